What follows belongs to an exercise in optimizing a design on an open flow for small area, a short achievable clock period and few clock cycles; a production flow would make more cautious choices.
RTL that was checked went through simulation tests only; none was proved equivalent to the original.
Runs are listed by start time; runs that overlapped did not see each other's results, and the first one shown may already differ from the original design.
The series may have gaps, and a smaller design here may also do less where the tests do not look.
Only the layout flow was run in runs 2 and 4; the RTL was not checked for function there.

`flow/config.mk`:
```
export PLATFORM = sky130hd
export DESIGN_NAME = CPU_top
export DESIGN_NICKNAME = CPU_top
export VERILOG_FILES = /design/flow/design.v
export SDC_FILE = /design/flow/constraint.sdc
export NUM_CORES = 8
export LEC_CHECK = 0
export CAP_MARGIN = 30
export CORE_MARGIN = 2
export CORE_UTILIZATION = 30
export SLEW_MARGIN = 30
```
`flow/constraint.sdc`:
```
create_clock -name core_clock -period 27.0 [get_ports {clk}]
set_input_delay 5.4000 -clock core_clock [delete_from_list [all_inputs] [get_ports {clk}]]
set_output_delay 5.4000 -clock core_clock [all_outputs]
set_load 0.01 [all_outputs]
```
`flow/design.v`:
```
`timescale 1ns / 1ps
module ALU(
input [63:0] aluin1_ex, aluin2_ex,
input [3:0] alu_control,
output sub_carryout,
output reg [63:0] result
    );
    wire [63:0] sub_in1, sub_in2;
    wire [63:0] sub_out;
    always@(alu_control, aluin1_ex, aluin2_ex ,sub_out)begin
        case(alu_control)
            4'b0000: begin  
                result = aluin1_ex & aluin2_ex; 
            end
            4'b0001: begin  
                result = aluin1_ex | aluin2_ex; 
            end
            4'b0010:begin  
                result = aluin1_ex + aluin2_ex;
            end
            4'b0110:begin  
                result = aluin1_ex - aluin2_ex;
            end
            4'b1011: begin 
                if (aluin1_ex[63] == 1'b1 && aluin2_ex[63] == 1'b0) result = 1; 
                else if (aluin1_ex[63] == 1'b0 && aluin2_ex[63] == 1'b1) result = 0;  
                else if (aluin1_ex[63] == 1'b0 && aluin2_ex[63] == 1'b0 && aluin1_ex < aluin2_ex) result = 1;  
                else if (aluin1_ex[63] == 1'b1 && aluin2_ex[63] == 1'b1 && aluin1_ex > aluin2_ex) result = 1;  
                else result = 0;  
            end
            4'b1111: result = aluin1_ex ^ aluin2_ex;  
            4'b1100: result = ~(aluin1_ex|aluin2_ex);  
            4'b0101 : begin 
                result = aluin1_ex << aluin2_ex[5:0]; 
            end
            4'b1010 : begin 
                result = (aluin1_ex < aluin2_ex) ? 1 : 0;
            end
            4'b0111 : begin  
                result = aluin1_ex >> aluin2_ex[5:0]; 
            end
            4'b1000: begin  
                result = $signed(aluin1_ex) >>> aluin2_ex[5:0];
            end
            default: begin
                result = 64'b0;
            end
        endcase
    end
    assign sub_in1 = aluin1_ex;
    assign sub_in2 = aluin2_ex;
    FA_alu sub_alu(
    .in1(sub_in1),
    .in2(sub_in2),
    .result(sub_out),
    .mod(1),
    .carry_out(sub_carryout)
    );
endmodule
module FA_alu(
    input mod,
    input [63:0] in1, in2,
    output carry_out,
    output [63:0] result  
    );
    wire [63:0] B_comp;
    wire [63:0] carry;
    wire [63:0] sum;
    assign carry_out = carry[63];
    assign B_comp = in2^{64{mod}};
    assign result = sum;
    adder adder0(
    .a(in1[0]),
    .b(B_comp[0]),
    .cin(mod),
    .cout(carry[0]),
    .sum(sum[0])
    );
    genvar i;
    generate
        for(i=1; i<64; i = i+1)begin: FA_loop
            adder adder(
            .a(in1[i]),
            .b(B_comp[i]),
            .cin(carry[i-1]),
            .sum(sum[i]),
            .cout(carry[i])
            );
        end
    endgenerate
endmodule
module adder(
    input a, b, cin,
    output cout, sum
    );
    assign cout = (a&b) | (a&cin) | (b&cin);
    assign sum = cin^a^b;
endmodule
`timescale 1ns / 1ps
module alu_ctrl(
input [1:0] aluop_ex,
input [6:0] funct7,
input [2:0] funct3,
output reg [3:0] alu_control
    );
    always@(*)begin
        case(aluop_ex)
            2'b00: alu_control = 4'b0010;  
            2'b01: alu_control = 4'b0110;  
            2'b10: begin  
                case(funct3)
                    3'b000:
                        case(funct7)
                            7'b0000000: alu_control = 4'b0010;  
                            7'b0100000: alu_control = 4'b0110;  
                            7'b0000001: alu_control = 4'b1001; 
                            default: alu_control = 4'b0000;  
                        endcase 
                    3'b001: alu_control = 4'b0101;  
                    3'b010: alu_control = 4'b1011;  
                    3'b011: alu_control = 4'b1010;  
                    3'b100:
                       case(funct7)
                            7'b0000001: alu_control = 4'b1101;  
                            7'b0000000: alu_control = 4'b1111;  
                            default: alu_control = 4'b0000;  
                       endcase
                    3'b110:
                       case(funct7) 
                            7'b0000000: alu_control = 4'b0001;  
                            7'b0000001: alu_control = 4'b1110 ; 
                            default: alu_control = 4'b0000;  
                       endcase
                    3'b111:
                       case(funct7)
                            7'b0000000: alu_control = 4'b0000;  
                            default: alu_control = 4'b0000;  
                       endcase 
                    3'b101:
                        case(funct7)
                            7'b0000000: alu_control = 4'b0111;  
                            7'b0100000: alu_control = 4'b1000;  
                            default: alu_control = 4'b0000;
                        endcase
                    default: alu_control = 4'b0000;
                endcase
            end
            2'b11: begin  
                case(funct3)
                    3'b000: alu_control = 4'b0010;  
                    3'b100: alu_control = 4'b1111;  
                    3'b111: alu_control = 4'b0000;  
                    3'b110: alu_control = 4'b0001;  
                    3'b010: alu_control = 4'b1011;  
                    3'b011: alu_control = 4'b1010;  
                    3'b001: alu_control = 4'b0101;  
                    3'b101: 
                        case(funct7)
                            7'b0000000: alu_control = 4'b0111;  
                            7'b0100000: alu_control = 4'b1000; 
                            default: alu_control = 4'b0000;  
                        endcase
                    default: alu_control = 4'b0000;  
                endcase
            end
        endcase
    end
endmodule
`timescale 1ns / 1ps
module branch_detection(
input branch, equal, hazard, jmp, jalr_id, jalr_ex, branch_ex, msb, msb2, 
input [2:0] funct3, funct3_ex,
output reg isbranch, if_flush, branch_select, pcwrite
    );
    always@(*)begin
        if(hazard)begin
            isbranch = 1'b0;
            if_flush = 1'b0;
            branch_select = 1'b0;
            pcwrite = 1'b1;
        end
        else if(jmp | jalr_id | jalr_ex)begin  
            isbranch = 1'b0;
            if_flush = 1'b1;
            branch_select = 1'b0;
            pcwrite = 1'b1;
        end 
        else if(branch) begin  
            if(equal == 1'b1 && funct3 == 3'b000)begin  
                isbranch = 1'b1;
                if_flush = 1'b1;
                branch_select = 1'b0;
                pcwrite = 1'b1;
            end
            else if(equal == 1'b0 && funct3 == 3'b001) begin  
                isbranch = 1'b1;
                if_flush = 1'b1;
                branch_select = 1'b0;
                pcwrite = 1'b1;
            end
            else if(funct3 == 3'b100 || funct3 == 3'b101 ||
                    funct3 == 3'b110 || funct3 == 3'b111) begin  
                isbranch = 1'b0;
                if_flush = 1'b1;
                branch_select = 1'b0;
                pcwrite = 1'b0;
            end
            else begin 
                isbranch = 1'b0;
                if_flush = 1'b0;
                branch_select = 1'b0;
                pcwrite = 1'b1;
            end
        end
        else if(branch_ex) begin  
            if(msb == 1'b1 && funct3_ex == 3'b100)begin  
                isbranch = 1'b1;
                if_flush = 1'b1;
                branch_select = 1'b1;
                pcwrite = 1'b1;
            end 
            else if(msb == 1'b0 && funct3_ex == 3'b101)begin  
                isbranch = 1'b1;
                if_flush = 1'b1;
                branch_select = 1'b1;
                pcwrite = 1'b1;
            end 
            else if(msb2 == 1'b0 && funct3_ex == 3'b110)begin  
                isbranch = 1'b1;
                if_flush = 1'b1;
                branch_select = 1'b1;
                pcwrite = 1'b1;
            end 
            else if(msb2 == 1'b1 && funct3_ex == 3'b111)begin  
                isbranch = 1'b1;
                if_flush = 1'b1;
                branch_select = 1'b1;
                pcwrite = 1'b1;
            end 
            else begin
                isbranch = 1'b0;
                if_flush = 1'b0;
                branch_select = 1'b0;
                pcwrite = 1'b1;
            end
        end
        else begin  
            isbranch = 1'b0;
            if_flush = 1'b0;
            branch_select = 1'b0;
            pcwrite = 1'b1;
        end
    end
endmodule
module branch_mux (
input regwrite_ex, regwrite_mem, branch,
input [4:0] rs_id, rt_id, dst_ex, dst_mem,
output reg [1:0] forwardA_id, forwardB_id);
    always@*begin
        if(branch)begin
            if(regwrite_ex && dst_ex && dst_ex == rt_id)begin  
                forwardB_id = 2'b01;
            end
            else if(regwrite_mem && dst_mem && dst_mem == rt_id)begin 
                forwardB_id = 2'b10;
            end
            else begin 
                forwardB_id = 2'b00;
            end
            if(regwrite_ex && dst_ex && dst_ex == rs_id)begin  
                forwardA_id = 2'b01;
            end
            else if(regwrite_mem && dst_mem && dst_mem == rs_id)begin 
                forwardA_id = 2'b10;
            end
            else begin 
                forwardA_id = 2'b00;
            end
        end
        else begin 
            forwardA_id = 2'b00;
            forwardB_id = 2'b00;
        end
    end  
endmodule
`timescale 1ns / 1ps
module control_unit(
input [6:0] opcode,
output reg jmp, branch, memread, memtoreg, memwrite, alusrc, regwrite, regdst_id, jalr_id,
           illegal_opcode, exception_ret,
output reg [1:0] aluop,
output reg [2:0] sign_select
    );
    always@(opcode)begin
        case(opcode)
            7'b0110011:begin  
                sign_select <= 3'b000;
                regdst_id <= 1'b0;
                jmp <= 1'b0;
                regdst_id <= 1'b0;
                branch <= 1'b0;
                memread <= 1'b0;
                memtoreg <= 1'b0;
                memwrite <= 1'b0;
                alusrc <= 1'b0;
                regwrite <= 1'b1;
                aluop <= 2'b10;
                jalr_id <= 1'b0;
                illegal_opcode <= 1'b0;
                exception_ret <= 1'b0;
            end
            7'b0010011:begin  
                sign_select <= 3'b000;
                jmp <= 1'b0;
                regdst_id <= 1'b0;
                branch <= 1'b0;
                memread <= 1'b0;
                memtoreg <= 1'b0;
                memwrite <= 1'b0;
                alusrc <= 1'b1;
                regwrite <= 1'b1;
                aluop <= 2'b11;
                jalr_id <= 1'b0;
                illegal_opcode <= 1'b0;
                exception_ret <= 1'b0;
            end
            7'b0000011:begin  
                sign_select <= 3'b000;
                jmp <= 1'b0;
                branch <= 1'b0;
                regdst_id <= 1'b0;
                memread <= 1'b1;
                memtoreg <= 1'b1;
                memwrite <= 1'b0;
                alusrc <= 1'b1;
                regwrite <= 1'b1;
                aluop <= 2'b00;
                jalr_id <= 1'b0;
                illegal_opcode <= 1'b0;
                exception_ret <= 1'b0;
            end
            7'b1100111:begin  
                sign_select <= 3'b000;
                jmp <= 1'b0;
                branch <= 1'b0;
                memread <= 1'b0;
                regdst_id <= 1'b0;
                memtoreg <= 1'b0;
                memwrite <= 1'b0;
                alusrc <= 1'b1;
                regwrite <= 1'b1;
                aluop <= 2'b00;
                jalr_id <= 1'b1;
                illegal_opcode <= 1'b0;
                exception_ret <= 1'b0;
            end
            7'b1110011:begin  
                sign_select <= 3'b000;
                jmp <= 1'b0;
                branch <= 1'b0;
                memread <= 1'b0;
                regdst_id <= 1'b0;
                memtoreg <= 1'b0;
                memwrite <= 1'b0;
                alusrc <= 1'b0;
                regwrite <= 1'b0;
                aluop <= 2'b00;
                jalr_id <= 1'b0;
                illegal_opcode <= 1'b0;
                exception_ret <= 1'b1;
            end
            7'b1100011:begin  
                sign_select <= 3'b011;
                jmp <= 1'b0;
                branch <= 1'b1;
                regdst_id <= 1'b0;
                memread <= 1'b0;
                memtoreg <= 1'b0;
                memwrite <= 1'b0;
                alusrc <= 1'b0;
                regwrite <= 1'b0;
                aluop <= 2'b01;
                jalr_id <= 1'b0;
                illegal_opcode <= 1'b0;
                exception_ret <= 1'b0;
            end
            7'b0100011:begin  
                sign_select <= 3'b001;
                jmp <= 1'b0;
                branch <= 1'b0;
                regdst_id <= 1'b1;
                memread <= 1'b0;
                memtoreg <= 1'b0;
                memwrite <= 1'b1;
                alusrc <= 1'b1;
                regwrite <= 1'b0;
                aluop <= 2'b00;
                jalr_id <= 1'b0;
                illegal_opcode <= 1'b0;
                exception_ret <= 1'b0;
            end
            7'b1101111:begin  
                sign_select <= 3'b000;
                jmp <= 1'b1;
                branch <= 1'b0;
                memread <= 1'b0;
                regdst_id <= 1'b0;
                memtoreg <= 1'b0;
                memwrite <= 1'b0;
                alusrc <= 1'b0;
                regwrite <= 1'b1;
                aluop <= 2'b00;
                jalr_id <= 1'b0;
                illegal_opcode <= 1'b0;
                exception_ret <= 1'b0;
            end
            7'b0000000: begin 
                sign_select <= 3'b000;
                jmp <= 1'b0;
                branch <= 1'b0;
                regdst_id <= 1'b0;
                memread <= 1'b0;
                memtoreg <= 1'b0;
                memwrite <= 1'b0;
                alusrc <= 1'b0;
                regwrite <= 1'b0;
                aluop <= 2'b00;
                jalr_id <= 1'b0;
                illegal_opcode <= 1'b0;
                exception_ret <= 1'b0;
            end
            default: begin
                sign_select <= 3'b000;
                jmp <= 1'b0;
                branch <= 1'b0;
                regdst_id <= 1'b0;
                memread <= 1'b0;
                memtoreg <= 1'b0;
                memwrite <= 1'b0;
                alusrc <= 1'b0;
                regwrite <= 1'b0;
                aluop <= 2'b00;
                jalr_id <= 1'b0;
                illegal_opcode <= 1'b1;
                exception_ret <= 1'b0;
            end
        endcase
    end
endmodule
module flush_control (
    input branch_flush, hazard, exception_ret,
    input [2:0] trap_type,
    output reg ifid_flush, idex_flush, exmem_flush, memwb_flush, exception_handled
    );
    always @(*) begin
        ifid_flush = 1'b0;
        idex_flush = 1'b0;
        exmem_flush = 1'b0;
        memwb_flush = 1'b0;
        exception_handled = 1'b0;
        if(exception_ret) begin
            ifid_flush = 1'b1;
            exception_handled = 1'b1;
        end
        else if(branch_flush) begin
            ifid_flush = 1'b1;
        end
        else if(hazard) begin
            idex_flush = 1'b1;
        end
        case (trap_type)
            3'b011: begin
                ifid_flush = 1'b1;
            end
            3'b010: begin
                ifid_flush = 1'b1;
                idex_flush = 1'b1;
            end
            3'b001: begin
                ifid_flush = 1'b1;
                idex_flush = 1'b1;
                exmem_flush = 1'b1;
                memwb_flush = 1'b1;
            end
        default: ;
    endcase
end
endmodule
module exception_pc_ctrl(
    input [2:0] trap_type,
    output reg exception_mod
    );
    always@(*)begin
        case(trap_type)
            3'b001: exception_mod = 1;
            3'b011: exception_mod = 1;
            3'b010: exception_mod = 1;
            default: exception_mod = 0;
        endcase
    end
endmodule
`timescale 1ns / 1ps
module ex_mem(
input clk, rstn, memread_ex, memwrite_ex, memtoreg_ex, regwrite_ex, exmem_flush,
input [4:0] dst_ex,
input [63:0] aluresult_ex, forwardBout_ex, pcadd4_ex, dmem_rdata,
output mem_access_fault,
output [63:0] dmemrd_mem,
output reg memread_mem, memtoreg_mem, regwrite_mem,
output reg [4:0] dst_mem,
output reg [63:0] aluresult_mem, pcadd4_mem
    );
    always@(posedge clk or negedge rstn)begin
        if(!rstn)begin
            memread_mem <= 1'b0;
            memtoreg_mem <= 1'b0;
            regwrite_mem <= 1'b0;
            aluresult_mem = 64'b0;
            pcadd4_mem <= 64'b0;
            dst_mem <= 5'b0;
        end
        else if(exmem_flush)begin
            memread_mem <= 1'b0;
            memtoreg_mem <= 1'b0;
            regwrite_mem <= 1'b0;
            aluresult_mem <= aluresult_ex;
            dst_mem <= dst_ex;
            pcadd4_mem <= pcadd4_ex;
        end
        else begin
            memread_mem <= memread_ex;
            memtoreg_mem <= memtoreg_ex;
            regwrite_mem <= regwrite_ex;
            aluresult_mem <= aluresult_ex;
            dst_mem <= dst_ex;
            pcadd4_mem <= pcadd4_ex;
        end
    end
    assign mem_access_fault = 1'b0;
    assign dmemrd_mem = dmem_rdata;
endmodule
`timescale 1ns / 1ps
module forwarding_unit(
input regwrite_mem, regwrite_wb,
input [4:0] rs_id, rt_id, rs_ex, rt_ex, dst_mem, dst_wb,
output reg [1:0] forwardA, forwardB
    );
    always@(*)begin
        if(regwrite_mem && dst_mem && dst_mem == rs_ex)
            forwardA = 2'b10;
        else if(regwrite_wb && dst_wb && dst_wb == rs_ex)
            forwardA = 2'b01;
        else 
            forwardA = 2'b00;
        if(regwrite_mem && dst_mem && dst_mem == rt_ex)
            forwardB = 2'b10;
        else if(regwrite_wb && dst_wb && dst_wb == rt_ex)
            forwardB = 2'b01;
        else 
            forwardB = 2'b00;
    end
endmodule
`timescale 1ns / 1ps
module hazard_detection_unit(
input branch, memread_ex, regwrite_ex, regwrite_mem, memread_mem, 
input [4:0] rs_id, rt_id, rt_ex, dst_ex, dst_mem, rd_ex,
output reg ifid_write, hazard, pcwrite
    );
    always@(*)begin
        if(memread_ex && rd_ex && (dst_ex == rs_id || dst_ex == rt_id))begin
            ifid_write = 1'b0;
            hazard = 1'b1;
            pcwrite = 1'b0;
        end
        else begin 
            ifid_write = 1'b1;
            hazard = 1'b0;
            pcwrite = 1'b1;
        end
    end  
endmodule
`timescale 1ns / 1ps
module id_ex(
input clk, idex_flush, rstn, alusrc_id, memread_id, memwrite_id,
      memtoreg_id, regwrite_id, regdst_id,jalr_id, jmp, branch,
input [1:0] aluop_id,
input [2:0] funct3_id,
input [4:0] rs_id, rt_id, rd_id,
input [6:0] funct7_id,
input [63:0] bmuxA, bmuxB, signextend_id, pcadd4_id, branch_addr,
output reg alusrc_ex, memread_ex, memwrite_ex, memtoreg_ex,
           regwrite_ex, regdst_ex, jalr_ex, jmp_ex, branch_ex,
output reg [1:0] aluop_ex,
output reg [2:0] funct3_ex,
output reg [4:0] rs_ex, rt_ex, rd_ex,
output reg [6:0] funct7_ex,
output reg [63:0] regrd1_ex, regrd2_ex, signextend_ex, pcadd4_ex, branch_addr_ex
    );
    always@(posedge clk or negedge rstn)begin
        if(!rstn) begin
            funct3_ex <= 3'b0;
            funct7_ex <= 7'b0;
            regdst_ex   <= 1'b0;
            alusrc_ex   <= 1'b0;
            memread_ex  <= 1'b0;
            memwrite_ex <= 1'b0;
            memtoreg_ex <= 1'b0;
            regwrite_ex <= 1'b0;
            jalr_ex     <= 1'b0;
            jmp_ex      <= 1'b0;
            branch_ex      <= 1'b0;
            aluop_ex <= 2'b00;
            rs_ex <= 5'b0;
            rt_ex <= 5'b0;
            rd_ex <= 5'b0;
            regrd1_ex <= 64'b0;
            regrd2_ex <= 64'b0;
            signextend_ex <= 64'b0;
            pcadd4_ex <= 64'b0;
            branch_addr_ex <= 64'b0;
        end
        else begin
            if(idex_flush)begin
                funct3_ex   <= 3'b0;
                funct7_ex   <= 7'b0;
                regdst_ex   <= 1'b0;
                alusrc_ex   <= 1'b0;
                memread_ex  <= 1'b0;
                memwrite_ex <= 1'b0;
                memtoreg_ex <= 1'b0;
                regwrite_ex <= 1'b0;
                jalr_ex     <= 1'b0;
                jmp_ex      <= 1'b0;
                branch_ex      <= 1'b0;
                aluop_ex <= 2'b00;
                rs_ex <= rs_id;
                rt_ex <= rt_id;
                rd_ex <= rd_id;
                regrd1_ex <= bmuxA;
                regrd2_ex <= bmuxB;
                signextend_ex <= signextend_id;
                pcadd4_ex <= pcadd4_id;
                branch_addr_ex <= branch_addr;
            end
            else begin
                funct3_ex <= funct3_id;
                funct7_ex <= funct7_id;
                regdst_ex   <= regdst_id;
                alusrc_ex   <= alusrc_id;
                memread_ex  <= memread_id;
                memwrite_ex <= memwrite_id;
                memtoreg_ex <= memtoreg_id;
                regwrite_ex <= regwrite_id;
                jalr_ex     <= jalr_id;
                jmp_ex      <= jmp;
                branch_ex      <= branch;
                aluop_ex <= aluop_id;
                rs_ex <= rs_id;
                rt_ex <= rt_id;
                rd_ex <= rd_id;
                regrd1_ex <= bmuxA;
                regrd2_ex <= bmuxB;
                signextend_ex <= signextend_id;
                pcadd4_ex <= pcadd4_id;
                branch_addr_ex <= branch_addr;
            end
        end
    end
endmodule
`timescale 1ns / 1ps
module if_id(
input clk, rstn, ifid_flush, ifid_write,
input [31:0] inst_if,
input [63:0] pcadd4_if,
output reg [31:0] inst_id,
output reg [63:0] pcadd4_id
    );
    always@(posedge clk or negedge rstn)begin
        if(!rstn) begin
            pcadd4_id <= 64'b0;
            inst_id <= 32'b0;
        end 
        else begin
            if(ifid_flush) begin
                pcadd4_id <= 64'd0;
                inst_id <= 32'b0;
            end
            else if(ifid_write)begin
                pcadd4_id <= pcadd4_if;
                inst_id <= inst_if;
            end
        end
    end
endmodule
`timescale 1ns / 1ps
module mem_wb(
input clk, rstn, memtoreg_mem, regwrite_mem, memwb_flush,
input [4:0] dst_mem,
input [63:0] dmemrd_mem, aluresult_mem,
output reg memtoreg_wb, regwrite_wb,
output reg [4:0] dst_wb,
output reg [63:0] dmemrd_wb, ALUresult_wb
    );
    always@(posedge clk)begin
        if(!rstn)begin 
            memtoreg_wb = 1'b0;
            regwrite_wb = 1'b0;
            dmemrd_wb = 64'b0;
            ALUresult_wb = 64'b0;
            dst_wb = 5'b0;
        end
        else if(memwb_flush)begin
            memtoreg_wb = 1'b0;
            regwrite_wb = 1'b0;
            dmemrd_wb    <= dmemrd_mem;
            dst_wb       <= dst_mem;
            ALUresult_wb <= aluresult_mem;
        end
        else begin
            memtoreg_wb  <= memtoreg_mem;
            regwrite_wb  <= regwrite_mem;
            dmemrd_wb    <= dmemrd_mem;
            dst_wb       <= dst_mem;
            ALUresult_wb <= aluresult_mem;
        end
    end
endmodule
`timescale 1ns / 1ps
module mux(
input [1:0] select,
input [63:0] a,b,c,d,
output reg [63:0] o
    );
    always@(*)begin
        case(select)
            2'b00: o = a;
            2'b01: o = b;
            2'b10: o = c;
            2'b11: o = d;
            default: o = 64'b0;
        endcase
    end
endmodule
`timescale 1ns / 1ps
module pc(
input clk, rstn, pcwrite,
input [63:0] pcin_if,
output reg [63:0] pcout_if
    );
    wire enable;
    assign enable = pcwrite & rstn;
    always@(posedge clk or negedge rstn)begin
        if(!rstn) pcout_if <= 64'hFFFFFFFFFFFFFFFC;
        else begin 
            if(enable) pcout_if <= pcin_if;
        end
    end
endmodule
`timescale 1ns / 1ps
module reg_file(
input clk, rstn, regwrite_wb,
input [4:0] rs_id, rt_id, dst_wb,
input [63:0] regwd_wb,
output [63:0] regrd1_id, regrd2_id
    );
    reg [63:0] register [0:31];
    always@(negedge clk or negedge rstn)begin
        if(!rstn)begin   
            register[0] <= 64'b0;     
            register[1] <= 64'b0;     
            register[2] <= 64'd2048;  
            register[3] <= 64'b0;     
            register[4] <= 64'b0;     
            register[5] <= 64'b0;     
            register[6] <= 64'b0;     
            register[7] <= 64'b0;     
            register[8] <= 64'b0;     
            register[9] <= 64'b0;     
            register[10] <= 64'b0;    
            register[11] <= 64'b0;    
            register[12] <= 64'b0;    
            register[13] <= 64'b0;    
            register[14] <= 64'b0;    
            register[15] <= 64'b0;    
            register[16] <= 64'b0;    
            register[17] <= 64'b0;    
            register[18] <= 64'b0;    
            register[19] <= 64'b0;    
            register[20] <= 64'b0;    
            register[21] <= 64'b0;    
            register[22] <= 64'b0;    
            register[23] <= 64'b0;    
            register[24] <= 64'b0;    
            register[25] <= 64'b0;    
            register[26] <= 64'b0;    
            register[27] <= 64'b0;    
            register[28] <= 64'b0;    
            register[29] <= 64'b0;    
            register[30] <= 64'b0;    
            register[31] <= 64'b0;    
        end
        else begin
            if(regwrite_wb)begin
                if(dst_wb != 5'b0)begin  
                    register[dst_wb] <= regwd_wb;
                end
            end
        end
    end
    assign regrd1_id = register[rs_id];
    assign regrd2_id = register[rt_id];
endmodule
`timescale 1ns / 1ps
module sign_mux(
input [63:0] a,b,c,d,e,
input [2:0] select,
output reg [63:0] o
    );
    always@*
        case(select)
            3'b000: o = a;
            3'b001: o = b;
            3'b010: o = c; 
            3'b011: o = d;
            3'b100: o = e;
            default: o = 3'b000;
        endcase
endmodule
`timescale 1ns / 1ps
module trap_detection(
    input rstn, illegal_opcode, inst_access_fault, mem_access_fault,clk,
    input [63:0] pc_ex_if, pcadd4_id, pcadd4_ex, pcadd4_mem,
    output [2:0] trap_type,
    output reg [63:0] mepc, mtvec_addr
    );
    reg mem_access_fault_d, illegal_opcode_d, inst_access_fault_d;
    reg [2:0] mcause;
        reg [63:0] mtvec [0:4];
    assign trap_type = mcause;
    always @(posedge clk) begin
        mem_access_fault_d     <= mem_access_fault;
        illegal_opcode_d       <= illegal_opcode;
        inst_access_fault_d    <= inst_access_fault;
    end
    wire mem_access_fault_edge  = mem_access_fault & ~mem_access_fault_d;
    wire illegal_opcode_edge    = illegal_opcode & ~illegal_opcode_d;
    wire inst_access_fault_edge = inst_access_fault & ~inst_access_fault_d;
    always @(posedge clk or negedge rstn) begin
        if(!rstn) begin
            mtvec[0] <= 64'd472;    
            mtvec[1] <= 64'd480;    
            mtvec[2] <= 64'd488;    
            mtvec[3] <= 64'd496;
            mtvec[4] <= 64'd504;
            mepc <= 0;
        end
        else begin
            if (mem_access_fault_edge) mepc <= pcadd4_mem;
            else if (illegal_opcode_edge) mepc <= pcadd4_id;
            else if (inst_access_fault_edge) mepc <= pc_ex_if;
        end
    end
    always@(*) begin 
        if(mem_access_fault) begin        
            mcause = 3'b001; 
            mtvec_addr = mtvec[0];
        end
        else if(illegal_opcode) begin     
            mcause = 3'b010;
            mtvec_addr = mtvec[1];
        end
        else if(inst_access_fault) begin    
            mcause = 3'b011;
            mtvec_addr = mtvec[2];
        end
        else begin
            mcause = 3'b000;        
            mtvec_addr = 64'd0;
        end
    end
endmodule
`timescale 1ns / 1ps
module CPU_top(
input clk, rstn,
output imem_en,
output [63:0] imem_addr,
input [31:0] imem_rdata,
output dmem_re, dmem_we,
output [63:0] dmem_addr, dmem_wdata,
input [63:0] dmem_rdata
    );
    wire [31:0] inst_if;
    wire [63:0] pcadd4_if, pcin_if, pcout_if, branch_if, pc_exception, pc_ex_if;
    wire pcwrite_en, ifid_write, branch, equal, hazard, jmp, isbranch, branch_flush,
         alusrc_id, memread_id, memwrite_id, memtoreg_id, regwrite_id, regdst_id, jalr_id, branch_select
         ,pcwrite_bu, illegal_opcode, inst_access_fault, exception_mod, exception_handled,
         ifid_flush, idex_flush, exmem_flush, memwb_flush, exception_ret;
    wire pcwrite;
    wire [1:0] aluop_id, forwardA_id, forwardB_id;
    wire [2:0] funct3_id,sign_select_id;
    wire [4:0] rs1_id, rs2_id, rd_id;
    wire [6:0] opcode, funct7_id;
    wire [31:0] inst_id;
    wire [63:0] pcadd4_id, signextend_id, branch_addr, jmp_addr,
                regrd1_id, regrd2_id, bmuxA, bmuxB, signextend_itype, signextend_stype, 
                signextend_utype, signextend_btype, signextend_jtype;
    wire memread_ex, regwrite_ex, alusrc_ex, regdst_ex,
         memwrite_ex, memtoreg_ex, jalr_ex, jmp_ex, branch_ex, msb2;
    wire [1:0] aluop_ex, forwardA, forwardB;
    wire [2:0] funct3_ex, trap_type;
    wire [3:0] alucontrol_ex;
    wire [4:0] rs_ex, rt_ex, rd_ex, dst_ex;
    wire [6:0] funct7_ex;
    wire [63:0] signextend_ex, aluresult_ex, regrd1_ex, regrd2_ex, forwardBout_ex,
                aluin1_ex, aluin2_ex, aluresult_exx, pcadd4_ex, branch_addr_ex, mepc_addr, mtvec_addr;
    wire regwrite_mem, memread_mem, memwrite_mem, memtoreg_mem, mem_access_fault;
    wire [4:0] dst_mem;
    wire [63:0] aluresult_mem, forwardBout_mem, dmemrd_mem, pcadd4_mem;
    wire memtoreg_wb, regwrite_wb;
    wire [4:0] dst_wb;
    wire [63:0] dmemrd_wb, regwd_wb, ALUresult_wb;
    (* DONT_TOUCH = "true" *) mux pc_mux(
    .a(pcadd4_if), 
    .b(jmp_addr),
    .c(branch_if),
    .d(64'b0),
    .select({isbranch,jmp}),
    .o(pcin_if) 
    );
    (* DONT_TOUCH = "true" *) pc pc(
    .clk(clk), 
    .rstn(rstn),
    .pcin_if(pcin_if),
    .pcwrite(pcwrite_en),
    .pcout_if(pcout_if) 
    );
    assign pc_exception = exception_handled? mepc_addr : mtvec_addr;
    assign pcwrite_en = pcwrite & pcwrite_bu;
    assign pcadd4_if =  (exception_mod|exception_handled)? pc_exception: jalr_ex? aluresult_ex : (pcout_if + 4);
    assign branch_if = branch_select? branch_addr_ex : branch_addr;
    assign pc_ex_if = pcout_if + 4;
    assign imem_en = pcwrite_en;
    assign imem_addr = pcin_if;
    assign inst_if = imem_rdata;
    assign inst_access_fault = 1'b0;
    (* DONT_TOUCH = "true" *) if_id if_id(
    .clk(clk), 
    .rstn(rstn),
    .ifid_flush(ifid_flush),
    .ifid_write(ifid_write),
    .inst_if(inst_if),
    .pcadd4_if(pcadd4_if),
    .pcadd4_id(pcadd4_id), 
    .inst_id(inst_id)
    );
    assign opcode = inst_id[6:0];
    assign rd_id = inst_id[11:7];
    assign funct3_id = inst_id[14:12];
    assign rs1_id = inst_id[19:15];
    assign rs2_id = inst_id[24:20];
    assign funct7_id = inst_id[31:25];
    (* DONT_TOUCH = "true" *) reg_file register_file(
    .clk(clk), 
    .rstn(rstn),
    .rs_id(rs1_id),
    .rt_id(rs2_id),
    .dst_wb(dst_wb),
    .regwd_wb(regwd_wb),
    .regwrite_wb(regwrite_wb),
    .regrd1_id(regrd1_id), 
    .regrd2_id(regrd2_id)
    );
    assign signextend_itype = {{52{inst_id[31]}},inst_id[31:20]};
    assign signextend_stype = {{52{inst_id[31]}},{inst_id[31:25],inst_id[11:7]}};
    assign signextend_utype = {{44{inst_id[31]}},inst_id[31:12]};
    assign signextend_btype = {{51{inst_id[31]}},{inst_id[31],inst_id[7],inst_id[30:25],inst_id[11:8]}, 1'b0};
    assign signextend_jtype = {{43{inst_id[31]}}, inst_id[31], inst_id[19:12], inst_id[20], inst_id[30:21], 1'b0};
    (* DONT_TOUCH = "true" *) sign_mux sign_mux(
    .a(signextend_itype), 
    .b(signextend_stype),
    .c(signextend_utype),
    .d(signextend_btype),
    .e(64'b0),
    .select(sign_select_id),
    .o(signextend_id) 
    );
    assign branch_addr = pcadd4_id - 64'd4 + (signextend_id << 1);
    assign jmp_addr = pcadd4_id - 64'd4 + (signextend_jtype << 1);
    assign equal = (bmuxA == bmuxB);
   (* DONT_TOUCH = "true" *) hazard_detection_unit hazard_detection_unit(
    .branch(branch), 
    .memread_ex(memread_ex),
    .regwrite_mem(regwrite_mem),
    .regwrite_ex(regwrite_ex),
    .memread_mem(memread_mem),
    .rs_id(rs1_id),
    .rt_id(rs2_id),
    .rt_ex(rt_ex),
    .rd_ex(rd_ex),
    .dst_ex(dst_ex),
    .dst_mem(dst_mem),
    .ifid_write(ifid_write), 
    .hazard(hazard),
    .pcwrite(pcwrite)
    );
    (* DONT_TOUCH = "true" *) control_unit control_unit(
    .opcode(opcode), 
    .sign_select(sign_select_id), 
    .jmp(jmp),
    .branch(branch),
    .memread(memread_id),
    .memtoreg(memtoreg_id),
    .memwrite(memwrite_id),
    .alusrc(alusrc_id),
    .regwrite(regwrite_id),
    .aluop(aluop_id),
    .regdst_id(regdst_id),
    .jalr_id(jalr_id),
    .illegal_opcode(illegal_opcode),
    .exception_ret(exception_ret)
    );
    (* DONT_TOUCH = "true" *) branch_detection branch_detection(
    .branch(branch), 
    .branch_ex(branch_ex),
    .equal(equal),
    .hazard(hazard),
    .msb2(msb2),
    .jmp(jmp),
    .msb(aluresult_ex[63]),
    .jalr_id(jalr_id),
    .jalr_ex(jalr_ex),
    .funct3(funct3_id),
    .funct3_ex(funct3_ex),
    .isbranch(isbranch), 
    .if_flush(branch_flush),
    .branch_select(branch_select),
    .pcwrite(pcwrite_bu)
    );
    branch_mux branch_mux(
    .regwrite_ex(regwrite_ex),
    .regwrite_mem(regwrite_mem),
    .rs_id(rs1_id),
    .rt_id(rs2_id),
    .dst_ex(dst_ex),
    .dst_mem(dst_mem),
    .forwardA_id(forwardA_id),
    .forwardB_id(forwardB_id),
    .branch(branch)
    );
    (* DONT_TOUCH = "true" *) mux branch_muxA(
    .a(regrd1_id), 
    .b(aluresult_exx),
    .c(aluresult_mem),
    .d(64'b0),
    .select(forwardA_id),
    .o(bmuxA) 
    );
    (* DONT_TOUCH = "true" *) mux branch_muxB(
    .a(regrd2_id), 
    .b(aluresult_exx),
    .c(aluresult_mem),
    .d(64'b0),
    .select(forwardB_id),
    .o(bmuxB) 
    );
    (* DONT_TOUCH = "true" *) flush_control flush_control(
    .trap_type(trap_type),  
    .branch_flush(branch_flush),
    .hazard(hazard),
    .exception_ret(exception_ret),
    .ifid_flush(ifid_flush),  
    .idex_flush(idex_flush),
    .exmem_flush(exmem_flush),
    .memwb_flush(memwb_flush),
    .exception_handled(exception_handled)
    );
    (* DONT_TOUCH = "true" *) exception_pc_ctrl exception_pc_ctrl(
    .trap_type(trap_type),
    .exception_mod(exception_mod)
    );
    (* DONT_TOUCH = "true" *) id_ex id_ex(
    .clk(clk), 
    .idex_flush(idex_flush),
    .funct3_id(funct3_id),
    .funct7_id(funct7_id),
    .rstn(rstn),
    .alusrc_id(alusrc_id),
    .memread_id(memread_id),
    .memwrite_id(memwrite_id),
    .memtoreg_id(memtoreg_id),
    .regwrite_id(regwrite_id),
    .aluop_id(aluop_id),
    .rs_id(rs1_id),
    .rt_id(rs2_id),
    .branch(branch),
    .regdst_id(regdst_id),
    .rd_id(rd_id),
    .bmuxA(bmuxA),
    .bmuxB(bmuxB),
    .signextend_id(signextend_id), 
    .jalr_id(jalr_id),
    .pcadd4_id(pcadd4_id),
    .jmp(jmp),
    .branch_addr(branch_addr),
    .alusrc_ex(alusrc_ex), 
    .memread_ex(memread_ex),
    .memwrite_ex(memwrite_ex),
    .memtoreg_ex(memtoreg_ex),
    .regwrite_ex(regwrite_ex),
    .aluop_ex(aluop_ex),
    .funct3_ex(funct3_ex),
    .funct7_ex(funct7_ex),
    .rs_ex(rs_ex),
    .rt_ex(rt_ex),
    .rd_ex(rd_ex),
    .branch_ex(branch_ex),
    .regrd1_ex(regrd1_ex),
    .regrd2_ex(regrd2_ex),
    .signextend_ex(signextend_ex),
    .regdst_ex(regdst_ex),
    .jalr_ex(jalr_ex),
    .pcadd4_ex(pcadd4_ex),
    .jmp_ex(jmp_ex),
    .branch_addr_ex(branch_addr_ex)
    );
    (* DONT_TOUCH = "true" *) alu_ctrl clu_ctrl(
    .aluop_ex(aluop_ex), 
    .funct7(funct7_ex),
    .funct3(funct3_ex),
    .alu_control(alucontrol_ex) 
    );
    (* DONT_TOUCH = "true" *) ALU ALU(
    .aluin1_ex(aluin1_ex), 
    .aluin2_ex(aluin2_ex),
    .alu_control(alucontrol_ex),
    .result(aluresult_ex), 
    .sub_carryout(msb2)
    );
    assign aluresult_exx = (jalr_ex | jmp_ex)? pcadd4_ex : aluresult_ex;
    (* DONT_TOUCH = "true" *) mux forwardAmux(
    .a(regrd1_ex), 
    .b(regwd_wb),
    .c(aluresult_mem),
    .d(64'b0),
    .select(forwardA),
    .o(aluin1_ex) 
    );
    (* DONT_TOUCH = "true" *) mux forwardBmux(
    .a(regrd2_ex), 
    .b(regwd_wb),
    .c(aluresult_mem),
    .d(64'b0),
    .select(forwardB),
    .o(forwardBout_ex) 
    );
    assign aluin2_ex = alusrc_ex? signextend_ex : forwardBout_ex;
    (* DONT_TOUCH = "true" *) forwarding_unit forwarding_unit(
    .regwrite_mem(regwrite_mem), 
    .regwrite_wb(regwrite_wb),
    .rs_id(rs1_id),
    .rt_id(rs2_id),
    .rs_ex(rs_ex),
    .rt_ex(rt_ex),
    .dst_mem(dst_mem),
    .dst_wb(dst_wb),
    .forwardA(forwardA), 
    .forwardB(forwardB)
    );
    assign dst_ex = regdst_ex? rt_ex : rd_ex;
    (* DONT_TOUCH = "true" *) trap_detection trap_detection(
    .rstn(rstn),  
    .clk(clk),
    .illegal_opcode(illegal_opcode),
    .inst_access_fault(inst_access_fault),
    .mem_access_fault(mem_access_fault),
    .pc_ex_if(pc_ex_if),
    .pcadd4_id(pcadd4_id),
    .pcadd4_ex(pcadd4_ex),
    .pcadd4_mem(pcadd4_mem),
    .trap_type(trap_type),  
    .mepc(mepc_addr),
    .mtvec_addr(mtvec_addr)
    );
    (* DONT_TOUCH = "true" *) ex_mem ex_mem(
    .clk(clk), 
    .rstn(rstn),
    .memread_ex(memread_ex),
    .memwrite_ex(memwrite_ex),
    .memtoreg_ex(memtoreg_ex),
    .regwrite_ex(regwrite_ex),
    .dst_ex(dst_ex),
    .aluresult_ex(aluresult_exx),
    .forwardBout_ex(forwardBout_ex),
    .exmem_flush(exmem_flush),
    .pcadd4_ex(pcadd4_ex),
    .dmem_rdata(dmem_rdata),
    .memread_mem(memread_mem),  
    .memtoreg_mem(memtoreg_mem),
    .regwrite_mem(regwrite_mem),
    .dmemrd_mem(dmemrd_mem),
    .mem_access_fault(mem_access_fault),
    .dst_mem(dst_mem),
    .aluresult_mem(aluresult_mem),
    .pcadd4_mem(pcadd4_mem)
    );
    assign dmem_re = memread_ex;
    assign dmem_we = memwrite_ex;
    assign dmem_addr = aluresult_exx;
    assign dmem_wdata = forwardBout_ex;
    (* DONT_TOUCH = "true" *) mem_wb mem_wb(
    .clk(clk), 
    .rstn(rstn),
    .memtoreg_mem(memtoreg_mem),
    .regwrite_mem(regwrite_mem),
    .dst_mem(dst_mem),
    .dmemrd_mem(dmemrd_mem),
    .aluresult_mem(aluresult_mem),
    .memwb_flush(memwb_flush),
    .memtoreg_wb(memtoreg_wb), 
    .regwrite_wb(regwrite_wb),
    .dst_wb(dst_wb),
    .dmemrd_wb(dmemrd_wb),
    .ALUresult_wb(ALUresult_wb)
    );
    assign regwd_wb = memtoreg_wb? dmemrd_wb : ALUresult_wb;
endmodule
```
`flow/run.sh`:
```
#!/bin/bash
# synth_recipe.tcl (not shown) runs the flow's synth.tcl, then flattens the netlist and writes it again
# the make line also repeats each setting of config.mk as NAME=value (left out here)
make -C /OpenROAD-flow-scripts/flow DESIGN_CONFIG=/design/flow/config.mk WORK_HOME=/design/flow/orfs CLKGATE_MAP_FILE= SYNTH_SCRIPT=/design/flow/synth_recipe.tcl finish
```
==> results of run 1 <==
[cells in the final DEF, fill, tap and decap left out, types with 68 or more instances in the layout]
| master | instances |
|---|---|
| nand2_1 | 2159 |
| dfrtn_1 | 1983 |
| o21ai_0 | 1820 |
| a22oi_1 | 1733 |
| nor2_1 | 1689 |
| a21oi_1 | 1532 |
| buf_4 | 670 |
| dfrtp_1 | 538 |
| nand3_1 | 440 |
| nor3_1 | 392 |
| inv_1 | 381 |
| ha_1 | 319 |
| clkbuf_16 | 315 |
| clkdlybuf4s50_1 | 291 |
| and2_1 | 227 |
| xnor2_1 | 223 |
| a222oi_1 | 210 |
| nand4_1 | 158 |
| a211oi_1 | 155 |
| o211ai_1 | 147 |
| dfxtp_1 | 135 |
| mux2_2 | 132 |
| a22o_1 | 126 |
| a31oi_1 | 123 |
| o22ai_1 | 120 |
| mux2i_1 | 119 |
| xor2_1 | 115 |
| nor4_1 | 113 |
| a221oi_1 | 104 |
| diode_2 | 103 |
| a21o_1 | 96 |
| nand2b_1 | 90 |
| o21ai_1 | 86 |
| o21a_1 | 85 |
| nor2_4 | 77 |
| or3_1 | 75 |
| clkbuf_1 | 68 |
[kinds of logic after synthesis]
family	share of synthesized area
xor gates and xnor gates	0.0189
and+or+nand+nor	0.163
muxes	0.0238
DFF	0.429
adders and majority gates	0.0260
buffers and inverters	0.0506
AOI/OAI and AO/OA	0.288
[flip-flops by register name, indices dropped and copies added, names as in the netlist, 32 cells and up]
signal	count
register_file.register	1984
pc.pcout_if	64
id_ex.regrd1_ex	64
id_ex.branch_addr_ex	64
ex_mem.aluresult_mem	64
mem_wb.dmemrd_wb	64
if_id.inst_id	32
mem_wb.ALUresult_wb	64
trap_detection.mepc	64
id_ex.pcadd4_ex	63
if_id.pcadd4_id	64
id_ex.regrd2_ex	64
[layer usage]
metal,share of wire,wire length (microns),GRT usage
met1,0.39,415000,0.509
met2,0.38,407000,0.510
met3,0.14,150000,0.145
met4,0.089,94700,0.277
met5,0.00065,696,0.00136
[through the flow]
stage	worst slack, ns	instances
floorplan	3.46	18600
global placement	0.844	24900
detailed placement	0.907	24900
CTS	0.0196	25500
global route	0.0530	25500
finish	0.112	25600
[final cells by class]
cell class / instances / area (sq um)
Clock inverter: 114 / 1540
Fill cell: 54000 / 339000
Clock buffer: 448 / 9030
Inverter: 392 / 1480
Sequential cell: 2724 / 67600
Multi-Input combinational cell: 13800 / 84400
Timing Repair Buffer: 1050 / 9650
Tap cell: 6942 / 8690
Antenna cell: 103 / 258
[critical path, stage by stage, from the launching register on]
cell and delay, ns:
dfrtn_1 0.38, a222oi_1 0.35, nand3_1 0.13, nor3_1 0.32, nand2_1 0.30, a222oi_1 0.63
xnor2_1 0.21, o21ai_1 0.10, a221o_1 0.36, nor4_4 0.38, nand4_1 0.55, nor4_2 0.37
nand4_1 0.15, a211oi_1 0.27, and4_4 0.29, buf_12 0.18, mux2i_2 0.13, nor3_4 0.56
buf_4 0.36, a221o_1 0.41, clkdlybuf4s50_1 0.62
[how the worst max path moves through the flow]
| stage | start | slack (ns) | cells past startpoint | endpoint |
|---|---|---|---|---|
| floorplan | register_file.register[12][8]$_DFFE_NN0P_ | 3.46 | 21 | imem_addr[5] |
| global placement | register_file.register[24][15]$_DFFE_NN0P_ | 0.84 | 20 | imem_addr[0] |
| detailed placement | register_file.register[24][15]$_DFFE_NN0P_ | 0.91 | 20 | imem_addr[0] |
| CTS | register_file.register[24][15]$_DFFE_NN0P_ | 0.02 | 19 | imem_addr[1] |
| global route | register_file.register[24][15]$_DFFE_NN0P_ | 0.05 | 21 | imem_addr[8] |
| finish | register_file.register[24][15]$_DFFE_NN0P_ | 0.11 | 20 | imem_addr[1] |
[timing repair]
action | CTS | global route
setup endpoints to repair | 5 | 47
gates cloned | 0 | 0
pin swaps | 2 | 3
gates resized for setup | 1 | 3
buffers inserted | 0 | 3
endpoints found under the hold margin | 0 | 0
==> results.ini, run 1 <==
[route]
first_iter_violations=33900
antenna_left=0
remaining_drc_errors=0
num_vias=172000
drtPass1Iterations=17
wire_per_inst_microns=41.7
via_per_inst=6.71
wl_mm=1070

[placement]
gp_congestion=1.08
placed_cell_area_sq_um=171000
dp_hpwl_mm=732
io_buffers=292

[clocking]
cts.sinks=2724
cts_tree=yes
numCtsBuffers=312
cts_buffer_depth=4
ctsHoldBuffers=0
worstSkewPairLatency_ns=1.09
path_clk_slew_ns=0.06
cts.htree.levels=5
cts-root-buf=clkbuf_16

[worst_setup_path]
start_kind=flop
reg2reg_slack_ns=6.88
rr_endpoint=pc.pcout_if[8]$_DFFE_PN1P_
cp-end-kind=output pin
timing.rr.start=register_file.register[24][15]$_DFFE_NN0P_
crit_type=flop to output pin
cp.arrival_ns=21.49
worstPathRequired_ns=21.60
r2r_cells=20
crit_fanout=11

[floorplan]
start_util=0.302
io_pins=293
rows=265
core_sq_um=522000
die_height_microns=728
die_area_sq_um=530000
die_w_microns=728

[yosys]
ys.flop_type=dfrtn_1
synthTopCellsByCount=nand2_1, dfrtn_1, o21ai_0
yosys_warnings=21
synth_most_common_cell=nand2_1
synth_cells=18600
synth.avg_cell_area_sq_um=8.47
synth_area_sq_um=157000
synth_cell_types=116
ys_seq_elements=2724
ys_top_cells_by_area=dfrtn_1, dfrtp_1, a22oi_1
ys_seq_area_frac=0.429
synth_top_area_cell=dfrtn_1
synth_top_cell_area_share=0.315
synth_async_sr_flop_share=0.950
synth_enable_flop_cells=0

[global_routing]
grt-ovfl-total=0
antenna_found_initial=145
track_usage=0.386
grt_first_pass_wirelength_mm=1410
grt_pass1_vias=157000
grt_max_degree=169

[status]
outcome=complete, no violations

[worst_hold_path]
worstHoldStart=id_ex.regwrite_ex$_DFF_PN0_
hold_path.class=flop to flop
min_to=ex_mem.regwrite_mem$_DFF_PN0_
holdPathStages=0

[run]
max_cap_violations=0

[sta]
tightest_slew_ns=1.32
rsz0062_at_grt=false
worst_hold_slack_ns=0.383
max-slew-margin-rel=0.119
hold_viol=0
fin_setup_tns_ns=0
report.final.slew_viol_count=0
setup_viol_count_final=0
fin_skew_ns=0.183

[layout]
finalNetCount=18700
finish.utilization=0.350
drive_above_1_share=0.106
layout.cell_area.non_filler_sq_um=183000
area_delta_synth_final_pct=16.1

Testbench counts, summed over its fixed seeds: cycles 37,456.
Power of run 1 is not shown: the default activity estimate is doubtful for this run.
==> run 2, diff against run 1 <==
==> flow/design.v (replaced) <==
`timescale 1ns / 1ps
module ALU(
input [63:0] a, b,
input sub,         
input arith,       
input left,        
input s_add, s_sll, s_slt, s_sltu, s_xor, s_sr, s_or, s_and,
output [63:0] sum,
output carry,      
output eq,         
output [63:0] res
    );
    wire [63:0] bx = b ^ {64{sub}};
    wire [63:0] g0 = a & bx;
    wire [63:0] p0 = a ^ bx;
    wire [63:0] G [0:6];
    wire [63:0] P [0:6];
    assign G[0] = {g0[63:1], g0[0] | (p0[0] & sub)};
    assign P[0] = p0;
    genvar l, j;
    generate
        for (l = 0; l < 6; l = l + 1) begin: g_lv
            for (j = 0; j < 64; j = j + 1) begin: g_bit
                if (((j >> l) & 1) == 1) begin: g_op
                    localparam integer k = ((j >> l) << l) - 1;
                    assign G[l+1][j] = G[l][j] | (P[l][j] & G[l][k]);
                    assign P[l+1][j] = P[l][j] & P[l][k];
                end else begin: g_pass
                    assign G[l+1][j] = G[l][j];
                    assign P[l+1][j] = P[l][j];
                end
            end
        end
    endgenerate
    assign sum = p0 ^ {G[6][62:0], sub};
    assign carry = G[6][63];
    wire [63:0] x = a ^ b;
    assign eq = ~|x;
    wire ltu = ~carry;
    wire gtu = carry & ~eq;
    wire slt = (a[63] ^ b[63]) ? a[63] : (a[63] ? gtu : ltu);
    wire [63:0] ain, sr, sl;
    genvar i;
    generate
        for (i = 0; i < 64; i = i + 1) begin: g_rev
            assign ain[i] = left ? a[63-i] : a[i];
            assign sl[i] = sr[63-i];
        end
    endgenerate
    wire f = arith & a[63];
    wire [111:0] x0 = {{48{f}}, ain};
    reg [63:0] r0, r1;
    always @* begin
        case (b[5:4])
            2'd0: r0 = x0[63:0];
            2'd1: r0 = x0[79:16];
            2'd2: r0 = x0[95:32];
            default: r0 = x0[111:48];
        endcase
    end
    wire [75:0] x1 = {{12{f}}, r0};
    always @* begin
        case (b[3:2])
            2'd0: r1 = x1[63:0];
            2'd1: r1 = x1[67:4];
            2'd2: r1 = x1[71:8];
            default: r1 = x1[75:12];
        endcase
    end
    wire [66:0] x2 = {{3{f}}, r1};
    reg [63:0] r2;
    always @* begin
        case (b[1:0])
            2'd0: r2 = x2[63:0];
            2'd1: r2 = x2[64:1];
            2'd2: r2 = x2[65:2];
            default: r2 = x2[66:3];
        endcase
    end
    assign sr = r2;
    assign res = ({64{s_add}} & sum)
               | ({64{s_sll}} & sl)
               | {63'd0, s_slt & slt}
               | {63'd0, s_sltu & ltu}
               | ({64{s_xor}} & x)
               | ({64{s_sr}} & sr)
               | ({64{s_or}} & (a | b))
               | ({64{s_and}} & (a & b));
endmodule
`timescale 1ns / 1ps
module branch_detection(
input [31:0] w,
input [11:0] pc,
output pt,
output [63:0] tgt
    );
    wire w_jal = (w[6:0] == 7'b1101111) & ({w[31], w[19:12], w[20], w[30:21]} != 20'd1);
    wire w_bb = (w[6:0] == 7'b1100011) & w[31];
    assign pt = w_jal | w_bb;
    wire [22:0] off = w[2] ? {w[31], w[31], w[19:12], w[20], w[30:21], 2'b00}
                           : {{9{w[31]}}, w[31], w[7], w[30:25], w[11:8], 2'b00};
    wire [23:0] t = {12'd0, pc} + {off[22], off};
    assign tgt = {{40{t[23]}}, t};
endmodule
`timescale 1ns / 1ps
module control_unit(
input [31:0] w,
output [31:0] rs1_oh, rs2_oh,    
output c_op, c_opi, c_ld, c_st, c_br, c_jal, c_jalr,
output c_use1, c_use2, c_wr, c_ldw,
output c_sub, c_arith, c_left,
output s_add, s_sll, s_slt, s_sltu, s_xor, s_sr, s_or, s_and, s_link,
output b_rs2, b_immi, b_imms,
output t_eq, t_ne, t_lt, t_ge, t_ltu, t_geu, c_pt
    );
    wire [6:0] op = w[6:0];
    wire [2:0] f3 = w[14:12];
    wire [4:0] rs1 = w[19:15];
    wire [4:0] rs2 = w[24:20];
    wire rdnz = (w[11:7] != 5'd0);
    wire alt = w[30];
    genvar i;
    generate
        for (i = 0; i < 32; i = i + 1) begin: g_oh
            assign rs1_oh[i] = (rs1 == i);
            assign rs2_oh[i] = (rs2 == i);
        end
    endgenerate
    assign c_op   = (op == 7'b0110011);
    assign c_opi  = (op == 7'b0010011);
    assign c_ld   = (op == 7'b0000011);
    assign c_st   = (op == 7'b0100011);
    assign c_br   = (op == 7'b1100011);
    assign c_jal  = (op == 7'b1101111);
    assign c_jalr = (op == 7'b1100111);
    wire alu = c_op | c_opi;
    wire ft_b = ({w[31], w[7], w[30:25], w[11:8]} == 12'd1);
    wire ft_j = ({w[31], w[19:12], w[20], w[30:21]} == 20'd1);
    wire brt = c_br & ~ft_b;
    assign c_use1 = c_op | c_opi | c_ld | c_st | c_br | c_jalr;
    assign c_use2 = c_op | c_st | c_br;
    assign c_wr = (alu | c_jal | c_jalr) & rdnz;
    assign c_ldw = c_ld & rdnz;
    assign c_sub = c_br | (alu & (f3 == 3'b010 || f3 == 3'b011)) | (c_op & f3 == 3'b000 & alt);
    assign c_arith = alt & (f3 == 3'b101);
    assign c_left = (f3 == 3'b001);
    assign s_add = alu & (f3 == 3'b000);
    assign s_sll = alu & (f3 == 3'b001);
    assign s_slt = alu & (f3 == 3'b010);
    assign s_sltu = alu & (f3 == 3'b011);
    assign s_xor = alu & (f3 == 3'b100);
    assign s_sr = alu & (f3 == 3'b101);
    assign s_or = alu & (f3 == 3'b110);
    assign s_and = alu & (f3 == 3'b111);
    assign s_link = c_jal | c_jalr;
    assign b_rs2 = c_op | c_br;
    assign b_immi = c_opi | c_ld | c_jalr;
    assign b_imms = c_st;
    assign t_eq = brt & (f3 == 3'b000);
    assign t_ne = brt & (f3 == 3'b001);
    assign t_lt = brt & (f3 == 3'b100);
    assign t_ge = brt & (f3 == 3'b101);
    assign t_ltu = brt & (f3 == 3'b110);
    assign t_geu = brt & (f3 == 3'b111);
    assign c_pt = (c_jal & ~ft_j) | (c_br & w[31]);
endmodule
`timescale 1ns / 1ps
module rdmux(
input [31:1] sel,
input [64*31-1:0] d,
output [63:0] o
    );
    reg [63:0] m;
    integer k;
    always @* begin
        m = 64'd0;
        for (k = 1; k < 32; k = k + 1)
            m = m | ({64{sel[k]}} & d[64*(k-1) +: 64]);
    end
    assign o = m;
endmodule
`timescale 1ns / 1ps
module CPU_top(
input clk, rstn,
output imem_en,
output [63:0] imem_addr,
input [31:0] imem_rdata,
output dmem_re, dmem_we,
output [63:0] dmem_addr, dmem_wdata,
input [63:0] dmem_rdata
    );
    wire rst = ~rstn;
    reg [63:0] pcf;           
    reg        en;            
    reg        rv;            
    reg [11:0] rpc;           
    reg [31:0] ir;            
    reg [11:0] irpc;
    reg        irv;
    reg [31:0] ib;            
    reg [11:0] ibpc;
    reg        ibv;
    reg        mv, wv;        
    reg [4:0]  mrd, wrd;
    reg        ldrv;          
    reg [4:0]  ldrrd;
    reg [63:0] ldr;
    reg        resv;          
    reg [4:0]  resrd;
    reg [63:0] res;
    reg        dwe, dre;
    reg [11:3] daddr;         
    reg [63:0] dwdata;
    reg [64*31-1:0] rf;       
    reg [31:1] rfv;           
    reg c_op, c_opi, c_ld, c_st, c_br, c_jal, c_jalr;
    reg c_use1, c_use2, c_wr, c_ldw;
    reg c_sub, c_arith, c_left;
    reg s_add, s_sll, s_slt, s_sltu, s_xor, s_sr, s_or, s_and, s_link;
    reg b_rs2, b_immi, b_imms;
    reg t_eq, t_ne, t_lt, t_ge, t_ltu, t_geu, c_pt;
    reg [31:1] sel1, sel2;    
    reg sr1, sr2;             
    reg sl1, sl2;             
    reg x2a, x2b;             
    assign imem_en = en;
    assign imem_addr = pcf;
    assign dmem_we = dwe;
    assign dmem_re = dre;
    assign dmem_addr = {52'd0, daddr, 3'b000};
    assign dmem_wdata = dwdata;
    wire [4:0] rs1 = ir[19:15];
    wire [4:0] rs2 = ir[24:20];
    wire [4:0] rd  = ir[11:7];
    wire haz1 = c_use1 & ((mv & (mrd == rs1)) | (wv & (wrd == rs1)));
    wire haz2 = c_use2 & ((mv & (mrd == rs2)) | (wv & (wrd == rs2)));
    wire hazw = c_wr & mv & (wv | (ldrv & resv));
    wire fire = irv & ~(haz1 | haz2 | hazw);
    wire wdx = fire & c_wr;
    wire [63:0] p1, p2;
    rdmux rd1(.sel(sel1), .d(rf), .o(p1));
    rdmux rd2(.sel(sel2), .d(rf), .o(p2));
    wire [63:0] va = p1 | ({64{sl1}} & ldr) | ({64{sr1}} & res) | {52'd0, x2a, 11'd0};
    wire [63:0] vb = p2 | ({64{sl2}} & ldr) | ({64{sr2}} & res) | {52'd0, x2b, 11'd0};
    wire [63:0] imm_i = {{52{ir[31]}}, ir[31:20]};
    wire [63:0] imm_s = {{52{ir[31]}}, ir[31:25], ir[11:7]};
    wire [63:0] bop = ({64{b_rs2}} & vb) | ({64{b_immi}} & imm_i) | ({64{b_imms}} & imm_s);
    wire [63:0] sum, alu_res;
    wire carry, eq;
    ALU ALU(
    .a(va), .b(bop),
    .sub(c_sub), .arith(c_arith), .left(c_left),
    .s_add(s_add), .s_sll(s_sll), .s_slt(s_slt), .s_sltu(s_sltu),
    .s_xor(s_xor), .s_sr(s_sr), .s_or(s_or), .s_and(s_and),
    .sum(sum), .carry(carry), .eq(eq), .res(alu_res)
    );
    wire [12:0] link = {1'b0, irpc} + 13'd4;
    wire taken = (t_eq & eq) | (t_ne & ~eq) | (t_lt & sum[63]) | (t_ge & ~sum[63])
               | (t_ltu & ~carry) | (t_geu & carry);
    wire [22:0] off_b = {{9{ir[31]}}, ir[31], ir[7], ir[30:25], ir[11:8], 2'b00};
    wire [23:0] tgt = {12'd0, irpc} + (c_pt ? 24'd4 : {off_b[22], off_b});
    wire redir = fire & ((c_br & (taken ^ c_pt)) | c_jalr);
    wire [63:0] target = c_jalr ? sum : {{40{tgt[23]}}, tgt};
    wire pt;
    wire [63:0] ptgt;
    branch_detection predict(.w(imem_rdata), .pc(rpc), .pt(pt), .tgt(ptgt));
    wire irfree = ~irv | fire;
    wire take = rv & ~ibv;                
    wire pred = take & pt;
    wire ibv_n = ~redir & (irfree ? 1'b0 : (ibv | rv));
    wire [63:0] pcf_seq = pred ? ptgt : (en ? pcf + 64'd4 : pcf);
    always @(posedge clk) begin
        if (rst) begin
            pcf <= 64'd0;
            en <= 1'b1;
            rv <= 1'b0;
            irv <= 1'b0;
            ibv <= 1'b0;
        end else begin
            en <= ~ibv_n;
            ibv <= ibv_n;
            pcf <= redir ? target : pcf_seq;
            rv <= ~redir & ~pred & (en | (rv & ~take));
            if (redir) irv <= 1'b0;
            else if (irfree) irv <= ibv | rv;
        end
    end
    always @(posedge clk) begin
        if (en) rpc <= pcf[11:0];
        if (irfree) begin
            ir <= ibv ? ib : imem_rdata;
            irpc <= ibv ? ibpc : rpc;
        end
        if (~irfree & ~ibv) begin
            ib <= imem_rdata;
            ibpc <= rpc;
        end
    end
    wire wl = ldrv & ~resv;
    wire [4:0] wa = resv ? resrd : ldrrd;
    wire [63:0] wd = resv ? res : ldr;
    wire kill_m = wdx & (mrd == rd);
    wire kill_w = wdx & (wrd == rd);
    wire kill_l = wdx & (ldrrd == rd);
    wire ldnew = wv & ~kill_w;
    wire ldrv_n = ldnew | (ldrv & ~(wl | kill_l));
    wire [4:0] ldrrd_n = ldnew ? wrd : ldrrd;
    wire [31:1] wdec;
    wire [31:1] rfv_n;
    genvar gi;
    generate
        for (gi = 1; gi < 32; gi = gi + 1) begin: g_rf
            assign wdec[gi] = (resv | wl) & (wa == gi);
            assign rfv_n[gi] = rfv[gi] | wdec[gi];
            always @(posedge clk)
                if (wdec[gi]) rf[64*(gi-1) +: 64] <= wd;
        end
    endgenerate
    always @(posedge clk) begin
        if (rst) begin
            rfv <= 31'd0;
            dwe <= 1'b0;
            dre <= 1'b0;
            mv <= 1'b0;
            wv <= 1'b0;
            ldrv <= 1'b0;
            resv <= 1'b0;
        end else begin
            rfv <= rfv_n;
            dwe <= fire & c_st;
            dre <= fire & c_ld;
            mv <= fire & c_ldw;
            wv <= mv & ~kill_m;
            ldrv <= ldrv_n;
            resv <= wdx;
        end
    end
    always @(posedge clk) begin
        daddr <= sum[11:3];
        dwdata <= vb;
        mrd <= rd;
        wrd <= mrd;
        if (ldnew) ldr <= dmem_rdata;
        ldrrd <= ldrrd_n;
        res <= alu_res | {51'd0, {13{s_link}} & link};
        resrd <= rd;
    end
    wire take_rd = irfree & ~ibv;
    wire [31:0] hold = irfree ? ib : ir;
    wire [31:0] r1_r, r2_r, r1_h, r2_h;
    wire [32:0] k_r, k_h;
    control_unit dec_r(
    .w(imem_rdata), .rs1_oh(r1_r), .rs2_oh(r2_r),
    .c_op(k_r[0]), .c_opi(k_r[1]), .c_ld(k_r[2]), .c_st(k_r[3]), .c_br(k_r[4]),
    .c_jal(k_r[5]), .c_jalr(k_r[6]), .c_use1(k_r[7]), .c_use2(k_r[8]), .c_wr(k_r[9]),
    .c_ldw(k_r[10]), .c_sub(k_r[11]), .c_arith(k_r[12]), .c_left(k_r[13]),
    .s_add(k_r[14]), .s_sll(k_r[15]), .s_slt(k_r[16]), .s_sltu(k_r[17]), .s_xor(k_r[18]),
    .s_sr(k_r[19]), .s_or(k_r[20]), .s_and(k_r[21]), .s_link(k_r[22]),
    .b_rs2(k_r[23]), .b_immi(k_r[24]), .b_imms(k_r[25]),
    .t_eq(k_r[26]), .t_ne(k_r[27]), .t_lt(k_r[28]), .t_ge(k_r[29]),
    .t_ltu(k_r[30]), .t_geu(k_r[31]), .c_pt(k_r[32])
    );
    control_unit dec_h(
    .w(hold), .rs1_oh(r1_h), .rs2_oh(r2_h),
    .c_op(k_h[0]), .c_opi(k_h[1]), .c_ld(k_h[2]), .c_st(k_h[3]), .c_br(k_h[4]),
    .c_jal(k_h[5]), .c_jalr(k_h[6]), .c_use1(k_h[7]), .c_use2(k_h[8]), .c_wr(k_h[9]),
    .c_ldw(k_h[10]), .c_sub(k_h[11]), .c_arith(k_h[12]), .c_left(k_h[13]),
    .s_add(k_h[14]), .s_sll(k_h[15]), .s_slt(k_h[16]), .s_sltu(k_h[17]), .s_xor(k_h[18]),
    .s_sr(k_h[19]), .s_or(k_h[20]), .s_and(k_h[21]), .s_link(k_h[22]),
    .b_rs2(k_h[23]), .b_immi(k_h[24]), .b_imms(k_h[25]),
    .t_eq(k_h[26]), .t_ne(k_h[27]), .t_lt(k_h[28]), .t_ge(k_h[29]),
    .t_ltu(k_h[30]), .t_geu(k_h[31]), .c_pt(k_h[32])
    );
    wire [32:0] k_n = take_rd ? k_r : k_h;
    wire [31:0] r1_n = take_rd ? r1_r : r1_h;
    wire [31:0] r2_n = take_rd ? r2_r : r2_h;
    wire [4:0] resrd_n = rd;
    wire [31:0] onres, onldr;
    generate
        for (gi = 0; gi < 32; gi = gi + 1) begin: g_src
            assign onres[gi] = wdx & (resrd_n == gi);
            assign onldr[gi] = ldrv_n & (ldrrd_n == gi);
        end
    endgenerate
    wire [31:1] rfok_n = rfv_n & ~onres[31:1] & ~onldr[31:1];
    always @(posedge clk) begin
        {c_pt, t_geu, t_ltu, t_ge, t_lt, t_ne, t_eq, b_imms, b_immi, b_rs2, s_link, s_and, s_or, s_sr,
         s_xor, s_sltu, s_slt, s_sll, s_add, c_left, c_arith, c_sub, c_ldw, c_wr,
         c_use2, c_use1, c_jalr, c_jal, c_br, c_st, c_ld, c_opi, c_op} <= k_n;
        sel1 <= r1_n[31:1] & rfok_n;
        sel2 <= r2_n[31:1] & rfok_n;
        sr1 <= |(r1_n & onres);
        sr2 <= |(r2_n & onres);
        sl1 <= |(r1_n & onldr);
        sl2 <= |(r2_n & onldr);
        x2a <= r1_n[2] & ~rfv_n[2] & ~onres[2] & ~onldr[2];
        x2b <= r2_n[2] & ~rfv_n[2] & ~onres[2] & ~onldr[2];
    end
endmodule
==> flow/flow/run.sh (new file) <==
#!/bin/bash
# The standard ORFS layout (standard.sh) with these changes:
#  - the timing repair steps aim at more setup slack than zero, so that they
#    work on the paths that set the achieved period (SDC, clock period and I/O
#    constraints stay the standard flow's);
#  - ports are buffered with buf_4 rather than the delay cell buffer_ports
#    picks on its own;
#  - CTS clusters somewhat more sinks per leaf buffer and adds no dummy loads.
set -euo pipefail
bash standard.sh \
  SETUP_SLACK_MARGIN=20.3 \
  "BUFFER_PORTS_ARGS=-buffer_cell sky130_fd_sc_hd__buf_4" \
  "CTS_ARGS=-sink_clustering_enable -repair_clock_nets -dont_use_dummy_load -sink_clustering_size 25 -sink_clustering_max_diameter 80" \
  finish > standard.log 2>&1
==> flow/standard.sh (new file) <==
#!/bin/bash
# synth_recipe.tcl (not shown) runs the flow's synth.tcl, then flattens the netlist and writes it again
# the make line also repeats each setting of config.mk as NAME=value (left out here)
make -C /OpenROAD-flow-scripts/flow DESIGN_CONFIG=/design/flow/config.mk WORK_HOME=/design/flow/orfs CLKGATE_MAP_FILE= SYNTH_SCRIPT=/design/flow/synth_recipe.tcl "${@:-finish}"
--- a/flow/config.mk
+++ b/flow/config.mk
@@ -8,4 +8,5 @@
 export CAP_MARGIN = 30
 export CORE_MARGIN = 2
-export CORE_UTILIZATION = 30
+export CORE_UTILIZATION = 55
 export SLEW_MARGIN = 30
+export SYNTH_HIERARCHICAL = 1
removed: flow/run.sh
==> results.ini, run 2 <==
[sta]
fin_skew_ns=0.126  ; -0.0572 ns
layout_min_cycle_time_ns=7.70
worst_hold_slack_ns=0.464  ; +0.0813 ns
max-slew-margin-rel=0.113  ; -0.00648
setup_viol_count_final=0  ; unchanged
tightest_slew_ns=1.33  ; +0.00482 ns
rsz0062_at_grt=true
fin_crit_sh=0.285
report.final.slew_viol_count=0  ; unchanged
max_freq_mhz=130
hold_viol=0  ; unchanged
fin_setup_tns_ns=0  ; unchanged

[clocking]
cts.sinks=2503  ; -8.1%
numCtsBuffers=139  ; -55%
cts.htree.levels=4  ; -1
worstSkewPairLatency_ns=0.89  ; -0.20 ns
cts_buffer_depth=3  ; -1
ctsHoldBuffers=0  ; unchanged
cts-root-buf=clkbuf_16
path_clk_slew_ns=0.10  ; +0.04 ns
cts_tree=yes

[worst_setup_path]
r2r_cells=28  ; +40%
slowest_delay_ns=0.69  ; +0.06 ns
timing.rr.start=sel1[30]$_DFF_P_
worstPathRequired_ns=27.65  ; +6.05 ns
reg2reg_slack_ns=19.30  ; +12.42 ns
critPathSlowestCell=or4_1
cp-startpoint=sel1[30]$_DFF_P_
cp-end-kind=flop
start_kind=flop
rr_endpoint=pcf[46]$_SDFFE_PN0P_
cpMostUsedCell=buf_6
cp.arrival_ns=8.35  ; -13.14 ns
crit_type=flop to flop
crit_fanout=26  ; +15

[placement]
io_buffers=237  ; -19%
dp_hpwl_mm=356  ; -51%
gp_congestion=1.05  ; -2.6%
placed_cell_area_sq_um=127000  ; -26%

[global_routing]
grt_pass1_vias=94800  ; -40%
grt-ovfl-total=0  ; unchanged
antenna_found_initial=66  ; -54%
grt_max_degree=65  ; -62%
track_usage=0.479  ; +0.0931
grt_first_pass_wirelength_mm=764  ; -46%

[yosys]
synth_area_sq_um=123000  ; -22%
synth_cells=9793  ; -47%
yosys_warnings=9  ; -57%
synth.avg_cell_area_sq_um=12.6  ; +48%

[route]
via_per_inst=7.96  ; +19%
remaining_drc_errors=0  ; unchanged
first_iter_violations=20100  ; -41%
wire_per_inst_microns=43.8  ; +4.9%
drtPass1Iterations=13  ; -4
wl_mm=567  ; -47%
antenna_left=0  ; unchanged
num_vias=103000  ; -40%

[layout]
area_delta_synth_final_pct=11.8
drive_above_1_share=0.206  ; +0.0995
fillCellCount=16900  ; -69%
layout.cell_area.non_filler_sq_um=138000  ; -25%
top_register=rf
register_area_sq_um=72200  ; +6.9%
finalNetCount=10200  ; -45%
final_common_cell=edfxtp_1
final_cell_mix=edfxtp_1, a22oi_1, buf_4, nand2_1, nor2_1
multi_input_area_sq_um=49000  ; -42%
largest_reg_flops=1984  ; unchanged
finish.utilization=0.619  ; +0.269

[floorplan]
io_pins=293  ; unchanged
rows=173  ; -35%
start_util=0.554  ; +0.252
die_area_sq_um=228000  ; -57%
die_height_microns=477  ; -34%
die_w_microns=477  ; -34%
core_sq_um=222000  ; -57%

[worst_hold_path]
worstHoldStart=rfv[3]$_SDFF_PN0_
min_to=rfv[3]$_SDFF_PN0_
holdPathStages=2  ; +2
hold_path.class=flop to flop

[run]
max_cap_violations=0  ; unchanged

[status]
outcome=complete, no violations

## run 2: cell types whose count changed in the layout (fill, tap and decap cells not counted), sizes merged, moves of 542 or more
cell / before / now
a21oi: 1552 / 246
dfrtn: 1983 / 0
dfrtp: 542 / 0
edfxtp: 0 / 2148
nand2: 2181 / 500
nor2: 1782 / 533
o21ai: 1941 / 217
## run 2: metrics by stage
| step | worst slack (ns) | instances |
|---|---|---|
| 4_1_cts | 19.65 | 12800 |
| 6_report | 19.30 | 13000 |
| 3_5_place_dp | 17.05 | 12400 |
| 5_1_grt | 19.34 | 12900 |
| 3_3_place_gp | 17.06 | 12400 |
| 2_1_floorplan | 18.82 | 9847 |
## run 2: worst max path at each step
| stage | endpoint | slack (ns) | cells after the start |
|---|---|---|---|
| 2_1_floorplan | pcf[56]$_SDFFE_PN0P_ | 18.82 | 15 |
| 3_3_place_gp | pcf[36]$_SDFFE_PN0P_ | 17.06 | 30 |
| 3_5_place_dp | pcf[49]$_SDFFE_PN0P_ | 17.05 | 30 |
| 4_1_cts | pcf[23]$_SDFFE_PN0P_ | 19.65 | 16 |
| 5_1_grt | pcf[21]$_SDFFE_PN0P_ | 19.34 | 29 |
| 6_report | pcf[46]$_SDFFE_PN0P_ | 19.30 | 28 |
## run 2: what timing repair did
action	CTS	global route
gates cloned	32	5
pin swaps	69	64
endpoints found under the setup margin	204	157
gates resized for setup	623	164
buffers inserted	203	63
## run 2: cell type report
cell class,count,area share
flip-flops and latches,2503,0.525
multi-input cells,6287,0.356
repair buffers,773,0.0600
well taps,2975,0.0271
clock buffers,139,0.0253
inverters,206,0.00571
diodes,68,0.00124
## run 2: worst max-delay path, delay by kind of cell (launching register included)
kind | cells | cell delay [ns]
multiplexers | 1 | 0.22
flip-flops | 1 | 0.50
AO/OA/AOI/OAI | 11 | 2.94
buffers and inverters | 6 | 1.16
AND/OR/NAND/NOR | 7 | 1.76
XOR/XNOR | 2 | 0.33
adder cells (fa/ha/maj) | 1 | 0.49
## run 2: layer usage
metal	vias up	track usage	routed length (microns)
met2	10100	0.691	237000
li1	39800	-	-
met1	50700	0.591	191000
met5	-	0.00546	437
met3	2446	0.186	88700
met4	42	0.331	50100
Power of run 2 is not shown: the default activity estimate is doubtful for this run.
==> run 3, diff against run 2 <==
==> flow/design.v (replaced) <==
`timescale 1ns / 1ps
module ALU(
input [63:0] a, b,
input sub,         
input arith,       
input left,        
input s_add, s_sll, s_slt, s_sltu, s_xor, s_sr, s_or, s_and,
output [63:0] sum,
output carry,      
output eq,         
output [63:0] res
    );
    wire [63:0] bx = b ^ {64{sub}};
    wire [63:0] g0 = a & bx;
    wire [63:0] p0 = a ^ bx;
    wire [63:0] G [0:6];
    wire [63:0] P [0:6];
    assign G[0] = {g0[63:1], g0[0] | (p0[0] & sub)};
    assign P[0] = p0;
    genvar l, j;
    generate
        for (l = 0; l < 6; l = l + 1) begin: g_lv
            for (j = 0; j < 64; j = j + 1) begin: g_bit
                if (((j >> l) & 1) == 1) begin: g_op
                    localparam integer k = ((j >> l) << l) - 1;
                    assign G[l+1][j] = G[l][j] | (P[l][j] & G[l][k]);
                    assign P[l+1][j] = P[l][j] & P[l][k];
                end else begin: g_pass
                    assign G[l+1][j] = G[l][j];
                    assign P[l+1][j] = P[l][j];
                end
            end
        end
    endgenerate
    assign sum = p0 ^ {G[6][62:0], sub};
    assign carry = G[6][63];
    wire [63:0] x = a ^ b;
    assign eq = ~|x;
    wire ltu = ~carry;
    wire gtu = carry & ~eq;
    wire slt = (a[63] ^ b[63]) ? a[63] : (a[63] ? gtu : ltu);
    wire [63:0] ain, sr, sl;
    genvar i;
    generate
        for (i = 0; i < 64; i = i + 1) begin: g_rev
            assign ain[i] = left ? a[63-i] : a[i];
            assign sl[i] = sr[63-i];
        end
    endgenerate
    wire f = arith & a[63];
    wire [111:0] x0 = {{48{f}}, ain};
    reg [63:0] r0, r1;
    always @* begin
        case (b[5:4])
            2'd0: r0 = x0[63:0];
            2'd1: r0 = x0[79:16];
            2'd2: r0 = x0[95:32];
            default: r0 = x0[111:48];
        endcase
    end
    wire [75:0] x1 = {{12{f}}, r0};
    always @* begin
        case (b[3:2])
            2'd0: r1 = x1[63:0];
            2'd1: r1 = x1[67:4];
            2'd2: r1 = x1[71:8];
            default: r1 = x1[75:12];
        endcase
    end
    wire [66:0] x2 = {{3{f}}, r1};
    reg [63:0] r2;
    always @* begin
        case (b[1:0])
            2'd0: r2 = x2[63:0];
            2'd1: r2 = x2[64:1];
            2'd2: r2 = x2[65:2];
            default: r2 = x2[66:3];
        endcase
    end
    assign sr = r2;
    assign res = ({64{s_add}} & sum)
               | ({64{s_sll}} & sl)
               | {63'd0, s_slt & slt}
               | {63'd0, s_sltu & ltu}
               | ({64{s_xor}} & x)
               | ({64{s_sr}} & sr)
               | ({64{s_or}} & (a | b))
               | ({64{s_and}} & (a & b));
endmodule
`timescale 1ns / 1ps
module rdmux(
input [31:1] sel,
input [64*31-1:0] d,
output [63:0] o
    );
    reg [63:0] m;
    integer k;
    always @* begin
        m = 64'd0;
        for (k = 1; k < 32; k = k + 1)
            m = m | ({64{sel[k]}} & d[64*(k-1) +: 64]);
    end
    assign o = m;
endmodule
`timescale 1ns / 1ps
module CPU_top(
input clk, rstn,
output imem_en,
output [63:0] imem_addr,
input [31:0] imem_rdata,
output dmem_re, dmem_we,
output [63:0] dmem_addr, dmem_wdata,
input [63:0] dmem_rdata
    );
    wire rst = ~rstn;
    reg [63:0] pcf;           
    reg        en;            
    reg        rv;            
    reg [11:0] rpc;           
    reg [31:0] ir;            
    reg [11:0] irpc;
    reg        irv;
    reg [31:0] ib;            
    reg [11:0] ibpc;
    reg        ibv;
    reg        mv, wv;        
    reg [4:0]  mrd, wrd;
    reg        ldrv;          
    reg [4:0]  ldrrd;
    reg [63:0] ldr;
    reg        dwe, dre;
    reg [11:3] daddr;         
    reg [63:0] dwdata;
    reg [64*31-1:0] rf;       
    reg [31:1] rfv;           
    reg c_op, c_opi, c_ld, c_st, c_br, c_jal, c_jalr;
    reg c_use1, c_use2, c_wr, c_ldw;
    reg c_sub, c_arith, c_left;
    reg s_add, s_sll, s_slt, s_sltu, s_xor, s_sr, s_or, s_and, s_link;
    reg b_rs2, b_immi, b_imms;
    reg t_eq, t_ne, t_lt, t_ge, t_ltu, t_geu, c_pt;
    reg [31:1] sel1, sel2;    
    reg sl1, sl2;             
    reg x2a, x2b;             
    assign imem_en = en;
    assign imem_addr = pcf;
    assign dmem_we = dwe;
    assign dmem_re = dre;
    assign dmem_addr = {52'd0, daddr, 3'b000};
    assign dmem_wdata = dwdata;
    wire [4:0] rs1 = ir[19:15];
    wire [4:0] rs2 = ir[24:20];
    wire [4:0] rd  = ir[11:7];
    wire haz1 = c_use1 & ((mv & (mrd == rs1)) | (wv & (wrd == rs1)));
    wire haz2 = c_use2 & ((mv & (mrd == rs2)) | (wv & (wrd == rs2)));
    wire conflict = wv & ldrv & c_wr;    
    wire fire = irv & ~(haz1 | haz2 | conflict);
    wire wsel_dx = fire & c_wr;
    wire wsel_ld = ldrv & ~wsel_dx;
    wire [63:0] p1, p2;
    rdmux rd1(.sel(sel1), .d(rf), .o(p1));
    rdmux rd2(.sel(sel2), .d(rf), .o(p2));
    wire [63:0] va = p1 | ({64{sl1}} & ldr) | {52'd0, x2a, 11'd0};
    wire [63:0] vb = p2 | ({64{sl2}} & ldr) | {52'd0, x2b, 11'd0};
    wire [63:0] imm_i = {{52{ir[31]}}, ir[31:20]};
    wire [63:0] imm_s = {{52{ir[31]}}, ir[31:25], ir[11:7]};
    wire [63:0] bop = ({64{b_rs2}} & vb) | ({64{b_immi}} & imm_i) | ({64{b_imms}} & imm_s);
    wire [63:0] sum, alu_res;
    wire carry, eq;
    ALU ALU(
    .a(va), .b(bop),
    .sub(c_sub), .arith(c_arith), .left(c_left),
    .s_add(s_add), .s_sll(s_sll), .s_slt(s_slt), .s_sltu(s_sltu),
    .s_xor(s_xor), .s_sr(s_sr), .s_or(s_or), .s_and(s_and),
    .sum(sum), .carry(carry), .eq(eq), .res(alu_res)
    );
    wire [12:0] link = {1'b0, irpc} + 13'd4;
    wire [63:0] wres = alu_res | {51'd0, {13{s_link}} & link};
    wire [63:0] wd = wsel_dx ? wres : ldr;
    wire taken = (t_eq & eq) | (t_ne & ~eq) | (t_lt & sum[63]) | (t_ge & ~sum[63])
               | (t_ltu & ~carry) | (t_geu & carry);
    wire [22:0] off_b = {{9{ir[31]}}, ir[31], ir[7], ir[30:25], ir[11:8], 2'b00};
    wire [23:0] tgt = {12'd0, irpc} + (c_pt ? 24'd4 : {off_b[22], off_b});
    wire redir = fire & ((c_br & (taken ^ c_pt)) | c_jalr);
    wire [63:0] target = c_jalr ? sum : {{40{tgt[23]}}, tgt};
    wire [31:0] w = imem_rdata;
    wire w_jal = (w[6:0] == 7'b1101111) & ({w[31], w[19:12], w[20], w[30:21]} != 20'd1);
    wire w_bb = (w[6:0] == 7'b1100011) & w[31];
    wire [22:0] w_off = (w[2] ? {w[31], w[31], w[19:12], w[20], w[30:21], 2'b00}
                              : {{9{w[31]}}, w[31], w[7], w[30:25], w[11:8], 2'b00});
    wire [23:0] ptgt = {12'd0, rpc} + {w_off[22], w_off};
    wire irfree = ~irv | fire;
    reg take;
    reg ibv_n;
    always @* begin
        take = 1'b0;
        ibv_n = ibv;
        if (redir) ibv_n = 1'b0;
        else if (irfree) begin
            if (ibv) ibv_n = 1'b0;
            else take = rv;
        end else if (~ibv & rv) begin
            take = 1'b1;
            ibv_n = 1'b1;
        end
    end
    wire pred = take & (w_jal | w_bb);
    always @(posedge clk) begin
        if (rst) begin
            pcf <= 64'd0;
            en <= 1'b1;
            rv <= 1'b0;
            irv <= 1'b0;
            ibv <= 1'b0;
        end else begin
            en <= ~ibv_n;
            ibv <= ibv_n;
            if (redir) begin
                pcf <= target;
                rv <= 1'b0;
                irv <= 1'b0;
            end else begin
                if (pred) begin
                    pcf <= {{40{ptgt[23]}}, ptgt};
                    rv <= 1'b0;
                end else begin
                    if (en) pcf <= pcf + 64'd4;
                    rv <= en | (rv & ~take);
                end
                if (irfree) irv <= ibv | rv;
            end
        end
    end
    wire [31:0] ir_n = irfree ? (ibv ? ib : imem_rdata) : ir;
    always @(posedge clk) begin
        if (en) rpc <= pcf[11:0];
        ir <= ir_n;
        if (irfree) irpc <= ibv ? ibpc : rpc;
        if (~irfree & ~ibv) begin
            ib <= imem_rdata;
            ibpc <= rpc;
        end
    end
    wire kill_m = wsel_dx & (mrd == rd);
    wire kill_w = wsel_dx & (wrd == rd);
    wire kill_l = wsel_dx & (ldrrd == rd);
    wire ldnew = wv & ~kill_w;
    wire ldrv_n = ldnew | (ldrv & ~(wsel_ld | kill_l));
    wire [4:0] ldrrd_n = ldnew ? wrd : ldrrd;
    wire [31:1] wdec;
    wire [31:1] rfv_n;
    wire [31:1] rfok_n;       
    genvar gi;
    generate
        for (gi = 1; gi < 32; gi = gi + 1) begin: g_rf
            assign wdec[gi] = (wsel_dx & (rd == gi)) | (wsel_ld & (ldrrd == gi));
            assign rfv_n[gi] = rfv[gi] | wdec[gi];
            assign rfok_n[gi] = rfv_n[gi] & ~(ldrv_n & (ldrrd_n == gi));
            always @(posedge clk)
                if (wdec[gi]) rf[64*(gi-1) +: 64] <= wd;
        end
    endgenerate
    always @(posedge clk) begin
        if (rst) begin
            rfv <= 31'd0;
            dwe <= 1'b0;
            dre <= 1'b0;
            mv <= 1'b0;
            wv <= 1'b0;
            ldrv <= 1'b0;
        end else begin
            rfv <= rfv_n;
            dwe <= fire & c_st;
            dre <= fire & c_ld;
            mv <= fire & c_ldw;
            wv <= mv & ~kill_m;
            ldrv <= ldrv_n;
        end
    end
    always @(posedge clk) begin
        daddr <= sum[11:3];
        dwdata <= vb;
        mrd <= rd;
        wrd <= mrd;
        if (ldnew) ldr <= dmem_rdata;
        ldrrd <= ldrrd_n;
    end
    wire [6:0] op_n = ir_n[6:0];
    wire [2:0] f3_n = ir_n[14:12];
    wire [4:0] rs1_n = ir_n[19:15];
    wire [4:0] rs2_n = ir_n[24:20];
    wire [4:0] rd_n = ir_n[11:7];
    wire alt_n = ir_n[30];
    wire op_op   = (op_n == 7'b0110011);
    wire op_opi  = (op_n == 7'b0010011);
    wire op_ld   = (op_n == 7'b0000011);
    wire op_st   = (op_n == 7'b0100011);
    wire op_br   = (op_n == 7'b1100011);
    wire op_jal  = (op_n == 7'b1101111);
    wire op_jalr = (op_n == 7'b1100111);
    wire alu_n = op_op | op_opi;
    wire rdnz_n = (rd_n != 5'd0);
    wire ft_b = ({ir_n[31], ir_n[7], ir_n[30:25], ir_n[11:8]} == 12'd1);
    wire ft_j = ({ir_n[31], ir_n[19:12], ir_n[20], ir_n[30:21]} == 20'd1);
    wire brt = op_br & ~ft_b;
    integer k;
    always @(posedge clk) begin
        c_op <= op_op;
        c_opi <= op_opi;
        c_ld <= op_ld;
        c_st <= op_st;
        c_br <= op_br;
        c_jal <= op_jal;
        c_jalr <= op_jalr;
        c_use1 <= op_op | op_opi | op_ld | op_st | op_br | op_jalr;
        c_use2 <= op_op | op_st | op_br;
        c_wr <= (alu_n | op_jal | op_jalr) & rdnz_n;
        c_ldw <= op_ld & rdnz_n;
        c_sub <= op_br | (alu_n & (f3_n == 3'b010 || f3_n == 3'b011)) | (op_op & f3_n == 3'b000 & alt_n);
        c_arith <= alt_n & (f3_n == 3'b101);
        c_left <= (f3_n == 3'b001);
        s_add <= alu_n & (f3_n == 3'b000);
        s_sll <= alu_n & (f3_n == 3'b001);
        s_slt <= alu_n & (f3_n == 3'b010);
        s_sltu <= alu_n & (f3_n == 3'b011);
        s_xor <= alu_n & (f3_n == 3'b100);
        s_sr <= alu_n & (f3_n == 3'b101);
        s_or <= alu_n & (f3_n == 3'b110);
        s_and <= alu_n & (f3_n == 3'b111);
        s_link <= op_jal | op_jalr;
        b_rs2 <= op_op | op_br;
        b_immi <= op_opi | op_ld | op_jalr;
        b_imms <= op_st;
        t_eq <= brt & (f3_n == 3'b000);
        t_ne <= brt & (f3_n == 3'b001);
        t_lt <= brt & (f3_n == 3'b100);
        t_ge <= brt & (f3_n == 3'b101);
        t_ltu <= brt & (f3_n == 3'b110);
        t_geu <= brt & (f3_n == 3'b111);
        c_pt <= (op_jal & ~ft_j) | (op_br & ir_n[31]);
        for (k = 1; k < 32; k = k + 1) begin
            sel1[k] <= (rs1_n == k) & rfok_n[k];
            sel2[k] <= (rs2_n == k) & rfok_n[k];
        end
        sl1 <= ldrv_n & (ldrrd_n == rs1_n);
        sl2 <= ldrv_n & (ldrrd_n == rs2_n);
        x2a <= (rs1_n == 5'd2) & ~rfv_n[2] & ~(ldrv_n & (ldrrd_n == 5'd2));
        x2b <= (rs2_n == 5'd2) & ~rfv_n[2] & ~(ldrv_n & (ldrrd_n == 5'd2));
    end
endmodule
==> results.ini, run 3 <==
[status]
outcome=complete, no violations

[floorplan]
die_w_microns=465  ; -2.6%
die_area_sq_um=216000  ; -5.1%
die_height_microns=465  ; -2.6%
rows=169  ; -2.3%
start_util=0.552  ; -0.00184
io_pins=293  ; unchanged
core_sq_um=212000  ; -4.8%

[yosys]
synth_most_common_cell=edfxtp_1
yosys_warnings=9  ; unchanged
ys.flop_type=edfxtp_1
synth_cells=9173  ; -6.3%
ys_top_cells_by_area=edfxtp_1, a22oi_1, dfxtp_1
synth-compound-area-share=0.200
ys_seq_area_frac=0.599
synth_area_sq_um=117000  ; -5.1%
synth.avg_cell_area_sq_um=12.7  ; +1.3%
synthTopCellsByCount=edfxtp_1, a22oi_1, nand2_1
synth_top_cell_area_share=0.544
synth_async_sr_flop_share=0
synth_top_family_by_area=compound AO/OA/AOI/OAI gates
synthMuxAreaShare=0.0376
ys_seq_elements=2435
synth_top_area_cell=edfxtp_1
synth_cell_types=106
synthXorXnorAreaFrac=0.0182
yosys.area_share.simple=0.0841
synth_fa_ha_area_frac=0.0241
synth_enable_flop_cells=2116

[layout]
final_common_cell=edfxtp_1
fillCellCount=16300  ; -3.5%
area_delta_synth_final_pct=12.0
finalNetCount=9644  ; -5.7%
drive_above_1_share=0.199  ; -0.00685
final_cell_mix=edfxtp_1, a22oi_1, nand2_1, buf_4, nand3_1
top_register=rf
fin_cells=12200  ; -5.8%
largest_reg_flops=1984  ; unchanged

[route]
wire_per_inst_microns=43.4  ; -0.91%
via_per_inst=7.89  ; -0.85%
first_iter_violations=19800  ; -1.8%
remaining_drc_errors=0  ; unchanged
antenna_left=0  ; unchanged
drtPass1Iterations=13  ; unchanged
wl_mm=529  ; -6.7%
num_vias=96200  ; -6.6%

[clocking]
cts.sinks=2435  ; -2.7%
ctsHoldBuffers=0  ; unchanged
cts_tree=yes
numCtsBuffers=132  ; -5.0%
worstSkewPairLatency_ns=0.87  ; -0.02 ns
cts_buffer_depth=3  ; unchanged
cts-root-buf=clkbuf_16
cts.htree.levels=4  ; unchanged
path_clk_slew_ns=0.08  ; -0.02 ns

[sta]
worst_hold_slack_ns=0.413  ; -0.0513 ns
tightest_slew_ns=1.18  ; -0.148 ns
max-slew-margin-rel=0.215  ; +0.102
fin_setup_tns_ns=0  ; unchanged
layout_min_cycle_time_ns=7.24  ; -0.461 ns
rsz0062_at_grt=true
report.final.slew_viol_count=0  ; unchanged
hold_viol=0  ; unchanged
fin_skew_ns=0.156  ; +0.0303 ns
setup_viol_count_final=0  ; unchanged
max_freq_mhz=138  ; +6.4%
fin_crit_sh=0.268  ; -0.0171

[worst_setup_path]
crit_fanout=5  ; -81%
crit_buf_inv=4  ; -2
slowest_delay_ns=0.38  ; -0.31 ns
critical_path.top_delay_family=compound AO/OA/AOI/OAI gates
critPathSlowestCell=fa_2
worstPathRequired_ns=27.64  ; about the same
cp.arrival_ns=7.88  ; -0.47 ns
reg2reg_slack_ns=19.78  ; +0.48 ns
worstPathCellList=buf_16, mux2_4, ha_4, inv_2, fa_2, nor2b_4, o31ai_4, a211oi_2, nor2_2, o211ai_1, buf_4, a21o_4, buf_12, o21ai_2, a31oi_1, nor2_1
start_kind=input pin
cp-end-kind=flop
crit_type=input pin to flop

[worst_hold_path]
hold_path.class=flop to flop

[global_routing]
grt_first_pass_wirelength_mm=706  ; -7.6%
grt_pass1_vias=87600  ; -7.6%
grt_max_degree=71  ; +9.2%
track_usage=0.469  ; -0.00950
grt-ovfl-total=0  ; unchanged
antenna_found_initial=65  ; -1.5%

[run]
max_cap_violations=0  ; unchanged

[placement]
dp_hpwl_mm=328  ; -7.9%
io_buffers=237  ; unchanged
dp.cells=11700  ; -5.6%
gp_congestion=1.04  ; -1.2%

## run 3: final timing paths
path / endpoint / depth (start not counted) / startpoint
min: wrd[1]$_DFF_P_ / 0 / mrd[1]$_DFF_P_
max: pcf[40]$_SDFFE_PN0P_ / 16 / imem_rdata[2]
max reg2reg: pcf[21]$_SDFFE_PN0P_ / 28 / sel1[10]$_DFF_P_
min reg2reg: wrd[1]$_DFF_P_ / 0 / mrd[1]$_DFF_P_
## run 3: cell type report
class / count / area, sq um / share of cell area
Sequential cell: 2435 / 70500 / 0.539
Antenna cell: 52 / 130 / 0.000995
Multi-Input combinational cell: 5840 / 45100 / 0.345
Timing Repair Buffer: 715 / 7480 / 0.0572
Tap cell: 2821 / 3530 / 0.0270
Clock buffer: 132 / 3300 / 0.0253
Inverter: 202 / 764 / 0.00584
## run 3: what timing repair did
| item | 4_1_cts | 5_1_grt |
|---|---|---|
| gates cloned | 20 | 17 |
| endpoints found under the setup margin | 2071 | 1508 |
| pin swaps | 91 | 82 |
| setup buffers | 175 | 55 |
| gates resized for setup | 550 | 208 |
## run 3: modules after synthesis (local to each module, per instance)
module | flip-flops and latches | cells inside | copies in the design | area, sq um
rdmux | 0 | 1497 | 2 | 10900
CPU_top | 2435 | 4303 | 1 | 81400
ALU | 0 | 1876 | 1 | 13600
## run 3: worst register-to-register path, delay by kind of cell (launching register included)
| family | cells | cell delay (ns) |
|---|---|---|
| adder cells (fa/ha/maj) | 1 | 0.49 |
| flip-flops | 1 | 0.59 |
| AND/OR/NAND/NOR | 8 | 1.94 |
| buffers and inverters | 5 | 1.14 |
| multiplexers | 2 | 0.44 |
| AO/OA/AOI/OAI | 12 | 2.54 |
## run 3: kinds of logic after synthesis
group,count (synthesis)
compound gates,3019
flops,2435
simple gates,1938
buf+inv,962
mux,355
xor+xnor,243
fa+ha+maj,220
other cells,1
## run 3: stage by stage
stage,cell area [sq um],setup WS [ns],utilization
3_5_place_dp,121000,17.59,0.574
6_report,131000,19.76,0.618
4_1_cts,129000,19.90,0.609
3_3_place_gp,121000,17.60,0.573
2_1_floorplan,117000,17.74,-
5_1_grt,131000,19.72,0.617
## run 3: layer usage
layer / vias to the layer above / GRT usage / wire length [microns]
met5: - / 0.00334 / 545
met4: 54 / 0.273 / 39900
met3: 2069 / 0.208 / 89300
met2: 9203 / 0.663 / 219000
met1: 47600 / 0.596 / 181000
li1: 37300 / - / -
Testbench counts for the RTL of run 3, summed over its fixed seeds: cycles 37,687.
Power of run 3 is not shown: the default activity estimate is doubtful for this run.
==> run 4, diff against run 3 <==
==> flow/design.v (replaced) <==
`timescale 1ns / 1ps
module ALU(
input [63:0] a, b,
input sub,         
input arith,       
input left,        
input s_add, s_sll, s_slt, s_sltu, s_xor, s_sr, s_or, s_and,
output [63:0] sum,
output carry,      
output eq,         
output [63:0] res
    );
    wire [63:0] p, g;
    adder add(.a(a), .b(b), .sub(sub), .sum(sum), .carry(carry), .p(p), .g(g));
    assign eq = &p;
    wire ltu = ~carry;
    wire gtu = carry & ~eq;
    wire slt = (a[63] ^ b[63]) ? a[63] : (a[63] ? gtu : ltu);
    wire f = arith & a[63];
    wire fn = ~f;
    wire [63:0] t [0:6];
    genvar i, l;
    generate
        for (i = 0; i < 64; i = i + 1) begin: g_rev
            g_mux2i u(.a0(a[i]), .a1(a[63-i]), .s(left), .y(t[0][i]));
        end
        for (l = 1; l < 7; l = l + 1) begin: g_lvl
            localparam integer SH = 1 << (6 - l);
            wire fill = ((l - 1) % 2 == 0) ? fn : f;
            for (i = 0; i < 64; i = i + 1) begin: g_bit
                if (i + SH < 64) begin: g_in
                    g_mux2i u(.a0(t[l-1][i]), .a1(t[l-1][i+SH]), .s(b[6-l]), .y(t[l][i]));
                end else begin: g_fill
                    g_mux2i u(.a0(t[l-1][i]), .a1(fill), .s(b[6-l]), .y(t[l][i]));
                end
            end
        end
    endgenerate
    wire [63:0] sr_n = t[6];
    wire [63:0] sl_n;
    generate
        for (i = 0; i < 64; i = i + 1) begin: g_sl
            assign sl_n[i] = sr_n[63-i];
        end
    endgenerate
    wire sp = s_xor | s_or;
    wire sg = s_and | s_or;
    wire ns_sll = ~s_sll;
    wire ns_sr = ~s_sr;
    wire [63:0] y1;
    generate
        for (i = 0; i < 64; i = i + 1) begin: g_res
            g_aoi222 u1(.a1(s_add), .b1(sum[i]), .a2(sp), .b2(p[i]), .a3(sg), .b3(g[i]), .y(y1[i]));
            if (i > 0) begin: g_hi
                g_o221ai u2(.a1(ns_sll), .a2(sl_n[i]), .b1(ns_sr), .b2(sr_n[i]), .c(y1[i]), .y(res[i]));
            end
        end
    endgenerate
    assign res[0] = ~y1[0] | (s_sll & ~sl_n[0]) | (s_sr & ~sr_n[0])
                  | (s_slt & slt) | (s_sltu & ltu);
endmodule
module adder(
input [63:0] a, b,
input sub,
output [63:0] sum,
output carry,
output [63:0] p, g
    );
    wire [63:0] bx = b ^ {64{sub}};
    assign g = a & bx;
    assign p = a ^ bx;
    wire [63:0] G [0:6];
    wire [63:0] P [0:6];
    assign G[0] = {g[63:1], g[0] | (p[0] & sub)};
    assign P[0] = p;
    genvar l, j;
    generate
        for (l = 0; l < 6; l = l + 1) begin: g_lv
            for (j = 0; j < 64; j = j + 1) begin: g_bit
                if (((j >> l) & 1) == 1) begin: g_op
                    localparam integer k = ((j >> l) << l) - 1;
                    assign G[l+1][j] = G[l][j] | (P[l][j] & G[l][k]);
                    assign P[l+1][j] = P[l][j] & P[l][k];
                end else begin: g_pass
                    assign G[l+1][j] = G[l][j];
                    assign P[l+1][j] = P[l][j];
                end
            end
        end
    endgenerate
    assign sum = p ^ {G[6][62:0], sub};
    assign carry = G[6][63];
endmodule
`timescale 1ns / 1ps
module branch_detection(
input [31:0] w,
input [11:0] pc,
output pt,
output [11:0] tgt,
output bad
    );
    wire w_jal = (w[6:0] == 7'b1101111) & ({w[31], w[19:12], w[20], w[30:21]} != 20'd1);
    wire w_bb = (w[6:0] == 7'b1100011) & w[31];
    assign pt = w_jal | w_bb;
    wire [11:2] off = {w[30:25], w[2] ? w[24:21] : w[11:8]};
    wire [10:0] hi = w[2] ? {w[31], w[31], w[19:12], w[20]} : {{9{w[31]}}, w[31], w[7]};
    wire [11:2] g, p;
    wire [11:2] G1, P1, G2, P2, G3, P3, G4;
    genvar i;
    generate
        for (i = 2; i < 12; i = i + 1) begin: g_pre
            g_and2 ug(.a(pc[i]), .b(off[i]), .y(g[i]));
            g_xor2 up(.a(pc[i]), .b(off[i]), .y(p[i]));
            if (((i - 2) & 1) == 1) begin: l1
                g_ao21 uG(.a(g[i]), .b(p[i]), .c(g[i-1]), .y(G1[i]));
                g_and2 uP(.a(p[i]), .b(p[i-1]), .y(P1[i]));
            end else begin: l1p
                assign G1[i] = g[i];
                assign P1[i] = p[i];
            end
            if (((i - 2) & 2) == 2) begin: l2
                localparam integer k = ((i - 2) & ~3) + 1 + 2;
                g_ao21 uG(.a(G1[i]), .b(P1[i]), .c(G1[k]), .y(G2[i]));
                g_and2 uP(.a(P1[i]), .b(P1[k]), .y(P2[i]));
            end else begin: l2p
                assign G2[i] = G1[i];
                assign P2[i] = P1[i];
            end
            if (((i - 2) & 4) == 4) begin: l3
                localparam integer k = ((i - 2) & ~7) + 3 + 2;
                g_ao21 uG(.a(G2[i]), .b(P2[i]), .c(G2[k]), .y(G3[i]));
                g_and2 uP(.a(P2[i]), .b(P2[k]), .y(P3[i]));
            end else begin: l3p
                assign G3[i] = G2[i];
                assign P3[i] = P2[i];
            end
            if (((i - 2) & 8) == 8) begin: l4
                g_ao21 uG(.a(G3[i]), .b(P3[i]), .c(G3[9]), .y(G4[i]));
            end else begin: l4p
                assign G4[i] = G3[i];
            end
        end
    endgenerate
    wire [11:3] s;
    generate
        for (i = 3; i < 12; i = i + 1) begin: g_sum
            g_xor2 us(.a(p[i]), .b(G4[i-1]), .y(s[i]));
        end
    endgenerate
    assign tgt = {s, p[2], pc[1:0]};
    wire c12 = G4[11];
    assign bad = c12 ? (hi != 11'h7ff) : (hi != 11'd0);
endmodule
`timescale 1ns / 1ps
module control_unit(
input [31:0] w,
output [31:0] rs1_oh, rs2_oh,    
output c_op, c_opi, c_ld, c_st, c_br, c_jal, c_jalr,
output c_use1, c_use2, c_wr, c_ldw,
output c_sub, c_arith, c_left,
output s_add, s_sll, s_slt, s_sltu, s_xor, s_sr, s_or, s_and, s_link,
output b_rs2, b_immi, b_imms,
output t_eq, t_ne, t_lt, t_ge, t_ltu, t_geu, c_pt
    );
    wire [6:0] op = w[6:0];
    wire [2:0] f3 = w[14:12];
    wire [4:0] rs1 = w[19:15];
    wire [4:0] rs2 = w[24:20];
    wire rdnz = (w[11:7] != 5'd0);
    wire alt = w[30];
    genvar i;
    generate
        for (i = 0; i < 32; i = i + 1) begin: g_oh
            assign rs1_oh[i] = (rs1 == i);
            assign rs2_oh[i] = (rs2 == i);
        end
    endgenerate
    assign c_op   = (op == 7'b0110011);
    assign c_opi  = (op == 7'b0010011);
    assign c_ld   = (op == 7'b0000011);
    assign c_st   = (op == 7'b0100011);
    assign c_br   = (op == 7'b1100011);
    assign c_jal  = (op == 7'b1101111);
    assign c_jalr = (op == 7'b1100111);
    wire alu = c_op | c_opi;
    wire ft_b = ({w[31], w[7], w[30:25], w[11:8]} == 12'd1);
    wire ft_j = ({w[31], w[19:12], w[20], w[30:21]} == 20'd1);
    wire brt = c_br & ~ft_b;
    assign c_use1 = c_op | c_opi | c_ld | c_st | c_br | c_jalr;
    assign c_use2 = c_op | c_st | c_br;
    assign c_wr = (alu | c_jal | c_jalr) & rdnz;
    assign c_ldw = c_ld & rdnz;
    assign c_sub = c_br | (alu & (f3 == 3'b010 || f3 == 3'b011)) | (c_op & f3 == 3'b000 & alt);
    assign c_arith = alt & (f3 == 3'b101);
    assign c_left = (f3 == 3'b001);
    assign s_add = alu & (f3 == 3'b000);
    assign s_sll = alu & (f3 == 3'b001);
    assign s_slt = alu & (f3 == 3'b010);
    assign s_sltu = alu & (f3 == 3'b011);
    assign s_xor = alu & (f3 == 3'b100);
    assign s_sr = alu & (f3 == 3'b101);
    assign s_or = alu & (f3 == 3'b110);
    assign s_and = alu & (f3 == 3'b111);
    assign s_link = c_jal | c_jalr;
    assign b_rs2 = c_op | c_br;
    assign b_immi = c_opi | c_ld | c_jalr;
    assign b_imms = c_st;
    assign t_eq = brt & (f3 == 3'b000);
    assign t_ne = brt & (f3 == 3'b001);
    assign t_lt = brt & (f3 == 3'b100);
    assign t_ge = brt & (f3 == 3'b101);
    assign t_ltu = brt & (f3 == 3'b110);
    assign t_geu = brt & (f3 == 3'b111);
    assign c_pt = (c_jal & ~ft_j) | (c_br & w[31]);
endmodule
`timescale 1ns / 1ps
module rdbit(
input [31:1] sel,
input [31:1] d,
input sl, l, sr, r,
input e,
output o
    );
    wire [10:0] x;
    genvar k;
    generate
        for (k = 0; k < 10; k = k + 1) begin: g_x
            g_aoi222 u(.a1(sel[3*k+1]), .b1(d[3*k+1]), .a2(sel[3*k+2]), .b2(d[3*k+2]),
                       .a3(sel[3*k+3]), .b3(d[3*k+3]), .y(x[k]));
        end
    endgenerate
    g_aoi222 u10(.a1(sel[31]), .b1(d[31]), .a2(sl), .b2(l), .a3(sr), .b3(r), .y(x[10]));
    wire y0, y1, y2;
    g_nand4 n0(.a(x[0]), .b(x[1]), .c(x[2]), .d(x[3]), .y(y0));
    g_nand4 n1(.a(x[4]), .b(x[5]), .c(x[6]), .d(x[7]), .y(y1));
    g_nand3 n2(.a(x[8]), .b(x[9]), .c(x[10]), .y(y2));
    g_or4 n3(.a(y0), .b(y1), .c(y2), .d(e), .y(o));
endmodule
module rdmux(
input [31:1] sel,
input [64*31-1:0] d,
input sl, sr,
input [63:0] l, r,
input [63:0] e,
output [63:0] o
    );
    genvar b, k;
    generate
        for (b = 0; b < 64; b = b + 1) begin: g_bit
            wire [31:1] db;
            for (k = 1; k < 32; k = k + 1) begin: g_reg
                assign db[k] = d[64*(k-1) + b];
            end
            rdbit u(.sel(sel), .d(db), .sl(sl), .l(l[b]), .sr(sr), .r(r[b]), .e(e[b]), .o(o[b]));
        end
    endgenerate
endmodule
`timescale 1ns / 1ps
module g_aoi222(input a1, b1, a2, b2, a3, b3, output y);
    assign y = ~((a1 & b1) | (a2 & b2) | (a3 & b3));
endmodule
module g_aoi22(input a1, b1, a2, b2, output y);
    assign y = ~((a1 & b1) | (a2 & b2));
endmodule
module g_nand4(input a, b, c, d, output y);
    assign y = ~(a & b & c & d);
endmodule
module g_nand3(input a, b, c, output y);
    assign y = ~(a & b & c);
endmodule
module g_or3(input a, b, c, output y);
    assign y = a | b | c;
endmodule
module g_mux2i(input a0, a1, s, output y);
    assign y = ~(s ? a1 : a0);
endmodule
module g_o221ai(input a1, a2, b1, b2, c, output y);
    assign y = ~((a1 | a2) & (b1 | b2) & c);
endmodule
module g_or4(input a, b, c, d, output y);
    assign y = a | b | c | d;
endmodule
module g_xor2(input a, b, output y);
    assign y = a ^ b;
endmodule
module g_and2(input a, b, output y);
    assign y = a & b;
endmodule
module g_ao21(input a, b, c, output y);
    assign y = a | (b & c);
endmodule
module g_ao22(input a1, b1, a2, b2, output y);
    assign y = (a1 & b1) | (a2 & b2);
endmodule
module g_mux2(input a0, a1, s, output y);
    assign y = s ? a1 : a0;
endmodule
module g_pcnext(input a1, b1, c1, a0, fj, b0, c0, tb1, tb0, s, pt, sq, tk, output d);
    wire t1n, x0n, y0n, t0n;
    g_aoi222 u1(.a1(a1), .b1(tb1), .a2(b1), .b2(pt), .a3(c1), .b3(sq), .y(t1n));
    g_aoi22 ux(.a1(a0), .b1(tb0), .a2(fj), .b2(s), .y(x0n));
    g_aoi22 uy(.a1(b0), .b1(pt), .a2(c0), .b2(sq), .y(y0n));
    g_and2 u0(.a(x0n), .b(y0n), .y(t0n));
    g_mux2i um(.a0(t0n), .a1(t1n), .s(tk), .y(d));
endmodule
module g_pcnext_hi(input a1, n1, a0, fj, n0, tb1, tb0, s, sq, tk, output d);
    wire t1n, t0n;
    g_aoi22 u1(.a1(a1), .b1(tb1), .a2(n1), .b2(sq), .y(t1n));
    g_aoi222 u0(.a1(a0), .b1(tb0), .a2(fj), .b2(s), .a3(n0), .b3(sq), .y(t0n));
    g_mux2i um(.a0(t0n), .a1(t1n), .s(tk), .y(d));
endmodule
`timescale 1ns / 1ps
module CPU_top(
input clk, rstn,
output imem_en,
output [63:0] imem_addr,
input [31:0] imem_rdata,
output dmem_re, dmem_we,
output [63:0] dmem_addr, dmem_wdata,
input [63:0] dmem_rdata
    );
    wire rst = ~rstn;
    reg [63:0] pcf;           
    reg        en;            
    reg        rv;            
    reg [11:0] rpc;           
    reg [31:0] ir;            
    reg [11:0] irpc;
    reg        irv;
    reg [31:0] ib;            
    reg [11:0] ibpc;
    reg        ibv;
    reg        mv, wv;        
    reg [4:0]  mrd, wrd;
    reg        ldrv;          
    reg [4:0]  ldrrd;
    reg [63:0] ldr;
    reg        resv;          
    reg [4:0]  resrd;
    reg [63:0] res;
    reg        dwe, dre;
    reg [11:3] daddr;         
    reg [63:0] dwdata;
    reg [64*31-1:0] rf;       
    reg [31:1] rfv;           
    reg c_op, c_opi, c_ld, c_st, c_br, c_jal, c_jalr;
    reg c_use1, c_use2, c_wr, c_ldw;
    reg c_sub, c_arith, c_left;
    reg s_add, s_sll, s_slt, s_sltu, s_xor, s_sr, s_or, s_and, s_link;
    reg b_rs2, b_immi, b_imms;
    reg t_eq, t_ne, t_lt, t_ge, t_ltu, t_geu, c_pt;
    reg [31:1] sel1, sel2;    
    reg sr1, sr2;             
    reg sl1, sl2;             
    reg x2a, x2b;             
    assign imem_en = en;
    assign imem_addr = pcf;
    assign dmem_we = dwe;
    assign dmem_re = dre;
    assign dmem_addr = {52'd0, daddr, 3'b000};
    assign dmem_wdata = dwdata;
    wire [4:0] rs1 = ir[19:15];
    wire [4:0] rs2 = ir[24:20];
    wire [4:0] rd  = ir[11:7];
    wire haz1 = c_use1 & ((mv & (mrd == rs1)) | (wv & (wrd == rs1)));
    wire haz2 = c_use2 & ((mv & (mrd == rs2)) | (wv & (wrd == rs2)));
    wire ldw_if = (wv & (wrd != rd)) | (ldrv & resv & (ldrrd != rd));
    wire [4:0] ldrd_if = (wv & (wrd != rd)) ? wrd : ldrrd;
    wire hazw = c_wr & mv & (mrd != rd) & ldw_if & (ldrd_if != mrd);
    wire fire = irv & ~(haz1 | haz2 | hazw);
    wire wdx = fire & c_wr;
    wire [63:0] p1, p2;
    wire [63:0] imm_i = {{52{ir[31]}}, ir[31:20]};
    wire [63:0] imm_s = {{52{ir[31]}}, ir[31:25], ir[11:7]};
    wire [63:0] e1 = {52'd0, x2a, 11'd0};
    wire [63:0] e2 = ({64{b_immi}} & imm_i) | {52'd0, x2b, 11'd0};
    rdmux rd1(.sel(sel1), .d(rf), .sl(sl1), .l(ldr), .sr(sr1), .r(res), .e(e1), .o(p1));
    rdmux rd2(.sel(sel2), .d(rf), .sl(sl2), .l(ldr), .sr(sr2), .r(res), .e(e2), .o(p2));
    wire [63:0] va = p1;
    wire [63:0] vb = p2;
    wire [11:0] aoff = c_st ? imm_s[11:0] : imm_i[11:0];
    wire [11:0] asum = va[11:0] + aoff;
    wire [63:0] sum, alu_res;
    wire carry, eq;
    ALU ALU(
    .a(va), .b(vb),
    .sub(c_sub), .arith(c_arith), .left(c_left),
    .s_add(s_add), .s_sll(s_sll), .s_slt(s_slt), .s_sltu(s_sltu),
    .s_xor(s_xor), .s_sr(s_sr), .s_or(s_or), .s_and(s_and),
    .sum(sum), .carry(carry), .eq(eq), .res(alu_res)
    );
    wire [12:0] link = {1'b0, irpc} + 13'd4;
    wire taken = (t_eq & eq) | (t_ne & ~eq) | (t_lt & sum[63]) | (t_ge & ~sum[63])
               | (t_ltu & ~carry) | (t_geu & carry);
    wire [22:0] off_b = {{9{ir[31]}}, ir[31], ir[7], ir[30:25], ir[11:8], 2'b00};
    wire [22:0] off_j = {ir[31], ir[31], ir[19:12], ir[20], ir[30:21], 2'b00};
    wire [23:0] tbr = {12'd0, irpc} + (c_jal ? {off_j[22], off_j} : {off_b[22], off_b});
    wire [63:0] tgt_br = {{40{tbr[23]}}, tbr};
    wire c_bad;
    branch_detection dxbad(.w(ir), .pc(irpc), .pt(), .tgt(), .bad(c_bad));
    wire fbr = fire & c_br;
    wire fjr = fire & c_jalr;
    wire jbad = fire & c_jal & c_pt & c_bad;
    wire redir = fjr | (fbr & (taken ? (~c_pt | c_bad) : c_pt)) | jbad;
    wire pt;
    wire [11:0] ptgt;
    branch_detection predict(.w(imem_rdata), .pc(rpc), .pt(pt), .tgt(ptgt), .bad());
    wire irfree = ~irv | fire;
    wire take = rv & ~ibv;                
    wire pred = take & pt;
    wire ibv_n = ~redir & (irfree ? 1'b0 : (ibv | rv));
    wire [63:0] pcf_seq = en ? pcf + 64'd4 : pcf;
    wire a1 = fbr & (~c_pt | c_bad);       
    wire a0 = (fbr & c_pt) | jbad;         
    wire [63:0] tb0 = c_jal ? tgt_br : {51'd0, link};
    wire b1 = ~a1 & pred;
    wire c1 = ~a1 & ~pred;
    wire b0 = ~a0 & ~fjr & pred;
    wire c0 = ~a0 & ~fjr & ~pred;
    wire [63:0] pcf_d;
    genvar pb;
    generate
        for (pb = 0; pb < 13; pb = pb + 1) begin: g_pc
            g_pcnext u(.a1(a1), .b1(b1), .c1(c1), .a0(a0), .fj(fjr), .b0(b0), .c0(c0),
                       .tb1(tgt_br[pb]), .tb0(tb0[pb]), .s(sum[pb]),
                       .pt(pb < 12 ? ptgt[pb % 12] : 1'b0), .sq(pcf_seq[pb]),
                       .tk(taken), .d(pcf_d[pb]));
        end
        for (pb = 13; pb < 64; pb = pb + 1) begin: g_pch
            g_pcnext_hi u(.a1(a1), .n1(~a1), .a0(a0), .fj(fjr), .n0(~a0 & ~fjr),
                          .tb1(tgt_br[pb]), .tb0(tb0[pb]), .s(sum[pb]), .sq(pcf_seq[pb]),
                          .tk(taken), .d(pcf_d[pb]));
        end
    endgenerate
    always @(posedge clk or negedge rstn) begin
        if (!rstn) pcf <= 64'd0;
        else pcf <= pcf_d;
    end
    always @(posedge clk) begin
        if (rst) begin
            en <= 1'b1;
            rv <= 1'b0;
            irv <= 1'b0;
            ibv <= 1'b0;
        end else begin
            en <= ~ibv_n;
            ibv <= ibv_n;
            rv <= ~redir & ~pred & (en | (rv & ~take));
            if (redir) irv <= 1'b0;
            else if (irfree) irv <= ibv | rv;
        end
    end
    always @(posedge clk) begin
        if (en) rpc <= pcf[11:0];
        if (irfree) begin
            ir <= ibv ? ib : imem_rdata;
            irpc <= ibv ? ibpc : rpc;
        end
        if (~irfree & ~ibv) begin
            ib <= imem_rdata;
            ibpc <= rpc;
        end
    end
    wire wl = ldrv & ~resv;
    wire [4:0] wa = resv ? resrd : ldrrd;
    wire [63:0] wd = resv ? res : ldr;
    wire kill_m = wdx & (mrd == rd);
    wire kill_w = wdx & (wrd == rd);
    wire kill_l = wdx & (ldrrd == rd);
    wire ldnew = wv & ~kill_w;
    wire ldrv_n = ldnew | (ldrv & ~(wl | kill_l));
    wire [4:0] ldrrd_n = ldnew ? wrd : ldrrd;
    wire [31:1] wdec;
    wire [31:1] rfv_n;
    genvar gi, gb;
    generate
        for (gi = 1; gi < 32; gi = gi + 1) begin: g_rf
            assign wdec[gi] = (resv | wl) & (wa == gi);
            assign rfv_n[gi] = rfv[gi] | wdec[gi];
            wire [63:0] rf_n;
            for (gb = 0; gb < 64; gb = gb + 1) begin: g_b
                g_ao22 u(.a1(wdec[gi]), .b1(wd[gb]), .a2(~wdec[gi]), .b2(rf[64*(gi-1) + gb]), .y(rf_n[gb]));
            end
            always @(posedge clk)
                rf[64*(gi-1) +: 64] <= rf_n;
        end
    endgenerate
    always @(posedge clk) begin
        if (rst) begin
            rfv <= 31'd0;
            dwe <= 1'b0;
            dre <= 1'b0;
            mv <= 1'b0;
            wv <= 1'b0;
            ldrv <= 1'b0;
            resv <= 1'b0;
        end else begin
            rfv <= rfv_n;
            dwe <= fire & c_st;
            dre <= fire & c_ld;
            mv <= fire & c_ldw;
            wv <= mv & ~kill_m;
            ldrv <= ldrv_n;
            resv <= wdx;
        end
    end
    always @(posedge clk) begin
        daddr <= asum[11:3];
        dwdata <= vb;
        mrd <= rd;
        wrd <= mrd;
        if (ldnew) ldr <= dmem_rdata;
        ldrrd <= ldrrd_n;
        res <= alu_res | {51'd0, {13{s_link}} & link};
        resrd <= rd;
    end
    wire take_rd = irfree & ~ibv;
    wire [31:0] hold = irfree ? ib : ir;
    wire [31:0] r1_r, r2_r, r1_h, r2_h;
    wire [32:0] k_r, k_h;
    control_unit dec_r(
    .w(imem_rdata), .rs1_oh(r1_r), .rs2_oh(r2_r),
    .c_op(k_r[0]), .c_opi(k_r[1]), .c_ld(k_r[2]), .c_st(k_r[3]), .c_br(k_r[4]),
    .c_jal(k_r[5]), .c_jalr(k_r[6]), .c_use1(k_r[7]), .c_use2(k_r[8]), .c_wr(k_r[9]),
    .c_ldw(k_r[10]), .c_sub(k_r[11]), .c_arith(k_r[12]), .c_left(k_r[13]),
    .s_add(k_r[14]), .s_sll(k_r[15]), .s_slt(k_r[16]), .s_sltu(k_r[17]), .s_xor(k_r[18]),
    .s_sr(k_r[19]), .s_or(k_r[20]), .s_and(k_r[21]), .s_link(k_r[22]),
    .b_rs2(k_r[23]), .b_immi(k_r[24]), .b_imms(k_r[25]),
    .t_eq(k_r[26]), .t_ne(k_r[27]), .t_lt(k_r[28]), .t_ge(k_r[29]),
    .t_ltu(k_r[30]), .t_geu(k_r[31]), .c_pt(k_r[32])
    );
    control_unit dec_h(
    .w(hold), .rs1_oh(r1_h), .rs2_oh(r2_h),
    .c_op(k_h[0]), .c_opi(k_h[1]), .c_ld(k_h[2]), .c_st(k_h[3]), .c_br(k_h[4]),
    .c_jal(k_h[5]), .c_jalr(k_h[6]), .c_use1(k_h[7]), .c_use2(k_h[8]), .c_wr(k_h[9]),
    .c_ldw(k_h[10]), .c_sub(k_h[11]), .c_arith(k_h[12]), .c_left(k_h[13]),
    .s_add(k_h[14]), .s_sll(k_h[15]), .s_slt(k_h[16]), .s_sltu(k_h[17]), .s_xor(k_h[18]),
    .s_sr(k_h[19]), .s_or(k_h[20]), .s_and(k_h[21]), .s_link(k_h[22]),
    .b_rs2(k_h[23]), .b_immi(k_h[24]), .b_imms(k_h[25]),
    .t_eq(k_h[26]), .t_ne(k_h[27]), .t_lt(k_h[28]), .t_ge(k_h[29]),
    .t_ltu(k_h[30]), .t_geu(k_h[31]), .c_pt(k_h[32])
    );
    wire [32:0] k_n = take_rd ? k_r : k_h;
    wire [31:0] r1_n = take_rd ? r1_r : r1_h;
    wire [31:0] r2_n = take_rd ? r2_r : r2_h;
    wire [4:0] resrd_n = rd;
    wire [31:0] onres, onldr;
    generate
        for (gi = 0; gi < 32; gi = gi + 1) begin: g_src
            assign onres[gi] = wdx & (resrd_n == gi);
            assign onldr[gi] = ldrv_n & (ldrrd_n == gi);
        end
    endgenerate
    wire [31:1] rfok_n = rfv_n & ~onres[31:1] & ~onldr[31:1];
    wire g2_n = k_n[0] | k_n[4] | k_n[3];     
    always @(posedge clk) begin
        {c_pt, t_geu, t_ltu, t_ge, t_lt, t_ne, t_eq, b_imms, b_immi, b_rs2, s_link, s_and, s_or, s_sr,
         s_xor, s_sltu, s_slt, s_sll, s_add, c_left, c_arith, c_sub, c_ldw, c_wr,
         c_use2, c_use1, c_jalr, c_jal, c_br, c_st, c_ld, c_opi, c_op} <= k_n;
        sel1 <= r1_n[31:1] & rfok_n;
        sel2 <= r2_n[31:1] & rfok_n & {31{g2_n}};
        sr1 <= |(r1_n & onres);
        sr2 <= |(r2_n & onres) & g2_n;
        sl1 <= |(r1_n & onldr);
        sl2 <= |(r2_n & onldr) & g2_n;
        x2a <= r1_n[2] & ~rfv_n[2] & ~onres[2] & ~onldr[2];
        x2b <= r2_n[2] & ~rfv_n[2] & ~onres[2] & ~onldr[2] & g2_n;
    end
endmodule
==> flow/flow/run.sh (replaced) <==
#!/bin/bash
# The standard ORFS layout (standard.sh) with these changes:
#  - the timing repair steps aim at more setup slack than zero, so that they
#    work on the paths that set the achieved period (SDC, clock period and I/O
#    constraints stay the standard flow's);
#  - every port still gets one buffer: buf_2 on inputs, buf_4 on outputs
#    (flow/bp.tcl), rather than the delay cell buffer_ports picks on its own;
#  - CTS clusters somewhat more sinks per leaf buffer and adds no dummy loads.
set -euo pipefail
here=$(pwd)
bash standard.sh \
  SETUP_SLACK_MARGIN=20.3 \
  DONT_BUFFER_PORTS=1 \
  "PRE_GLOBAL_PLACE_TCL=$here/flow/bp.tcl" \
  "CTS_ARGS=-sink_clustering_enable -repair_clock_nets -dont_use_dummy_load -sink_clustering_size 25 -sink_clustering_max_diameter 80" \
  finish > standard.log 2>&1
==> flow/flow/bp.tcl (new file) <==
# Port buffers: inputs get buf_2, outputs buf_4 (every port gets one buffer,
# as in the standard flow).
buffer_ports -inputs -buffer_cell sky130_fd_sc_hd__buf_2
buffer_ports -outputs -buffer_cell sky130_fd_sc_hd__buf_4
==> results.ini, run 4 <==
[layout]
final_cell_mix=dfxtp_1, a22o_1, a222oi_1, mux2i_1, nor2_1
finish.utilization=0.602  ; -0.0164
final_common_cell=dfxtp_1
area_delta_synth_final_pct=9.06
fillCellCount=16300  ; +0.26%
largest_reg_flops=1984  ; unchanged
drive_above_1_share=0.111  ; -0.0883
finalNetCount=10100  ; +4.6%
top_register=rf
fin_cells=12600  ; +3.4%

[status]
outcome=complete, no violations

[sta]
max-slew-margin-rel=0.215  ; +0.000514
max_freq_mhz=146  ; +5.6%
report.final.slew_viol_count=0  ; unchanged
fin_setup_tns_ns=0  ; unchanged
layout_min_cycle_time_ns=6.85  ; -0.383 ns
rsz0062_at_grt=true
fin_skew_ns=0.110  ; -0.0457 ns
fin_crit_sh=0.254  ; -0.0142
hold_viol=0  ; unchanged
tightest_slew_ns=1.16  ; -0.0131 ns
setup_viol_count_final=0  ; unchanged

[worst_setup_path]
worstPathRequired_ns=27.76  ; +0.12 ns
crit_type=flop to flop
crit_fanout=43  ; +38
crit_buf_inv=3  ; -1
critPathSlowestCell=buf_4
r2r_cells=21  ; -25%
worstPathCellList=buf_4, a222oi_1, nand4_1, or4_1, inv_1, fa_1, nor2b_1, o2111ai_1, a311o_2, a211oi_4, o31ai_4, buf_12, nand3_1, a31oi_4, xnor2_4, mux2i_2, nand3_4, mux2_2, a221oi_1, o21ai_0, a21oi_1
rr_endpoint=irv$_SDFFE_PP0N_
critical_path.top_delay_family=compound AO/OA/AOI/OAI gates
start_kind=flop
cp.arrival_ns=7.62  ; -0.26 ns
slowest_delay_ns=0.87  ; +0.49 ns
cp-end-kind=flop
timing.rr.start=sel1[18]$_DFF_P_
reg2reg_slack_ns=20.15  ; +0.37 ns

[worst_hold_path]
min_to=x2a$_DFF_P_
hold_path.class=flop to flop
holdPathStages=1  ; +1
worstHoldStart=rfv[2]$_SDFF_PN0_

[global_routing]
antenna_found_initial=48  ; -26%
grt_pass1_vias=104000  ; +19%
grt-ovfl-total=0  ; unchanged
grt_max_degree=104  ; +46%
track_usage=0.542  ; +0.0725
grt_first_pass_wirelength_mm=806  ; +14%

[floorplan]
rows=165  ; -2.4%
die_height_microns=454  ; -2.4%
start_util=0.552  ; about the same
die_area_sq_um=206000  ; -4.7%
io_pins=293  ; unchanged
core_sq_um=202000  ; -4.7%
die_w_microns=454  ; -2.4%

[yosys]
synth_cells=9555  ; +4.2%
yosys_warnings=9  ; unchanged
synth.avg_cell_area_sq_um=11.6  ; -8.6%
synth_area_sq_um=111000  ; -4.8%

[clocking]
cts.sinks=2502  ; +2.8%
worstSkewPairLatency_ns=0.88  ; about the same
numCtsBuffers=134  ; +1.5%
ctsHoldBuffers=0  ; unchanged
path_clk_slew_ns=0.10  ; +0.02 ns
cts-root-buf=clkbuf_16
cts.htree.levels=4  ; unchanged
cts_tree=yes
cts_buffer_depth=3  ; unchanged

[placement]
dp_hpwl_mm=371  ; +13%
dp.cells=12400  ; +5.5%
gp_congestion=1.05  ; +1.7%
io_buffers=237  ; unchanged

[route]
first_iter_violations=31100  ; +57%
wl_mm=590  ; +11%
remaining_drc_errors=0  ; unchanged
num_vias=113000  ; +17%
drtPass1Iterations=23  ; +10
wire_per_inst_microns=46.7  ; +7.7%
antenna_left=0  ; unchanged
via_per_inst=8.92  ; +13%

[run]
max_cap_violations=0  ; unchanged

-- run 4: cell type report --
cell class | count | area, sq um | area share
multi-input combinational | 6881 | 59100 | 0.487
sequential | 2502 | 52400 | 0.432
tap | 2672 | 3340 | 0.0276
timing repair buffer | 263 | 2540 | 0.0210
inverter | 119 | 504 | 0.00416
clock buffer | 134 | 3350 | 0.0276
antenna | 46 | 115 | 0.000949
-- run 4: through the flow --
step | cell area [sq um] | setup WS [ns] | hold WS [ns]
floorplan | 112000 | 19.60 | 0.329
global route | 121000 | 20.17 | 0.442
finish | 121000 | 20.15 | 0.416
global placement | 116000 | 19.14 | 0.408
CTS | 121000 | 20.18 | 0.414
detailed placement | 117000 | 19.19 | 0.421
-- run 4: worst max path at each step --
| stage | slack (ns) | cells past startpoint | end | start |
|---|---|---|---|---|
| after floorplan | 19.60 | 11 | pcf[11]$_DFF_PN0_ | imem_rdata[2] |
| after global placement | 19.14 | 8 | sel2[4]$_DFF_P_ | imem_rdata[3] |
| after detailed placement | 19.19 | 18 | pcf[30]$_DFF_PN0_ | sel2[10]$_DFF_P_ |
| after CTS | 20.18 | 0 | imem_addr[2] | pcf[2]$_DFF_PN0_ |
| after global routing | 20.17 | 0 | imem_addr[2] | pcf[2]$_DFF_PN0_ |
| final | 20.15 | 21 | irv$_SDFFE_PP0N_ | sel1[18]$_DFF_P_ |
-- run 4: metal layers --
metal	vias to the layer above	part of all wire	global-route usage	wire, microns
li1	42800	-	-	-
met1	54400	0.33	0.662	196000
met2	12100	0.38	0.726	225000
met3	3169	0.17	0.223	100000
met4	18	0.12	0.476	68000
met5	-	0.00027	0.00840	161
-- run 4: repair_timing --
item,CTS,global route
cloned,2,1
endpoints found under the setup margin,124,110
pin swaps,26,20
gates resized for setup,122,49
buffers inserted,8,27
Power of run 4 is not shown: the default activity estimate is doubtful for this run.
==> run 5, diff against run 4 <==
--- a/flow/design.v
+++ b/flow/design.v
@@ -97,4 +97,5 @@
 input [11:0] pc,
 output pt,
+output bb,           
 output [11:0] tgt,
 output bad
@@ -103,4 +104,5 @@
     wire w_bb = (w[6:0] == 7'b1100011) & w[31];
     assign pt = w_jal | w_bb;
+    assign bb = w_bb;
     wire [11:2] off = {w[30:25], w[2] ? w[24:21] : w[11:8]};
     wire [10:0] hi = w[2] ? {w[31], w[31], w[19:12], w[20]} : {{9{w[31]}}, w[31], w[7]};
@@ -237,5 +239,26 @@
     g_or4 n3(.a(y0), .b(y1), .c(y2), .d(e), .y(o));
 endmodule
-module rdmux(
+module rdbit_ne(
+input [31:1] sel,
+input [31:1] d,
+input sl, l, sr, r,
+output o
+    );
+    wire [10:0] x;
+    genvar k;
+    generate
+        for (k = 0; k < 10; k = k + 1) begin: g_x
+            g_aoi222 u(.a1(sel[3*k+1]), .b1(d[3*k+1]), .a2(sel[3*k+2]), .b2(d[3*k+2]),
+                       .a3(sel[3*k+3]), .b3(d[3*k+3]), .y(x[k]));
+        end
+    endgenerate
+    g_aoi222 u10(.a1(sel[31]), .b1(d[31]), .a2(sl), .b2(l), .a3(sr), .b3(r), .y(x[10]));
+    wire y0, y1, y2;
+    g_nand4 n0(.a(x[0]), .b(x[1]), .c(x[2]), .d(x[3]), .y(y0));
+    g_nand4 n1(.a(x[4]), .b(x[5]), .c(x[6]), .d(x[7]), .y(y1));
+    g_nand3 n2(.a(x[8]), .b(x[9]), .c(x[10]), .y(y2));
+    g_or3 n3(.a(y0), .b(y1), .c(y2), .y(o));
+endmodule
+module rdmux #(parameter [63:0] EMASK = {64{1'b1}}) (
 input [31:1] sel,
 input [64*31-1:0] d,
@@ -252,5 +275,9 @@
                 assign db[k] = d[64*(k-1) + b];
             end
-            rdbit u(.sel(sel), .d(db), .sl(sl), .l(l[b]), .sr(sr), .r(r[b]), .e(e[b]), .o(o[b]));
+            if (EMASK[b]) begin: g_e
+                rdbit u(.sel(sel), .d(db), .sl(sl), .l(l[b]), .sr(sr), .r(r[b]), .e(e[b]), .o(o[b]));
+            end else begin: g_ne
+                rdbit_ne u(.sel(sel), .d(db), .sl(sl), .l(l[b]), .sr(sr), .r(r[b]), .o(o[b]));
+            end
         end
     endgenerate
@@ -266,4 +293,10 @@
     assign y = ~(a & b & c & d);
 endmodule
+module g_nand2(input a, b, output y);
+    assign y = ~(a & b);
+endmodule
+module g_and3(input a, b, c, output y);
+    assign y = a & b & c;
+endmodule
 module g_nand3(input a, b, c, output y);
     assign y = ~(a & b & c);
@@ -296,10 +329,14 @@
     assign y = s ? a1 : a0;
 endmodule
-module g_pcnext(input a1, b1, c1, a0, fj, b0, c0, tb1, tb0, s, pt, sq, tk, output d);
-    wire t1n, x0n, y0n, t0n;
-    g_aoi222 u1(.a1(a1), .b1(tb1), .a2(b1), .b2(pt), .a3(c1), .b3(sq), .y(t1n));
-    g_aoi22 ux(.a1(a0), .b1(tb0), .a2(fj), .b2(s), .y(x0n));
-    g_aoi22 uy(.a1(b0), .b1(pt), .a2(c0), .b2(sq), .y(y0n));
-    g_and2 u0(.a(x0n), .b(y0n), .y(t0n));
+module g_pcnext(input a1, b1, h1, c1, a0, fj, b0, h0, c0, tb1, tb0, s, pt, bt, sq, tk,
+                output d);
+    wire x1n, y1n, t1n, x0n, y0n, z0n, t0n;
+    g_aoi22 ux1(.a1(b1), .b1(pt), .a2(h1), .b2(bt), .y(x1n));
+    g_aoi22 uy1(.a1(a1), .b1(tb1), .a2(c1), .b2(sq), .y(y1n));
+    g_and2 u1(.a(x1n), .b(y1n), .y(t1n));
+    g_aoi22 ux0(.a1(b0), .b1(pt), .a2(h0), .b2(bt), .y(x0n));
+    g_aoi22 uy0(.a1(a0), .b1(tb0), .a2(fj), .b2(s), .y(y0n));
+    g_nand2 uz0(.a(c0), .b(sq), .y(z0n));
+    g_and3 u0(.a(x0n), .b(y0n), .c(z0n), .y(t0n));
     g_mux2i um(.a0(t0n), .a1(t1n), .s(tk), .y(d));
 endmodule
@@ -328,7 +365,5 @@
     reg [11:0] irpc;
     reg        irv;
-    reg [31:0] ib;            
-    reg [11:0] ibpc;
-    reg        ibv;
+    reg        stl;           
     reg        mv, wv;        
     reg [4:0]  mrd, wrd;
@@ -363,10 +398,5 @@
     wire [4:0] rs2 = ir[24:20];
     wire [4:0] rd  = ir[11:7];
-    wire haz1 = c_use1 & ((mv & (mrd == rs1)) | (wv & (wrd == rs1)));
-    wire haz2 = c_use2 & ((mv & (mrd == rs2)) | (wv & (wrd == rs2)));
-    wire ldw_if = (wv & (wrd != rd)) | (ldrv & resv & (ldrrd != rd));
-    wire [4:0] ldrd_if = (wv & (wrd != rd)) ? wrd : ldrrd;
-    wire hazw = c_wr & mv & (mrd != rd) & ldw_if & (ldrd_if != mrd);
-    wire fire = irv & ~(haz1 | haz2 | hazw);
+    wire fire = irv & ~stl;
     wire wdx = fire & c_wr;
     wire [63:0] p1, p2;
@@ -375,5 +405,5 @@
     wire [63:0] e1 = {52'd0, x2a, 11'd0};
     wire [63:0] e2 = ({64{b_immi}} & imm_i) | {52'd0, x2b, 11'd0};
-    rdmux rd1(.sel(sel1), .d(rf), .sl(sl1), .l(ldr), .sr(sr1), .r(res), .e(e1), .o(p1));
+    rdmux #(.EMASK(64'h800)) rd1(.sel(sel1), .d(rf), .sl(sl1), .l(ldr), .sr(sr1), .r(res), .e(e1), .o(p1));
     rdmux rd2(.sel(sel2), .d(rf), .sl(sl2), .l(ldr), .sr(sr2), .r(res), .e(e2), .o(p2));
     wire [63:0] va = p1;
@@ -398,5 +428,5 @@
     wire [63:0] tgt_br = {{40{tbr[23]}}, tbr};
     wire c_bad;
-    branch_detection dxbad(.w(ir), .pc(irpc), .pt(), .tgt(), .bad(c_bad));
+    branch_detection dxbad(.w(ir), .pc(irpc), .pt(), .bb(), .tgt(), .bad(c_bad));
     wire fbr = fire & c_br;
     wire fjr = fire & c_jalr;
@@ -405,9 +435,12 @@
     wire pt;
     wire [11:0] ptgt;
-    branch_detection predict(.w(imem_rdata), .pc(rpc), .pt(pt), .tgt(ptgt), .bad());
+    wire pbb;
+    branch_detection predict(.w(imem_rdata), .pc(rpc), .pt(pt), .bb(pbb), .tgt(ptgt), .bad());
+    reg        btbv, rvb;
+    reg [11:0] btbtag, btbtgt;
+    wire hit = btbv & en & (pcf[11:0] == btbtag) & (pcf[63:12] == 52'd0);
     wire irfree = ~irv | fire;
-    wire take = rv & ~ibv;                
-    wire pred = take & pt;
-    wire ibv_n = ~redir & (irfree ? 1'b0 : (ibv | rv));
+    wire take = rv & irfree;              
+    wire pred = take & pt & ~rvb;
     wire [63:0] pcf_seq = en ? pcf + 64'd4 : pcf;
     wire a1 = fbr & (~c_pt | c_bad);       
@@ -415,15 +448,18 @@
     wire [63:0] tb0 = c_jal ? tgt_br : {51'd0, link};
     wire b1 = ~a1 & pred;
-    wire c1 = ~a1 & ~pred;
+    wire h1 = ~a1 & ~pred & hit;
+    wire c1 = ~a1 & ~pred & ~hit;
     wire b0 = ~a0 & ~fjr & pred;
-    wire c0 = ~a0 & ~fjr & ~pred;
+    wire h0 = ~a0 & ~fjr & ~pred & hit;
+    wire c0 = ~a0 & ~fjr & ~pred & ~hit;
     wire [63:0] pcf_d;
     genvar pb;
     generate
         for (pb = 0; pb < 13; pb = pb + 1) begin: g_pc
-            g_pcnext u(.a1(a1), .b1(b1), .c1(c1), .a0(a0), .fj(fjr), .b0(b0), .c0(c0),
+            g_pcnext u(.a1(a1), .b1(b1), .h1(h1), .c1(c1),
+                       .a0(a0), .fj(fjr), .b0(b0), .h0(h0), .c0(c0),
                        .tb1(tgt_br[pb]), .tb0(tb0[pb]), .s(sum[pb]),
-                       .pt(pb < 12 ? ptgt[pb % 12] : 1'b0), .sq(pcf_seq[pb]),
-                       .tk(taken), .d(pcf_d[pb]));
+                       .pt(pb < 12 ? ptgt[pb % 12] : 1'b0), .bt(pb < 12 ? btbtgt[pb % 12] : 1'b0),
+                       .sq(pcf_seq[pb]), .tk(taken), .d(pcf_d[pb]));
         end
         for (pb = 13; pb < 64; pb = pb + 1) begin: g_pch
@@ -439,14 +475,22 @@
     always @(posedge clk) begin
         if (rst) begin
+            btbv <= 1'b0;
+            rvb <= 1'b0;
             en <= 1'b1;
             rv <= 1'b0;
             irv <= 1'b0;
-            ibv <= 1'b0;
+            stl <= 1'b0;
         end else begin
-            en <= ~ibv_n;
-            ibv <= ibv_n;
+            en <= ~stl_n;
+            stl <= stl_n;
             rv <= ~redir & ~pred & (en | (rv & ~take));
+            if (en) rvb <= hit;
+            if (fbr & c_pt) begin
+                btbv <= 1'b1;
+                btbtag <= irpc;
+                btbtgt <= tbr[11:0];
+            end
             if (redir) irv <= 1'b0;
-            else if (irfree) irv <= ibv | rv;
+            else if (irfree) irv <= rv;
         end
     end
@@ -454,10 +498,6 @@
         if (en) rpc <= pcf[11:0];
         if (irfree) begin
-            ir <= ibv ? ib : imem_rdata;
-            irpc <= ibv ? ibpc : rpc;
-        end
-        if (~irfree & ~ibv) begin
-            ib <= imem_rdata;
-            ibpc <= rpc;
+            ir <= imem_rdata;
+            irpc <= rpc;
         end
     end
@@ -515,6 +555,6 @@
         resrd <= rd;
     end
-    wire take_rd = irfree & ~ibv;
-    wire [31:0] hold = irfree ? ib : ir;
+    wire take_rd = irfree;
+    wire [31:0] hold = ir;
     wire [31:0] r1_r, r2_r, r1_h, r2_h;
     wire [32:0] k_r, k_h;
@@ -567,3 +607,18 @@
         x2b <= r2_n[2] & ~rfv_n[2] & ~onres[2] & ~onldr[2] & g2_n;
     end
+    wire [31:0] ir_n = take_rd ? imem_rdata : ir;
+    wire [4:0] rs1_n = ir_n[19:15];
+    wire [4:0] rs2_n = ir_n[24:20];
+    wire [4:0] rd_n = ir_n[11:7];
+    wire irv_n = ~redir & (irfree ? rv : irv);
+    wire mv_n = fire & c_ldw;
+    wire [4:0] mrd_n = rd;
+    wire wv_n = mv & ~kill_m;
+    wire [4:0] wrd_n = mrd;
+    wire haz1_n = k_n[7] & ((mv_n & (mrd_n == rs1_n)) | (wv_n & (wrd_n == rs1_n)));
+    wire haz2_n = k_n[8] & ((mv_n & (mrd_n == rs2_n)) | (wv_n & (wrd_n == rs2_n)));
+    wire ldw_if = (wv_n & (wrd_n != rd_n)) | (ldrv_n & wdx & (ldrrd_n != rd_n));
+    wire [4:0] ldrd_if = (wv_n & (wrd_n != rd_n)) ? wrd_n : ldrrd_n;
+    wire hazw_n = k_n[9] & mv_n & (mrd_n != rd_n) & ldw_if & (ldrd_if != mrd_n);
+    wire stl_n = irv_n & (haz1_n | haz2_n | hazw_n);
 endmodule
==> flow/flow/run.sh (replaced) <==
#!/bin/bash
# The standard ORFS layout (standard.sh) with these changes:
#  - before floorplanning, combinational cells synthesis sized up go back to
#    their smallest size (flow/downsize.tcl); the timing repair sizes up those
#    on critical paths again;
#  - the timing repair steps aim at more setup slack than zero, so that they
#    work on the paths that set the achieved period (SDC, clock period and I/O
#    constraints stay the standard flow's);
#  - ports are buffered with buf_4 rather than the delay cell buffer_ports
#    picks on its own;
#  - CTS clusters somewhat more sinks per leaf buffer and adds no dummy loads.
set -euo pipefail
here=$(pwd)
bash standard.sh \
  "PRE_FLOORPLAN_TCL=$here/flow/downsize.tcl" \
  SETUP_SLACK_MARGIN=20.2 \
  "BUFFER_PORTS_ARGS=-buffer_cell sky130_fd_sc_hd__buf_4" \
  "CTS_ARGS=-sink_clustering_enable -repair_clock_nets -dont_use_dummy_load -sink_clustering_size 25 -sink_clustering_max_diameter 80" \
  finish > standard.log 2>&1
==> flow/flow/downsize.tcl (new file) <==
# Before floorplanning: put combinational cells that synthesis sized up back
# at their smallest drive strength; the timing repair that follows sizes up
# the ones on critical paths again.
set db [ord::get_db]
set block [ord::get_db_block]
set n 0
foreach inst [$block getInsts] {
  set name [[$inst getMaster] getName]
  if {![regexp {^(sky130_fd_sc_hd__[a-z0-9]+)_([0-9]+)$} $name -> base size]} { continue }
  if {$size eq "0" || $size eq "1"} { continue }
  if {[regexp {__(df|edf|sdf|dl|clk|conb|tap|fill|decap|diode)} $base]} { continue }
  set small [$db findMaster ${base}_1]
  if {$small eq "NULL"} { set small [$db findMaster ${base}_0] }
  if {$small eq "NULL"} { continue }
  $inst swapMaster $small
  incr n
}
puts "downsize.tcl: $n cells set to their smallest drive strength"
removed: flow/flow/bp.tcl
==> results.ini, run 5 <==
[floorplan]
die_area_sq_um=201000  ; -2.4%
io_pins=293  ; unchanged
die_w_microns=448  ; -1.2%
start_util=0.552  ; about the same
die_height_microns=448  ; -1.2%
rows=163  ; -1.2%
core_sq_um=197000  ; -2.4%

[run]
max_cap_violations=0  ; unchanged

[sta]
hold_viol=0  ; unchanged
report.final.slew_viol_count=0  ; unchanged
max_freq_mhz=137  ; -5.8%
layout_min_cycle_time_ns=7.28  ; +0.424 ns
rsz0062_at_grt=true
max-slew-margin-rel=0.196  ; -0.0198
fin_crit_sh=0.270  ; +0.0157
fin_setup_tns_ns=0  ; unchanged
fin_skew_ns=0.0983  ; -0.0118 ns
tightest_slew_ns=1.21  ; +0.0419 ns
setup_viol_count_final=0  ; unchanged

[yosys]
synth.avg_cell_area_sq_um=11.4  ; -1.8%
synth_area_sq_um=109000  ; -2.4%
synth_cells=9494  ; -0.64%
yosys_warnings=9  ; unchanged

[placement]
gp_congestion=1.11  ; +5.8%
dp.cells=12500  ; +1.2%
io_buffers=237  ; unchanged
dp_hpwl_mm=389  ; +5.0%

[clocking]
cts.sinks=2480  ; -0.88%
worstSkewPairLatency_ns=0.89  ; about the same
ctsHoldBuffers=0  ; unchanged
numCtsBuffers=134  ; unchanged
cts-root-buf=clkbuf_16
cts_buffer_depth=3  ; unchanged
path_clk_slew_ns=0.09  ; about the same
cts_tree=yes
cts.htree.levels=4  ; unchanged

[layout]
largest_reg_flops=1984  ; unchanged
final_common_cell=dfxtp_1
top_register=rf
fin_cells=12900  ; +2.6%
drive_above_1_share=0.133  ; +0.0220
finalNetCount=10400  ; +3.4%
area_delta_synth_final_pct=14.2
finish.utilization=0.630  ; +0.0285
final_cell_mix=dfxtp_1, a22o_1, a222oi_1, mux2i_1, buf_4

[worst_setup_path]
slowest_delay_ns=0.99  ; +0.12 ns
crit_type=flop to flop
crit_buf_inv=3  ; unchanged
start_kind=flop
critical_path.top_delay_family=compound AO/OA/AOI/OAI gates
crit_fanout=38  ; -12%
worstPathRequired_ns=27.62  ; -0.14 ns
critPathSlowestCell=a222oi_1
cp-end-kind=flop
cp.arrival_ns=7.90  ; +0.28 ns
worstPathCellList=buf_12, a222oi_1, nand4_1, or4_4, xor2_1, ha_4, nand4_1, a211oi_2, nor2_1, o31ai_2, buf_4, a21oi_4, buf_4, a21oi_4, or2_1, a21oi_1, xnor2_1, a222oi_1, o221ai_2

[route]
routed-wl-met2_mm=229  ; +1.8%
antenna_left=0  ; unchanged
num_vias=117000  ; +4.3%
remaining_drc_errors=0  ; unchanged
drtPass1Iterations=37  ; +61%
met1Wirelength_mm=200  ; +2.1%
wl_mm=624  ; +5.8%
top_layer_used=met5
met3_length_mm=117  ; +16%
first_iter_violations=37100  ; +19%
wire_per_inst_microns=48.2  ; +3.1%
via_per_inst=9.07  ; +1.7%

[global_routing]
grt_max_degree=65  ; -38%
grt-ovfl-total=0  ; unchanged
grt_pass1_vias=104000  ; -0.34%
antenna_found_initial=73  ; +52%
grt_first_pass_wirelength_mm=837  ; +3.8%
track_usage=0.583  ; +0.0410

[status]
outcome=complete, no violations

[worst_hold_path]
hold_path.class=flop to flop

-- run 5: metal layers --
metal  vias to the layer above  track usage
li1                      43500            -
met1                     55900        0.687
met2                     13700        0.763
met3                      4200        0.308
met4                        78        0.494
met5                         -       0.0447
-- run 5: layout make-up --
class                      instances  area (sq um)
inverter                         117           536
sequential                      2480         51700
fill                           15800         72800
multi-input combinational       6809         58300
tap                             2640          3300
antenna                           55           138
clock buffer                     134          3350
timing repair buffer             707          6750
-- run 5: repair_timing --
action | in CTS | in global routing
setup buffers | 117 | 82
endpoints found under the setup margin | 190 | 169
resized for setup | 339 | 208
hold endpoints to repair | 0 | 0
gates cloned | 4 | 5
pin swaps | 49 | 104
-- run 5: path summary, 6_finish.rpt --
path	start	endpoint	slack, ns	cells after the start
worst min register to register	c_ld$_DFF_P_	dre$_SDFF_PN0_	0.46	1
min in group asynchronous	rstn	pcf[2]$_DFF_PN0_	4.66	1
worst max-delay path	sel2[1]$_DFF_P_	res[49]$_DFF_P_	19.72	19
worst min-delay path	c_ld$_DFF_P_	dre$_SDFF_PN0_	0.46	1
worst max register to register	sel2[1]$_DFF_P_	res[49]$_DFF_P_	19.72	19
max in group asynchronous	rstn	pcf[23]$_DFF_PN0_	21.02	2
-- run 5: stage by stage --
stage	cell area [sq um]	hold WS, ns	worst slack (ns)
final	124000	0.459	19.72
after global routing	124000	0.476	19.93
after CTS	122000	0.459	20.07
after detailed placement	116000	0.441	18.67
after global placement	116000	0.438	18.72
after floorplan	109000	0.329	19.56
Testbench counts for the RTL of run 5, summed over its fixed seeds: cycles 36,678.
Power of run 5 is not shown: the default activity estimate is doubtful for this run.
==> run 6, diff against run 5 <==
--- a/flow/design.v
+++ b/flow/design.v
@@ -513,15 +513,11 @@
     wire [31:1] wdec;
     wire [31:1] rfv_n;
-    genvar gi, gb;
+    genvar gi;
     generate
         for (gi = 1; gi < 32; gi = gi + 1) begin: g_rf
             assign wdec[gi] = (resv | wl) & (wa == gi);
             assign rfv_n[gi] = rfv[gi] | wdec[gi];
-            wire [63:0] rf_n;
-            for (gb = 0; gb < 64; gb = gb + 1) begin: g_b
-                g_ao22 u(.a1(wdec[gi]), .b1(wd[gb]), .a2(~wdec[gi]), .b2(rf[64*(gi-1) + gb]), .y(rf_n[gb]));
-            end
             always @(posedge clk)
-                rf[64*(gi-1) +: 64] <= rf_n;
+                if (wdec[gi]) rf[64*(gi-1) +: 64] <= wd;
         end
     endgenerate
==> results.ini, run 6 <==
[status]
outcome=complete, no violations

[sta]
fin_setup_tns_ns=0  ; unchanged
fin_skew_ns=0.113  ; +0.0150 ns
report.final.slew_viol_count=0  ; unchanged
setup_viol_count_final=0  ; unchanged
hold_viol=0  ; unchanged
max_freq_mhz=135  ; -1.8%
layout_min_cycle_time_ns=7.41  ; +0.133 ns
rsz0062_at_grt=true
max-slew-margin-rel=0.262  ; +0.0661
fin_crit_sh=0.275  ; +0.00492
tightest_slew_ns=1.10  ; -0.107 ns

[worst_setup_path]
critical_path.top_delay_family=simple AND/OR/NAND/NOR gates
worstPathCellList=buf_6, buf_6, a222oi_1, nand4_1, or3_4, ha_2, nand4_1, nor4_1, and4_1, mux2i_1, nand3_4, mux2_4, a221o_1, a21boi_2, o21ai_2, inv_2, nand4_1, o22a_1
crit_type=flop to flop
cp.arrival_ns=8.11  ; +0.21 ns
start_kind=flop
cpMostUsedCell=nand4_1
crit_buf_inv=3  ; unchanged
cp-end-kind=flop
worstPathRequired_ns=27.69  ; +0.07 ns
critPathSlowestCell=nand4_1
slowest_delay_ns=0.86  ; -0.13 ns
crit_fanout=22  ; -42%

[floorplan]
die_w_microns=453  ; +1.1%
start_util=0.554  ; +0.00268
die_height_microns=453  ; +1.1%
rows=164  ; +0.61%
io_pins=293  ; unchanged
die_area_sq_um=205000  ; +2.1%
core_sq_um=200000  ; +1.7%

[global_routing]
track_usage=0.524  ; -0.0581
top_usage_layer=met2
grt_max_degree=65  ; unchanged
grt_first_pass_wirelength_mm=734  ; -12%
use_met1=0.636  ; -0.0509
antenna_found_initial=79  ; +8.2%
grt_pass1_vias=85500  ; -17%
grt-ovfl-total=0  ; unchanged
use_met2=0.716  ; -0.0473
met3_usage=0.300  ; -0.00725

[clocking]
numCtsBuffers=138  ; +3.0%
cts-root-buf=clkbuf_16
cts_buffer_depth=3  ; unchanged
path_clk_slew_ns=0.10  ; about the same
cts.htree.levels=4  ; unchanged
cts.sinks=2480  ; unchanged
cts_tree=yes
worstSkewPairLatency_ns=0.88  ; about the same
ctsHoldBuffers=0  ; unchanged

[layout]
fillCellCount=14700  ; -6.9%
area_delta_synth_final_pct=15.6
top_register=rf
largest_reg_flops=1984  ; unchanged
finalNetCount=8592  ; -18%
multi_input_area_sq_um=40800  ; -30%
final_common_cell=edfxtp_1
fin_cells=11100  ; -14%
drive_above_1_share=0.172  ; +0.0395
final_cell_mix=edfxtp_1, a222oi_1, mux2i_1, buf_4, nor2_1
register_area_sq_um=71500  ; +38%

[route]
wl_mm=562  ; -9.8%
drtPass1Iterations=22  ; -41%
via_per_inst=8.70  ; -4.0%
num_vias=96700  ; -18%
first_iter_violations=30100  ; -19%
wire_per_inst_microns=50.6  ; +5.0%
remaining_drc_errors=0  ; unchanged
antenna_left=0  ; unchanged

[placement]
io_buffers=237  ; unchanged
dp.cells=10600  ; -16%
dp_hpwl_mm=352  ; -9.6%
gp_congestion=1.04  ; -6.5%

[yosys]
yosys_warnings=9  ; unchanged
synth.avg_cell_area_sq_um=14.7  ; +28%
synth_area_sq_um=111000  ; +2.2%
synth_cells=7552  ; -20%

[worst_hold_path]
hold_path.class=flop to flop

[run]
max_cap_violations=0  ; unchanged

-- run 6: through the flow --
| stage | setup WS (ns) | hold slack (ns) | utilization | instance area (sq um) |
|---|---|---|---|---|
| 2_1_floorplan | 19.56 | 0.329 | - | 111000 |
| 3_3_place_gp | 17.93 | 0.433 | 0.589 | 118000 |
| 3_5_place_dp | 18.12 | 0.455 | 0.590 | 118000 |
| 4_1_cts | 20.09 | 0.474 | 0.633 | 127000 |
| 5_1_grt | 19.87 | 0.487 | 0.640 | 128000 |
| 6_report | 19.59 | 0.474 | 0.641 | 128000 |
-- run 6: worst paths after layout --
path | start | end | slack (ns) | cells past startpoint
worst max-delay path | sel1[20]$_DFF_P_ | en$_SDFF_PN1_ | 19.59 | 18
worst min-delay path | rfv[2]$_SDFF_PN0_ | x2b$_DFF_P_ | 0.47 | 1
worst max register to register | sel1[20]$_DFF_P_ | en$_SDFF_PN1_ | 19.59 | 18
worst min register to register | rfv[2]$_SDFF_PN0_ | x2b$_DFF_P_ | 0.47 | 1
max in group asynchronous | rstn | pcf[30]$_DFF_PN0_ | 20.71 | 3
min in group asynchronous | rstn | pcf[2]$_DFF_PN0_ | 5.11 | 2
-- run 6: worst reg2reg max path, stage by stage, from the launching register on --
cell,delay [ns]
dfxtp_4,0.48
buf_6,0.26
buf_6,0.23
a222oi_1,0.53
nand4_1,0.86
or3_4,0.70
ha_2,0.40
nand4_1,0.45
nor4_1,0.79
and4_1,0.51
mux2i_1,0.55
nand3_4,0.16
mux2_4,0.34
a221o_1,0.31
a21boi_2,0.16
o21ai_2,0.10
inv_2,0.11
nand4_1,0.11
o22a_1,0.22
-- run 6: routing by layer --
layer  part of all wire  up-vias
li1                   -    35700
met1               0.32    47500
met2               0.39    10900
met3               0.20     2620
met4              0.091       66
met5             0.0016        -
-- run 6: repair_timing --
action | in CTS | in global routing
setup buffers | 253 | 79
gates cloned | 26 | 9
setup endpoints to repair | 193 | 133
resized for setup | 474 | 113
pin swaps | 155 | 96
-- run 6: layout make-up --
cell class / instances / share of cell area
diodes: 56 / 0.00109
clock buffers: 138 / 0.0269
inverters: 86 / 0.00264
multi-input cells: 4880 / 0.318
flip-flops and latches: 2480 / 0.558
well taps: 2656 / 0.0259
repair buffers: 815 / 0.0669
Testbench counts for the RTL of run 6, summed over its fixed seeds: cycles 36,678.
Power of run 6 is not shown: the default activity estimate is doubtful for this run.
==> run 7, diff against run 6 <==
--- a/flow/design.v
+++ b/flow/design.v
@@ -607,5 +607,5 @@
     wire [4:0] rs2_n = ir_n[24:20];
     wire [4:0] rd_n = ir_n[11:7];
-    wire irv_n = ~redir & (irfree ? rv : irv);
+    wire irv_n = irfree ? rv : irv;
     wire mv_n = fire & c_ldw;
     wire [4:0] mrd_n = rd;
--- a/flow/flow/run.sh
+++ b/flow/flow/run.sh
@@ -14,5 +14,5 @@
 bash standard.sh \
   "PRE_FLOORPLAN_TCL=$here/flow/downsize.tcl" \
-  SETUP_SLACK_MARGIN=20.2 \
+  SETUP_SLACK_MARGIN=20.35 \
   "BUFFER_PORTS_ARGS=-buffer_cell sky130_fd_sc_hd__buf_4" \
   "CTS_ARGS=-sink_clustering_enable -repair_clock_nets -dont_use_dummy_load -sink_clustering_size 25 -sink_clustering_max_diameter 80" \
==> results.ini, run 7 <==
[status]
outcome=complete, no violations

[layout]
fillCellCount=14700  ; -0.12%
area_delta_synth_final_pct=14.8
finalNetCount=8471  ; -1.4%
largest_reg_flops=1984  ; unchanged
final_common_cell=edfxtp_1
final_cell_mix=edfxtp_1, a222oi_1, mux2i_1, buf_4, nor2_1
drive_above_1_share=0.170  ; -0.00183
register_area_sq_um=71600  ; +0.12%
top_register=rf
finish.utilization=0.636  ; -0.00438
multi_input_area_sq_um=41300  ; +1.2%

[global_routing]
track_usage=0.497  ; -0.0271
use_met2=0.692  ; -0.0232
grt_first_pass_wirelength_mm=705  ; -3.9%
grt_pass1_vias=85200  ; -0.42%
use_met1=0.630  ; -0.00641
met3_usage=0.261  ; -0.0392
antenna_found_initial=72  ; -8.9%
grt_max_degree=72  ; +11%
top_usage_layer=met2
grt-ovfl-total=0  ; unchanged

[sta]
report.final.slew_viol_count=0  ; unchanged
rsz0062_at_grt=true
worst_hold_slack_ns=0.472  ; -0.00170 ns
fin_skew_ns=0.133  ; +0.0195 ns
fin_setup_tns_ns=0  ; unchanged
fin_crit_sh=0.260  ; -0.0148
max-slew-margin-rel=0.254  ; -0.00740
hold_viol=0  ; unchanged
max_freq_mhz=143  ; +5.7%
setup_viol_count_final=0  ; unchanged
tightest_slew_ns=1.12  ; +0.0164 ns
layout_min_cycle_time_ns=7.01  ; -0.399 ns

[yosys]
synth_cells=7551  ; -0.013%
synth.avg_cell_area_sq_um=14.7  ; about the same
yosys_warnings=9  ; unchanged
synth_area_sq_um=111000  ; about the same

[floorplan]
die_height_microns=453  ; about the same
die_w_microns=453  ; about the same
start_util=0.554  ; about the same
io_pins=293  ; unchanged
rows=164  ; unchanged
core_sq_um=200000  ; unchanged
die_area_sq_um=205000  ; about the same

[clocking]
cts.htree.levels=4  ; unchanged
cts_buffer_depth=3  ; unchanged
numCtsBuffers=135  ; -2.2%
worstSkewPairLatency_ns=0.88  ; about the same
cts_tree=yes
path_clk_slew_ns=0.09  ; about the same
ctsHoldBuffers=0  ; unchanged
cts.sinks=2480  ; unchanged
cts-root-buf=clkbuf_16

[placement]
gp_congestion=1.06  ; +1.3%
dp_hpwl_mm=344  ; -2.3%
io_buffers=237  ; unchanged

[worst_hold_path]
hold_path.class=flop to flop
holdPathStages=1  ; unchanged

[route]
via_per_inst=8.65  ; -0.60%
first_iter_violations=29200  ; -2.7%
wl_mm=536  ; -4.7%
wire_per_inst_microns=48.8  ; -3.6%
num_vias=95100  ; -1.7%
remaining_drc_errors=0  ; unchanged
drtPass1Iterations=17  ; -23%
antenna_left=0  ; unchanged

[worst_setup_path]
critPathSlowestCell=dfrtp_4
slowest_delay_ns=0.60  ; -0.26 ns
crit_cells=1  ; -17
critical_path.top_delay_family=flip-flops
cp-end-kind=output pin
crit_buf_inv=1  ; -2
worstPathCellList=buf_6
worstPathRequired_ns=21.60  ; -6.09 ns
crit_type=flop to output pin
start_kind=flop
r2r_cells=25  ; +7
crit_fanout=4  ; -82%
cp.arrival_ns=1.61  ; -6.50 ns

[run]
max_cap_violations=0  ; unchanged

-- run 7: changes by cell type in the layout (fill, tap and decap cells not counted), sizes merged, moves of 7 or more --
cell	change
nand2	+13
nor2	-27
buf	-129
nor3	+18
nand3	+19
xor2	-17
mux2	-7
o22ai	-26
o22a	-15
a21oi	+16
and2	+7
o211ai	+10
-- run 7: metal layers --
layer / wire length, microns / up-vias
met5: 1870 / -
met3: 106000 / 2252
met2: 213000 / 10500
met4: 41800 / 82
li1: - / 35500
met1: 173000 / 46800
-- run 7: final timing paths --
path | slack [ns] | startpoint | to
max in group asynchronous | 21.14 | rstn | pcf[42]$_DFF_PN0_
min in group asynchronous | 4.54 | rstn | pcf[60]$_DFF_PN0_
worst min register to register | 0.47 | c_ld$_DFF_P_ | dre$_SDFF_PN0_
worst max register to register | 20.01 | sel2[7]$_DFF_P_ | irv$_SDFF_PP0_
worst min-delay path | 0.47 | c_ld$_DFF_P_ | dre$_SDFF_PN0_
worst max-delay path | 19.99 | pcf[42]$_DFF_PN0_ | imem_addr[42]
-- run 7: layout make-up --
type                    instances  area share
well taps                    2656      0.0261
flip-flops and latches       2480       0.563
diodes                         60     0.00118
clock buffers                 135      0.0265
inverters                      85     0.00262
multi-input cells            4890       0.324
repair buffers                688      0.0565
-- run 7: stage by stage --
stage | instances | setup WS, ns | cell area, sq um
detailed placement | 10600 | 18.35 | 118000
finish | 11000 | 19.99 | 127000
global placement | 10600 | 18.43 | 118000
global route | 10900 | 20.00 | 127000
floorplan | 7609 | 19.56 | 112000
CTS | 10900 | 19.97 | 125000
-- run 7: repair_timing --
| action | CTS | global route |
|---|---|---|
| setup buffers | 144 | 66 |
| setup endpoints to repair | 261 | 216 |
| gates cloned | 15 | 12 |
| pin swaps | 96 | 109 |
| gates resized for setup | 569 | 170 |
Testbench counts for the RTL of run 7, summed over its fixed seeds: cycles 36,688.
Power of run 7 is not shown: the default activity estimate is doubtful for this run.
==> run 8, diff against run 7 <==
--- a/flow/flow/run.sh
+++ b/flow/flow/run.sh
@@ -14,5 +14,5 @@
 bash standard.sh \
   "PRE_FLOORPLAN_TCL=$here/flow/downsize.tcl" \
-  SETUP_SLACK_MARGIN=20.35 \
+  SETUP_SLACK_MARGIN=20.2 \
   "BUFFER_PORTS_ARGS=-buffer_cell sky130_fd_sc_hd__buf_4" \
   "CTS_ARGS=-sink_clustering_enable -repair_clock_nets -dont_use_dummy_load -sink_clustering_size 25 -sink_clustering_max_diameter 80" \
==> results.ini, run 8 <==
[clocking]
numCtsBuffers=134  ; -0.74%
cts.htree.levels=4  ; unchanged
cts.sinks=2480  ; unchanged
path_clk_slew_ns=0.10  ; about the same
cts-root-buf=clkbuf_16
cts_tree=yes
cts_buffer_depth=3  ; unchanged
worstSkewPairLatency_ns=0.87  ; about the same

[sta]
fin_setup_tns_ns=0  ; unchanged
setup_viol_count_final=0  ; unchanged
hold_viol=0  ; unchanged
report.final.slew_viol_count=0  ; unchanged
fin_skew_ns=0.118  ; -0.0149 ns
max-slew-margin-rel=0.200  ; -0.0541
tightest_slew_ns=1.20  ; +0.0809 ns
max_freq_mhz=143  ; about the same
rsz0062_at_grt=true
fin_crit_sh=0.260  ; about the same
layout_min_cycle_time_ns=7.01  ; -0.00580 ns

[route]
antenna_left=0  ; unchanged
first_iter_violations=31000  ; +6.1%
drtPass1Iterations=22  ; +5
num_vias=95400  ; +0.31%
wl_mm=545  ; +1.7%
remaining_drc_errors=0  ; unchanged
via_per_inst=8.74  ; +0.98%
wire_per_inst_microns=49.9  ; +2.4%

[layout]
finalNetCount=8426  ; -0.53%
top_register=rf
drive_above_1_share=0.147  ; -0.0235
final_common_cell=edfxtp_1
final_cell_mix=edfxtp_1, a222oi_1, mux2i_1, buf_4, nor2_1
largest_reg_flops=1984  ; unchanged
area_delta_synth_final_pct=13.0

[worst_setup_path]
crit_fanout=34  ; +30
cp.arrival_ns=7.69  ; +6.08 ns
critPathSlowestCell=nor3_2
crit_type=input pin to flop
cp-end-kind=flop
start_kind=input pin
worstPathRequired_ns=27.69  ; +6.09 ns
cpMostUsedCell=buf_4
slowest_delay_ns=0.72  ; +0.12 ns
worstPathCellList=buf_4, nand4bb_1, or3_1, clkinv_4, mux2i_1, inv_1, a2111oi_4, buf_4, nor3_2

[floorplan]
start_util=0.554  ; unchanged
rows=164  ; unchanged
die_height_microns=453  ; unchanged
die_area_sq_um=205000  ; unchanged
io_pins=293  ; unchanged
core_sq_um=200000  ; unchanged
die_w_microns=453  ; unchanged

[placement]
dp_hpwl_mm=343  ; -0.32%
gp_congestion=1.07  ; +1.2%
io_buffers=237  ; unchanged

[status]
outcome=complete, no violations

[run]
max_cap_violations=0  ; unchanged

[yosys]
synth_cells=7551  ; unchanged
synth_area_sq_um=111000  ; unchanged
yosys_warnings=9  ; unchanged
synth.avg_cell_area_sq_um=14.7  ; unchanged

[global_routing]
track_usage=0.506  ; +0.00887
antenna_found_initial=76  ; +5.6%
met3_usage=0.268  ; +0.00654
grt_first_pass_wirelength_mm=716  ; +1.6%
grt-ovfl-total=0  ; unchanged
use_met1=0.625  ; -0.00403
grt_max_degree=73  ; +1.4%
top_usage_layer=met2
grt_pass1_vias=86500  ; +1.6%
use_met2=0.698  ; +0.00550

[worst_hold_path]
hold_path.class=flop to flop

==> run 8: final timing paths <==
kind                                        start                 to  slack, ns  depth (start not counted)
worst max-delay path                imem_rdata[3]    sel2[4]$_DFF_P_      19.99                          9
worst min-delay path            rfv[2]$_SDFF_PN0_        x2a$_DFF_P_       0.46                          1
worst max register to register    sel1[7]$_DFF_P_      rv$_SDFF_PN0_      20.02                         22
worst min register to register  rfv[2]$_SDFF_PN0_        x2a$_DFF_P_       0.46                          1
max in group asynchronous                    rstn  pcf[27]$_DFF_PN0_      20.82                          3
min in group asynchronous                    rstn  pcf[58]$_DFF_PN0_       4.91                          2
==> run 8: metrics by stage <==
stage                     setup WS, ns  hold slack [ns]  area, sq um   util  std cells
final                            19.99            0.456       125000  0.626      10900
after global routing             20.07            0.462       125000  0.626      10900
after floorplan                  19.56            0.329       111000      -       7609
after detailed placement         18.71            0.440       118000  0.591      10600
after CTS                        20.09            0.451       124000  0.619      10800
after global placement           18.76            0.432       118000  0.590      10600
==> run 8: layout make-up <==
cell class                 instances  area (sq um)
multi-input combinational       4888         40500
timing repair buffer             646          6260
inverter                          85           334
tap                             2656          3320
fill                           14800         74800
clock buffer                     134          3350
sequential                      2480         71500
antenna                           32          80.1
==> run 8: metal layers <==
layer  vias to the layer above  routed length (microns)
li1                      35400                        -
met1                     46500                   176000
met2                     10800                   216000
met3                      2605                   106000
met4                        86                    46700
met5                         -                     1470
==> run 8: critical path, delay by kind of cell <==
family	cells	cell delay, ns
AND/OR/NAND/NOR	3	1.39
buffers and inverters	4	0.75
AO/OA/AOI/OAI	1	0.05
multiplexers	1	0.07
==> run 8: timing repair <==
item	CTS	global route
setup endpoints to repair	188	146
cloned	4	3
pin swaps	25	69
hold buffers	0	0
gates resized for setup	294	137
buffers inserted	122	59
Power of run 8 is not shown: the default activity estimate is doubtful for this run.
==> run 9, diff against run 8 <==
--- a/flow/design.v
+++ b/flow/design.v
@@ -220,5 +220,5 @@
 input [31:1] sel,
 input [31:1] d,
-input sl, l, sr, r,
+input sl, l,
 input e,
 output o
@@ -232,5 +232,5 @@
         end
     endgenerate
-    g_aoi222 u10(.a1(sel[31]), .b1(d[31]), .a2(sl), .b2(l), .a3(sr), .b3(r), .y(x[10]));
+    g_aoi22 u10(.a1(sel[31]), .b1(d[31]), .a2(sl), .b2(l), .y(x[10]));
     wire y0, y1, y2;
     g_nand4 n0(.a(x[0]), .b(x[1]), .c(x[2]), .d(x[3]), .y(y0));
@@ -242,5 +242,5 @@
 input [31:1] sel,
 input [31:1] d,
-input sl, l, sr, r,
+input sl, l,
 output o
     );
@@ -253,5 +253,5 @@
         end
     endgenerate
-    g_aoi222 u10(.a1(sel[31]), .b1(d[31]), .a2(sl), .b2(l), .a3(sr), .b3(r), .y(x[10]));
+    g_aoi22 u10(.a1(sel[31]), .b1(d[31]), .a2(sl), .b2(l), .y(x[10]));
     wire y0, y1, y2;
     g_nand4 n0(.a(x[0]), .b(x[1]), .c(x[2]), .d(x[3]), .y(y0));
@@ -263,6 +263,6 @@
 input [31:1] sel,
 input [64*31-1:0] d,
-input sl, sr,
-input [63:0] l, r,
+input sl,
+input [63:0] l,
 input [63:0] e,
 output [63:0] o
@@ -276,7 +276,7 @@
             end
             if (EMASK[b]) begin: g_e
-                rdbit u(.sel(sel), .d(db), .sl(sl), .l(l[b]), .sr(sr), .r(r[b]), .e(e[b]), .o(o[b]));
+                rdbit u(.sel(sel), .d(db), .sl(sl), .l(l[b]), .e(e[b]), .o(o[b]));
             end else begin: g_ne
-                rdbit_ne u(.sel(sel), .d(db), .sl(sl), .l(l[b]), .sr(sr), .r(r[b]), .o(o[b]));
+                rdbit_ne u(.sel(sel), .d(db), .sl(sl), .l(l[b]), .o(o[b]));
             end
         end
@@ -371,7 +371,4 @@
     reg [4:0]  ldrrd;
     reg [63:0] ldr;
-    reg        resv;          
-    reg [4:0]  resrd;
-    reg [63:0] res;
     reg        dwe, dre;
     reg [11:3] daddr;         
@@ -386,5 +383,4 @@
     reg t_eq, t_ne, t_lt, t_ge, t_ltu, t_geu, c_pt;
     reg [31:1] sel1, sel2;    
-    reg sr1, sr2;             
     reg sl1, sl2;             
     reg x2a, x2b;             
@@ -405,6 +401,6 @@
     wire [63:0] e1 = {52'd0, x2a, 11'd0};
     wire [63:0] e2 = ({64{b_immi}} & imm_i) | {52'd0, x2b, 11'd0};
-    rdmux #(.EMASK(64'h800)) rd1(.sel(sel1), .d(rf), .sl(sl1), .l(ldr), .sr(sr1), .r(res), .e(e1), .o(p1));
-    rdmux rd2(.sel(sel2), .d(rf), .sl(sl2), .l(ldr), .sr(sr2), .r(res), .e(e2), .o(p2));
+    rdmux #(.EMASK(64'h800)) rd1(.sel(sel1), .d(rf), .sl(sl1), .l(ldr), .e(e1), .o(p1));
+    rdmux rd2(.sel(sel2), .d(rf), .sl(sl2), .l(ldr), .e(e2), .o(p2));
     wire [63:0] va = p1;
     wire [63:0] vb = p2;
@@ -502,7 +498,6 @@
         end
     end
-    wire wl = ldrv & ~resv;
-    wire [4:0] wa = resv ? resrd : ldrrd;
-    wire [63:0] wd = resv ? res : ldr;
+    wire wl = ldrv & ~wdx;
+    wire [63:0] wd = wdx ? (alu_res | {51'd0, {13{s_link}} & link}) : ldr;
     wire kill_m = wdx & (mrd == rd);
     wire kill_w = wdx & (wrd == rd);
@@ -516,5 +511,5 @@
     generate
         for (gi = 1; gi < 32; gi = gi + 1) begin: g_rf
-            assign wdec[gi] = (resv | wl) & (wa == gi);
+            assign wdec[gi] = (wdx & (rd == gi)) | (wl & (ldrrd == gi));
             assign rfv_n[gi] = rfv[gi] | wdec[gi];
             always @(posedge clk)
@@ -530,5 +525,4 @@
             wv <= 1'b0;
             ldrv <= 1'b0;
-            resv <= 1'b0;
         end else begin
             rfv <= rfv_n;
@@ -538,5 +532,4 @@
             wv <= mv & ~kill_m;
             ldrv <= ldrv_n;
-            resv <= wdx;
         end
     end
@@ -548,6 +541,4 @@
         if (ldnew) ldr <= dmem_rdata;
         ldrrd <= ldrrd_n;
-        res <= alu_res | {51'd0, {13{s_link}} & link};
-        resrd <= rd;
     end
     wire take_rd = irfree;
@@ -580,13 +571,11 @@
     wire [31:0] r1_n = take_rd ? r1_r : r1_h;
     wire [31:0] r2_n = take_rd ? r2_r : r2_h;
-    wire [4:0] resrd_n = rd;
-    wire [31:0] onres, onldr;
+    wire [31:0] onldr;
     generate
         for (gi = 0; gi < 32; gi = gi + 1) begin: g_src
-            assign onres[gi] = wdx & (resrd_n == gi);
             assign onldr[gi] = ldrv_n & (ldrrd_n == gi);
         end
     endgenerate
-    wire [31:1] rfok_n = rfv_n & ~onres[31:1] & ~onldr[31:1];
+    wire [31:1] rfok_n = rfv_n & ~onldr[31:1];
     wire g2_n = k_n[0] | k_n[4] | k_n[3];     
     always @(posedge clk) begin
@@ -596,10 +585,8 @@
         sel1 <= r1_n[31:1] & rfok_n;
         sel2 <= r2_n[31:1] & rfok_n & {31{g2_n}};
-        sr1 <= |(r1_n & onres);
-        sr2 <= |(r2_n & onres) & g2_n;
         sl1 <= |(r1_n & onldr);
         sl2 <= |(r2_n & onldr) & g2_n;
-        x2a <= r1_n[2] & ~rfv_n[2] & ~onres[2] & ~onldr[2];
-        x2b <= r2_n[2] & ~rfv_n[2] & ~onres[2] & ~onldr[2] & g2_n;
+        x2a <= r1_n[2] & ~rfv_n[2] & ~onldr[2];
+        x2b <= r2_n[2] & ~rfv_n[2] & ~onldr[2] & g2_n;
     end
     wire [31:0] ir_n = take_rd ? imem_rdata : ir;
@@ -614,7 +601,5 @@
     wire haz1_n = k_n[7] & ((mv_n & (mrd_n == rs1_n)) | (wv_n & (wrd_n == rs1_n)));
     wire haz2_n = k_n[8] & ((mv_n & (mrd_n == rs2_n)) | (wv_n & (wrd_n == rs2_n)));
-    wire ldw_if = (wv_n & (wrd_n != rd_n)) | (ldrv_n & wdx & (ldrrd_n != rd_n));
-    wire [4:0] ldrd_if = (wv_n & (wrd_n != rd_n)) ? wrd_n : ldrrd_n;
-    wire hazw_n = k_n[9] & mv_n & (mrd_n != rd_n) & ldw_if & (ldrd_if != mrd_n);
+    wire hazw_n = k_n[9] & wv_n & ldrv_n & (wrd_n != rd_n) & (ldrrd_n != rd_n) & (ldrrd_n != wrd_n);
     wire stl_n = irv_n & (haz1_n | haz2_n | hazw_n);
 endmodule
--- a/flow/flow/run.sh
+++ b/flow/flow/run.sh
@@ -14,5 +14,5 @@
 bash standard.sh \
   "PRE_FLOORPLAN_TCL=$here/flow/downsize.tcl" \
-  SETUP_SLACK_MARGIN=20.2 \
+  SETUP_SLACK_MARGIN=20.35 \
   "BUFFER_PORTS_ARGS=-buffer_cell sky130_fd_sc_hd__buf_4" \
   "CTS_ARGS=-sink_clustering_enable -repair_clock_nets -dont_use_dummy_load -sink_clustering_size 25 -sink_clustering_max_diameter 80" \
==> results.ini, run 9 <==
[clocking]
cts.htree.levels=4  ; unchanged
path_clk_slew_ns=0.09  ; about the same
cts-root-buf=clkbuf_16
cts.sinks=2413  ; -2.7%
cts_tree=yes
worstSkewPairLatency_ns=0.88  ; about the same
numCtsBuffers=133  ; -0.75%
cts_buffer_depth=3  ; unchanged

[sta]
max-slew-margin-rel=0.194  ; -0.00642
rsz0062_at_grt=true
max_freq_mhz=137  ; -3.9%
tightest_slew_ns=1.20  ; +0.00802 ns
fin_setup_tns_ns=0  ; unchanged
setup_viol_count_final=0  ; unchanged
fin_skew_ns=0.113  ; -0.00530 ns
fin_crit_sh=0.270  ; +0.0107
hold_viol=0  ; unchanged
report.final.slew_viol_count=0  ; unchanged
layout_min_cycle_time_ns=7.29  ; +0.288 ns

[global_routing]
grt_first_pass_wirelength_mm=719  ; +0.48%
grt_max_degree=67  ; -8.2%
antenna_found_initial=86  ; +13%
grt_pass1_vias=85600  ; -1.1%
grt-ovfl-total=0  ; unchanged
track_usage=0.526  ; +0.0198

[floorplan]
die_area_sq_um=201000  ; -2.2%
start_util=0.555  ; +0.000561
die_height_microns=448  ; -1.1%
rows=162  ; -1.2%
io_pins=293  ; unchanged
die_w_microns=448  ; -1.1%
core_sq_um=195000  ; -2.3%

[yosys]
yosys_warnings=9  ; unchanged
synth_cells=7481  ; -0.93%
synth_area_sq_um=108000  ; -2.2%
synth.avg_cell_area_sq_um=14.5  ; -1.3%

[worst_setup_path]
cp-startpoint=sel2[9]$_DFF_P_
crit_fanout=9  ; -74%
start_kind=flop
crit_type=flop to flop
rr_endpoint=rv$_SDFF_PN0_
reg2reg_slack_ns=19.71  ; -0.31 ns
cp.arrival_ns=8.05  ; +0.36 ns
worstPathRequired_ns=27.75  ; +0.06 ns
cp-end-kind=flop
worstSetupEndpoint=rv$_SDFF_PN0_
timing.rr.start=sel2[9]$_DFF_P_
r2r_cells=17  ; -23%

[layout]
finalNetCount=8461  ; +0.42%
area_delta_synth_final_pct=15.7
largest_reg_flops=1984  ; unchanged
final_cell_mix=edfxtp_1, a222oi_1, mux2i_1, buf_4, nor2_1
final_common_cell=edfxtp_1
top_register=rf
drive_above_1_share=0.178  ; +0.0309

[route]
num_vias=95100  ; -0.35%
first_iter_violations=29100  ; -6.2%
wl_mm=551  ; +1.0%
antenna_left=0  ; unchanged
wire_per_inst_microns=50.3  ; +0.74%
drtPass1Iterations=17  ; -23%
remaining_drc_errors=0  ; unchanged
via_per_inst=8.68  ; -0.62%

[run]
max_cap_violations=0  ; unchanged

[worst_hold_path]
holdPathStages=1  ; unchanged
hold_path.class=flop to flop

[status]
outcome=complete, no violations

[placement]
gp_congestion=1.15  ; +7.7%
io_buffers=237  ; unchanged
dp_hpwl_mm=345  ; +0.73%

[run 9: how the worst min path moves through the flow]
stage                                    to               from  slack, ns
after floorplan              wrd[1]$_DFF_P_     mrd[1]$_DFF_P_       0.33
after global placement    rfv[3]$_SDFF_PN0_  rfv[3]$_SDFF_PN0_       0.45
after detailed placement     dre$_SDFF_PN0_       c_ld$_DFF_P_       0.45
after CTS                    dre$_SDFF_PN0_       c_ld$_DFF_P_       0.46
after global routing         dre$_SDFF_PN0_       c_ld$_DFF_P_       0.48
final                        dre$_SDFF_PN0_       c_ld$_DFF_P_       0.46
[run 9: cell type report]
type                            instances  area [sq um]
Antenna cell                           58           145
Timing Repair inverter                  1          7.51
Clock buffer                          133          3330
Multi-Input combinational cell       4885         40500
Timing Repair Buffer                  752          7560
Fill cell                           14500         70000
Sequential cell                      2413         70200
Inverter                               84           337
Tap cell                             2624          3280
[run 9: routing by layer]
metal	global-route usage	vias up	routed length, microns
li1	-	35000	-
met1	0.621	46200	171000
met2	0.720	11000	217000
met3	0.288	2797	105000
met4	0.381	68	56600
met5	0.0156	-	1260
[run 9: repair_timing]
action,4_1_cts,5_1_grt
gates cloned,11,8
hold buffers,0,0
resized for setup,560,201
pin swaps,101,111
setup buffers,171,81
setup endpoints to repair,1841,1741
[run 9: through the flow]
stage,util,cells,hold slack [ns],worst slack [ns],area [sq um]
after CTS,0.632,10800,0.464,20.01,123000
after detailed placement,0.595,10500,0.453,18.19,116000
after global routing,0.641,10900,0.483,19.97,125000
after floorplan,-,7539,0.329,19.56,109000
final,0.642,11000,0.464,19.71,125000
after global placement,0.594,10500,0.445,18.03,116000
[run 9: critical path: stages (launching register included)]
cell      delay (ns)
dfxtp_4         0.44
buf_4           0.23
a222oi_1        0.37
nand4_1         0.75
or4_4           0.82
xor2_1          0.17
ha_1            0.33
buf_4           0.14
nand4_1         0.29
nor4_1          0.93
and4_1          0.61
mux2i_2         0.76
nand3_4         0.25
mux2_4          0.36
a221o_1         0.35
nand2_2         0.11
nand2_2         0.07
nor3b_2         0.19
Testbench counts for the RTL of run 9, summed over its fixed seeds: cycles 36,776.
Power of run 9 is not shown: the default activity estimate is doubtful for this run.
==> run 10, diff against run 9 <==
--- a/flow/design.v
+++ b/flow/design.v
@@ -220,5 +220,5 @@
 input [31:1] sel,
 input [31:1] d,
-input sl, l,
+input sl, l, sr, r,
 input e,
 output o
@@ -232,5 +232,5 @@
         end
     endgenerate
-    g_aoi22 u10(.a1(sel[31]), .b1(d[31]), .a2(sl), .b2(l), .y(x[10]));
+    g_aoi222 u10(.a1(sel[31]), .b1(d[31]), .a2(sl), .b2(l), .a3(sr), .b3(r), .y(x[10]));
     wire y0, y1, y2;
     g_nand4 n0(.a(x[0]), .b(x[1]), .c(x[2]), .d(x[3]), .y(y0));
@@ -242,5 +242,5 @@
 input [31:1] sel,
 input [31:1] d,
-input sl, l,
+input sl, l, sr, r,
 output o
     );
@@ -253,5 +253,5 @@
         end
     endgenerate
-    g_aoi22 u10(.a1(sel[31]), .b1(d[31]), .a2(sl), .b2(l), .y(x[10]));
+    g_aoi222 u10(.a1(sel[31]), .b1(d[31]), .a2(sl), .b2(l), .a3(sr), .b3(r), .y(x[10]));
     wire y0, y1, y2;
     g_nand4 n0(.a(x[0]), .b(x[1]), .c(x[2]), .d(x[3]), .y(y0));
@@ -263,6 +263,6 @@
 input [31:1] sel,
 input [64*31-1:0] d,
-input sl,
-input [63:0] l,
+input sl, sr,
+input [63:0] l, r,
 input [63:0] e,
 output [63:0] o
@@ -276,7 +276,7 @@
             end
             if (EMASK[b]) begin: g_e
-                rdbit u(.sel(sel), .d(db), .sl(sl), .l(l[b]), .e(e[b]), .o(o[b]));
+                rdbit u(.sel(sel), .d(db), .sl(sl), .l(l[b]), .sr(sr), .r(r[b]), .e(e[b]), .o(o[b]));
             end else begin: g_ne
-                rdbit_ne u(.sel(sel), .d(db), .sl(sl), .l(l[b]), .o(o[b]));
+                rdbit_ne u(.sel(sel), .d(db), .sl(sl), .l(l[b]), .sr(sr), .r(r[b]), .o(o[b]));
             end
         end
@@ -371,4 +371,7 @@
     reg [4:0]  ldrrd;
     reg [63:0] ldr;
+    reg        resv;          
+    reg [4:0]  resrd;
+    reg [63:0] res;
     reg        dwe, dre;
     reg [11:3] daddr;         
@@ -383,4 +386,5 @@
     reg t_eq, t_ne, t_lt, t_ge, t_ltu, t_geu, c_pt;
     reg [31:1] sel1, sel2;    
+    reg sr1, sr2;             
     reg sl1, sl2;             
     reg x2a, x2b;             
@@ -401,6 +405,6 @@
     wire [63:0] e1 = {52'd0, x2a, 11'd0};
     wire [63:0] e2 = ({64{b_immi}} & imm_i) | {52'd0, x2b, 11'd0};
-    rdmux #(.EMASK(64'h800)) rd1(.sel(sel1), .d(rf), .sl(sl1), .l(ldr), .e(e1), .o(p1));
-    rdmux rd2(.sel(sel2), .d(rf), .sl(sl2), .l(ldr), .e(e2), .o(p2));
+    rdmux #(.EMASK(64'h800)) rd1(.sel(sel1), .d(rf), .sl(sl1), .l(ldr), .sr(sr1), .r(res), .e(e1), .o(p1));
+    rdmux rd2(.sel(sel2), .d(rf), .sl(sl2), .l(ldr), .sr(sr2), .r(res), .e(e2), .o(p2));
     wire [63:0] va = p1;
     wire [63:0] vb = p2;
@@ -428,5 +432,7 @@
     wire fjr = fire & c_jalr;
     wire jbad = fire & c_jal & c_pt & c_bad;
-    wire redir = fjr | (fbr & (taken ? (~c_pt | c_bad) : c_pt)) | jbad;
+    wire redir_t = fjr | (fbr & (~c_pt | c_bad)) | jbad;    
+    wire redir_nt = fjr | (fbr & c_pt) | jbad;              
+    wire redir = taken ? redir_t : redir_nt;
     wire pt;
     wire [11:0] ptgt;
@@ -469,4 +475,9 @@
         else pcf <= pcf_d;
     end
+    wire rv_keep = ~pred & (en | (rv & ~take));
+    wire irv_keep = irfree ? rv : irv;
+    wire rv_n, irv_d;
+    g_mux2 u_rv(.a0(~redir_nt & rv_keep), .a1(~redir_t & rv_keep), .s(taken), .y(rv_n));
+    g_mux2 u_irv(.a0(~redir_nt & irv_keep), .a1(~redir_t & irv_keep), .s(taken), .y(irv_d));
     always @(posedge clk) begin
         if (rst) begin
@@ -480,5 +491,5 @@
             en <= ~stl_n;
             stl <= stl_n;
-            rv <= ~redir & ~pred & (en | (rv & ~take));
+            rv <= rv_n;
             if (en) rvb <= hit;
             if (fbr & c_pt) begin
@@ -487,6 +498,5 @@
                 btbtgt <= tbr[11:0];
             end
-            if (redir) irv <= 1'b0;
-            else if (irfree) irv <= rv;
+            irv <= irv_d;
         end
     end
@@ -498,6 +508,7 @@
         end
     end
-    wire wl = ldrv & ~wdx;
-    wire [63:0] wd = wdx ? (alu_res | {51'd0, {13{s_link}} & link}) : ldr;
+    wire wl = ldrv & ~resv;
+    wire [4:0] wa = resv ? resrd : ldrrd;
+    wire [63:0] wd = resv ? res : ldr;
     wire kill_m = wdx & (mrd == rd);
     wire kill_w = wdx & (wrd == rd);
@@ -511,5 +522,5 @@
     generate
         for (gi = 1; gi < 32; gi = gi + 1) begin: g_rf
-            assign wdec[gi] = (wdx & (rd == gi)) | (wl & (ldrrd == gi));
+            assign wdec[gi] = (resv | wl) & (wa == gi);
             assign rfv_n[gi] = rfv[gi] | wdec[gi];
             always @(posedge clk)
@@ -525,4 +536,5 @@
             wv <= 1'b0;
             ldrv <= 1'b0;
+            resv <= 1'b0;
         end else begin
             rfv <= rfv_n;
@@ -532,4 +544,5 @@
             wv <= mv & ~kill_m;
             ldrv <= ldrv_n;
+            resv <= wdx;
         end
     end
@@ -541,4 +554,6 @@
         if (ldnew) ldr <= dmem_rdata;
         ldrrd <= ldrrd_n;
+        res <= alu_res | {51'd0, {13{s_link}} & link};
+        resrd <= rd;
     end
     wire take_rd = irfree;
@@ -571,11 +586,13 @@
     wire [31:0] r1_n = take_rd ? r1_r : r1_h;
     wire [31:0] r2_n = take_rd ? r2_r : r2_h;
-    wire [31:0] onldr;
+    wire [4:0] resrd_n = rd;
+    wire [31:0] onres, onldr;
     generate
         for (gi = 0; gi < 32; gi = gi + 1) begin: g_src
+            assign onres[gi] = wdx & (resrd_n == gi);
             assign onldr[gi] = ldrv_n & (ldrrd_n == gi);
         end
     endgenerate
-    wire [31:1] rfok_n = rfv_n & ~onldr[31:1];
+    wire [31:1] rfok_n = rfv_n & ~onres[31:1] & ~onldr[31:1];
     wire g2_n = k_n[0] | k_n[4] | k_n[3];     
     always @(posedge clk) begin
@@ -585,8 +602,10 @@
         sel1 <= r1_n[31:1] & rfok_n;
         sel2 <= r2_n[31:1] & rfok_n & {31{g2_n}};
+        sr1 <= |(r1_n & onres);
+        sr2 <= |(r2_n & onres) & g2_n;
         sl1 <= |(r1_n & onldr);
         sl2 <= |(r2_n & onldr) & g2_n;
-        x2a <= r1_n[2] & ~rfv_n[2] & ~onldr[2];
-        x2b <= r2_n[2] & ~rfv_n[2] & ~onldr[2] & g2_n;
+        x2a <= r1_n[2] & ~rfv_n[2] & ~onres[2] & ~onldr[2];
+        x2b <= r2_n[2] & ~rfv_n[2] & ~onres[2] & ~onldr[2] & g2_n;
     end
     wire [31:0] ir_n = take_rd ? imem_rdata : ir;
@@ -601,5 +620,7 @@
     wire haz1_n = k_n[7] & ((mv_n & (mrd_n == rs1_n)) | (wv_n & (wrd_n == rs1_n)));
     wire haz2_n = k_n[8] & ((mv_n & (mrd_n == rs2_n)) | (wv_n & (wrd_n == rs2_n)));
-    wire hazw_n = k_n[9] & wv_n & ldrv_n & (wrd_n != rd_n) & (ldrrd_n != rd_n) & (ldrrd_n != wrd_n);
+    wire ldw_if = (wv_n & (wrd_n != rd_n)) | (ldrv_n & wdx & (ldrrd_n != rd_n));
+    wire [4:0] ldrd_if = (wv_n & (wrd_n != rd_n)) ? wrd_n : ldrrd_n;
+    wire hazw_n = k_n[9] & mv_n & (mrd_n != rd_n) & ldw_if & (ldrd_if != mrd_n);
     wire stl_n = irv_n & (haz1_n | haz2_n | hazw_n);
 endmodule
--- a/flow/flow/run.sh
+++ b/flow/flow/run.sh
@@ -14,5 +14,5 @@
 bash standard.sh \
   "PRE_FLOORPLAN_TCL=$here/flow/downsize.tcl" \
-  SETUP_SLACK_MARGIN=20.35 \
+  SETUP_SLACK_MARGIN=20.25 \
   "BUFFER_PORTS_ARGS=-buffer_cell sky130_fd_sc_hd__buf_4" \
   "CTS_ARGS=-sink_clustering_enable -repair_clock_nets -dont_use_dummy_load -sink_clustering_size 25 -sink_clustering_max_diameter 80" \
==> results.ini, run 10 <==
[clocking]
cts_buffer_depth=3  ; unchanged
ctsHoldBuffers=0  ; unchanged
cts.htree.levels=4  ; unchanged
numCtsBuffers=134  ; +0.75%
cts_tree=yes
cts-root-buf=clkbuf_16
path_clk_slew_ns=0.10  ; about the same
worstSkewPairLatency_ns=0.88  ; about the same
cts.sinks=2480  ; +2.8%

[layout]
final_cell_mix=edfxtp_1, a222oi_1, mux2i_1, buf_4, nor2_1
largest_reg_flops=1984  ; unchanged
finalNetCount=8460  ; -0.012%
final_common_cell=edfxtp_1
area_delta_synth_final_pct=13.5
fin_cells=11000  ; +0.10%
drive_above_1_share=0.153  ; -0.0251
finish.utilization=0.629  ; -0.0129
top_register=rf

[global_routing]
antenna_found_initial=75  ; -13%
use_met1=0.629  ; +0.00752
track_usage=0.506  ; -0.0204
grt_pass1_vias=86500  ; +1.1%
met3_usage=0.252  ; -0.0362
grt_max_degree=72  ; +7.5%
use_met2=0.698  ; -0.0217
grt_first_pass_wirelength_mm=715  ; -0.63%
top_usage_layer=met2
grt-ovfl-total=0  ; unchanged

[sta]
report.final.slew_viol_count=0  ; unchanged
hold_viol=0  ; unchanged
layout_min_cycle_time_ns=7.04  ; -0.253 ns
tightest_slew_ns=1.20  ; -0.00562 ns
max-slew-margin-rel=0.178  ; -0.0162
rsz0062_at_grt=true
fin_skew_ns=0.131  ; +0.0186 ns
fin_setup_tns_ns=0  ; unchanged
worst_hold_slack_ns=0.452  ; -0.0121 ns
fin_crit_sh=0.261  ; -0.00938
max_freq_mhz=142  ; +3.6%
setup_viol_count_final=0  ; unchanged

[worst_setup_path]
worstPathRequired_ns=27.63  ; -0.12 ns
cp.arrival_ns=7.67  ; -0.38 ns
crit_type=flop to flop
reg2reg_slack_ns=19.96  ; +0.25 ns
r2r_cells=20  ; +3
crit_fanout=24  ; +15
cp-end-kind=flop
start_kind=flop

[floorplan]
core_sq_um=200000  ; +2.5%
start_util=0.554  ; about the same
die_area_sq_um=205000  ; +2.4%
rows=164  ; +1.2%
die_w_microns=453  ; +1.2%
io_pins=293  ; unchanged
die_height_microns=453  ; +1.2%

[route]
wl_mm=547  ; -0.68%
remaining_drc_errors=0  ; unchanged
via_per_inst=8.72  ; +0.43%
num_vias=95600  ; +0.53%
drtPass1Iterations=17  ; unchanged
wire_per_inst_microns=49.9  ; -0.78%
first_iter_violations=29400  ; +1.1%
antenna_left=0  ; unchanged

[yosys]
synth_cells=7560  ; +1.1%
synth.avg_cell_area_sq_um=14.7  ; +1.3%
synth_area_sq_um=111000  ; +2.4%
yosys_warnings=9  ; unchanged

[worst_hold_path]
holdPathStages=1  ; unchanged
hold_path.class=flop to flop

[placement]
dp.cells=10600  ; +0.94%
io_buffers=237  ; unchanged
gp_congestion=1.11  ; -3.5%
dp_hpwl_mm=344  ; -0.53%

[run]
max_cap_violations=0  ; unchanged

[status]
outcome=complete, no violations

-- run 10: timing repair --
| item | CTS | global route |
|---|---|---|
| pin swaps | 43 | 91 |
| setup endpoints to repair | 194 | 164 |
| buffers inserted | 109 | 73 |
| gates resized for setup | 287 | 193 |
| gates cloned | 5 | 11 |
| endpoints found under the hold margin | 0 | 0 |
-- run 10: critical path, stage by stage, from the launching register on --
cell and delay (ns):
dfxtp_4 0.47, buf_4 0.34, buf_6 0.31, a222oi_1 0.47, nand3_1 0.36, or4_4 0.58
xor2_1 0.20, ha_4 0.43, and4_1 0.27, and3_4 0.20, o211ai_1 0.08, buf_4 0.20
a2111oi_4 0.39, o21ai_2 0.13, buf_4 0.16, o21ai_1 0.57, a21o_1 0.31, and2_1 0.16
o311ai_1 0.28, a222oi_1 0.52, o221ai_1 0.40
-- run 10: area by class of cell --
| type | count | area, sq um |
|---|---|---|
| Antenna cell | 38 | 95.1 |
| Clock buffer | 134 | 3350 |
| Fill cell | 15200 | 74300 |
| Inverter | 91 | 357 |
| Multi-Input combinational cell | 4894 | 40800 |
| Sequential cell | 2480 | 71500 |
| Tap cell | 2656 | 3320 |
| Timing Repair Buffer | 668 | 6550 |
-- run 10: worst paths after layout --
check	from	to
setup / recovery	sel2[25]$_DFF_P_	res[51]$_DFF_P_
hold / removal	c_ld$_DFF_P_	dre$_SDFF_PN0_
setup reg to reg	sel2[25]$_DFF_P_	res[51]$_DFF_P_
hold reg to reg	c_ld$_DFF_P_	dre$_SDFF_PN0_
max in group asynchronous	rstn	pcf[31]$_DFF_PN0_
min in group asynchronous	rstn	pcf[59]$_DFF_PN0_
-- run 10: routing by layer --
layer	vias to the layer above	share of wire	wire, microns
li1	35400	-	-
met1	46800	0.32	175000
met2	10700	0.40	216000
met3	2533	0.19	104000
met4	52	0.092	50400
met5	-	0.0010	565
-- run 10: through the flow --
| step | worst slack [ns] | area [sq um] |
|---|---|---|
| 2_1_floorplan | 19.57 | 112000 |
| 3_3_place_gp | 18.23 | 118000 |
| 3_5_place_dp | 18.54 | 118000 |
| 4_1_cts | 20.03 | 124000 |
| 5_1_grt | 20.04 | 126000 |
| 6_report | 19.96 | 126000 |
Testbench counts for the RTL of run 10, summed over its fixed seeds: cycles 36,688.
Power of run 10 is not shown: the default activity estimate is doubtful for this run.
==> run 11, diff against run 10 <==
--- a/flow/flow/run.sh
+++ b/flow/flow/run.sh
@@ -14,5 +14,5 @@
 bash standard.sh \
   "PRE_FLOORPLAN_TCL=$here/flow/downsize.tcl" \
-  SETUP_SLACK_MARGIN=20.25 \
+  SETUP_SLACK_MARGIN=20.2 \
   "BUFFER_PORTS_ARGS=-buffer_cell sky130_fd_sc_hd__buf_4" \
   "CTS_ARGS=-sink_clustering_enable -repair_clock_nets -dont_use_dummy_load -sink_clustering_size 25 -sink_clustering_max_diameter 80" \
==> results.ini, run 11 <==
[sta]
max-slew-margin-rel=0.183  ; +0.00550
fin_skew_ns=0.112  ; -0.0197 ns
rsz0062_at_grt=true
setup_viol_count_final=0  ; unchanged
fin_crit_sh=0.259  ; -0.00229
hold_viol=0  ; unchanged
max_freq_mhz=143  ; +0.88%
fin_setup_tns_ns=0  ; unchanged
tightest_slew_ns=1.23  ; +0.0261 ns
layout_min_cycle_time_ns=6.98  ; -0.0617 ns
report.final.slew_viol_count=0  ; unchanged

[clocking]
path_clk_slew_ns=0.07  ; -0.03 ns
cts.sinks=2480  ; unchanged
cts-root-buf=clkbuf_16
cts_tree=yes
cts.htree.levels=4  ; unchanged
numCtsBuffers=132  ; -1.5%
cts_buffer_depth=3  ; unchanged
worstSkewPairLatency_ns=0.88  ; about the same

[worst_setup_path]
cp.arrival_ns=1.58  ; -6.09 ns
crit_buf_inv=1  ; -3
cp-end-kind=output pin
crit_type=flop to output pin
critical_path.top_delay_family=flip-flops
critPathSlowestCell=dfrtp_4
crit_fanout=2  ; -92%
worstPathCellList=buf_6
worstPathRequired_ns=21.60  ; -6.03 ns
start_kind=flop
slowest_delay_ns=0.59  ; about the same

[yosys]
synth.avg_cell_area_sq_um=14.7  ; unchanged
yosys_warnings=9  ; unchanged
synth_area_sq_um=111000  ; unchanged
synth_cells=7560  ; unchanged

[layout]
final_common_cell=edfxtp_1
register_area_sq_um=71500  ; about the same
drive_above_1_share=0.145  ; -0.00781
area_delta_synth_final_pct=12.4
largest_reg_flops=1984  ; unchanged
fillCellCount=15100  ; -1.1%
finalNetCount=8388  ; -0.85%
multi_input_area_sq_um=40600  ; -0.35%
top_register=rf
final_cell_mix=edfxtp_1, a222oi_1, mux2i_1, buf_4, nor2_1

[route]
first_iter_violations=28800  ; -2.1%
antenna_left=0  ; unchanged
num_vias=93700  ; -1.9%
wire_per_inst_microns=48.2  ; -3.4%
via_per_inst=8.60  ; -1.3%
drtPass1Iterations=17  ; unchanged
wl_mm=525  ; -3.9%
remaining_drc_errors=0  ; unchanged

[floorplan]
io_pins=293  ; unchanged
rows=164  ; unchanged
die_w_microns=453  ; unchanged
die_area_sq_um=205000  ; unchanged
core_sq_um=200000  ; unchanged
start_util=0.554  ; unchanged
die_height_microns=453  ; unchanged

[worst_hold_path]
hold_path.class=flop to flop

[placement]
dp_hpwl_mm=344  ; about the same
io_buffers=237  ; unchanged
gp_congestion=1.05  ; -5.6%

[status]
outcome=complete, no violations

[global_routing]
grt_pass1_vias=83400  ; -3.6%
grt_first_pass_wirelength_mm=694  ; -2.9%
grt-ovfl-total=0  ; unchanged
track_usage=0.489  ; -0.0169
grt_max_degree=67  ; -6.9%
antenna_found_initial=69  ; -8.0%

[run]
max_cap_violations=0  ; unchanged

-- run 11: changes by cell type in the layout (fill, tap and decap cells not counted), moves of 10 or more --
cell | before | now
buf_4 | 466 | 443
buf_12 | 38 | 18
nand2_1 | 232 | 247
buf_6 | 125 | 113
dfrtp_2 | 47 | 59
a22oi_1 | 91 | 81
a22oi_2 | 16 | 26
and3_1 | 26 | 36
and3_4 | 10 | 0
buf_16 | 16 | 6
nor3_2 | 8 | 18
-- run 11: worst paths after layout --
kind                                   start                 to  slack [ns]  cells past startpoint
max                        pcf[46]$_DFF_PN0_      imem_addr[46]       20.02                      1
max in group asynchronous               rstn  pcf[46]$_DFF_PN0_       20.79                      3
min                             c_ld$_DFF_P_     dre$_SDFF_PN0_        0.47                      1
max reg2reg                 sel2[31]$_DFF_P_    res[54]$_DFF_P_       20.06                     16
min in group asynchronous               rstn  pcf[57]$_DFF_PN0_        4.84                      2
min reg2reg                     c_ld$_DFF_P_     dre$_SDFF_PN0_        0.47                      1
-- run 11: area by class of cell --
class                           instances  area share
Tap cell                             2656      0.0266
Clock buffer                          132      0.0265
Antenna cell                           47    0.000943
Inverter                               91     0.00286
Timing Repair Buffer                  600      0.0441
Sequential cell                      2480       0.573
Multi-Input combinational cell       4892       0.326
-- run 11: metrics by stage --
stage                     cell area [sq um]  cells  setup WS (ns)  hold slack [ns]   util
after global placement               118000  10600          18.35            0.440  0.590
after CTS                            123000  10800          19.96            0.466  0.615
final                                125000  10900          20.02            0.469  0.623
after global routing                 125000  10900          20.03            0.474  0.623
after floorplan                      111000   7618          19.57            0.329      -
after detailed placement             118000  10600          18.62            0.445  0.590
-- run 11: what timing repair did --
| action | in CTS | in global routing |
|---|---|---|
| gates cloned | 3 | 7 |
| setup buffers | 86 | 47 |
| hold buffers | 0 | 0 |
| pin swaps | 24 | 103 |
| endpoints found under the hold margin | 0 | 0 |
| endpoints found under the setup margin | 212 | 174 |
| gates resized for setup | 268 | 194 |
-- run 11: routing by layer --
metal	part of all wire	track usage	wire length, microns
met5	0.0011	0.00117	563
met4	0.072	0.251	37900
met3	0.19	0.236	101000
met2	0.40	0.675	210000
met1	0.33	0.637	176000
Power of run 11 is not shown: the default activity estimate is doubtful for this run.
==> run 12, diff against run 11 <==
--- a/flow/design.v
+++ b/flow/design.v
@@ -432,7 +432,5 @@
     wire fjr = fire & c_jalr;
     wire jbad = fire & c_jal & c_pt & c_bad;
-    wire redir_t = fjr | (fbr & (~c_pt | c_bad)) | jbad;    
-    wire redir_nt = fjr | (fbr & c_pt) | jbad;              
-    wire redir = taken ? redir_t : redir_nt;
+    wire redir = fjr | (fbr & (taken ? (~c_pt | c_bad) : c_pt)) | jbad;
     wire pt;
     wire [11:0] ptgt;
@@ -475,9 +473,4 @@
         else pcf <= pcf_d;
     end
-    wire rv_keep = ~pred & (en | (rv & ~take));
-    wire irv_keep = irfree ? rv : irv;
-    wire rv_n, irv_d;
-    g_mux2 u_rv(.a0(~redir_nt & rv_keep), .a1(~redir_t & rv_keep), .s(taken), .y(rv_n));
-    g_mux2 u_irv(.a0(~redir_nt & irv_keep), .a1(~redir_t & irv_keep), .s(taken), .y(irv_d));
     always @(posedge clk) begin
         if (rst) begin
@@ -491,5 +484,5 @@
             en <= ~stl_n;
             stl <= stl_n;
-            rv <= rv_n;
+            rv <= ~redir & ~pred & (en | (rv & ~take));
             if (en) rvb <= hit;
             if (fbr & c_pt) begin
@@ -498,5 +491,6 @@
                 btbtgt <= tbr[11:0];
             end
-            irv <= irv_d;
+            if (redir) irv <= 1'b0;
+            else if (irfree) irv <= rv;
         end
     end
--- a/flow/flow/run.sh
+++ b/flow/flow/run.sh
@@ -14,5 +14,5 @@
 bash standard.sh \
   "PRE_FLOORPLAN_TCL=$here/flow/downsize.tcl" \
-  SETUP_SLACK_MARGIN=20.2 \
+  SETUP_SLACK_MARGIN=20.1 \
   "BUFFER_PORTS_ARGS=-buffer_cell sky130_fd_sc_hd__buf_4" \
   "CTS_ARGS=-sink_clustering_enable -repair_clock_nets -dont_use_dummy_load -sink_clustering_size 25 -sink_clustering_max_diameter 80" \
==> results.ini, run 12 <==
[worst_setup_path]
crit_fanout=37  ; +35
worstPathCellList=buf_4, a222oi_1, nand4_1, or3_4, ha_4, nand2_1, o21ai_1, a221oi_2, buf_4, o221a_1, o21a_1, o31ai_4, a221o_1, a41oi_2, o31a_1, mux2i_2, nand3_4, mux2_1, a221o_1, nand2_1, nand2_1, nor3b_1
crit_buf_inv=2  ; +1
critPathSlowestCell=nand4_1
critical_path.top_delay_family=compound AO/OA/AOI/OAI gates
crit_type=flop to flop
worstPathRequired_ns=27.73  ; +6.13 ns
cp.arrival_ns=7.85  ; +6.27 ns
timing.rr.start=sel1[5]$_DFF_P_
cpMostUsedCell=nand2_1
reg2reg_slack_ns=19.88  ; -0.18 ns
start_kind=flop
slowest_delay_ns=0.86  ; +0.27 ns
cp-end-kind=flop
cp-startpoint=sel1[5]$_DFF_P_

[placement]
gp_congestion=1.11  ; +5.6%
io_buffers=237  ; unchanged
place_ws_ns=19.08  ; +0.467 ns
dp_hpwl_mm=342  ; -0.62%

[sta]
rsz0062_at_grt=true
fin_crit_sh=0.264  ; +0.00508
tightest_slew_ns=1.25  ; +0.0222 ns
max-slew-margin-rel=0.168  ; -0.0148
hold_viol=0  ; unchanged
fin_setup_tns_ns=0  ; unchanged
setup_viol_count_final=0  ; unchanged
max_freq_mhz=141  ; -1.9%
fin_skew_ns=0.115  ; +0.00393 ns
report.final.slew_viol_count=0  ; unchanged
layout_min_cycle_time_ns=7.12  ; +0.137 ns
fin_ws_ns=19.88  ; -0.137 ns

[floorplan]
start_util=0.554  ; about the same
die_w_microns=453  ; about the same
io_pins=293  ; unchanged
die_area_sq_um=205000  ; -0.11%
rows=164  ; unchanged
core_sq_um=200000  ; -0.10%
die_height_microns=453  ; about the same

[clocking]
worstSkewPairLatency_ns=0.87  ; about the same
cts.sinks=2480  ; unchanged
cts-root-buf=clkbuf_16
path_clk_slew_ns=0.10  ; +0.03 ns
ctsHoldBuffers=0  ; unchanged
cts_tree=yes
cts_buffer_depth=3  ; unchanged
cts.htree.levels=4  ; unchanged
numCtsBuffers=130  ; -1.5%

[global_routing]
grt_max_degree=73  ; +9.0%
grt_pass1_vias=86000  ; +3.0%
track_usage=0.500  ; +0.0108
antenna_found_initial=54  ; -22%
grt_first_pass_wirelength_mm=707  ; +1.9%
grt-ovfl-total=0  ; unchanged

[route]
num_vias=94900  ; +1.2%
first_iter_violations=29300  ; +1.8%
wire_per_inst_microns=49.7  ; +3.1%
wl_mm=539  ; +2.7%
antenna_left=0  ; unchanged
via_per_inst=8.74  ; +1.6%
remaining_drc_errors=0  ; unchanged
drtPass1Iterations=17  ; unchanged

[layout]
largest_reg_flops=1984  ; unchanged
fillCellCount=15100  ; +0.36%
area_delta_synth_final_pct=11.7
multi_input_area_sq_um=40100  ; -1.2%
register_area_sq_um=71400  ; -0.11%
final_common_cell=edfxtp_1
finalNetCount=8365  ; -0.27%
top_register=rf
drive_above_1_share=0.132  ; -0.0129
final_cell_mix=edfxtp_1, a222oi_1, mux2i_1, buf_4, nor2_1

[yosys]
synth_area_sq_um=111000  ; -0.11%
synth.avg_cell_area_sq_um=14.7  ; about the same
yosys_warnings=9  ; unchanged
synth_cells=7551  ; -0.12%

[worst_hold_path]
worstHoldStart=c_ld$_DFF_P_
hold_path.class=flop to flop

[status]
outcome=complete, no violations

[run]
max_cap_violations=0  ; unchanged

## run 12: path summary, 6_finish.rpt
path	to	depth (start not counted)
worst max-delay path	rv$_SDFF_PN0_	22
worst max register to register	rv$_SDFF_PN0_	22
max in group asynchronous	pcf[40]$_DFF_PN0_	3
min in group asynchronous	pcf[59]$_DFF_PN0_	2
worst min-delay path	dre$_SDFF_PN0_	1
worst min register to register	dre$_SDFF_PN0_	1
## run 12: through the flow
step	utilization	hold slack [ns]	std cells	instance area [sq um]
5_1_grt	0.619	0.456	10800	124000
2_1_floorplan	-	0.329	7609	111000
3_5_place_dp	0.591	0.433	10600	118000
4_1_cts	0.613	0.443	10800	123000
3_3_place_gp	0.590	0.424	10600	118000
6_report	0.619	0.439	10900	124000
## run 12: metal layers
metal	up-vias	wire length [microns]	global-route usage
met1	46200	174000	0.625
met2	10900	213000	0.685
met5	-	479	0.00233
met4	64	50500	0.341
met3	2539	101000	0.233
li1	35200	-	-
## run 12: timing repair
| action | CTS | global route |
|---|---|---|
| endpoints found under the setup margin | 149 | 81 |
| setup buffers | 63 | 49 |
| resized for setup | 163 | 172 |
| pin swaps | 28 | 65 |
| cloned | 4 | 3 |
## run 12: cell type report
| cell class | count | share of cell area |
|---|---|---|
| Antenna cell | 24 | 0.000485 |
| Clock buffer | 130 | 0.0263 |
| Inverter | 85 | 0.00270 |
| Multi-Input combinational cell | 4889 | 0.324 |
| Sequential cell | 2480 | 0.577 |
| Tap cell | 2656 | 0.0268 |
| Timing Repair Buffer | 588 | 0.0430 |
Testbench counts for the RTL of run 12, summed over its fixed seeds: cycles 36,688.
Power of run 12 is not shown: the default activity estimate is doubtful for this run.

-- separate check: timing with driven ports --
In the flow no input, the clock included, has a driving cell. The finished layouts below were timed again as built, in two steps. Step 1 assumes that a clkbuf_16 drives the clock port and a buf_2 every other input. Step 2, shift: input delay + t, output delay - t, t = (earliest + latest rising clock arrival at the registers) / 2. This alone moves slack from input paths to output paths. Three values: no drivers, after step 1, after step 2; two values: the first two.
run | shift t [ns] | setup slack, ns | worst setup path at the end | slew at the worst register clock pin (ns) | max-slew violations | capacitance violations
run 2 | 0.920 | 19.301 / 19.301 / 18.641 | input to register | 0.11 / 0.11 | 0 / 0 | 0 / 0
run 3 | 0.889 | 19.763 / 19.761 / 18.873 | input to register | 0.10 / 0.10 | 0 / 0 | 0 / 0
run 4 | 0.928 | 20.145 / 19.896 / 18.968 | input, reset recovery | 0.11 / 0.11 | 0 / 104 | 0 / 1
run 5 | 0.946 | 19.721 / 19.721 / 19.297 | input to register | 0.11 / 0.11 | 0 / 0 | 0 / 0
run 6 | 0.933 | 19.588 / 19.588 / 19.209 | input to register | 0.10 / 0.10 | 0 / 0 | 0 / 0
run 7 | 0.922 | 19.987 / 19.879 / 19.277 | input to register | 0.10 / 0.10 | 0 / 0 | 0 / 0
run 8 | 0.914 | 19.993 / 20.016 / 19.150 | input to register | 0.11 / 0.11 | 0 / 0 | 0 / 0
run 9 | 0.918 | 19.705 / 19.705 / 19.287 | input to register | 0.10 / 0.10 | 0 / 0 | 0 / 0
run 10 | 0.904 | 19.958 / 19.956 / 19.274 | input to register | 0.10 / 0.10 | 0 / 0 | 0 / 0
run 11 | 0.930 | 20.020 / 19.919 / 19.222 | input to register | 0.10 / 0.10 | 0 / 0 | 0 / 0
run 12 | 0.903 | 19.883 / 19.883 / 19.225 | input to register | 0.11 / 0.11 | 0 / 0 | 0 / 0
After both steps setup and hold are still met in every run listed. With drivers on, slew violations rise in run 4. The drivers bring new capacitance violations in run 4. For run 4, which loses most, drivers alone change the setup slack by -0.249 ns; drivers and shift together by -1.177 ns. Setup slack includes reset recovery checks.
